What follows belongs to an exercise in optimizing a design on an open flow for a short achievable clock period and few clock cycles; a production flow would make more cautious choices.
Only simulation tests tie the RTL to the original design; equivalence was not proved.
Runs are listed by start time; runs that overlapped did not see each other's results, and the first one shown may already differ from the original design.
The series may have gaps, and a smaller design here may also do less where the tests do not look.

==> flow/config.mk <==
export PLATFORM = sky130hd
export DESIGN_NAME = cpu
export DESIGN_NICKNAME = cpu
export VERILOG_FILES = /design/flow/design.v
export SDC_FILE = /design/flow/constraint.sdc
export NUM_CORES = 8
export LEC_CHECK = 0
export ABC_CLOCK_PERIOD_IN_PS = 10000
export CAP_MARGIN = 20
export CORE_MARGIN = 2
export CORE_UTILIZATION = 40
export SETUP_SLACK_MARGIN = 3.0
export SLEW_MARGIN = 20
==> flow/constraint.sdc <==
create_clock -name core_clock -period 14.0 [get_ports {clk}]
set_input_delay 2.8000 -clock core_clock [delete_from_list [all_inputs] [get_ports {clk}]]
set_output_delay 2.8000 -clock core_clock [all_outputs]
set_load 0.01 [all_outputs]
==> flow/design.v <==
module gnrl_dfflrs #(
    parameter DW = 32 
) (
    input lden,
    input [DW-1:0] dnxt,
    output [DW-1:0] qout,
    input clk,
    input rst_n
);
reg [DW-1: 0] qout_r;
always @(posedge clk or negedge rst_n) begin
    if (rst_n == 1'b0) begin
        qout_r <= {DW{1'b1}};
    end
    else if (lden == 1'b1) begin
        qout_r  <= dnxt;
    end
end
assign qout = qout_r;
endmodule
module gnrl_dfflr #(
    parameter DW = 32 
) (
    input lden,
    input [DW-1:0] dnxt,
    output [DW-1:0] qout,
    input clk,
    input rst_n
);
reg [DW-1: 0] qout_r;
always @(posedge clk or negedge rst_n) begin
    if (rst_n == 1'b0) begin
        qout_r <= {DW{1'b0}};
    end
    else if (lden == 1'b1) begin
        qout_r  <= dnxt;
    end
end
assign qout = qout_r;
endmodule
module gnrl_dffl #(
    parameter DW = 32 
) (
    input lden,
    input [DW-1:0] dnxt,
    output [DW-1:0] qout,
    input clk
);
reg [DW-1: 0] qout_r;
always @(posedge clk) begin
    if (lden == 1'b1) begin
        qout_r  <= dnxt;
    end
end
assign qout = qout_r;
endmodule
module gnrl_dffrs #(
    parameter DW = 32 
) (
    input [DW-1:0] dnxt,
    output [DW-1:0] qout,
    input clk,
    input rst_n
);
reg [DW-1: 0] qout_r;
always @(posedge clk or negedge rst_n) begin
    if (rst_n == 1'b0) begin
        qout_r <= {DW{1'b1}};
    end
    else begin
        qout_r  <= dnxt;
    end
end
assign qout = qout_r;
endmodule
module gnrl_dffr #(
    parameter DW = 32 
) (
    input [DW-1:0] dnxt,
    output [DW-1:0] qout,
    input clk,
    input rst_n
);
reg [DW-1: 0] qout_r;
always @(posedge clk or negedge rst_n) begin
    if (rst_n == 1'b0) begin
        qout_r <= {DW{1'b0}};
    end
    else begin
        qout_r  <= dnxt;
    end
end
assign qout = qout_r;
endmodule
module gnrl_pipe_stage #(
    parameter DP = 1,
    parameter DW = 32
)(
    input           i_vld, 
    output          i_rdy, 
    input  [DW-1:0] i_dat,
    output          o_vld, 
    input           o_rdy, 
    output [DW-1:0] o_dat,
    input           clk,
    input           rst_n
);
    wire vld_set;
    wire vld_clr;
    wire vld_ena;
    wire vld_r;
    wire vld_nxt;
    assign vld_set = i_vld & i_rdy;
    assign vld_clr = o_vld & o_rdy;
    assign vld_ena = vld_set | vld_clr;
    assign vld_nxt = vld_set | (~ vld_clr);
    gnrl_dfflr #(1) vld_dfflr(vld_ena, vld_nxt, vld_r, clk, rst_n);
    gnrl_dfflr #(DW) dat_dfflr(vld_set, i_dat, o_dat, clk, rst_n);
    assign o_vld = vld_r;
    assign i_rdy = (~vld_r) | vld_clr;
endmodule
module exu_decode (
    input[32-1: 0] i_instr,
    input[32-1:0] i_pc,
    input i_prdt_taken,
    output dec_rs1en,
    output dec_rs2en,
    output dec_rdwen,
    output [5-1:0] dec_rs1idx,
    output [5-1:0] dec_rs2idx,
    output [5-1:0] dec_rdidx,
    output [0+2 - 1+1+1+1+1+1+1+1+1+1+1+1+1+1+1+1-1:0] dec_info,
    output [32-1:0] dec_imm,
    output [32-1:0] dec_pc,
    output dec_illegal,
    output dec_bjp,
    output dec_jal,
    output dec_jalr,
    output dec_bxx,
    output [5-1:0] dec_jalr_rs1idx,
    output [32-1:0] dec_bjp_imm
);
wire opcode_1_0_00 = i_instr[1:0] == 2'b00;
wire opcode_1_0_11 = i_instr[1:0] == 2'b11;
wire opcode_4_2_000 = i_instr[4:2] == 3'b000;
wire opcode_4_2_001 = i_instr[4:2] == 3'b001;
wire opcode_4_2_011 = i_instr[4:2] == 3'b011;
wire opcode_4_2_100 = i_instr[4:2] == 3'b100;
wire opcode_4_2_101 = i_instr[4:2] == 3'b101;
wire opcode_4_2_111 = i_instr[4:2] == 3'b111;
wire opcode_6_5_00 = i_instr[6:5] == 2'b00;
wire opcode_6_5_01 = i_instr[6:5] == 2'b01;
wire opcode_6_5_11 = i_instr[6:5] == 2'b11;
wire func3_000 = i_instr[14:12] == 3'b000;
wire func3_001 = i_instr[14:12] == 3'b001;
wire func3_010 = i_instr[14:12] == 3'b010;
wire func3_011 = i_instr[14:12] == 3'b011;
wire func3_100 = i_instr[14:12] == 3'b100;
wire func3_101 = i_instr[14:12] == 3'b101;
wire func3_110 = i_instr[14:12] == 3'b110;
wire func3_111 = i_instr[14:12] == 3'b111;
wire func7_0000000 = i_instr[31:25] == 7'b000_0000;
wire func7_0000001 = i_instr[31:25] == 7'b000_0001;
wire func7_0100000 = i_instr[31:25] == 7'b010_0000;
wire func7_1111111 = i_instr[31:25] == 7'b111_1111;
wire rv32_lui = opcode_4_2_101 & opcode_6_5_01;
wire rv32_auipc = opcode_4_2_101 & opcode_6_5_00;
wire rv32_jal = opcode_4_2_011 & opcode_6_5_11;
wire rv32_jalr = opcode_4_2_001 & opcode_6_5_11;
wire rv32_branch = opcode_4_2_000 & opcode_6_5_11;
wire rv32_load = opcode_4_2_000 & opcode_6_5_00 & opcode_1_0_11;
wire rv32_store = opcode_4_2_000 & opcode_6_5_01;
wire rv32_op_imm = opcode_4_2_100 & opcode_6_5_00;
wire rv32_op = opcode_4_2_100 & opcode_6_5_01; 
wire need_rs1 = ~(rv32_lui | rv32_auipc | rv32_jal) ;
wire need_rs2 = rv32_branch | rv32_store | rv32_op;
wire need_rd = ~(rv32_branch | rv32_store);
wire[5-1:0] rs1_idx = i_instr[19:15];
wire[5-1:0] rs2_idx = i_instr[24:20];
wire[5-1:0] rd_idx = i_instr[11:7];
wire rs1_x0 = rs1_idx == {5{1'b0}};
wire rd_x0 = rd_idx == {5{1'b0}};
wire rs1_x31 = rs1_idx == {5{1'b1}};
wire rs2_x31 = rs1_idx == {5{1'b1}};
wire rd_x31 = rd_idx == {5{1'b1}};
wire rv32_beq = rv32_branch & func3_000;
wire rv32_bne = rv32_branch & func3_001;
wire rv32_blt = rv32_branch & func3_100;
wire rv32_bge = rv32_branch & func3_101;
wire rv32_bltu = rv32_branch & func3_110;
wire rv32_bgeu = rv32_branch & func3_111;
wire bjp_op = rv32_branch | rv32_jal | rv32_jalr;
wire [0+2 - 1+1+1+1+1+1+1+1+1+1+1-1:0] bjp_info_bus;
assign bjp_info_bus[0+2 - 1:0] = 2'd1;  
assign bjp_info_bus[0+2 - 1+1] = rv32_jal | rv32_jalr;
assign bjp_info_bus[0+2 - 1+1+1] = i_prdt_taken;
assign bjp_info_bus[0+2 - 1+1+1+1] = rv32_beq;
assign bjp_info_bus[0+2 - 1+1+1+1+1] = rv32_bne;
assign bjp_info_bus[0+2 - 1+1+1+1+1+1] = rv32_blt;
assign bjp_info_bus[0+2 - 1+1+1+1+1+1+1] = rv32_bge;
assign bjp_info_bus[0+2 - 1+1+1+1+1+1+1+1] = rv32_bltu;
assign bjp_info_bus[0+2 - 1+1+1+1+1+1+1+1+1] = rv32_bgeu;
assign bjp_info_bus[0+2 - 1+1+1+1+1+1+1+1+1+1] = rv32_branch;
wire rv32_addi = rv32_op_imm & func3_000;
wire rv32_slti = rv32_op_imm & func3_010;
wire rv32_sltiu = rv32_op_imm & func3_011;
wire rv32_xori = rv32_op_imm & func3_100;
wire rv32_ori = rv32_op_imm & func3_110;
wire rv32_andi = rv32_op_imm & func3_111;
wire rv32_slli = rv32_op_imm & func3_001 & func7_0000000;
wire rv32_srli = rv32_op_imm & func3_101 & func7_0000000;
wire rv32_srai = rv32_op_imm & func3_101 &func7_0100000;
wire rv32_op_imm_sxxi  = rv32_slli | rv32_srli | rv32_srai;
wire rv32_nop = rv32_addi & rs1_x0 & rd_x0 & (~(|i_instr[31:20])); 
wire rv32_add = rv32_op & func3_000 & func7_0000000;
wire rv32_sub = rv32_op & func3_000 & func7_0100000;
wire rv32_sll = rv32_op & func3_001 & func7_0000000;
wire rv32_slt = rv32_op & func3_010 & func7_0000000;
wire rv32_sltu = rv32_op & func3_011 & func7_0000000;
wire rv32_xor = rv32_op & func3_100 & func7_0000000;
wire rv32_srl = rv32_op & func3_101 & func7_0000000;
wire rv32_sra = rv32_op & func3_101 & func7_0100000;
wire rv32_or = rv32_op & func3_110 & func7_0000000;
wire rv32_and = rv32_op & func3_111 & func7_0000000;
wire rv32_mul = rv32_op & func3_000 & func7_0000001;
wire rv32_mulh = rv32_op & func3_001 & func7_0000001;
wire rv32_mulhsu = rv32_op & func3_010 & func7_0000001;
wire rv32_mulhu = rv32_op & func3_011 & func7_0000001;
wire rv32_div = rv32_op & func3_100 & func7_0000001;
wire rv32_divu = rv32_op & func3_101 & func7_0000001;
wire rv32_rem = rv32_op & func3_110 & func7_0000001;
wire rv32_remu = rv32_op & func3_111 & func7_0000001;
wire alu_op =  
                (rv32_lui
                | rv32_auipc
                | rv32_op_imm
                | (rv32_op & ~func7_0000001)  
                );
wire need_imm;
wire [0+2 - 1+1+1+1+1+1+1+1+1+1+1+1+1+1+1+1-1:0] alu_info_bus;
assign alu_info_bus[0+2 - 1:0] = 2'd0;
assign alu_info_bus[0+2 - 1+1] = rv32_add | rv32_addi | rv32_auipc;
assign alu_info_bus[0+2 - 1+1+1] = rv32_sub; 
assign alu_info_bus[0+2 - 1+1+1+1] = rv32_slt | rv32_slti;
assign alu_info_bus[0+2 - 1+1+1+1+1] = rv32_sltu | rv32_sltiu;
assign alu_info_bus[0+2 - 1+1+1+1+1+1] = rv32_xor | rv32_xori;
assign alu_info_bus[0+2 - 1+1+1+1+1+1+1] = rv32_or | rv32_ori;
assign alu_info_bus[0+2 - 1+1+1+1+1+1+1+1] = rv32_and | rv32_andi;
assign alu_info_bus[0+2 - 1+1+1+1+1+1+1+1+1] = rv32_sll | rv32_slli;
assign alu_info_bus[0+2 - 1+1+1+1+1+1+1+1+1+1] = rv32_srl | rv32_srli;
assign alu_info_bus[0+2 - 1+1+1+1+1+1+1+1+1+1+1] = rv32_sra | rv32_srai;
assign alu_info_bus[0+2 - 1+1+1+1+1+1+1+1+1+1+1+1] = rv32_lui;
assign alu_info_bus[0+2 - 1+1+1+1+1+1+1+1+1+1+1+1+1] = need_imm;
assign alu_info_bus[0+2 - 1+1+1+1+1+1+1+1+1+1+1+1+1+1] =rv32_auipc;
assign alu_info_bus[0+2 - 1+1+1+1+1+1+1+1+1+1+1+1+1+1+1] = rv32_nop;
wire muldiv_op = rv32_op & func7_0000001;
wire [0+2 - 1+1+1+1+1+1+1+1+1+1-1:0] muldiv_info_bus;
assign muldiv_info_bus[0+2 - 1:0] = 2'd2;
assign muldiv_info_bus[0+2 - 1+1] = rv32_mul;
assign muldiv_info_bus[0+2 - 1+1+1] = rv32_mulh;
assign muldiv_info_bus[0+2 - 1+1+1+1] = rv32_mulhsu;
assign muldiv_info_bus[0+2 - 1+1+1+1+1] = rv32_mulhu;
assign muldiv_info_bus[0+2 - 1+1+1+1+1+1] = rv32_div;
assign muldiv_info_bus[0+2 - 1+1+1+1+1+1+1] = rv32_divu;
assign muldiv_info_bus[0+2 - 1+1+1+1+1+1+1+1] = rv32_rem;
assign muldiv_info_bus[0+2 - 1+1+1+1+1+1+1+1+1] = rv32_remu;
wire rv32_lb = rv32_load & func3_000;
wire rv32_lh = rv32_load & func3_001;
wire rv32_lw = rv32_load & func3_010;
wire rv32_lbu = rv32_load & func3_100;
wire rv32_lhu = rv32_load & func3_101;
wire rv32_sb = rv32_store & func3_000;
wire rv32_sh = rv32_store & func3_001;
wire rv32_sw = rv32_store & func3_010;
wire ls_op = rv32_load | rv32_store;
wire [1:0] lsu_info_size = i_instr[13:12];
wire lsu_info_usign = i_instr[14];
wire [0+2 - 1+1+1+2+1+1+1-1:0] agu_info_bus;
assign agu_info_bus[0+2 - 1:0] = 2'd3;
assign agu_info_bus[0+2 - 1+1] = rv32_load;
assign agu_info_bus[0+2 - 1+1+1] = rv32_store;
assign agu_info_bus[0+2 - 1+1+1+2:0+2 - 1+1+1+1] = lsu_info_size; 
assign agu_info_bus[0+2 - 1+1+1+2+1] = lsu_info_usign;
assign agu_info_bus[0+2 - 1+1+1+2+1+1] = need_imm;
wire rv32_imm_sel_i = rv32_jalr | rv32_op_imm | rv32_load;
wire rv32_imm_sel_s = rv32_store;
wire rv32_imm_sel_b = rv32_branch;
wire rv32_imm_sel_u = rv32_lui | rv32_auipc;
wire rv32_imm_sel_j = rv32_jal;
assign need_imm = ~rv32_op;
wire[32-1:0] rv32_i_imm =  {{20{i_instr[31]}},i_instr[31:20]};
wire[32-1:0] rv32_s_imm = {{20{i_instr[31]}},i_instr[31], i_instr[30:25],i_instr[11:8], i_instr[7]};
wire[32-1:0] rv32_b_imm = {{20{i_instr[31]}},
                                                 i_instr[7], 
                                                 i_instr[30:25], 
                                                 i_instr[11:8], 
                                                 1'b0};
wire[32-1:0] rv32_u_imm ={i_instr[31:12],
                                                12'b0};
wire[32-1:0] rv32_j_imm = {{11{i_instr[31]}},
                                                i_instr[31],
                                                i_instr[19:12],
                                                i_instr[20],
                                                i_instr[30:25],
                                                i_instr[24:21],
                                                1'b0};
wire all_zeros_illegal = opcode_1_0_00 
                                    & opcode_4_2_000 
                                    & opcode_6_5_00
                                    & rd_x0
                                    & func3_000
                                    & i_instr[15] == 1'b0;
wire all_ones_illegal = opcode_1_0_11
                                    & opcode_4_2_111
                                    & opcode_6_5_11
                                    & rd_x31
                                    & func3_111
                                    & rs1_x31
                                    & rs2_x31
                                    & func7_1111111;
wire rv32_legal_ops = alu_op | muldiv_op | ls_op | bjp_op;
assign dec_rs1idx = rs1_idx;
assign dec_rs2idx = rs2_idx;
assign dec_rs1en = need_rs1;
assign dec_rs2en = need_rs2;
assign dec_rdidx = rd_idx;
assign dec_rdwen = need_rd & (~dec_illegal);
assign dec_jalr_rs1idx = rs1_idx;
assign dec_pc = i_pc;
assign dec_imm = ({32{rv32_imm_sel_i}} & rv32_i_imm)
                            | ({32{rv32_imm_sel_s}} & rv32_s_imm)
                            | ({32{rv32_imm_sel_b}} & rv32_b_imm)
                            | ({32{rv32_imm_sel_u}} & rv32_u_imm)
                            | ({32{rv32_imm_sel_j}} & rv32_j_imm);
assign dec_illegal = all_ones_illegal
                                | all_zeros_illegal
                                | ~rv32_legal_ops;
assign dec_jal = rv32_jal;
assign dec_jalr = rv32_jalr;
assign dec_bjp = bjp_op;
assign dec_bjp_imm =({32{rv32_jalr}} & rv32_i_imm)
                            | ({32{rv32_branch}} & rv32_b_imm)
                            | ({32{rv32_jal}} & rv32_j_imm);
assign dec_bxx = rv32_branch;
assign dec_info = {{0+2 - 1+1+1+1+1+1+1+1+1+1+1+1+1+1+1+1{bjp_op}}&
                            {{0+2 - 1+1+1+1+1+1+1+1+1+1+1+1+1+1+1+1-0+2 - 1+1+1+1+1+1+1+1+1+1+1{1'b0}},bjp_info_bus}}
                            | ({0+2 - 1+1+1+1+1+1+1+1+1+1+1+1+1+1+1+1{alu_op}} & 
                            {{0+2 - 1+1+1+1+1+1+1+1+1+1+1+1+1+1+1+1-0+2 - 1+1+1+1+1+1+1+1+1+1+1+1+1+1+1+1{1'b0}},
                            alu_info_bus})
                            | ({0+2 - 1+1+1+1+1+1+1+1+1+1+1+1+1+1+1+1{muldiv_op}} & 
                            {{0+2 - 1+1+1+1+1+1+1+1+1+1+1+1+1+1+1+1-0+2 - 1+1+1+1+1+1+1+1+1+1{1'b0}},
                            muldiv_info_bus})
                            |({0+2 - 1+1+1+1+1+1+1+1+1+1+1+1+1+1+1+1{ls_op}} & 
                            {{0+2 - 1+1+1+1+1+1+1+1+1+1+1+1+1+1+1+1-0+2 - 1+1+1+2+1+1+1{1'b0}},
                            agu_info_bus});
endmodule
module ifu_minidec(
  input  [32-1:0] instr,
  output dec_rs1en,
  output dec_rs2en,
  output [5-1:0] dec_rs1idx,
  output [5-1:0] dec_rs2idx,
  output dec_bjp,  
  output dec_jal,
  output dec_jalr,
  output dec_bxx,  
  output [5-1:0] dec_jalr_rs1idx,
  output [32-1:0] dec_bjp_imm 
  );
  exu_decode u_exu_decode(
  .i_instr(instr),
  .i_pc(32'b0),
  .i_prdt_taken(1'b0), 
  .dec_illegal(),
  .dec_rs1en(dec_rs1en),
  .dec_rs2en(dec_rs2en),
  .dec_rdwen(),
  .dec_rs1idx(dec_rs1idx),
  .dec_rs2idx(dec_rs2idx),
  .dec_rdidx(),
  .dec_info(),  
  .dec_imm(),
  .dec_pc(),
  .dec_bjp (dec_bjp ),
  .dec_jal (dec_jal ),
  .dec_jalr(dec_jalr),
  .dec_bxx (dec_bxx ),
  .dec_jalr_rs1idx(dec_jalr_rs1idx),
  .dec_bjp_imm    (dec_bjp_imm    )  
  );
endmodule
module ifu_bpu(
  input  [32-1:0] pc,
  input  dec_jal,  
  input  dec_jalr,
  input  dec_bxx,   
  input  [32-1:0] dec_bjp_imm,  
  input  [5-1:0] dec_jalr_rs1idx,
  input  oitf_empty,  
  input  ir_rs1en,
  input  jalr_rs1idx_match_irrdidx,
  output bpu_wait,  
  output prdt_taken,   
  output [32-1:0] prdt_pc_add_op1,  
  output [32-1:0] prdt_pc_add_op2,
  input  dec_i_valid,
  input  ir_nop_instr,
  input  [32-1:0] rf2bpu_x1,
  input  [32-1:0] rf2bpu_rs1,
  input  clk,
  input  rst_n
);
  assign prdt_taken   = (dec_jal | dec_jalr | (dec_bxx & dec_bjp_imm[32-1]));  
  wire dec_jalr_rs1x0 = (dec_jalr_rs1idx == 5'd0);     
  wire dec_jalr_rs1x1 = (dec_jalr_rs1idx == 5'd1);     
  wire dec_jalr_rs1xn = (~dec_jalr_rs1x0) & (~dec_jalr_rs1x1);    
  wire jalr_rs1x1_dep = dec_i_valid & dec_jalr & dec_jalr_rs1x1 & ((~oitf_empty) | (jalr_rs1idx_match_irrdidx));
  wire jalr_rs1xn_dep = dec_i_valid & dec_jalr & dec_jalr_rs1xn & ((~oitf_empty) | (~ir_nop_instr));
  assign bpu_wait = jalr_rs1x1_dep | jalr_rs1xn_dep;
  assign prdt_pc_add_op1 = (dec_bxx | dec_jal) ? pc[32-1:0]                        
                         : (dec_jalr & dec_jalr_rs1x0) ? 32'b0                     
                         : (dec_jalr & dec_jalr_rs1x1) ? rf2bpu_x1[32-1:0]         
                         : rf2bpu_rs1[32-1:0];                                     
  assign prdt_pc_add_op2 = dec_bjp_imm[32-1:0];  
endmodule
module ifu_ifetch(
   input  [32-1:0] pc_rtvec,               
   output ifu_req_valid, 
   input  ifu_req_ready,
   output [32-1:0] ifu_req_pc,
   input  ifu_rsp_valid, 
   output ifu_rsp_ready, 
   input  [32-1:0] ifu_rsp_instr, 
   output [32-1:0] ifu_o_ir,            
   output [32-1:0] ifu_o_pc,
   output [5-1:0] ifu_o_rs1idx,
   output [5-1:0] ifu_o_rs2idx,
   output ifu_o_prdt_taken,                      
   output ifu_o_valid,                           
   input  ifu_o_ready,
   output  pipe_flush_ack,                       
   input   pipe_flush_req,                       
   input   [32-1:0] pipe_flush_add_op1,  
   input   [32-1:0] pipe_flush_add_op2,
   input  oitf_empty,
   input  [32-1:0] rf2ifu_x1,
   input  [32-1:0] rf2ifu_rs1,
   input  dec2ifu_rs1en,
   input  dec2ifu_rden,
   input  [5-1:0] dec2ifu_rdidx,
   input  clk,
   input  rst_n
);
   wire [32-1:0] pc_r;
   wire prdt_taken;
   wire ir_nop_instr_r;
   wire minidec_bjp;
   wire minidec_jal;
   wire minidec_jalr;
   wire minidec_bxx;
   wire [32-1:0] minidec_bjp_imm;
   wire [5-1:0] minidec_jalr_rs1idx;
   wire minidec_rs1en;  
   wire minidec_rs2en;
   wire [5-1:0] minidec_rs1idx;
   wire [5-1:0] minidec_rs2idx;
   ifu_minidec u_ifu_minidec (
      .instr       (ifu_rsp_instr         ),
      .dec_rs1en   (minidec_rs1en      ),
      .dec_rs2en   (minidec_rs2en      ),
      .dec_rs1idx  (minidec_rs1idx     ),
      .dec_rs2idx  (minidec_rs2idx     ),
      .dec_bjp     (minidec_bjp        ),
      .dec_jal     (minidec_jal        ),
      .dec_jalr    (minidec_jalr       ),
      .dec_bxx     (minidec_bxx        ),
      .dec_jalr_rs1idx (minidec_jalr_rs1idx),
      .dec_bjp_imm (minidec_bjp_imm)
   );
   wire bpu_wait;
   wire [32-1:0] prdt_pc_add_op1;  
   wire [32-1:0] prdt_pc_add_op2;
   wire jalr_rs1idx_match_irrdidx = dec2ifu_rden & (minidec_jalr_rs1idx == dec2ifu_rdidx);
   ifu_bpu u_ifu_bpu(
      .pc                           (pc_r),
      .dec_jal                      (minidec_jal  ),
      .dec_jalr                     (minidec_jalr ),
      .dec_bxx                      (minidec_bxx  ),
      .dec_bjp_imm                  (minidec_bjp_imm  ),
      .dec_jalr_rs1idx              (minidec_jalr_rs1idx  ),
      .dec_i_valid                  (ifu_rsp_valid),
      .oitf_empty                   (oitf_empty),
      .ir_rs1en                     (dec2ifu_rs1en  ),
      .jalr_rs1idx_match_irrdidx    (jalr_rs1idx_match_irrdidx),
      .bpu_wait                     (bpu_wait       ),  
      .prdt_taken                   (prdt_taken     ),  
      .prdt_pc_add_op1              (prdt_pc_add_op1),  
      .prdt_pc_add_op2              (prdt_pc_add_op2),
      .ir_nop_instr                 (ir_nop_instr_r),
      .rf2bpu_x1                    (rf2ifu_x1    ),
      .rf2bpu_rs1                   (rf2ifu_rs1   ),
      .clk                          (clk  ) ,
      .rst_n                        (rst_n )                 
   );
   wire reset_flag_r;
   wire ifu_o_hsked = (ifu_o_valid & ifu_o_ready);              
   assign ifu_req_valid = ~reset_flag_r;
   wire ifu_req_hsked  = (ifu_req_valid & ifu_req_ready);
   wire ifu_rsp_hsked  = (ifu_rsp_valid & ifu_rsp_ready);
   assign pipe_flush_ack = 1'b1;                                
  gnrl_dffrs #(1) reset_flag_dffrs (1'b0, reset_flag_r, clk, rst_n);
  wire reset_req_r;
  wire reset_req_set = (~reset_req_r) & reset_flag_r;
  wire reset_req_clr = reset_req_r & ifu_req_hsked;
  wire reset_req_ena = reset_req_set | reset_req_clr;
  wire reset_req_nxt = reset_req_set | (~reset_req_clr);
  gnrl_dfflr #(1) reset_req_dfflr (reset_req_ena, reset_req_nxt, reset_req_r, clk, rst_n);
  wire ifu_reset_req = reset_req_r;
   wire pc_hold_req = (~ifu_o_hsked) | bpu_wait;                                 
   wire [32-1:0] ifu_ir_r;
   wire instr_nop_req = (bpu_wait & ifu_o_hsked) | pipe_flush_req;
   wire [32-1:0] ifu_ir_nxt = instr_nop_req ? 32'b0000000_00000_00000_000_00000_001_0011:ifu_rsp_instr; 
   wire [32-1:0] ifu_pc_nxt = pc_r;
   wire [32-1:0] ifu_pc_r;
   wire [5-1:0] ir_rs1idx_r;
   wire [5-1:0] ir_rs2idx_r;
   wire ifu_prdt_taken_r;
   wire ifu_exu_ena = ifu_o_hsked;
   gnrl_dfflr #(32) ifu_pc_dfflr (ifu_exu_ena, ifu_pc_nxt,  ifu_pc_r, clk, rst_n);
   gnrl_dfflr #(5) ifu_rs1idx_dfflr (ifu_exu_ena, minidec_rs1idx,  ir_rs1idx_r, clk, rst_n);
   gnrl_dfflr #(5) ifu_rs2idx_dfflr (ifu_exu_ena, minidec_rs2idx,  ir_rs2idx_r, clk, rst_n);
   gnrl_dfflr #(1) ifu_prdt_taken_dfflr (ifu_exu_ena, prdt_taken, ifu_prdt_taken_r, clk, rst_n);
   gnrl_dfflr #(32) ifu_ir_dfflr (ifu_exu_ena, ifu_ir_nxt, ifu_ir_r, clk, rst_n);
   assign ifu_o_ir  = ifu_ir_r;            
   assign ifu_o_pc  = ifu_pc_r;            
   wire ir_nop_instr_set = bpu_wait & ifu_o_hsked & (~pipe_flush_req);
   wire ir_nop_instr_clr = ir_nop_instr_r;
   wire ir_nop_instr_ena = ir_nop_instr_set | ir_nop_instr_clr;
   wire ir_nop_instr_nxt = ir_nop_instr_set | (~ir_nop_instr_clr);
   gnrl_dfflr #(1) ir_nop_instr_dfflr (ir_nop_instr_ena, ir_nop_instr_nxt, ir_nop_instr_r, clk, rst_n);
   assign ifu_o_rs1idx = ir_rs1idx_r;
   assign ifu_o_rs2idx = ir_rs2idx_r;
   assign ifu_o_prdt_taken = ifu_prdt_taken_r;
   assign ifu_o_valid  = ~reset_flag_r;
   wire bjp_req = minidec_bjp & prdt_taken;
   wire [32-1:0] pc_add_op1 = 
                                 reset_req_r ? pc_rtvec:
                                 pipe_flush_req  ? pipe_flush_add_op1 :
                                 pc_hold_req   ? pc_r :
                                 bjp_req ? prdt_pc_add_op1    :
                                                   pc_r;
   wire [32-1:0] pc_add_op2 =  
                                 reset_req_r ? 32'b0:
                                 pipe_flush_req  ? pipe_flush_add_op2 :
                                 pc_hold_req   ? 32'b0 :
                                 bjp_req ? prdt_pc_add_op2    :
                                  32'd4 ;
   wire [32-1:0] pc_nxt_pre = pc_add_op1 + pc_add_op2;
   wire [32-1:0] pc_nxt = {pc_nxt_pre[32-1:2],2'b00};
   gnrl_dfflr #(32) pc_dfflr (1'b1, pc_nxt, pc_r, clk, rst_n);
   assign ifu_rsp_ready = 1'b1;
   assign ifu_req_pc = pc_nxt;
   endmodule
module ifu_ifu2itcm(
  input  ifu_req_valid,  
  output ifu_req_ready,  
  input  [32-1:0] ifu_req_pc,  
  output ifu_rsp_valid,  
  input  ifu_rsp_ready,  
  output [32-1:0] ifu_rsp_instr,  
  output ifu2itcm_cmd_valid,  
  input  ifu2itcm_cmd_ready,  
  output [16-1:0]   ifu2itcm_cmd_addr,  
  input  ifu2itcm_rsp_valid,  
  output ifu2itcm_rsp_ready,  
  input  [32-1:0] ifu2itcm_rsp_rdata
);
  assign ifu2itcm_cmd_valid = ifu_req_valid;
  assign ifu_req_ready = ifu2itcm_cmd_ready;
  assign ifu2itcm_cmd_addr = ifu_req_pc[16-1:0]; 
  assign ifu_rsp_valid = ifu2itcm_rsp_valid;
  assign ifu2itcm_rsp_ready = ifu_rsp_ready;
  assign ifu_rsp_instr = ifu2itcm_rsp_rdata;
endmodule
module ifu (
   input [32-1:0] pc_rtvec,
  output [32-1:0] ifu_o_ir, 
  output [32-1:0] ifu_o_pc,    
  output [5-1:0] ifu_o_rs1idx,
  output [5-1:0] ifu_o_rs2idx,
  output ifu_o_prdt_taken,                
  output ifu_o_valid,  
  input  ifu_o_ready,
  output  pipe_flush_ack,
  input   pipe_flush_req,
  input   [32-1:0] pipe_flush_add_op1,  
  input   [32-1:0] pipe_flush_add_op2,
  output ifu2itcm_cmd_valid,  
  input  ifu2itcm_cmd_ready,  
  output [16-1:0]   ifu2itcm_cmd_addr,  
  input  ifu2itcm_rsp_valid,  
  output ifu2itcm_rsp_ready,  
  input  [32-1:0] ifu2itcm_rsp_rdata, 
  input  oitf_empty,
  input  [32-1:0] rf2ifu_x1,
  input  [32-1:0] rf2ifu_rs1,
  input  dec2ifu_rden,
  input  dec2ifu_rs1en,
  input  [5-1:0] dec2ifu_rdidx,
  input  clk,
  input  rst_n
);
  wire ifu_req_valid; 
  wire ifu_req_ready; 
  wire [32-1:0]   ifu_req_pc; 
  wire ifu_rsp_valid; 
  wire ifu_rsp_ready; 
  wire [32-1:0] ifu_rsp_instr; 
  ifu_ifetch u_ifu_ifetch(
    .pc_rtvec      (pc_rtvec),  
    .ifu_req_valid (ifu_req_valid),
    .ifu_req_ready (ifu_req_ready),
    .ifu_req_pc    (ifu_req_pc   ),
    .ifu_rsp_valid (ifu_rsp_valid),
    .ifu_rsp_ready (ifu_rsp_ready),
    .ifu_rsp_instr (ifu_rsp_instr),
    .ifu_o_ir      (ifu_o_ir     ),
    .ifu_o_pc      (ifu_o_pc     ),
    .ifu_o_rs1idx  (ifu_o_rs1idx),
    .ifu_o_rs2idx  (ifu_o_rs2idx),
    .ifu_o_prdt_taken(ifu_o_prdt_taken),
    .ifu_o_valid   (ifu_o_valid  ),
    .ifu_o_ready   (ifu_o_ready  ),
    .pipe_flush_ack (pipe_flush_ack),
    .pipe_flush_req     (pipe_flush_req),
    .pipe_flush_add_op1 (pipe_flush_add_op1),     
    .pipe_flush_add_op2 (pipe_flush_add_op2), 
    .oitf_empty    (oitf_empty   ),
    .rf2ifu_x1     (rf2ifu_x1    ),
    .rf2ifu_rs1    (rf2ifu_rs1   ),
    .dec2ifu_rden  (dec2ifu_rden ),
    .dec2ifu_rs1en (dec2ifu_rs1en),
    .dec2ifu_rdidx (dec2ifu_rdidx),
    .clk           (clk),
    .rst_n         (rst_n) 
  );
  ifu_ifu2itcm u_ifu_ifu2itcm (
    .ifu_req_valid (ifu_req_valid),
    .ifu_req_ready (ifu_req_ready),
    .ifu_req_pc    (ifu_req_pc),
    .ifu_rsp_valid (ifu_rsp_valid),
    .ifu_rsp_ready (ifu_rsp_ready),
    .ifu_rsp_instr (ifu_rsp_instr),
    .ifu2itcm_cmd_valid(ifu2itcm_cmd_valid),
    .ifu2itcm_cmd_ready(ifu2itcm_cmd_ready),
    .ifu2itcm_cmd_addr(ifu2itcm_cmd_addr),
    .ifu2itcm_rsp_valid(ifu2itcm_rsp_valid),
    .ifu2itcm_rsp_ready(ifu2itcm_rsp_ready),
    .ifu2itcm_rsp_rdata(ifu2itcm_rsp_rdata)
  );
endmodule
module exu_regfile (
    input [5-1:0] read_src1_idx,
    input [5-1:0] read_src2_idx,
    output [32-1:0] read_src1_data,
    output [32-1:0] read_src2_data,
    input [5-1:0] wbck_dest_idx,
    input [32-1:0] wbck_dest_data,
    input wbck_dest_ena,
    output [32-1:0] x1_data,
    input clk,
    input rst_n
);
wire [32-1:0] rf_r[32-1:0];
wire [32-1:0] rf_wen;
genvar i;
generate
    for(i=0; i<32; i=i+1) begin:regfile
        if(i==0) begin:x0
            assign rf_wen[i] = 1'b0;
            assign rf_r[i] = 32'b0;          
        end        
        else begin:not_x0
            assign rf_wen[i] = wbck_dest_ena & (wbck_dest_idx == i);
            gnrl_dfflr #(32) rf_dfflr(rf_wen[i], wbck_dest_data, rf_r[i], clk, rst_n);
        end
    end
endgenerate
assign read_src1_data = rf_r[read_src1_idx];
assign read_src2_data = rf_r[read_src2_idx];
assign x1_data = rf_r[1]; 
endmodule
module exu_disp (
    input oitf_empty,
    input disp_i_valid,          
    output disp_i_ready,      
    input disp_i_rs1en,
    input disp_i_rs2en,
    input disp_i_rdwen,
    input [5-1:0] disp_i_rs1idx,
    input [5-1:0] disp_i_rs2idx,
    input [5-1:0] disp_i_rdidx,
    input [32-1:0] disp_i_rs1,
    input [32-1:0] disp_i_rs2,
    input [0+2 - 1+1+1+1+1+1+1+1+1+1+1+1+1+1+1+1-1:0] disp_i_info,
    input [32-1:0] disp_i_imm,
    input [32-1:0] disp_i_pc,
    input disp_ilegl,
    output disp_o_alu_valid,
    input disp_o_alu_ready,
    input disp_o_alu_longpipe,  
    output [32-1:0] disp_o_alu_rs1,
    output [32-1:0] disp_o_alu_rs2,
    output disp_o_alu_rdwen,
    output [5-1:0] disp_o_alu_rdidx,
    output [0+2 - 1+1+1+1+1+1+1+1+1+1+1+1+1+1+1+1-1:0] disp_o_alu_info,
    output [32-1:0] disp_o_alu_imm,
    output [32-1:0] disp_o_alu_pc,
    output [1-1:0] disp_o_alu_itag,  
    output disp_o_alu_ilegl,
    input oitfrd_match_disprs1,  
    input oitfrd_match_disprs2,  
    input oitfrd_match_disprd,   
    input [1-1:0] disp_oitf_ptr, 
    output disp_oitf_ena,
    input disp_oitf_ready,
    output  disp_oitf_rs1en,
    output disp_oitf_rs2en,
    output disp_oitf_rdwen,
    output [5-1:0] disp_oitf_rs1idx,
    output [5-1:0] disp_oitf_rs2idx,
    output [5-1:0] disp_oitf_rdidx
);
wire raw_dep = oitfrd_match_disprs1 | oitfrd_match_disprs2;
wire waw_dep = oitfrd_match_disprd;
wire dep = raw_dep | waw_dep;
wire disp_condition = (~dep)
                                    & (disp_o_alu_longpipe ? disp_oitf_ready: 1'b1);
wire disp_i_valid_pos = disp_condition & disp_i_valid;
assign disp_i_ready = disp_condition & disp_o_alu_ready;
assign disp_o_alu_valid = disp_i_valid_pos;
assign disp_o_alu_rs1 = disp_i_rs1;
assign disp_o_alu_rs2 = disp_i_rs2;
assign disp_o_alu_rdwen = disp_i_rdwen;
assign disp_o_alu_rdidx = disp_i_rdidx;
assign disp_o_alu_info = disp_i_info;
assign disp_oitf_ena = disp_o_alu_valid & disp_o_alu_ready & disp_o_alu_longpipe;
assign disp_o_alu_imm = disp_i_imm;
assign disp_o_alu_pc = disp_i_pc;
assign disp_o_alu_itag = disp_oitf_ptr; 
assign disp_o_alu_ilegl = disp_ilegl;
assign disp_oitf_rs1en = disp_i_rs1en;
assign disp_oitf_rs2en = disp_i_rs2en;
assign disp_oitf_rdwen = disp_i_rdwen;
assign disp_oitf_rs1idx = disp_i_rs1idx;
assign disp_oitf_rs2idx = disp_i_rs2idx;
assign disp_oitf_rdidx = disp_i_rdidx;
endmodule
module exu_alu_dpath(
  input  alu_req_alu,
  input  alu_req_alu_add ,
  input  alu_req_alu_sub ,
  input  alu_req_alu_xor ,
  input  alu_req_alu_sll ,
  input  alu_req_alu_srl ,
  input  alu_req_alu_sra ,
  input  alu_req_alu_or  ,
  input  alu_req_alu_and ,
  input  alu_req_alu_slt ,
  input  alu_req_alu_sltu,
  input  alu_req_alu_lui ,
  input  [32-1:0] alu_req_alu_op1,
  input  [32-1:0] alu_req_alu_op2,
  output [32-1:0] alu_req_alu_res,
  input  bjp_req_alu,
  input  [32-1:0] bjp_req_alu_op1,
  input  [32-1:0] bjp_req_alu_op2,
  input  bjp_req_alu_cmp_eq ,
  input  bjp_req_alu_cmp_ne ,
  input  bjp_req_alu_cmp_lt ,
  input  bjp_req_alu_cmp_ge ,
  input  bjp_req_alu_cmp_ltu,
  input  bjp_req_alu_cmp_geu,
  input  bjp_req_alu_add,
  output bjp_req_alu_cmp_res,
  output [32-1:0] bjp_req_alu_add_res,
  input  agu_req_alu,
  input  [32-1:0] agu_req_alu_op1,
  input  [32-1:0] agu_req_alu_op2,
  input  agu_req_alu_swap,
  input  agu_req_alu_add ,
  input  agu_req_alu_and ,
  input  agu_req_alu_or  ,
  input  agu_req_alu_xor ,
  input  agu_req_alu_max ,
  input  agu_req_alu_min ,
  input  agu_req_alu_maxu,
  input  agu_req_alu_minu,
  output [32-1:0] agu_req_alu_res,
  input  agu_sbf_0_ena,
  input  [32-1:0] agu_sbf_0_nxt,
  output [32-1:0] agu_sbf_0_r,
  input  agu_sbf_1_ena,
  input  [32-1:0] agu_sbf_1_nxt,
  output [32-1:0] agu_sbf_1_r,
  input  muldiv_req_alu,
  input  [32+1-1:0] muldiv_req_alu_op1,
  input  [32+1-1:0] muldiv_req_alu_op2,
  input                         muldiv_req_alu_add,
  input                         muldiv_req_alu_sub,
  output [32+1-1:0] muldiv_req_alu_res,
  input           muldiv_sbf_0_ena,
  input  [33-1:0] muldiv_sbf_0_nxt,
  output [33-1:0] muldiv_sbf_0_r,
  input           muldiv_sbf_1_ena,
  input  [33-1:0] muldiv_sbf_1_nxt,
  output [33-1:0] muldiv_sbf_1_r,
  input  clk,
  input  rst_n
  );
  wire [32-1:0] mux_op1;
  wire [32-1:0] mux_op2;
  wire [32-1:0] misc_op1 = mux_op1[32-1:0];
  wire [32-1:0] misc_op2 = mux_op2[32-1:0];
  wire [32-1:0] shifter_op1 = alu_req_alu_op1[32-1:0];
  wire [32-1:0] shifter_op2 = alu_req_alu_op2[32-1:0];
  wire op_max;  
  wire op_min; 
  wire op_maxu;
  wire op_minu;
  wire op_add;
  wire op_sub;
  wire op_addsub = op_add | op_sub; 
  wire op_or;
  wire op_xor;
  wire op_and;
  wire op_sll;
  wire op_srl;
  wire op_sra;
  wire op_slt;
  wire op_sltu;
  wire op_mvop2;
  wire op_cmp_eq ;
  wire op_cmp_ne ;
  wire op_cmp_lt ;
  wire op_cmp_gt ;
  wire op_cmp_ltu;
  wire op_cmp_gtu;
  wire cmp_res;
  wire sbf_0_ena;
  wire [33-1:0] sbf_0_nxt;
  wire [33-1:0] sbf_0_r;
  wire sbf_1_ena;
  wire [33-1:0] sbf_1_nxt;
  wire [33-1:0] sbf_1_r;
  wire [32-1:0] shifter_in1;
  wire [4:0] shifter_in2;
  wire [32-1:0] shifter_res;
  wire op_shift = op_sra | op_sll | op_srl; 
  assign shifter_in1 = {32{op_shift}} &
           ((op_sra | op_srl) ? 
                 {
                    shifter_op1[00],shifter_op1[01],shifter_op1[02],shifter_op1[03],
                    shifter_op1[04],shifter_op1[05],shifter_op1[06],shifter_op1[07],
                    shifter_op1[08],shifter_op1[09],shifter_op1[10],shifter_op1[11],
                    shifter_op1[12],shifter_op1[13],shifter_op1[14],shifter_op1[15],
                    shifter_op1[16],shifter_op1[17],shifter_op1[18],shifter_op1[19],
                    shifter_op1[20],shifter_op1[21],shifter_op1[22],shifter_op1[23],
                    shifter_op1[24],shifter_op1[25],shifter_op1[26],shifter_op1[27],
                    shifter_op1[28],shifter_op1[29],shifter_op1[30],shifter_op1[31]
                 } : shifter_op1
           );
  assign shifter_in2 = {5{op_shift}} & shifter_op2[4:0];
  assign shifter_res = (shifter_in1 << shifter_in2);
  wire [32-1:0] sll_res = shifter_res;
  wire [32-1:0] srl_res =  
                 {
                    shifter_res[00],shifter_res[01],shifter_res[02],shifter_res[03],
                    shifter_res[04],shifter_res[05],shifter_res[06],shifter_res[07],
                    shifter_res[08],shifter_res[09],shifter_res[10],shifter_res[11],
                    shifter_res[12],shifter_res[13],shifter_res[14],shifter_res[15],
                    shifter_res[16],shifter_res[17],shifter_res[18],shifter_res[19],
                    shifter_res[20],shifter_res[21],shifter_res[22],shifter_res[23],
                    shifter_res[24],shifter_res[25],shifter_res[26],shifter_res[27],
                    shifter_res[28],shifter_res[29],shifter_res[30],shifter_res[31]
                 };
  wire [32-1:0] eff_mask = (~(32'b0)) >> shifter_in2;
  wire [32-1:0] sra_res = (srl_res & eff_mask) | ({32{shifter_op1[31]}} & (~eff_mask));
  wire op_unsigned = op_sltu | op_cmp_ltu | op_cmp_gtu | op_maxu | op_minu;
  wire [32+1-1:0] misc_adder_op1 =
      {{32+1-32{(~op_unsigned) & misc_op1[32-1]}},misc_op1};
  wire [32+1-1:0] misc_adder_op2 =
      {{32+1-32{(~op_unsigned) & misc_op2[32-1]}},misc_op2};
  wire [32+1-1:0] adder_op1 =  misc_adder_op1;
  wire [32+1-1:0] adder_op2 =  misc_adder_op2;
  wire adder_cin;
  wire [32+1-1:0] adder_in1;
  wire [32+1-1:0] adder_in2;
  wire [32+1-1:0] adder_res;
  wire adder_add;
  wire adder_sub;
  assign adder_add = op_add; 
  assign adder_sub = (
                      (op_sub) 
                    | (op_cmp_lt | op_cmp_gt  | 
                      op_cmp_ltu | op_cmp_gtu |
                      op_max     | op_maxu    |
                      op_min     | op_minu    |
                      op_slt     | op_sltu 
                    ));
  wire adder_addsub = adder_add | adder_sub; 
  assign adder_in1 = {32+1{adder_addsub}} & (adder_op1);
  assign adder_in2 = {32+1{adder_addsub}} & (adder_sub ? (~adder_op2) : adder_op2);
  assign adder_cin = adder_addsub & adder_sub;
  assign adder_res = adder_in1 + adder_in2 + adder_cin;
  wire [32-1:0] xorer_in1;
  wire [32-1:0] xorer_in2;
  wire xorer_op = op_xor | (op_cmp_eq | op_cmp_ne); 
  assign xorer_in1 = {32{xorer_op}} & misc_op1;
  assign xorer_in2 = {32{xorer_op}} & misc_op2;
  wire [32-1:0] xorer_res = xorer_in1 ^ xorer_in2;
  wire [32-1:0] orer_res  = misc_op1 | misc_op2; 
  wire [32-1:0] ander_res = misc_op1 & misc_op2; 
  wire neq  = (|xorer_res); 
  wire cmp_res_ne  = (op_cmp_ne & neq);
  wire cmp_res_eq  = op_cmp_eq  & (~neq);
  wire cmp_res_lt  = op_cmp_lt  & adder_res[32];
  wire cmp_res_ltu = op_cmp_ltu & adder_res[32];
  wire op1_gt_op2  = (~adder_res[32]);
  wire cmp_res_gt  = op_cmp_gt  & op1_gt_op2;
  wire cmp_res_gtu = op_cmp_gtu & op1_gt_op2;
  assign cmp_res = cmp_res_eq 
                 | cmp_res_ne 
                 | cmp_res_lt 
                 | cmp_res_gt  
                 | cmp_res_ltu 
                 | cmp_res_gtu; 
  wire [32-1:0] mvop2_res = misc_op2;
  wire op_slttu = (op_slt | op_sltu);
  wire slttu_cmp_lt = op_slttu & adder_res[32];
  wire [32-1:0] slttu_res = slttu_cmp_lt ? 32'b1 : 32'b0;
  wire maxmin_sel_op1 =  ((op_max | op_maxu) &   op1_gt_op2) 
                      |  ((op_min | op_minu) & (~op1_gt_op2));
  wire [32-1:0] maxmin_res  = maxmin_sel_op1 ? misc_op1 : misc_op2;  
  wire [32-1:0] alu_dpath_res = 
                                   ({32{op_or       }} & orer_res )
                                 | ({32{op_and      }} & ander_res)
                                 | ({32{op_xor      }} & xorer_res)
                                 | ({32{op_addsub   }} & adder_res[32-1:0])
                                 | ({32{op_srl      }} & srl_res)
                                 | ({32{op_sll      }} & sll_res)
                                 | ({32{op_sra      }} & sra_res)
                                 | ({32{op_mvop2    }} & mvop2_res)
                                 | ({32{op_slttu    }} & slttu_res)
                                 | ({32{op_max | op_maxu | op_min | op_minu}} & maxmin_res)
                                  ;
  gnrl_dffl #(33) sbf_0_dffl (sbf_0_ena, sbf_0_nxt, sbf_0_r, clk);
  gnrl_dffl #(33) sbf_1_dffl (sbf_1_ena, sbf_1_nxt, sbf_1_r, clk);
  localparam DPATH_MUX_WIDTH = ((32*2) + 21);
  assign  {
             mux_op1
            ,mux_op2
            ,op_max  
            ,op_min  
            ,op_maxu 
            ,op_minu 
            ,op_add
            ,op_sub
            ,op_or
            ,op_xor
            ,op_and
            ,op_sll
            ,op_srl
            ,op_sra
            ,op_slt
            ,op_sltu
            ,op_mvop2
            ,op_cmp_eq 
            ,op_cmp_ne 
            ,op_cmp_lt 
            ,op_cmp_gt 
            ,op_cmp_ltu
            ,op_cmp_gtu
            }
            = 
        ({DPATH_MUX_WIDTH{alu_req_alu}} & {
             alu_req_alu_op1
            ,alu_req_alu_op2
            ,1'b0
            ,1'b0
            ,1'b0
            ,1'b0
            ,alu_req_alu_add
            ,alu_req_alu_sub
            ,alu_req_alu_or
            ,alu_req_alu_xor
            ,alu_req_alu_and
            ,alu_req_alu_sll
            ,alu_req_alu_srl
            ,alu_req_alu_sra
            ,alu_req_alu_slt
            ,alu_req_alu_sltu
            ,alu_req_alu_lui 
            ,1'b0
            ,1'b0
            ,1'b0
            ,1'b0
            ,1'b0
            ,1'b0
        })
      | ({DPATH_MUX_WIDTH{bjp_req_alu}} & {
             bjp_req_alu_op1
            ,bjp_req_alu_op2
            ,1'b0
            ,1'b0
            ,1'b0
            ,1'b0
            ,bjp_req_alu_add
            ,1'b0
            ,1'b0
            ,1'b0
            ,1'b0
            ,1'b0
            ,1'b0
            ,1'b0
            ,1'b0
            ,1'b0
            ,1'b0
            ,bjp_req_alu_cmp_eq 
            ,bjp_req_alu_cmp_ne 
            ,bjp_req_alu_cmp_lt 
            ,bjp_req_alu_cmp_ge 
            ,bjp_req_alu_cmp_ltu
            ,bjp_req_alu_cmp_geu
        })
      | ({DPATH_MUX_WIDTH{agu_req_alu}} & {
             agu_req_alu_op1
            ,agu_req_alu_op2
            ,agu_req_alu_max  
            ,agu_req_alu_min  
            ,agu_req_alu_maxu 
            ,agu_req_alu_minu 
            ,agu_req_alu_add
            ,1'b0
            ,agu_req_alu_or
            ,agu_req_alu_xor
            ,agu_req_alu_and
            ,1'b0
            ,1'b0
            ,1'b0
            ,1'b0
            ,1'b0
            ,agu_req_alu_swap 
            ,1'b0
            ,1'b0
            ,1'b0
            ,1'b0
            ,1'b0
            ,1'b0
        })
        ;
  assign alu_req_alu_res     = alu_dpath_res[32-1:0];
  assign agu_req_alu_res     = alu_dpath_res[32-1:0];
  assign bjp_req_alu_add_res = alu_dpath_res[32-1:0];
  assign bjp_req_alu_cmp_res = cmp_res;
  assign muldiv_req_alu_res  = adder_res;
  assign sbf_0_ena = muldiv_req_alu ? muldiv_sbf_0_ena : agu_sbf_0_ena;
  assign sbf_1_ena = muldiv_req_alu ? muldiv_sbf_1_ena : agu_sbf_1_ena;
  assign sbf_0_nxt = muldiv_req_alu ? muldiv_sbf_0_nxt : {1'b0,agu_sbf_0_nxt};
  assign sbf_1_nxt = muldiv_req_alu ? muldiv_sbf_1_nxt : {1'b0,agu_sbf_1_nxt};
  assign agu_sbf_0_r = sbf_0_r[32-1:0];
  assign agu_sbf_1_r = sbf_1_r[32-1:0];
  assign muldiv_sbf_0_r = sbf_0_r;
  assign muldiv_sbf_1_r = sbf_1_r;
endmodule                                      
module exu_alu_rglr(
  input  alu_i_valid,  
  output alu_i_ready,  
  input  [32-1:0] alu_i_rs1,
  input  [32-1:0] alu_i_rs2,
  input  [32-1:0] alu_i_imm,
  input  [32-1:0] alu_i_pc,
  input  [0+2 - 1+1+1+1+1+1+1+1+1+1+1+1+1+1+1+1-1:0] alu_i_info,  
  output alu_o_valid,                          
  input  alu_o_ready,                          
  output [32-1:0] alu_o_wbck_wdat,
  output alu_req_alu_add ,
  output alu_req_alu_sub ,
  output alu_req_alu_xor ,
  output alu_req_alu_sll ,
  output alu_req_alu_srl ,
  output alu_req_alu_sra ,
  output alu_req_alu_or  ,
  output alu_req_alu_and ,
  output alu_req_alu_slt ,
  output alu_req_alu_sltu,
  output alu_req_alu_lui ,
  output [32-1:0] alu_req_alu_op1,
  output [32-1:0] alu_req_alu_op2,
  input  [32-1:0] alu_req_alu_res,
  input  clk,
  input  rst_n
  );
  wire op2imm  = alu_i_info [0+2 - 1+1+1+1+1+1+1+1+1+1+1+1+1];                   
  wire op1pc   = alu_i_info [0+2 - 1+1+1+1+1+1+1+1+1+1+1+1+1+1 ];                   
  assign alu_req_alu_op1  = op1pc  ? alu_i_pc  : alu_i_rs1;
  assign alu_req_alu_op2  = op2imm ? alu_i_imm : alu_i_rs2;  
  wire nop    = alu_i_info [0+2 - 1+1+1+1+1+1+1+1+1+1+1+1+1+1+1 ] ;                      
  assign alu_req_alu_add  = alu_i_info [0+2 - 1+1 ] & (~nop);  
  assign alu_req_alu_sub  = alu_i_info [0+2 - 1+1+1 ];           
  assign alu_req_alu_slt  = alu_i_info [0+2 - 1+1+1+1 ];           
  assign alu_req_alu_sltu = alu_i_info [0+2 - 1+1+1+1+1];           
  assign alu_req_alu_xor  = alu_i_info [0+2 - 1+1+1+1+1+1 ];           
  assign alu_req_alu_or   = alu_i_info [0+2 - 1+1+1+1+1+1+1  ];           
  assign alu_req_alu_and  = alu_i_info [0+2 - 1+1+1+1+1+1+1+1 ];           
  assign alu_req_alu_sll  = alu_i_info [0+2 - 1+1+1+1+1+1+1+1+1 ];           
  assign alu_req_alu_srl  = alu_i_info [0+2 - 1+1+1+1+1+1+1+1+1+1 ];           
  assign alu_req_alu_sra  = alu_i_info [0+2 - 1+1+1+1+1+1+1+1+1+1+1 ];           
  assign alu_req_alu_lui  = alu_i_info [0+2 - 1+1+1+1+1+1+1+1+1+1+1+1 ];           
  assign alu_o_valid = alu_i_valid;
  assign alu_i_ready = alu_o_ready;
  assign alu_o_wbck_wdat = alu_req_alu_res;
endmodule
module exu_alu_bjp(
  input  bjp_i_valid,        
  output bjp_i_ready,        
  input  [32-1:0] bjp_i_rs1,
  input  [32-1:0] bjp_i_rs2,
  input  [32-1:0] bjp_i_imm,
  input  [32-1:0] bjp_i_pc,
  input  [0+2 - 1+1+1+1+1+1+1+1+1+1+1-1:0] bjp_i_info,  
  output bjp_o_valid,        
  input  bjp_o_ready,        
  output [32-1:0] bjp_o_wbck_wdat,
  output bjp_o_wbck_err,
  output bjp_o_cmt_bjp,
  output bjp_o_cmt_prdt,     
  output bjp_o_cmt_rslv,     
  output [32-1:0] bjp_req_alu_op1,
  output [32-1:0] bjp_req_alu_op2,
  output bjp_req_alu_cmp_eq ,   
  output bjp_req_alu_cmp_ne ,  
  output bjp_req_alu_cmp_lt ,   
  output bjp_req_alu_cmp_ge ,    
  output bjp_req_alu_cmp_ltu,
  output bjp_req_alu_cmp_geu,
  output bjp_req_alu_add,
  input  bjp_req_alu_cmp_res,
  input  [32-1:0] bjp_req_alu_add_res,
  input  clk,
  input  rst_n
  );
  wire bxx   = bjp_i_info [0+2 - 1+1+1+1+1+1+1+1+1+1 ];    
  wire jump  = bjp_i_info [0+2 - 1+1 ];   
  wire wbck_link = jump;
  wire bjp_i_bprdt = bjp_i_info [0+2 - 1+1+1];
  assign bjp_req_alu_op1 = wbck_link ? bjp_i_pc : bjp_i_rs1;
  assign bjp_req_alu_op2 = wbck_link ? 32'd4 : bjp_i_rs2;
  assign bjp_o_cmt_bjp = bxx | jump;
  assign bjp_req_alu_cmp_eq  = bjp_i_info [0+2 - 1+1+1+1  ];   
  assign bjp_req_alu_cmp_ne  = bjp_i_info [0+2 - 1+1+1+1+1  ];   
  assign bjp_req_alu_cmp_lt  = bjp_i_info [0+2 - 1+1+1+1+1+1  ];   
  assign bjp_req_alu_cmp_ge  = bjp_i_info [0+2 - 1+1+1+1+1+1+1  ];   
  assign bjp_req_alu_cmp_ltu = bjp_i_info [0+2 - 1+1+1+1+1+1+1+1 ];   
  assign bjp_req_alu_cmp_geu = bjp_i_info [0+2 - 1+1+1+1+1+1+1+1+1 ];   
  assign bjp_req_alu_add  = wbck_link;
  assign bjp_o_valid     = bjp_i_valid;
  assign bjp_i_ready     = bjp_o_ready;
  assign bjp_o_cmt_prdt  = bjp_i_bprdt;
  assign bjp_o_cmt_rslv  = jump ? 1'b1 : bjp_req_alu_cmp_res;
  assign bjp_o_wbck_wdat  = bjp_req_alu_add_res;
  assign bjp_o_wbck_err   = 1'b0;
endmodule
module exu_alu_lsuagu(
  input  agu_i_valid,                                 
  output agu_i_ready,                                 
  input  [32-1:0] agu_i_rs1,
  input  [32-1:0] agu_i_rs2,
  input  [32-1:0] agu_i_imm,
  input  [0+2 - 1+1+1+2+1+1+1-1:0] agu_i_info,        
  input  [1-1:0] agu_i_itag,
  output agu_i_longpipe,
  output agu_o_valid,                                
  input  agu_o_ready,                                
  output [32-1:0] agu_o_wbck_wdat,
  output agu_cmd_usign,
  output [1:0] agu_cmd_size,
  output                  agu_cmd_valid,             
  input                   agu_cmd_ready,             
  output [16-1:0] agu_cmd_addr,              
  output                  agu_cmd_read,              
  output [32-1:0]      agu_cmd_wdata,
  output [32/8-1:0] agu_cmd_wmask,
  output [1-1:0]agu_cmd_itag,
  input                        agu_rsp_valid,        
  output                       agu_rsp_ready,        
  output [32-1:0] agu_req_alu_op1,
  output [32-1:0] agu_req_alu_op2,
  output agu_req_alu_swap,
  output agu_req_alu_add ,
  output agu_req_alu_and ,
  output agu_req_alu_or  ,
  output agu_req_alu_xor ,
  output agu_req_alu_max ,
  output agu_req_alu_min ,
  output agu_req_alu_maxu,
  output agu_req_alu_minu,
  input  [32-1:0] agu_req_alu_res,
  output agu_sbf_0_ena,
  output [32-1:0] agu_sbf_0_nxt,
  input  [32-1:0] agu_sbf_0_r,
  output agu_sbf_1_ena,
  output [32-1:0] agu_sbf_1_nxt,
  input  [32-1:0] agu_sbf_1_r,
  input  clk,
  input  rst_n
  );
  wire       sta_is_idle;                            
wire       agu_i_load    = agu_i_info [0+2 - 1+1   ];
wire       agu_i_store   = agu_i_info [0+2 - 1+1+1  ];
  wire [1:0] agu_i_size    = agu_i_info [0+2 - 1+1+1+2:0+2 - 1+1+1+1   ];
  wire       agu_i_usign   = agu_i_info [0+2 - 1+1+1+2+1  ];
  wire agu_i_size_b  = (agu_i_size == 2'b00);
  wire agu_i_size_hw = (agu_i_size == 2'b01);
  wire agu_i_size_w  = (agu_i_size == 2'b10);
  wire state_last_exit_ena;
  localparam STATE_WIDTH = 1;
  wire state_ena;
  wire [STATE_WIDTH-1:0] state_nxt;
  wire [STATE_WIDTH-1:0] state_r;
  localparam STATE_IDLE = 1'd0;
  assign sta_is_idle    = (state_r == STATE_IDLE);
  assign state_ena = 1'b0;
  assign state_nxt =({STATE_WIDTH{1'b0}});
  gnrl_dfflr #(STATE_WIDTH) state_dfflr (state_ena, state_nxt, state_r, clk, rst_n);
  wire  sta_is_last = 1'b0; 
  assign state_last_exit_ena = 1'b0;
  wire leftover_ena;
  wire [32-1:0] leftover_nxt;
  wire [32-1:0] leftover_r;
  wire leftover_err_nxt;
  wire leftover_err_r;
  wire [32-1:0] leftover_1_r;
  wire leftover_1_ena;
  wire [32-1:0] leftover_1_nxt;
  assign agu_sbf_0_ena = 1'b0;
  assign agu_sbf_0_nxt = {32{1'b0}};
  assign agu_sbf_1_ena = 1'b0;
  assign agu_sbf_1_nxt = {32{1'b0}};
  assign agu_req_alu_add  = 1'b0 | sta_is_idle;
  assign agu_req_alu_op1 =  sta_is_idle ? agu_i_rs1: 32'd0 ;
  wire [32-1:0] agu_addr_gen_op2 = agu_i_imm;
  assign agu_req_alu_op2 =  sta_is_idle   ? agu_addr_gen_op2 : 32'd0 ;
  assign agu_req_alu_swap = 1'b0;
  assign agu_req_alu_and  = 1'b0;
  assign agu_req_alu_or   = 1'b0;
  assign agu_req_alu_xor  = 1'b0;
  assign agu_req_alu_max  = 1'b0;
  assign agu_req_alu_min  = 1'b0;
  assign agu_req_alu_maxu = 1'b0;
  assign agu_req_alu_minu = 1'b0;
  assign agu_i_ready =( 1'b0) ? state_last_exit_ena : (agu_cmd_ready & agu_o_ready) ;
  assign agu_i_longpipe = agu_i_load | agu_i_store;
  assign agu_o_valid =   agu_i_valid & agu_cmd_ready;
  assign agu_o_wbck_wdat = {32{1'b0 }};
  assign agu_rsp_ready = 1'b1;
  assign agu_cmd_valid = agu_i_valid & agu_o_ready ;
  assign agu_cmd_addr = agu_req_alu_res[16-1:0];
  assign agu_cmd_read = agu_i_load;
  wire [32-1:0] algnst_wdata   = 
                                    ({32{agu_i_size_b }} & {4{agu_i_rs2[ 7:0]}})
                                  | ({32{agu_i_size_hw}} & {2{agu_i_rs2[15:0]}})
                                  | ({32{agu_i_size_w }} & {1{agu_i_rs2[31:0]}});
  assign agu_cmd_wmask =             ({32/8{agu_i_size_b }} & (4'b0001 << agu_cmd_addr[1:0]))
          | ({32/8{agu_i_size_hw}} & (4'b0011 << {agu_cmd_addr[1],1'b0}))
          | ({32/8{agu_i_size_w }} & (4'b1111));
  assign agu_cmd_wdata = algnst_wdata;
  assign agu_cmd_itag     = agu_i_itag;
  assign agu_cmd_usign    = agu_i_usign;
  assign agu_cmd_size     = agu_i_size;
endmodule       
module exu_alu(
  input  i_valid, 
  output i_ready, 
  output i_longpipe,                                 
  input  [1-1:0] i_itag,
  input  [32-1:0] i_rs1,
  input  [32-1:0] i_rs2,
  input  [32-1:0] i_imm,
  input  [0+2 - 1+1+1+1+1+1+1+1+1+1+1+1+1+1+1+1-1:0]  i_info,  
  input  [32-1:0] i_pc,
  input  i_pc_vld,
  input  [5-1:0] i_rdidx,
  input  i_rdwen,
  input  i_ilegl,
  output cmt_o_valid,                                
  input  cmt_o_ready,                                
  output cmt_o_pc_vld,  
  output [32-1:0] cmt_o_pc,  
  output [32-1:0]    cmt_o_imm,                  
  output cmt_o_bjp,
  output cmt_o_ifu_misalgn,
  output cmt_o_ifu_ilegl,
  output cmt_o_bjp_prdt,                             
  output cmt_o_bjp_rslv,                             
  output wbck_o_valid,                               
  input  wbck_o_ready,                               
  output [32-1:0] wbck_o_wdat,
  output [5-1:0] wbck_o_rdidx,
  input  mdv_nob2b,
  output                         agu_cmd_valid,      
  input                          agu_cmd_ready,     
  output [16-1:0]        agu_cmd_addr,            
  output                         agu_cmd_read,       
  output [32-1:0]             agu_cmd_wdata, 
  output [32/8-1:0] agu_cmd_wmask,
  output [1:0]                   agu_cmd_size,
  output                          agu_cmd_usign,
  output [1 -1:0]       agu_cmd_itag,
  input                          agu_rsp_valid,      
  output                         agu_rsp_ready,      
  input  [32-1:0]             agu_rsp_rdata,
  input  clk,
  input  rst_n
  );
  wire ifu_excp_op = i_ilegl;
  wire alu_op = (~ifu_excp_op) & (i_info[0+2 - 1:0] == 2'd0); 
  wire agu_op = (~ifu_excp_op) & (i_info[0+2 - 1:0] == 2'd3); 
  wire bjp_op = (~ifu_excp_op) & (i_info[0+2 - 1:0] == 2'd1); 
  wire mdv_op = (~ifu_excp_op) & (i_info[0+2 - 1:0] == 2'd2); 
  wire mdv_i_valid = i_valid & mdv_op;
  wire agu_i_valid = i_valid & agu_op;
  wire alu_i_valid = i_valid & alu_op;
  wire bjp_i_valid = i_valid & bjp_op;
  wire ifu_excp_i_valid = i_valid & ifu_excp_op;
  wire mdv_i_ready;
  wire agu_i_ready;
  wire alu_i_ready;
  wire bjp_i_ready;
  wire ifu_excp_i_ready;
  assign i_ready =   (agu_i_ready & agu_op)
                   | (mdv_i_ready & mdv_op)
                   | (alu_i_ready & alu_op)
                   | (ifu_excp_i_ready & ifu_excp_op)
                   | (bjp_i_ready & bjp_op)
                     ;
  wire agu_i_longpipe;
  assign i_longpipe = (agu_i_longpipe & agu_op)    
                   ;
  wire bjp_o_valid; 
  wire bjp_o_ready; 
  wire [32-1:0] bjp_o_wbck_wdat;
  wire bjp_o_wbck_err;
  wire bjp_o_cmt_bjp;
  wire bjp_o_cmt_prdt;
  wire bjp_o_cmt_rslv;
  wire [32-1:0] bjp_req_alu_op1;
  wire [32-1:0] bjp_req_alu_op2;
  wire bjp_req_alu_cmp_eq ;
  wire bjp_req_alu_cmp_ne ;
  wire bjp_req_alu_cmp_lt ;
  wire bjp_req_alu_cmp_ge ;
  wire bjp_req_alu_cmp_ltu;
  wire bjp_req_alu_cmp_geu;
  wire bjp_req_alu_add;
  wire bjp_req_alu_cmp_res;
  wire [32-1:0] bjp_req_alu_add_res;
  wire  [32-1:0]           bjp_i_rs1  = {32         {bjp_op}} & i_rs1;
  wire  [32-1:0]           bjp_i_rs2  = {32         {bjp_op}} & i_rs2;
  wire  [32-1:0]           bjp_i_imm  = {32         {bjp_op}} & i_imm;
  wire  [0+2 - 1+1+1+1+1+1+1+1+1+1+1+1+1+1+1+1-1:0]  bjp_i_info = {0+2 - 1+1+1+1+1+1+1+1+1+1+1+1+1+1+1+1{bjp_op}} & i_info;  
  wire  [32-1:0]        bjp_i_pc   = {32      {bjp_op}} & i_pc;  
  exu_alu_bjp u_exu_alu_bjp(
      .bjp_i_valid         (bjp_i_valid         ),
      .bjp_i_ready         (bjp_i_ready         ),
      .bjp_i_rs1           (bjp_i_rs1           ),
      .bjp_i_rs2           (bjp_i_rs2           ),
      .bjp_i_info          (bjp_i_info[0+2 - 1+1+1+1+1+1+1+1+1+1+1-1:0]),
      .bjp_i_imm           (bjp_i_imm           ),
      .bjp_i_pc            (bjp_i_pc            ),
      .bjp_o_valid         (bjp_o_valid      ),
      .bjp_o_ready         (bjp_o_ready      ),
      .bjp_o_wbck_wdat     (bjp_o_wbck_wdat  ),
      .bjp_o_wbck_err      (bjp_o_wbck_err   ),
      .bjp_o_cmt_bjp       (bjp_o_cmt_bjp    ),
      .bjp_o_cmt_prdt      (bjp_o_cmt_prdt   ),
      .bjp_o_cmt_rslv      (bjp_o_cmt_rslv   ),
      .bjp_req_alu_op1     (bjp_req_alu_op1       ),
      .bjp_req_alu_op2     (bjp_req_alu_op2       ),
      .bjp_req_alu_cmp_eq  (bjp_req_alu_cmp_eq    ),
      .bjp_req_alu_cmp_ne  (bjp_req_alu_cmp_ne    ),
      .bjp_req_alu_cmp_lt  (bjp_req_alu_cmp_lt    ),
      .bjp_req_alu_cmp_ge  (bjp_req_alu_cmp_ge    ),
      .bjp_req_alu_cmp_ltu (bjp_req_alu_cmp_ltu   ),
      .bjp_req_alu_cmp_geu (bjp_req_alu_cmp_geu   ),
      .bjp_req_alu_add     (bjp_req_alu_add       ),
      .bjp_req_alu_cmp_res (bjp_req_alu_cmp_res   ),
      .bjp_req_alu_add_res (bjp_req_alu_add_res   ),
      .clk                 (clk),
      .rst_n               (rst_n)
  );
  wire agu_o_valid; 
  wire agu_o_ready; 
  wire [32-1:0] agu_o_wbck_wdat;
  wire agu_o_wbck_err;   
  wire [32-1:0] agu_req_alu_op1;
  wire [32-1:0] agu_req_alu_op2;
  wire agu_req_alu_swap;
  wire agu_req_alu_add ;
  wire agu_req_alu_and ;
  wire agu_req_alu_or  ;
  wire agu_req_alu_xor ;
  wire agu_req_alu_max ;
  wire agu_req_alu_min ;
  wire agu_req_alu_maxu;
  wire agu_req_alu_minu;
  wire [32-1:0] agu_req_alu_res;
  wire agu_sbf_0_ena;
  wire [32-1:0] agu_sbf_0_nxt;
  wire [32-1:0] agu_sbf_0_r;
  wire agu_sbf_1_ena;
  wire [32-1:0] agu_sbf_1_nxt;
  wire [32-1:0] agu_sbf_1_r;
  wire  [32-1:0]           agu_i_rs1  = {32         {agu_op}} & i_rs1;
  wire  [32-1:0]           agu_i_rs2  = {32         {agu_op}} & i_rs2;
  wire  [32-1:0]           agu_i_imm  = {32         {agu_op}} & i_imm;
  wire  [0+2 - 1+1+1+1+1+1+1+1+1+1+1+1+1+1+1+1-1:0]  agu_i_info = {0+2 - 1+1+1+1+1+1+1+1+1+1+1+1+1+1+1+1{agu_op}} & i_info;  
  wire  [1-1:0]     agu_i_itag = {1   {agu_op}} & i_itag;  
  exu_alu_lsuagu u_exu_alu_lsuagu(
      .agu_i_valid         (agu_i_valid     ),
      .agu_i_ready         (agu_i_ready     ),
      .agu_i_rs1           (agu_i_rs1       ),
      .agu_i_rs2           (agu_i_rs2       ),
      .agu_i_imm           (agu_i_imm       ),
      .agu_i_info          (agu_i_info[0+2 - 1+1+1+2+1+1+1-1:0]),
      .agu_i_longpipe      (agu_i_longpipe  ),
      .agu_i_itag          (agu_i_itag      ),
      .agu_o_valid         (agu_o_valid         ),
      .agu_o_ready         (agu_o_ready         ),
      .agu_o_wbck_wdat     (agu_o_wbck_wdat     ),
      .agu_cmd_valid   (agu_cmd_valid   ),
      .agu_cmd_ready   (agu_cmd_ready   ),
      .agu_cmd_addr    (agu_cmd_addr    ),
      .agu_cmd_read    (agu_cmd_read    ),
      .agu_cmd_wdata   (agu_cmd_wdata   ),
      .agu_cmd_wmask (agu_cmd_wmask),
      .agu_cmd_size    (agu_cmd_size    ),
      .agu_cmd_usign   (agu_cmd_usign   ),
      .agu_cmd_itag    (agu_cmd_itag    ),
      .agu_rsp_valid   (agu_rsp_valid   ),
      .agu_rsp_ready   (agu_rsp_ready   ),
      .agu_req_alu_op1     (agu_req_alu_op1     ),
      .agu_req_alu_op2     (agu_req_alu_op2     ),
      .agu_req_alu_swap    (agu_req_alu_swap    ),
      .agu_req_alu_add     (agu_req_alu_add     ),
      .agu_req_alu_and     (agu_req_alu_and     ),
      .agu_req_alu_or      (agu_req_alu_or      ),
      .agu_req_alu_xor     (agu_req_alu_xor     ),
      .agu_req_alu_max     (agu_req_alu_max     ),
      .agu_req_alu_min     (agu_req_alu_min     ),
      .agu_req_alu_maxu    (agu_req_alu_maxu    ),
      .agu_req_alu_minu    (agu_req_alu_minu    ),
      .agu_req_alu_res     (agu_req_alu_res     ),
      .agu_sbf_0_ena       (agu_sbf_0_ena       ),
      .agu_sbf_0_nxt       (agu_sbf_0_nxt       ),
      .agu_sbf_0_r         (agu_sbf_0_r         ),
      .agu_sbf_1_ena       (agu_sbf_1_ena       ),
      .agu_sbf_1_nxt       (agu_sbf_1_nxt       ),
      .agu_sbf_1_r         (agu_sbf_1_r         ),
      .clk                 (clk),
      .rst_n               (rst_n)
  );
  wire alu_o_valid; 
  wire alu_o_ready; 
  wire [32-1:0] alu_o_wbck_wdat;
  wire alu_o_wbck_err;   
  wire alu_req_alu_add ;
  wire alu_req_alu_sub ;
  wire alu_req_alu_xor ;
  wire alu_req_alu_sll ;
  wire alu_req_alu_srl ;
  wire alu_req_alu_sra ;
  wire alu_req_alu_or  ;
  wire alu_req_alu_and ;
  wire alu_req_alu_slt ;
  wire alu_req_alu_sltu;
  wire alu_req_alu_lui ;
  wire [32-1:0] alu_req_alu_op1;
  wire [32-1:0] alu_req_alu_op2;
  wire [32-1:0] alu_req_alu_res;
  wire  [32-1:0]           alu_i_rs1  = {32         {alu_op}} & i_rs1;
  wire  [32-1:0]           alu_i_rs2  = {32         {alu_op}} & i_rs2;
  wire  [32-1:0]           alu_i_imm  = {32         {alu_op}} & i_imm;
  wire  [0+2 - 1+1+1+1+1+1+1+1+1+1+1+1+1+1+1+1-1:0]  alu_i_info = {0+2 - 1+1+1+1+1+1+1+1+1+1+1+1+1+1+1+1{alu_op}} & i_info;  
  wire  [32-1:0]        alu_i_pc   = {32      {alu_op}} & i_pc;  
  exu_alu_rglr u_exu_alu_rglr(
      .alu_i_valid         (alu_i_valid     ),
      .alu_i_ready         (alu_i_ready     ),
      .alu_i_rs1           (alu_i_rs1           ),
      .alu_i_rs2           (alu_i_rs2           ),
      .alu_i_info          (alu_i_info[0+2 - 1+1+1+1+1+1+1+1+1+1+1+1+1+1+1+1-1:0]),
      .alu_i_imm           (alu_i_imm           ),
      .alu_i_pc            (alu_i_pc            ),
      .alu_o_valid         (alu_o_valid         ),
      .alu_o_ready         (alu_o_ready         ),
      .alu_o_wbck_wdat     (alu_o_wbck_wdat     ),
      .alu_req_alu_add     (alu_req_alu_add       ),
      .alu_req_alu_sub     (alu_req_alu_sub       ),
      .alu_req_alu_xor     (alu_req_alu_xor       ),
      .alu_req_alu_sll     (alu_req_alu_sll       ),
      .alu_req_alu_srl     (alu_req_alu_srl       ),
      .alu_req_alu_sra     (alu_req_alu_sra       ),
      .alu_req_alu_or      (alu_req_alu_or        ),
      .alu_req_alu_and     (alu_req_alu_and       ),
      .alu_req_alu_slt     (alu_req_alu_slt       ),
      .alu_req_alu_sltu    (alu_req_alu_sltu      ),
      .alu_req_alu_lui     (alu_req_alu_lui       ),
      .alu_req_alu_op1     (alu_req_alu_op1       ),
      .alu_req_alu_op2     (alu_req_alu_op2       ),
      .alu_req_alu_res     (alu_req_alu_res       ),
      .clk                 (clk           ),
      .rst_n               (rst_n         ) 
  );
  wire [32-1:0]           mdv_i_rs1  = {32         {mdv_op}} & i_rs1;
  wire [32-1:0]           mdv_i_rs2  = {32         {mdv_op}} & i_rs2;
  wire [32-1:0]           mdv_i_imm  = {32         {mdv_op}} & i_imm;
  wire [0+2 - 1+1+1+1+1+1+1+1+1+1+1+1+1+1+1+1-1:0]  mdv_i_info = {0+2 - 1+1+1+1+1+1+1+1+1+1+1+1+1+1+1+1{mdv_op}} & i_info;  
  wire  [1-1:0]    mdv_i_itag = {1   {mdv_op}} & i_itag;  
  wire mdv_o_valid; 
  wire mdv_o_ready;
  wire [32-1:0] mdv_o_wbck_wdat;
  wire mdv_o_wbck_err;
  wire [32+1-1:0] muldiv_req_alu_op1;
  wire [32+1-1:0] muldiv_req_alu_op2;
  wire                             muldiv_req_alu_add ;
  wire                             muldiv_req_alu_sub ;
  wire [32+1-1:0] muldiv_req_alu_res;
  wire          muldiv_sbf_0_ena;
  wire [33-1:0] muldiv_sbf_0_nxt;
  wire [33-1:0] muldiv_sbf_0_r;
  wire          muldiv_sbf_1_ena;
  wire [33-1:0] muldiv_sbf_1_nxt;
  wire [33-1:0] muldiv_sbf_1_r;
  assign mdv_i_ready        = mdv_o_ready;
  assign mdv_o_valid        = mdv_i_valid;
  assign mdv_o_wbck_wdat    = 32'b0;
  assign mdv_o_wbck_err     = 1'b0;
  assign muldiv_req_alu_op1 = {32+1{1'b0}};
  assign muldiv_req_alu_op2 = {32+1{1'b0}};
  assign muldiv_req_alu_add = 1'b0;
  assign muldiv_req_alu_sub = 1'b0;
  assign muldiv_sbf_0_ena   = 1'b0;
  assign muldiv_sbf_0_nxt   = 33'b0;
  assign muldiv_sbf_1_ena   = 1'b0;
  assign muldiv_sbf_1_nxt   = 33'b0;
  wire alu_req_alu = alu_op & i_rdwen; 
  wire muldiv_req_alu = mdv_op; 
  wire bjp_req_alu = bjp_op; 
  wire agu_req_alu = agu_op; 
  exu_alu_dpath u_exu_alu_dpath(
      .alu_req_alu         (alu_req_alu           ),    
      .alu_req_alu_add     (alu_req_alu_add       ),
      .alu_req_alu_sub     (alu_req_alu_sub       ),
      .alu_req_alu_xor     (alu_req_alu_xor       ),
      .alu_req_alu_sll     (alu_req_alu_sll       ),
      .alu_req_alu_srl     (alu_req_alu_srl       ),
      .alu_req_alu_sra     (alu_req_alu_sra       ),
      .alu_req_alu_or      (alu_req_alu_or        ),
      .alu_req_alu_and     (alu_req_alu_and       ),
      .alu_req_alu_slt     (alu_req_alu_slt       ),
      .alu_req_alu_sltu    (alu_req_alu_sltu      ),
      .alu_req_alu_lui     (alu_req_alu_lui       ),
      .alu_req_alu_op1     (alu_req_alu_op1       ),
      .alu_req_alu_op2     (alu_req_alu_op2       ),
      .alu_req_alu_res     (alu_req_alu_res       ),
      .bjp_req_alu         (bjp_req_alu           ),
      .bjp_req_alu_op1     (bjp_req_alu_op1       ),
      .bjp_req_alu_op2     (bjp_req_alu_op2       ),
      .bjp_req_alu_cmp_eq  (bjp_req_alu_cmp_eq    ),
      .bjp_req_alu_cmp_ne  (bjp_req_alu_cmp_ne    ),
      .bjp_req_alu_cmp_lt  (bjp_req_alu_cmp_lt    ),
      .bjp_req_alu_cmp_ge  (bjp_req_alu_cmp_ge    ),
      .bjp_req_alu_cmp_ltu (bjp_req_alu_cmp_ltu   ),
      .bjp_req_alu_cmp_geu (bjp_req_alu_cmp_geu   ),
      .bjp_req_alu_add     (bjp_req_alu_add       ),
      .bjp_req_alu_cmp_res (bjp_req_alu_cmp_res   ),
      .bjp_req_alu_add_res (bjp_req_alu_add_res   ),
      .agu_req_alu         (agu_req_alu           ),
      .agu_req_alu_op1     (agu_req_alu_op1       ),
      .agu_req_alu_op2     (agu_req_alu_op2       ),
      .agu_req_alu_swap    (agu_req_alu_swap      ),
      .agu_req_alu_add     (agu_req_alu_add       ),
      .agu_req_alu_and     (agu_req_alu_and       ),
      .agu_req_alu_or      (agu_req_alu_or        ),
      .agu_req_alu_xor     (agu_req_alu_xor       ),
      .agu_req_alu_max     (agu_req_alu_max       ),
      .agu_req_alu_min     (agu_req_alu_min       ),
      .agu_req_alu_maxu    (agu_req_alu_maxu      ),
      .agu_req_alu_minu    (agu_req_alu_minu      ),
      .agu_req_alu_res     (agu_req_alu_res       ),
      .agu_sbf_0_ena       (agu_sbf_0_ena         ),
      .agu_sbf_0_nxt       (agu_sbf_0_nxt         ),
      .agu_sbf_0_r         (agu_sbf_0_r           ),
      .agu_sbf_1_ena       (agu_sbf_1_ena         ),
      .agu_sbf_1_nxt       (agu_sbf_1_nxt         ),
      .agu_sbf_1_r         (agu_sbf_1_r           ),      
      .muldiv_req_alu      (muldiv_req_alu    ),
      .muldiv_req_alu_op1  (muldiv_req_alu_op1),
      .muldiv_req_alu_op2  (muldiv_req_alu_op2),
      .muldiv_req_alu_add  (muldiv_req_alu_add),
      .muldiv_req_alu_sub  (muldiv_req_alu_sub),
      .muldiv_req_alu_res  (muldiv_req_alu_res),
      .muldiv_sbf_0_ena    (muldiv_sbf_0_ena  ),
      .muldiv_sbf_0_nxt    (muldiv_sbf_0_nxt  ),
      .muldiv_sbf_0_r      (muldiv_sbf_0_r    ),
      .muldiv_sbf_1_ena    (muldiv_sbf_1_ena  ),
      .muldiv_sbf_1_nxt    (muldiv_sbf_1_nxt  ),
      .muldiv_sbf_1_r      (muldiv_sbf_1_r    ),
      .clk                 (clk           ),
      .rst_n               (rst_n         ) 
    );
  wire ifu_excp_o_valid;
  wire ifu_excp_o_ready;
  wire [32-1:0] ifu_excp_o_wbck_wdat;
  wire ifu_excp_o_wbck_err;
  assign ifu_excp_i_ready = ifu_excp_o_ready;
  assign ifu_excp_o_valid = ifu_excp_i_valid;
  assign ifu_excp_o_wbck_wdat = 32'b0;
  assign ifu_excp_o_wbck_err  = 1'b1; 
  wire o_valid;
  wire o_ready;
  wire o_sel_ifu_excp = ifu_excp_op;
  wire o_sel_alu = alu_op;
  wire o_sel_bjp = bjp_op;
  wire o_sel_agu = agu_op;
  wire o_sel_mdv = mdv_op;
  assign o_valid =     (o_sel_alu      & alu_o_valid     )
                     | (o_sel_bjp      & bjp_o_valid     )
                     | (o_sel_agu      & agu_o_valid     )
                     | (o_sel_ifu_excp & ifu_excp_o_valid)
                     | (o_sel_mdv      & mdv_o_valid     )
                     ;
  assign ifu_excp_o_ready = o_sel_ifu_excp & o_ready;
  assign alu_o_ready      = o_sel_alu & o_ready;
  assign agu_o_ready      = o_sel_agu & o_ready;
  assign mdv_o_ready      = o_sel_mdv & o_ready;
  assign bjp_o_ready      = o_sel_bjp & o_ready;
  assign wbck_o_wdat = 
                    ({32{o_sel_alu}} & alu_o_wbck_wdat)
                  | ({32{o_sel_bjp}} & bjp_o_wbck_wdat)
                  | ({32{o_sel_agu}} & agu_o_wbck_wdat)
                  | ({32{o_sel_mdv}} & mdv_o_wbck_wdat)
                  | ({32{o_sel_ifu_excp}} & ifu_excp_o_wbck_wdat)
                  ;
  assign wbck_o_rdidx = i_rdidx; 
  wire wbck_o_rdwen = i_rdwen;                  
  wire o_need_wbck = wbck_o_rdwen & (~i_longpipe);
  wire o_need_cmt  = 1'b1;
  assign o_ready = 
           (o_need_cmt  ? cmt_o_ready  : 1'b1)  
         & (o_need_wbck ? wbck_o_ready : 1'b1); 
  assign wbck_o_valid = o_need_wbck & o_valid & (o_need_cmt  ? cmt_o_ready  : 1'b1);
  assign cmt_o_valid  = o_need_cmt  & o_valid & (o_need_wbck ? wbck_o_ready : 1'b1);
  assign cmt_o_pc   = i_pc;  
  assign cmt_o_imm  = i_imm;
  assign cmt_o_pc_vld      = i_pc_vld;
  assign cmt_o_bjp         = o_sel_bjp & bjp_o_cmt_bjp;
  assign cmt_o_bjp_prdt    = o_sel_bjp & bjp_o_cmt_prdt;
  assign cmt_o_bjp_rslv    = o_sel_bjp & bjp_o_cmt_rslv;
  assign cmt_o_ifu_ilegl   = i_ilegl;
  assign cmt_o_ifu_misalgn = 1'b0;
endmodule                                      
module exu_branchslv (
    input cmt_i_valid,
    output cmt_i_ready,
    input cmt_i_bjp,
    input cmt_i_bjp_prdt,  
    input cmt_i_bjp_rslv, 
    input [32-1:0] cmt_i_pc,
    input [32-1:0] cmt_i_imm,
    input brchmis_flush_ack, 
    output brchmis_flush_req,
    output [32-1:0] brchmis_flush_add_op1,
    output [32-1:0] brchmis_flush_add_op2
);
wire brchmis_need_flush = cmt_i_bjp
                                            & (cmt_i_bjp_prdt ^ cmt_i_bjp_rslv);  
assign brchmis_flush_req = cmt_i_valid & brchmis_need_flush;
assign cmt_i_ready = (~cmt_i_bjp) | 
                                   (brchmis_need_flush? brchmis_flush_ack:1'b1);
assign brchmis_flush_add_op1    = cmt_i_pc;
assign brchmis_flush_add_op2 = cmt_i_bjp_prdt? 32'd4:cmt_i_imm[32-1:0];
endmodule 
module exu_commit (
    output nonflush_cmt_ena,
    input alu_cmt_i_valid,
    output alu_cmt_i_ready,
    input [32-1:0] alu_cmt_i_imm,
    input alu_cmt_i_bjp,
    input alu_cmt_i_bjp_prdt, 
    input alu_cmt_i_bjp_rslv, 
    input [32-1:0] alu_cmt_i_pc,
    input alu_cmt_i_ilegl,
    output flush_pulse,
    input pipe_flush_ack,
    output pipe_flush_req,
    output [32-1:0] pipe_flush_add_op1,
    output [32-1:0] pipe_flush_add_op2
);
    wire alu_brchmis_flush_ack = pipe_flush_ack;
    wire [32-1:0] alu_brchmis_add_op1;
    wire [32-1:0] alu_brchmis_add_op2;
    assign pipe_flush_add_op1 = alu_brchmis_add_op1;
    assign pipe_flush_add_op2 = alu_brchmis_add_op2;
    exu_branchslv u_exu_branchslv (
        .cmt_i_valid(alu_cmt_i_valid),
        .cmt_i_ready(alu_cmt_i_ready),
        .cmt_i_bjp(alu_cmt_i_bjp),
        .cmt_i_bjp_prdt(alu_cmt_i_bjp_prdt),
        .cmt_i_bjp_rslv(alu_cmt_i_bjp_rslv),
        .cmt_i_pc(alu_cmt_i_pc),
        .cmt_i_imm(alu_cmt_i_imm),
        .brchmis_flush_ack(alu_brchmis_flush_ack),
        .brchmis_flush_req(pipe_flush_req),
        .brchmis_flush_add_op1(alu_brchmis_add_op1),
        .brchmis_flush_add_op2(alu_brchmis_add_op2)
    );
    assign flush_pulse = pipe_flush_ack & pipe_flush_req;  
    wire cmt_ena = alu_cmt_i_valid & alu_cmt_i_ready;
    assign nonflush_cmt_ena = (~pipe_flush_req) & cmt_ena;
endmodule
module exu_oitf (
    output disp_ready,
    input disp_ena,  
    input ret_ena,       
    output [1-1:0] dis_ptr,
    output [1-1:0] ret_ptr,
    output [5-1:0] ret_rdidx,
    output ret_rdwen,
    input disp_i_rs1en,
    input disp_i_rs2en,
    input disp_i_rdwen,
    input [5-1:0] disp_i_rs1idx,
    input [5-1:0] disp_i_rs2idx,
    input [5-1:0] disp_i_rdidx,
    output oitfrd_match_disprs1,
    output oitfrd_match_disprs2,
    output oitfrd_match_disprd,
    output oitf_empty,
    input clk,
    input rst_n
);
    wire [1-1:0] vld_set;
    wire [1-1:0] vld_clr;
    wire [1-1:0] vld_ena;
    wire [1-1:0] vld_nxt;
    wire [1-1:0] vld_r;
    wire [1-1:0] rdwen_r;
    wire [5-1:0] rdidx_r[1-1:0];
    wire alc_ptr_ena = disp_ena;
    wire ret_ptr_ena = ret_ena;
    wire oitf_full;  
    wire [1-1:0] alc_ptr_r;
    wire [1-1:0] ret_ptr_r;
    generate
        if(1 > 1) begin: depth_gt1
            wire alc_ptr_flg_r;
            wire alc_ptr_flg_nxt = ~alc_ptr_flg_r;
            wire alc_ptr_flg_ena = (alc_ptr_r == ($unsigned(1-1))) & alc_ptr_ena;
            wire [1-1:0] alc_ptr_nxt = alc_ptr_flg_ena ? 1'b0: (alc_ptr_r + 1'b1);
            wire ret_ptr_flg_r;
            wire ret_ptr_flg_nxt = ~ret_ptr_flg_r;
            wire ret_ptr_flg_ena = (ret_ptr_r == ($unsigned(1-1))) & ret_ptr_ena;
            wire [1-1:0] ret_ptr_nxt = ret_ptr_flg_ena? 1'b0:(ret_ptr_r + 1'b1);
            gnrl_dfflr #(1) alc_ptr_flg_dfflr(alc_ptr_flg_ena, alc_ptr_flg_nxt, alc_ptr_flg_r, clk, rst_n);
            gnrl_dfflr #(1) alc_ptr_dfflr(alc_ptr_ena, alc_ptr_nxt, alc_ptr_r, clk, rst_n);
            gnrl_dfflr #(1) ret_ptr_flg_dfflr(ret_ptr_flg_ena, ret_ptr_flg_nxt, ret_ptr_flg_r, clk, rst_n);
            gnrl_dfflr #(1) ret_ptr_dfflr(ret_ptr_ena, ret_ptr_nxt, ret_ptr_r, clk, rst_n);
            assign oitf_empty = (alc_ptr_r == ret_ptr_r) & (ret_ptr_flg_r == alc_ptr_flg_r);
            assign oitf_full = (alc_ptr_r == ret_ptr_r) & (~(ret_ptr_flg_r == alc_ptr_flg_r));
        end
        else begin: depth_eq1
            assign alc_ptr_r = 1'b0;
            assign ret_ptr_r = 1'b0;
            assign oitf_empty = ~vld_r[0];
            assign oitf_full = vld_r[0];
        end
    endgenerate
    assign dis_ptr = alc_ptr_r;
    assign ret_ptr = ret_ptr_r;
    assign disp_ready = ~oitf_full;
    wire [1-1:0] rd_match_rs1idx;
    wire [1-1:0] rd_match_rs2idx;
    wire [1-1:0] rd_match_rdidx;
    genvar i;
    generate
        for(i=0; i<1;i=i+1) begin:oitf_entries
            assign vld_set[i] = alc_ptr_ena & (alc_ptr_r == i);
            assign vld_clr[i] = ret_ptr_ena & (ret_ptr_r == i);
            assign vld_ena[i] = vld_set[i] | vld_clr[i];
            assign vld_nxt[i] = vld_set[i] | (~vld_clr[i]);
            gnrl_dfflr #(1) vld_dfflr(vld_ena[i], vld_nxt[i], vld_r[i], clk, rst_n);
            gnrl_dfflr #(5) rdidx_dffl(vld_set[i], disp_i_rdidx, rdidx_r[i],clk, rst_n);
            gnrl_dfflr #(1) rdwen_dffl(vld_set[i], disp_i_rdwen, rdwen_r[i], clk, rst_n);
            assign rd_match_rs1idx[i] = vld_r[i] & rdwen_r[i] & disp_i_rs1en & (rdidx_r[i] == disp_i_rs1idx);
            assign rd_match_rs2idx[i] = vld_r[i] & rdwen_r[i] & disp_i_rs2en & (rdidx_r[i] == disp_i_rs2idx);
            assign rd_match_rdidx[i] = vld_r[i] & rdwen_r[i] & disp_i_rdwen & (rdidx_r[i] == disp_i_rdidx);
        end
    endgenerate
    assign oitfrd_match_disprs1 = |rd_match_rs1idx;
    assign oitfrd_match_disprs2 = |rd_match_rs2idx;
    assign oitfrd_match_disprd = |rd_match_rdidx;
    assign ret_rdidx = rdidx_r[ret_ptr];
    assign ret_rdwen = rdwen_r[ret_ptr];
endmodule
module exu_longpwbck (
    input lsu_wbck_i_valid,
    output lsu_wbck_i_ready,
    input [32-1:0] lsu_wbck_i_data,
    input [1-1:0] lsu_wbck_i_itag,
    output longp_wbck_o_valid,
    input longp_wbck_o_ready,
    output [32-1:0] longp_wbck_o_data,
    output [5-1:0] longp_wbck_o_rdidx,
    input oitf_empty,
    input [1-1:0] oitf_ret_ptr,
    input oitf_ret_rdwen,
    output oitf_ret_ena,
    input [5-1:0] oitf_ret_rdidx
);
wire wbck_ready4lsu = (lsu_wbck_i_itag == oitf_ret_ptr) & (~oitf_empty);
wire need_wbck = oitf_ret_rdwen;
wire wbck_i_ready = need_wbck? longp_wbck_o_ready:1'b1;
assign lsu_wbck_i_ready = wbck_ready4lsu & wbck_i_ready;
wire wbck_i_valid = lsu_wbck_i_valid;
assign longp_wbck_o_valid = need_wbck & wbck_i_valid;
assign longp_wbck_o_data = lsu_wbck_i_data;
assign longp_wbck_o_rdidx = oitf_ret_rdidx;
assign oitf_ret_ena = wbck_i_valid & wbck_i_ready;
endmodule
module exu_wbck (
    input alu_wbck_i_valid, 
    output alu_wbck_i_ready,
    input [32-1:0] alu_wbck_i_data,
    input [5-1:0] alu_wbck_i_rdidx,
    input longp_wbck_i_valid,
    output longp_wbck_i_ready,
    input [32-1:0] longp_wbck_i_data,
    input [5-1:0] longp_wbck_i_rdidx,
    output rf_wbck_o_ena,
    output [32-1:0] rf_wbck_o_data,
    output [5-1:0] rf_wbck_o_rdidx
);
    wire wbck_ready4alu = (~longp_wbck_i_valid);
    wire wbck_sel_alu = alu_wbck_i_valid & wbck_ready4alu; 
    wire wbck_ready4longp = 1'b1;
    wire wbck_sel_longp = longp_wbck_i_valid & wbck_ready4longp;
    wire wbck_i_ready;
    wire wbck_i_valid;
    wire [32-1:0] wbck_i_data;
    wire [5-1:0] wbck_i_rdidx;
    assign alu_wbck_i_ready = wbck_i_ready & wbck_ready4alu;
    assign longp_wbck_i_ready = wbck_i_ready & wbck_ready4longp;
    assign wbck_i_valid = wbck_sel_alu? alu_wbck_i_valid : longp_wbck_i_valid;
    assign wbck_i_data = wbck_sel_alu? alu_wbck_i_data : longp_wbck_i_data;
    assign wbck_i_rdidx = wbck_sel_alu? alu_wbck_i_rdidx : longp_wbck_i_rdidx;
    wire rf_wbck_o_ready;
    assign rf_wbck_o_ready = 1'b1;  
    assign wbck_i_ready = rf_wbck_o_ready;
    wire rf_wbck_o_valid = wbck_i_valid;
    assign rf_wbck_o_ena = rf_wbck_o_valid & rf_wbck_o_ready;
    assign rf_wbck_o_rdidx = wbck_i_rdidx;
    assign rf_wbck_o_data = wbck_i_data;
endmodule
module exu (
    input i_valid,
    output i_ready,
    input [32-1:0] i_ir,
    input [32-1:0] i_pc,
    input i_prdt_taken, 
    input [5-1:0] i_rs1idx,  
    input [5-1:0] i_rs2idx,  
    input pipe_flush_ack,
    output pipe_flush_req,
    output [32-1:0] pipe_flush_add_op1,
    output [32-1:0] pipe_flush_add_op2,
    input lsu_wbck_i_valid,
    output lsu_wbck_i_ready,
    input [32-1:0] lsu_wbck_i_data,
    input [1-1:0] lsu_wbck_i_itag,
    output oitf_empty,
    output [32-1:0] rf2ifu_x1,
    output [32-1:0] rf2ifu_rs1,
    output dec2ifu_rden,
    output dec2ifu_rs1en,
    output [5-1:0] dec2ifu_rdidx,
    output agu_cmd_valid,
    input agu_cmd_ready,
    output [16-1:0] agu_cmd_addr,
    output agu_cmd_read,
    output [1-1:0] agu_cmd_itag,
    output [1:0] agu_cmd_size,
    output agu_cmd_usign,
    output [32-1:0] agu_cmd_wdata,
    output [32/8-1:0] agu_cmd_wmask,
    input agu_rsp_valid,
    output agu_rsp_ready,
    input [32-1:0] agu_rsp_rdata,
    input clk,
    input rst_n
);
wire [32-1:0] rf_read_src1_data;
wire [32-1:0] rf_read_src2_data;
wire [5-1:0] rf_wbck_o_rdidx;
wire rf_wbck_o_ena;
wire [32-1:0] rf_wbck_o_data;
wire [32-1:0] rf_x1_data;
assign rf2ifu_rs1 = rf_read_src1_data;
exu_regfile u_exu_regfile (
    .read_src1_idx(i_rs1idx),  
    .read_src2_idx(i_rs2idx),  
    .read_src1_data(rf_read_src1_data), 
    .read_src2_data(rf_read_src2_data), 
    .wbck_dest_idx(rf_wbck_o_rdidx), 
    .wbck_dest_data(rf_wbck_o_data), 
    .wbck_dest_ena(rf_wbck_o_ena), 
    .x1_data(rf2ifu_x1),
    .clk(clk),
    .rst_n(rst_n)
);  
wire [0+2 - 1+1+1+1+1+1+1+1+1+1+1+1+1+1+1+1-1:0] dec_info;
wire [32-1:0] dec_imm;
wire dec_rdwen;
wire [32-1:0] dec_pc;
wire dec_illegal;
wire [5-1:0] dec_rs1idx;
wire [5-1:0] dec_rs2idx;
wire [5-1:0] dec_rdidx;
wire dec_rs1en;
wire dec_rs2en;
assign dec2ifu_rden = dec_rdwen;
assign dec2ifu_rs1en = dec_rs1en;
assign dec2ifu_rdidx = dec_rdidx;
exu_decode u_exu_decode (
    .i_instr(i_ir), 
    .i_pc(i_pc), 
    .i_prdt_taken(i_prdt_taken), 
    .dec_rs1en(dec_rs1en), 
    .dec_rs2en(dec_rs2en), 
    .dec_rdwen(dec_rdwen), 
    .dec_rs1idx(),
    .dec_rs2idx(),
    .dec_rdidx(dec_rdidx), 
    .dec_info(dec_info), 
    .dec_imm(dec_imm), 
    .dec_pc(dec_pc), 
    .dec_illegal(dec_illegal), 
    .dec_bjp(),
    .dec_jal(),
    .dec_jalr(),
    .dec_bxx(),
    .dec_jalr_rs1idx(),
    .dec_bjp_imm()
);
wire disp_oitf_ena;
wire disp_oitf_rs1en;
wire disp_oitf_rs2en;
wire disp_oitf_rdwen;
wire [5-1:0] disp_oitf_rs1idx;
wire [5-1:0] disp_oitf_rs2idx;
wire [5-1:0] disp_oitf_rdidx;
wire disp_o_alu_valid;
wire [32-1:0] disp_o_alu_rs1;
wire [32-1:0] disp_o_alu_rs2;
wire disp_o_alu_rdwen;
wire [5-1:0] disp_o_alu_rdidx;
wire [0+2 - 1+1+1+1+1+1+1+1+1+1+1+1+1+1+1+1-1:0] disp_o_alu_info;
wire [32-1:0] disp_o_alu_imm;
wire [32-1:0] disp_o_alu_pc;
wire [1-1:0] disp_o_alu_itag;
wire disp_o_alu_ilegl;
wire oitfrd_match_disprs1;
wire oitfrd_match_disprs2;
wire oitfrd_match_disprd;
wire disp_oitf_ready;
wire [1-1:0] disp_oitf_ptr;
wire disp_o_alu_ready;
wire disp_o_alu_longpipe;
exu_disp u_exu_disp (
    .oitf_empty(oitf_empty), 
    .disp_i_valid(i_valid), 
    .disp_i_ready(i_ready), 
    .disp_i_rs1idx(i_rs1idx), 
    .disp_i_rs2idx(i_rs2idx), 
    .disp_i_rs1en(dec_rs1en), 
    .disp_i_rs2en(dec_rs2en), 
    .disp_i_rdwen(dec_rdwen), 
    .disp_i_rdidx(dec_rdidx),  
    .disp_i_rs1(rf_read_src1_data), 
    .disp_i_rs2(rf_read_src2_data), 
    .disp_i_info(dec_info), 
    .disp_i_imm(dec_imm), 
    .disp_i_pc(dec_pc), 
    .disp_ilegl(dec_illegal), 
    .disp_o_alu_valid(disp_o_alu_valid), 
    .disp_o_alu_ready(disp_o_alu_ready), 
    .disp_o_alu_longpipe(disp_o_alu_longpipe), 
    .disp_o_alu_rs1(disp_o_alu_rs1), 
    .disp_o_alu_rs2(disp_o_alu_rs2), 
    .disp_o_alu_rdwen(disp_o_alu_rdwen), 
    .disp_o_alu_rdidx(disp_o_alu_rdidx), 
    .disp_o_alu_info(disp_o_alu_info), 
    .disp_o_alu_imm(disp_o_alu_imm), 
    .disp_o_alu_pc(disp_o_alu_pc), 
    .disp_o_alu_itag(disp_o_alu_itag), 
    .disp_o_alu_ilegl(disp_o_alu_ilegl), 
    .oitfrd_match_disprs1(oitfrd_match_disprs1), 
    .oitfrd_match_disprs2(oitfrd_match_disprs2), 
    .oitfrd_match_disprd(oitfrd_match_disprd), 
    .disp_oitf_ptr(disp_oitf_ptr), 
    .disp_oitf_ena(disp_oitf_ena), 
    .disp_oitf_ready(disp_oitf_ready), 
    .disp_oitf_rs1en(disp_oitf_rs1en), 
    .disp_oitf_rs2en(disp_oitf_rs2en), 
    .disp_oitf_rdwen(disp_oitf_rdwen), 
    .disp_oitf_rs1idx(disp_oitf_rs1idx), 
    .disp_oitf_rs2idx(disp_oitf_rs2idx), 
    .disp_oitf_rdidx(disp_oitf_rdidx) 
);
wire alu_cmt_i_valid;
wire [32-1:0] alu_cmt_i_imm;
wire alu_cmt_i_bjp;
wire alu_cmt_i_ilegl;
wire alu_cmt_i_bjp_prdt;
wire alu_cmt_i_bjp_rslv;
wire alu_wbck_i_valid;
wire [32-1:0] alu_wbck_i_data;
wire [5-1:0] alu_wbck_i_rdidx;
wire alu_cmt_i_ready;
wire alu_wbck_i_ready;
wire [32-1:0] alu_cmt_i_pc;
exu_alu u_exu_alu (
    .i_valid(disp_o_alu_valid), 
    .i_ready(disp_o_alu_ready), 
    .i_longpipe(disp_o_alu_longpipe), 
    .i_itag(disp_o_alu_itag), 
    .i_rs1(disp_o_alu_rs1), 
    .i_rs2(disp_o_alu_rs2), 
    .i_imm(disp_o_alu_imm), 
    .i_info(disp_o_alu_info), 
    .i_pc(disp_o_alu_pc), 
    .i_pc_vld(), 
    .i_rdidx(disp_o_alu_rdidx), 
    .i_rdwen(disp_o_alu_rdwen), 
    .i_ilegl(disp_o_alu_ilegl), 
    .cmt_o_valid(alu_cmt_i_valid), 
    .cmt_o_ready(alu_cmt_i_ready), 
    .cmt_o_pc(alu_cmt_i_pc), 
    .cmt_o_imm(alu_cmt_i_imm), 
    .cmt_o_bjp(alu_cmt_i_bjp), 
    .cmt_o_ifu_ilegl(alu_cmt_i_ilegl), 
    .cmt_o_bjp_prdt(alu_cmt_i_bjp_prdt), 
    .cmt_o_bjp_rslv(alu_cmt_i_bjp_rslv), 
    .wbck_o_valid(alu_wbck_i_valid), 
    .wbck_o_ready(alu_wbck_i_ready), 
    .wbck_o_wdat(alu_wbck_i_data), 
    .wbck_o_rdidx(alu_wbck_i_rdidx), 
    .mdv_nob2b(),
    .agu_cmd_valid(agu_cmd_valid), 
    .agu_cmd_ready(agu_cmd_ready), 
    .agu_cmd_addr(agu_cmd_addr), 
    .agu_cmd_read(agu_cmd_read), 
    .agu_cmd_wdata(agu_cmd_wdata), 
    .agu_cmd_wmask(agu_cmd_wmask), 
    .agu_cmd_size(agu_cmd_size),
    .agu_cmd_usign(agu_cmd_usign),
    .agu_cmd_itag(agu_cmd_itag), 
    .agu_rsp_valid(agu_rsp_valid), 
    .agu_rsp_ready(agu_rsp_ready), 
    .agu_rsp_rdata(agu_rsp_rdata), 
    .clk(clk),
    .rst_n(rst_n)
);
exu_commit u_exu_commit (
    .nonflush_cmt_ena(),
    .alu_cmt_i_valid(alu_cmt_i_valid), 
    .alu_cmt_i_ready(alu_cmt_i_ready), 
    .alu_cmt_i_imm(alu_cmt_i_imm), 
    .alu_cmt_i_bjp(alu_cmt_i_bjp), 
    .alu_cmt_i_bjp_prdt(alu_cmt_i_bjp_prdt), 
    .alu_cmt_i_bjp_rslv(alu_cmt_i_bjp_rslv), 
    .alu_cmt_i_pc(alu_cmt_i_pc), 
    .alu_cmt_i_ilegl(alu_cmt_i_ilegl), 
    .pipe_flush_ack(pipe_flush_ack), 
    .pipe_flush_req(pipe_flush_req), 
    .pipe_flush_add_op1(pipe_flush_add_op1), 
    .pipe_flush_add_op2(pipe_flush_add_op2) 
);
wire [1-1:0] oitf_ret_ptr;
wire oitf_ret_ena;
wire [5-1:0] oitf_ret_rdidx;
wire oitf_ret_rdwen;
exu_oitf u_exu_oitf (
    .disp_ready(disp_oitf_ready), 
    .disp_ena(disp_oitf_ena), 
    .dis_ptr(disp_oitf_ptr), 
    .ret_ena(oitf_ret_ena), 
    .ret_ptr(oitf_ret_ptr), 
    .ret_rdidx(oitf_ret_rdidx), 
    .ret_rdwen(oitf_ret_rdwen), 
    .disp_i_rs1en(disp_oitf_rs1en), 
    .disp_i_rs2en(disp_oitf_rs2en), 
    .disp_i_rdwen(disp_oitf_rdwen), 
    .disp_i_rs1idx(disp_oitf_rs1idx), 
    .disp_i_rs2idx(disp_oitf_rs2idx), 
    .disp_i_rdidx(disp_oitf_rdidx), 
    .oitfrd_match_disprs1(oitfrd_match_disprs1), 
    .oitfrd_match_disprs2(oitfrd_match_disprs2), 
    .oitfrd_match_disprd(oitfrd_match_disprd), 
    .oitf_empty(oitf_empty),  
    .clk(clk),
    .rst_n(rst_n)
);
wire longp_wbck_o_valid;
wire [32-1:0] longp_wbck_o_data;
wire [5-1:0] longp_wbck_o_rdidx;
wire longp_wbck_o_ready;
exu_longpwbck u_exu_longpwbck (
    .lsu_wbck_i_valid(lsu_wbck_i_valid), 
    .lsu_wbck_i_ready(lsu_wbck_i_ready), 
    .lsu_wbck_i_data(lsu_wbck_i_data), 
    .lsu_wbck_i_itag(lsu_wbck_i_itag), 
    .longp_wbck_o_valid(longp_wbck_o_valid), 
    .longp_wbck_o_ready(longp_wbck_o_ready), 
    .longp_wbck_o_data(longp_wbck_o_data), 
    .longp_wbck_o_rdidx(longp_wbck_o_rdidx), 
    .oitf_empty(oitf_empty), 
    .oitf_ret_ptr(oitf_ret_ptr), 
    .oitf_ret_rdwen(oitf_ret_rdwen), 
    .oitf_ret_ena(oitf_ret_ena), 
    .oitf_ret_rdidx(oitf_ret_rdidx) 
);
exu_wbck u_exu_wbck (
    .alu_wbck_i_valid(alu_wbck_i_valid), 
    .alu_wbck_i_ready(alu_wbck_i_ready), 
    .alu_wbck_i_data(alu_wbck_i_data), 
    .alu_wbck_i_rdidx(alu_wbck_i_rdidx), 
    .longp_wbck_i_valid(longp_wbck_o_valid), 
    .longp_wbck_i_ready(longp_wbck_o_ready), 
    .longp_wbck_i_data(longp_wbck_o_data), 
    .longp_wbck_i_rdidx(longp_wbck_o_rdidx), 
    .rf_wbck_o_ena(rf_wbck_o_ena), 
    .rf_wbck_o_data(rf_wbck_o_data), 
    .rf_wbck_o_rdidx(rf_wbck_o_rdidx) 
);
endmodule
module lsu_ctrl (
    output lsu_o_valid,
    input lsu_o_ready,
    output [32-1:0] lsu_o_wbck_data,
    output [1-1:0] lsu_o_wbck_itag,
    input agu_cmd_valid,
    output agu_cmd_ready,
    input agu_cmd_read,
    input [16-1:0] agu_cmd_addr,
    input [32-1:0] agu_cmd_wdata,
    input [32/8-1:0] agu_cmd_wmask,
    input [1-1:0] agu_cmd_itag,
    input agu_cmd_usign,       
    input [1:0] agu_cmd_size,  
    output agu_rsp_valid,
    input agu_rsp_ready,
    output dtcm_cmd_valid,
    input dtcm_cmd_ready,
    output dtcm_cmd_read,
    output [16-1:0] dtcm_cmd_addr,
    output [32-1:0] dtcm_cmd_wdata,
    output [32/8-1:0] dtcm_cmd_wmask,
    input dtcm_rsp_valid,
    output dtcm_rsp_ready,
    input [32-1:0] dtcm_rsp_rdata,
    input clk,
    input rst_n
);
   wire wbck_hsked = dtcm_rsp_ready & dtcm_rsp_valid;
    assign lsu_o_valid = wbck_hsked;
    wire fifo_i_ready;
    assign agu_cmd_ready = fifo_i_ready;  
    assign agu_rsp_valid = wbck_hsked;
    assign dtcm_cmd_valid = agu_cmd_valid;
    assign dtcm_cmd_read = agu_cmd_read;
    assign dtcm_cmd_addr = agu_cmd_addr;
    assign dtcm_cmd_wdata = agu_cmd_wdata;
    assign dtcm_cmd_wmask = agu_cmd_wmask;
    assign dtcm_rsp_ready = 1'b1;  
    wire [1:0] agu_cmd_addr_align_shift = agu_cmd_addr[1:0];
    wire [1+6-1:0] agu_cmd_fifo_data = 
                                                {agu_cmd_itag, 
                                                agu_cmd_read, 
                                                agu_cmd_usign, 
                                                agu_cmd_size,
                                                agu_cmd_addr_align_shift};
    wire fifo_i_valid = agu_cmd_valid;
    wire fifo_o_valid;
    wire fifo_o_ready = 1'b1;
    wire [1+6-1:0] agu_cmd_fifo_data_o;
    assign lsu_o_wbck_itag= {1{wbck_hsked}} & agu_cmd_fifo_data_o;
    wire [1-1:0] agu_cmd_itag_o;
    wire agu_cmd_read_o;
    wire [1:0] agu_cmd_size_o;
    wire agu_cmd_usign_o;
    wire [1:0] agu_cmd_cmd_align_shift_o;
    assign {agu_cmd_itag_o,
            agu_cmd_read_o,
            agu_cmd_usign_o,
            agu_cmd_size_o,
            agu_cmd_cmd_align_shift_o} = agu_cmd_fifo_data_o;
    wire [2-1:0]     pre_agu_rsp_size;
    wire rsp_lb   = (agu_cmd_size_o == 2'b00) & (agu_cmd_usign_o  == 1'b0);
    wire rsp_lh   = (agu_cmd_size_o == 2'b01) & (agu_cmd_usign_o  == 1'b0);
    wire rsp_lw   = (agu_cmd_size_o == 2'b10);
    wire rsp_lbu  = (agu_cmd_size_o == 2'b00) & (agu_cmd_usign_o  == 1'b1);
    wire rsp_lhu  = (agu_cmd_size_o == 2'b01) & (agu_cmd_usign_o  == 1'b1);
    wire [16-1:0]   pre_agu_rsp_addr;
    assign   pre_agu_rsp_addr = dtcm_cmd_addr;
    wire [32-1:0] pre_agu_rsp_rdata;
    assign pre_agu_rsp_rdata = dtcm_rsp_rdata;
    wire [32-1:0] rdata_algn= 
      (pre_agu_rsp_rdata >> {agu_cmd_cmd_align_shift_o,3'b0});
    assign lsu_o_wbck_data   =  {(({32{rsp_lb }} & {{24{rdata_algn[7]}}, rdata_algn[ 7:0]})
                                | ({32{rsp_lh }} & {{16{rdata_algn[15]}}, rdata_algn[15:0]}) 
                                | ({32{rsp_lw }} & rdata_algn[31:0])) 
                                |({32{rsp_lbu }} & {{24'b0}, rdata_algn[ 7:0]})
                                | ({32{rsp_lhu }} & {{16'b0}, rdata_algn[15:0]})};
    gnrl_pipe_stage #(
        .DW(1+6),
        .DP(1)
    ) u_lsu_pipe_stage (
        .i_vld(fifo_i_valid),
        .i_rdy(fifo_i_ready),
        .i_dat(agu_cmd_fifo_data),
        .o_vld(fifo_o_valid),  
        .o_rdy(fifo_o_ready),
        .o_dat(agu_cmd_fifo_data_o),
        .clk(clk),
        .rst_n(rst_n)
    );
endmodule
module lsu (
    output lsu_o_valid,
    input lsu_o_ready,
    output [32-1:0] lsu_o_wbck_data,
    output [1-1:0] lsu_o_wbck_itag,
    input agu_cmd_valid,
    output agu_cmd_ready,
    input agu_cmd_read,
    input [16-1:0] agu_cmd_addr,
    input [32-1:0] agu_cmd_wdata,
    input [32/8-1:0] agu_cmd_wmask,
    input [1-1:0] agu_cmd_itag,
    input agu_cmd_usign,
    input [1:0] agu_cmd_size,
    output agu_rsp_valid,
    input agu_rsp_ready,
    output dtcm_cmd_valid,
    input dtcm_cmd_ready,
    output dtcm_cmd_read,
    output [16-1:0] dtcm_cmd_addr,
    output [32-1:0] dtcm_cmd_wdata,
    output [32/8-1:0] dtcm_cmd_wmask,
    input dtcm_rsp_valid,
    output dtcm_rsp_ready,
    input [32-1:0] dtcm_rsp_rdata,
    input clk,
    input rst_n
);
lsu_ctrl u_lsu_ctrl (
    .lsu_o_valid(lsu_o_valid),
    .lsu_o_ready(lsu_o_ready),
    .lsu_o_wbck_data(lsu_o_wbck_data),
    .lsu_o_wbck_itag(lsu_o_wbck_itag),
    .agu_cmd_valid(agu_cmd_valid),
    .agu_cmd_ready(agu_cmd_ready),
    .agu_cmd_read(agu_cmd_read),
    .agu_cmd_addr(agu_cmd_addr),
    .agu_cmd_wdata(agu_cmd_wdata),
    .agu_cmd_wmask(agu_cmd_wmask),
    .agu_cmd_itag(agu_cmd_itag),
     .agu_cmd_usign(agu_cmd_usign),
    .agu_cmd_size(agu_cmd_size),
    .agu_rsp_valid(agu_rsp_valid),
    .agu_rsp_ready(agu_rsp_ready),
    .dtcm_cmd_valid(dtcm_cmd_valid),
    .dtcm_cmd_ready(dtcm_cmd_ready),
    .dtcm_cmd_read(dtcm_cmd_read),
    .dtcm_cmd_addr(dtcm_cmd_addr),
    .dtcm_cmd_wdata(dtcm_cmd_wdata),
    .dtcm_cmd_wmask(dtcm_cmd_wmask),
    .dtcm_rsp_valid(dtcm_rsp_valid),
    .dtcm_rsp_ready(dtcm_rsp_ready),
    .dtcm_rsp_rdata(dtcm_rsp_rdata),
    .clk(clk),
    .rst_n(rst_n)
);
endmodule
module core (
    input [32-1:0] pc_rtvec,     
    output ifu2itcm_cmd_valid,    
    input ifu2itcm_cmd_ready,
    output [16-1:0] ifu2itcm_cmd_addr,
    input ifu2itcm_rsp_valid,
    output ifu2itcm_rsp_ready,
    input [32-1:0] ifu2itcm_rsp_rdata,
    output lsu2dtcm_cmd_valid,
    input lsu2dtcm_cmd_ready,
    output lsu2dtcm_cmd_read,
    output [16-1:0] lsu2dtcm_cmd_addr,
    output [32-1:0] lsu2dtcm_cmd_wdata,
    output [32/8-1:0] lsu2dtcm_cmd_wmask,
    input lsu2dtcm_rsp_valid,
    output lsu2dtcm_rsp_ready,
    input [32-1:0] lsu2dtcm_rsp_rdata,
    input clk,
    input rst_n
);
wire ifu_exu_valid;
wire [32-1:0] ifu_o_ir;
wire [32-1:0] ifu_o_pc;
wire [5-1:0]ifu_o_rs1idx;
wire [5-1:0]ifu_o_rs2idx;
wire ifu_o_prdt_taken;
wire ifu_exu_ready;
wire oitf_empty;
wire pipe_flush_ack;
wire pipe_flush_req;
wire [32-1:0] pipe_flush_add_op1;
wire [32-1:0] pipe_flush_add_op2;
wire [32-1:0] rf2ifu_x1;
wire [32-1:0] rf2ifu_rs1;
wire dec2ifu_rden;
wire dec2ifu_rs1en;
wire [5-1:0] dec2ifu_rdidx;
ifu u_ifu (
    .pc_rtvec(pc_rtvec),                         
    .ifu_o_ir(ifu_o_ir),                         
    .ifu_o_pc(ifu_o_pc),                         
    .ifu_o_rs1idx(ifu_o_rs1idx),                 
    .ifu_o_rs2idx(ifu_o_rs2idx),                 
    .ifu_o_prdt_taken(ifu_o_prdt_taken),         
    .ifu_o_valid(ifu_exu_valid),                 
    .ifu_o_ready(ifu_exu_ready),                 
    .pipe_flush_ack(pipe_flush_ack),             
    .pipe_flush_req(pipe_flush_req),             
    .pipe_flush_add_op1(pipe_flush_add_op1),     
    .pipe_flush_add_op2(pipe_flush_add_op2),     
    .ifu2itcm_cmd_valid(ifu2itcm_cmd_valid),     
    .ifu2itcm_cmd_ready(ifu2itcm_cmd_ready),     
    .ifu2itcm_cmd_addr(ifu2itcm_cmd_addr),       
    .ifu2itcm_rsp_valid(ifu2itcm_rsp_valid),     
    .ifu2itcm_rsp_ready(ifu2itcm_rsp_ready),     
    .ifu2itcm_rsp_rdata(ifu2itcm_rsp_rdata),     
    .oitf_empty(oitf_empty),                     
    .rf2ifu_x1(rf2ifu_x1),                       
    .rf2ifu_rs1(rf2ifu_rs1),                     
    .dec2ifu_rden(dec2ifu_rden),                 
    .dec2ifu_rs1en(dec2ifu_rs1en),               
    .dec2ifu_rdidx(dec2ifu_rdidx),               
    .clk(clk),
    .rst_n(rst_n)
);
wire agu_cmd_ready;
wire agu_cmd_usign;
wire agu_cmd_valid;
wire agu_cmd_read;
wire agu_rsp_valid;
wire agu_rsp_ready;
wire [1:0] agu_cmd_size;
wire [16-1:0] agu_cmd_addr;
wire [1-1:0] agu_cmd_itag;
wire [32-1:0] agu_cmd_wdata;
wire [32/8-1:0] agu_cmd_wmask;
wire lsu_o_valid;
wire lsu_o_ready;
wire [32-1:0] lsu_o_wbck_data;
wire [1-1:0] lsu_o_wbck_itag;
exu u_exu (
    .i_valid(ifu_exu_valid),                     
    .i_ready(ifu_exu_ready),                     
    .i_ir(ifu_o_ir),                             
    .i_pc(ifu_o_pc),                             
    .i_prdt_taken(ifu_o_prdt_taken),             
    .i_rs1idx(ifu_o_rs1idx),                     
    .i_rs2idx(ifu_o_rs2idx),                     
    .pipe_flush_ack(pipe_flush_ack),             
    .pipe_flush_req(pipe_flush_req),             
    .pipe_flush_add_op1(pipe_flush_add_op1),     
    .pipe_flush_add_op2(pipe_flush_add_op2),     
    .lsu_wbck_i_valid(lsu_o_valid),              
    .lsu_wbck_i_ready(lsu_o_ready),              
    .lsu_wbck_i_data(lsu_o_wbck_data),           
    .lsu_wbck_i_itag(lsu_o_wbck_itag),           
    .oitf_empty(oitf_empty),                     
    .rf2ifu_x1(rf2ifu_x1),                       
    .rf2ifu_rs1(rf2ifu_rs1),                     
    .dec2ifu_rden(dec2ifu_rden),                 
    .dec2ifu_rs1en(dec2ifu_rs1en),               
    .dec2ifu_rdidx(dec2ifu_rdidx),               
    .agu_cmd_valid(agu_cmd_valid),               
    .agu_cmd_ready(agu_cmd_ready),               
    .agu_cmd_addr(agu_cmd_addr),                 
    .agu_cmd_read(agu_cmd_read),                 
    .agu_cmd_itag(agu_cmd_itag),                 
     .agu_cmd_usign(agu_cmd_usign),              
    .agu_cmd_size(agu_cmd_size),                 
    .agu_cmd_wdata(agu_cmd_wdata),               
    .agu_cmd_wmask(agu_cmd_wmask),               
    .agu_rsp_valid(agu_rsp_valid),               
    .agu_rsp_ready(agu_rsp_ready),               
    .clk(clk),
    .rst_n(rst_n)
);
lsu u_lsu (
    .lsu_o_valid(lsu_o_valid),                   
    .lsu_o_ready(lsu_o_ready),                   
    .lsu_o_wbck_data(lsu_o_wbck_data),           
    .lsu_o_wbck_itag(lsu_o_wbck_itag),           
    .agu_cmd_valid(agu_cmd_valid),               
    .agu_cmd_ready(agu_cmd_ready),               
    .agu_cmd_read(agu_cmd_read),                 
    .agu_cmd_addr(agu_cmd_addr),                 
    .agu_cmd_wdata(agu_cmd_wdata),               
    .agu_cmd_wmask(agu_cmd_wmask),               
    .agu_cmd_itag(agu_cmd_itag),                 
    .agu_cmd_usign(agu_cmd_usign),               
    .agu_cmd_size(agu_cmd_size),                 
    .agu_rsp_valid(agu_rsp_valid),               
    .agu_rsp_ready(agu_rsp_ready),               
    .dtcm_cmd_valid(lsu2dtcm_cmd_valid),         
    .dtcm_cmd_ready(lsu2dtcm_cmd_ready),         
    .dtcm_cmd_read(lsu2dtcm_cmd_read),           
    .dtcm_cmd_addr(lsu2dtcm_cmd_addr),           
    .dtcm_cmd_wdata(lsu2dtcm_cmd_wdata),         
    .dtcm_cmd_wmask(lsu2dtcm_cmd_wmask),         
    .dtcm_rsp_valid(lsu2dtcm_rsp_valid),         
    .dtcm_rsp_ready(lsu2dtcm_rsp_ready),         
    .dtcm_rsp_rdata(lsu2dtcm_rsp_rdata),         
    .clk(clk),
    .rst_n(rst_n)
);
endmodule
module itcm_ctrl (
    input ifu2itcm_cmd_valid,
    output ifu2itcm_cmd_ready,
    input [16-1:0] ifu2itcm_cmd_addr,
    output ifu2itcm_rsp_valid,
    input ifu2itcm_rsp_ready,
    output [32-1:0] ifu2itcm_rsp_rdata,
    output [16-2-1:0] itcm_ram_addr,
    input [32-1:0] itcm_ram_dout,
    input clk,
    input rst_n
);
    assign ifu2itcm_cmd_ready = 1; 
    wire ifu2itcm_rsp_hdskd = ifu2itcm_rsp_valid & ifu2itcm_rsp_ready;
    assign ifu2itcm_rsp_rdata = {32{ifu2itcm_rsp_hdskd}} & itcm_ram_dout;
    assign itcm_ram_addr = ifu2itcm_cmd_addr[16-1:2];
    wire ifu2itcm_rsp_valid_set = ifu2itcm_cmd_valid;
    wire ifu2itcm_rsp_valid_clr = ifu2itcm_rsp_valid;
    wire ifu2itcm_rsp_valid_nxt = ifu2itcm_rsp_valid_set | (~ifu2itcm_rsp_valid_clr);
    wire ifu2itcm_rsp_valid_ena = ifu2itcm_rsp_valid_set | ifu2itcm_rsp_valid_clr;
    gnrl_dfflr #(1) ifu2itcm_rsp_valid_dfflr(ifu2itcm_rsp_valid_ena, ifu2itcm_rsp_valid_nxt, ifu2itcm_rsp_valid, clk, rst_n);
endmodule
module dtcm_ctrl (
    input lsu2dtcm_cmd_valid,
    output lsu2dtcm_cmd_ready,
    input lsu2dtcm_cmd_read,
    input [16-1:0] lsu2dtcm_cmd_addr,
    input [4-1:0] lsu2dtcm_cmd_wmask,
    input [32-1:0] lsu2dtcm_cmd_wdata,
    output lsu2dtcm_rsp_valid,
    input lsu2dtcm_rsp_ready,
    output [32-1:0] lsu2dtcm_rsp_rdata,
    output dtcm_ram_we,
    output [16-2-1:0] dtcm_ram_addr,
    output [4-1:0] dtcm_ram_wem,
    output [32-1:0] dtcm_ram_din,
    input [32-1:0] dtcm_ram_dout,
    input clk,
    input rst_n
);
    wire lsu2dtcm_rsp_valid_r;
    assign lsu2dtcm_cmd_ready = 1; 
    assign lsu2dtcm_rsp_valid = lsu2dtcm_rsp_valid_r;
    assign lsu2dtcm_rsp_rdata = dtcm_ram_dout;
    assign dtcm_ram_we = ~lsu2dtcm_cmd_read & lsu2dtcm_cmd_valid;
    assign dtcm_ram_addr = lsu2dtcm_cmd_addr[16-1:2];
    assign dtcm_ram_wem = lsu2dtcm_cmd_wmask;
    assign dtcm_ram_din = lsu2dtcm_cmd_wdata;
    wire lsu2dtcm_rsp_valid_set = lsu2dtcm_cmd_valid;
    wire lsu2dtcm_rsp_valid_clr = lsu2dtcm_rsp_valid_r;
    wire lsu2dtcm_rsp_valid_nxt = lsu2dtcm_rsp_valid_set | (~lsu2dtcm_rsp_valid_clr);
    wire lsu2dtcm_rsp_valid_ena = lsu2dtcm_rsp_valid_set | lsu2dtcm_rsp_valid_clr;
    gnrl_dfflr #(1) lsu2dtcm_rsp_valid_dfflr(lsu2dtcm_rsp_valid_ena, lsu2dtcm_rsp_valid_nxt, lsu2dtcm_rsp_valid_r, clk, rst_n);
endmodule
module cpu (
    input [32-1:0] pc_rtvec,
    output [16-2-1:0] itcm_ram_addr,
    input [32-1:0] itcm_ram_dout,
    output dtcm_ram_we,
    output [16-2-1:0] dtcm_ram_addr,
    output [32-1:0] dtcm_ram_din,
    output [4-1:0] dtcm_ram_wem,
    input [32-1:0] dtcm_ram_dout,
    input clk, 
    input rst_n 
);
wire ifu2itcm_cmd_valid;
wire ifu2itcm_cmd_ready;
wire [16-1:0] ifu2itcm_cmd_addr;
wire ifu2itcm_rsp_valid;
wire ifu2itcm_rsp_ready;
wire [32-1:0] ifu2itcm_rsp_rdata;
wire lsu2dtcm_cmd_valid;
wire lsu2dtcm_cmd_ready;
wire lsu2dtcm_cmd_read;
wire [16-1:0] lsu2dtcm_cmd_addr;
wire [32-1:0] lsu2dtcm_cmd_wdata;
wire [4-1:0] lsu2dtcm_cmd_wmask;
wire lsu2dtcm_rsp_valid;
wire lsu2dtcm_rsp_ready;
wire [32-1:0] lsu2dtcm_rsp_rdata;
core u_core (
    .pc_rtvec(pc_rtvec),
    .ifu2itcm_cmd_valid(ifu2itcm_cmd_valid),
    .ifu2itcm_cmd_ready(ifu2itcm_cmd_ready),
    .ifu2itcm_cmd_addr(ifu2itcm_cmd_addr),
    .ifu2itcm_rsp_valid(ifu2itcm_rsp_valid),
    .ifu2itcm_rsp_ready(ifu2itcm_rsp_ready),
    .ifu2itcm_rsp_rdata(ifu2itcm_rsp_rdata),
    .lsu2dtcm_cmd_valid(lsu2dtcm_cmd_valid),
    .lsu2dtcm_cmd_ready(lsu2dtcm_cmd_ready),
    .lsu2dtcm_cmd_read(lsu2dtcm_cmd_read),
    .lsu2dtcm_cmd_addr(lsu2dtcm_cmd_addr),
    .lsu2dtcm_cmd_wdata(lsu2dtcm_cmd_wdata),
    .lsu2dtcm_cmd_wmask(lsu2dtcm_cmd_wmask),
    .lsu2dtcm_rsp_valid(lsu2dtcm_rsp_valid),
    .lsu2dtcm_rsp_ready(lsu2dtcm_rsp_ready),
    .lsu2dtcm_rsp_rdata(lsu2dtcm_rsp_rdata),
    .clk(clk),
    .rst_n(rst_n)
);
itcm_ctrl u_itcm_ctrl (
    .ifu2itcm_cmd_valid(ifu2itcm_cmd_valid),
    .ifu2itcm_cmd_ready(ifu2itcm_cmd_ready),
    .ifu2itcm_cmd_addr(ifu2itcm_cmd_addr),
    .ifu2itcm_rsp_valid(ifu2itcm_rsp_valid),
    .ifu2itcm_rsp_ready(ifu2itcm_rsp_ready),
    .ifu2itcm_rsp_rdata(ifu2itcm_rsp_rdata),
    .itcm_ram_addr(itcm_ram_addr),
    .itcm_ram_dout(itcm_ram_dout),
    .clk(clk),
    .rst_n(rst_n)
);
dtcm_ctrl u_dtcm_ctrl (
    .lsu2dtcm_cmd_valid(lsu2dtcm_cmd_valid),
    .lsu2dtcm_cmd_ready(lsu2dtcm_cmd_ready),
    .lsu2dtcm_cmd_read(lsu2dtcm_cmd_read),
    .lsu2dtcm_cmd_addr(lsu2dtcm_cmd_addr),
    .lsu2dtcm_cmd_wmask(lsu2dtcm_cmd_wmask),
    .lsu2dtcm_cmd_wdata(lsu2dtcm_cmd_wdata),
    .lsu2dtcm_rsp_valid(lsu2dtcm_rsp_valid),
    .lsu2dtcm_rsp_ready(lsu2dtcm_rsp_ready),
    .lsu2dtcm_rsp_rdata(lsu2dtcm_rsp_rdata),
    .dtcm_ram_we(dtcm_ram_we),
    .dtcm_ram_addr(dtcm_ram_addr),
    .dtcm_ram_wem(dtcm_ram_wem),
    .dtcm_ram_din(dtcm_ram_din),
    .dtcm_ram_dout(dtcm_ram_dout),
    .clk(clk),
    .rst_n(rst_n)
);
endmodule
==> flow/run.sh <==
#!/bin/bash
# synth_recipe.tcl (not shown) runs the flow's synth.tcl, then flattens the netlist and writes it again
# the make line also repeats each setting of config.mk as NAME=value (left out here)
make -C /OpenROAD-flow-scripts/flow DESIGN_CONFIG=/design/flow/config.mk WORK_HOME=/design/flow/orfs CLKGATE_MAP_FILE= SYNTH_SCRIPT=/design/flow/synth_recipe.tcl finish
==> key figures, run 1 <==
Detailed routing
  – Top Metal Used: met5
  – Via density per instance: 7.16
  – Met3 Routed Length: 65.7 mm
  – Routed wire length on met2: 172 mm
  – Final ANT Viol Nets: 0
  – Vias: 78400
  – Number of DRC markers in iteration 0: 14800
  – Total length of routed wires: 438 mm
  – Length of the first detailed-routing pass in iterations: 14
  – Post-Route M1 WL: around 150 mm
  – DRC viols: 0
  – WL/cell: 40.0 microns

Synth
  – Sequential cell area fraction in the yosys report: 41.3%
  – Flip-flop cell with the highest count after synthesis: dfrtp_1
  – Yosys reg bits: 1112
  – Number of flops mapped to enable cells by yosys: 0
  – Post-synth design cell area: 67400 sq um
  – Synthesis Warnings: 8
  – Mapped Avg Cell Area: 8.38 sq um
  – Count of mapped cells out of synthesis: 8036
  – Number of distinct library cell variants in the gate-level netlist after synthesis: 116
  – Post-synthesis async set-or-reset flop share: 100%

STA
  – Fin Clk Skew: 61.0 ps
  – Maximum operating frequency: 0.0776 GHz
  – Number of hold violations in the final report: 0
  – PnR worst setup slack: 1110 ps
  – Minimum clock period after layout: around 13000 ps
  – Normalized max-slew margin: between 10% and 20%
  – Number of max-slew violations in the final report: 0
  – Number of setup violations in the final report: 0
  – Post-Route Setup TNS: 0 ps
  – Slew at the pin with the worst max-slew slack: 1330 ps
  – Share of the clock period used by the worst path: 92.0%
  – Unrepaired setup endpoints after global routing: yes

Global routing
  – Antenna violations before repair: 55
  – Total overflow reported by the global router: 0
  – Pin count of the biggest net entering global routing: 162
  – Global routing usage summed across all routing layers: about half
  – Wire length of the first global-routing pass: just under 600 mm
  – Via count of the first global-routing pass: 71500

Placed design
  – Placed cell count: 10300
  – Final weighted congestion in routability-driven placement: 1.07
  – Detailed-placement wirelength estimate: 290 mm
  – Dpl ws: 532 ps
  – IO Port Bufs: 161

Layout
  – Post-route non-filler standard cell count: 10900
  – Share of layout cells above drive strength 1: 21.2%
  – Fin util: about 51%
  – Most common cell after layout, fill and taps aside: nand2_1
  – Area added between synthesis and finish: 27.2%
  – Fillers: around 16000
  – Final nets: 8745
  – Leading cell types in the layout, fill and taps excluded: nand2_1 (1371), o21ai_0 (1133), dfrtp_1 (1098)

Clocking
  – Clock input transition at the sequential cells of the worst setup and hold paths: about 60 ps
  – Worst-skew pair later-pin latency: 860 ps
  – Root Driver: clkbuf_16
  – Number of buffers on the longest clock path: 3
  – Number of buffers inserted during clock tree synthesis: 130
  – Clock sink count: 1112
  – Depth of the CTS H-tree: 4
  – Hold-fix buffer count after cts: 0
  – Clock tree from TritonCTS: yes

Floorplan
  – Die width: ~410 microns
  – Std-Cell Rows: 150
  – Floorplan die area: between 150000 and 200000 sq um
  – Vertical die dimension: a little over 400 microns
  – Core box area: 167000 sq um
  – # IOs: 163
  – Initial Util: 40.3%

Setup path
  – Most used cell, CP: buf_4
  – Slowest cell delay on critical path: 760 ps
  – Critical path launch point type: flip-flop
  – Critical Path Sink Type: output port
  – Critical path class: reg2out
  – Critical path's slowest cell: nor4_4
  – Critical path arrival: 10090 ps
  – Worst-path maximum fanout: 19
  – Req. time, crit path: 11200 ps

Job
  – Max-cap viol count: 0

Run status
  – Outcome: no timing/DRC/antenna violations

Hold path
  – Hold Crit Class: reg2reg
[routing by layer]
layer  GRT usage, %  vias up
met5           6.36        -
met4           42.6       44
met3           25.2     2715
met2           67.5     7425
met1           55.8    37400
li1               -    30700
[worst max-delay path, delay by kind of cell, from the launching register on]
kind	cells	cell delay, ps
fa+ha+maj	2	610
simple gates	14	3220
flops	1	510
compound gates	15	2850
buf+inv	11	1650
xor+xnor	2	340
[per-stage QoR]
stage / area (sq um) / hold WS, ps
after floorplan: 67500 / 421
after global placement: 74500 / 460
after detailed placement: 74600 / 464
after CTS: 83800 / 478
after global routing: 85600 / 489
final: 85700 / 484
[state kept, by name (all words and copies together), names as in the netlist, 5 cells and up]
signal and cells:
u_core.u_ifu.u_ifu_ifetch.ifu_rs2idx_dfflr.qout_r 5, u_core.u_exu.u_exu_oitf.oitf_entries.rdidx_dffl.qout_r 5, u_core.u_lsu.u_lsu_ctrl.u_lsu_pipe_stage.dat_dfflr.qout_r 5, u_core.u_ifu.u_ifu_ifetch.pc_dfflr.qout_r 30, u_core.u_exu.u_exu_regfile.regfile.not_x0.rf_dfflr.qout_r 992, u_core.u_ifu.u_ifu_ifetch.ifu_rs1idx_dfflr.qout_r 5
u_core.u_ifu.u_ifu_ifetch.ifu_ir_dfflr.qout_r 32, u_core.u_ifu.u_ifu_ifetch.ifu_pc_dfflr.qout_r 30
[synth_stat cells, types with 22 or more instances]
| library cell | instances | area [sq um] |
|---|---|---|
| o21ai_1 | 89 | 445 |
| a211oi_1 | 28 | 210 |
| nand3_1 | 154 | 771 |
| o22ai_1 | 52 | 325 |
| and3_1 | 659 | 4120 |
| nor3_1 | 51 | 255 |
| inv_1 | 45 | 169 |
| mux2_2 | 83 | 935 |
| nand2_1 | 1411 | 5300 |
| nand3b_1 | 38 | 285 |
| clkbuf_2 | 22 | 110 |
| dfrtp_1 | 1111 | 27800 |
| a21o_1 | 45 | 338 |
| a21oi_1 | 276 | 1380 |
| a221oi_1 | 119 | 1040 |
| o21ai_0 | 1147 | 5740 |
| xnor2_1 | 58 | 508 |
| nor4_1 | 43 | 269 |
| and2_1 | 53 | 332 |
| a31oi_1 | 22 | 138 |
| buf_4 | 48 | 360 |
| nand4_1 | 126 | 788 |
| clkbuf_1 | 583 | 2190 |
| a32o_1 | 30 | 300 |
| ha_1 | 62 | 776 |
| nand2b_1 | 26 | 163 |
| a22o_1 | 51 | 447 |
| a2111oi_0 | 212 | 1860 |
| buf_2 | 101 | 505 |
| xor2_1 | 46 | 403 |
| mux2i_1 | 116 | 1160 |
| a22oi_1 | 399 | 3000 |
| nor2_1 | 289 | 1080 |
[final cells by class]
| cell class | instances | area [sq um] | area share, % |
|---|---|---|---|
| Tap cell | 2204 | 2760 | 3.22 |
| Inverter | 49 | 188 | 0.219 |
| Antenna cell | 58 | 145 | 0.169 |
| Sequential cell | 1112 | 27900 | 32.5 |
| Clock inverter | 44 | 672 | 0.784 |
| Multi-Input combinational cell | 6106 | 39000 | 45.5 |
| Clock buffer | 188 | 3810 | 4.45 |
| Timing Repair Buffer | 1184 | 11200 | 13.1 |
[worst paths after layout]
check,startpoint,to,slack [ps],cells past startpoint
worst max-delay path,flip-flop,itcm_ram_addr[12],1110,44
worst min-delay path,u_core.u_ifu.u_ifu_ifetch.reset_flag_dffrs.qout_r,u_itcm_ctrl.ifu2itcm_rsp_valid_dfflr.qout_r,480,1
worst max register to register,flip-flop,u_core.u_ifu.u_ifu_ifetch.pc_dfflr.qout_r[30],3320,50
worst min register to register,u_core.u_ifu.u_ifu_ifetch.reset_flag_dffrs.qout_r,u_itcm_ctrl.ifu2itcm_rsp_valid_dfflr.qout_r,480,1
max in group asynchronous,rst_n,asynchronous set/reset pin,8860,4
min in group asynchronous,rst_n,asynchronous set/reset pin,1980,1
[kinds of logic (layout without fill, tap and decap cells)]
kind of cell / Yosys count / in the layout / synth area share, %
and+or+nand+nor: 3042 / 3052 / 22.2
other: 1 / 59 / 0.00557
adders and majority gates: 64 / 64 / 1.21
DFF: 1112 / 1112 / 41.3
AOI/OAI and AO/OA: 2683 / 2683 / 25.5
muxes: 201 / 201 / 3.18
buffers and inverters: 828 / 1465 / 5.25
xor gates and xnor gates: 105 / 105 / 1.38
[repair_timing]
action / in CTS / in global routing
cloned: 14 / 1
pin swaps: 164 / 101
endpoints found under the setup margin: 35 / 30
resized for setup: 478 / 188
setup buffers: 308 / 73
Testbench counts, summed over its fixed seeds: cycles 723,629.
Power of run 1 is not shown: the default activity estimate is doubtful for this run.
==> run 2: changes to the inputs <==
==> flow/design.v (replaced) <==
module cpu (
    input  [31:0] pc_rtvec,
    output [13:0] itcm_ram_addr,
    input  [31:0] itcm_ram_dout,
    output        dtcm_ram_we,
    output [13:0] dtcm_ram_addr,
    output [31:0] dtcm_ram_din,
    output [3:0]  dtcm_ram_wem,
    input  [31:0] dtcm_ram_dout,
    input         clk,
    input         rst_n
);
reg         boot;                
reg  [31:0] fpc;                 
reg         fv;                  
reg         f2v;
reg  [31:0] f2pc;
reg         f2pt;                
reg  [31:2] f2tgt;               
reg         q0v, q1v, q2v;
reg  [31:0] q0i, q1i, q2i;
reg  [31:0] q0pc, q1pc, q2pc;
reg         q0pt, q1pt, q2pt;
reg  [31:2] q0tgt, q1tgt, q2tgt;
reg         e_v;
reg  [4:0]  e_rd;
reg         e_wen;
reg         e_ld, e_st, e_br, e_jal, e_jalr, e_pre_sel, e_imm_sel;
reg         e_sub, e_sra;
reg  [2:0]  e_f3;
reg  [31:0] e_a, e_b, e_imm, e_pre;
reg         e_am, e_aw, e_bm, e_bw;      
reg  [31:0] e_tgt, e_link;
reg         e_pt;
reg  [31:2] e_ptgt;
reg  [15:0] e_addr;
reg         e_we;
reg  [3:0]  e_wem;
reg  [31:0] e_pc;
reg         m_wen;
reg  [4:0]  m_rd;
reg  [31:0] m_res;
reg         m_ld;
reg  [1:0]  m_off;
reg  [2:0]  m_f3;
reg         w_wen;
reg  [4:0]  w_rd;
reg  [31:0] w_val;
reg  [31:0] rf [1:31];
reg         bt_v   [0:15];
reg  [31:6] bt_tag [0:15];
reg  [31:2] bt_tgt [0:15];
reg  [1:0]  bt_ctr [0:15];
reg         bt_jmp [0:15];
reg         u_v;
reg  [31:2] u_pc;
reg  [31:2] u_tgt;
reg         u_tk;
reg         u_jmp;
wire [3:0]  fidx  = fpc[5:2];
wire        bhit  = bt_v[fidx] && (bt_tag[fidx] == fpc[31:6]);
wire        btk   = bhit && (bt_jmp[fidx] || bt_ctr[fidx][1]);
wire [31:2] fseq  = fpc[31:2] + 30'd1;
wire [31:2] fpred = btk ? bt_tgt[fidx] : fseq;
assign itcm_ram_addr = fpc[15:2];
wire [31:0] ir  = q0i;
wire [4:0]  opc = ir[6:2];
wire [4:0]  rd  = ir[11:7];
wire [2:0]  f3  = ir[14:12];
wire [4:0]  rs1 = ir[19:15];
wire [4:0]  rs2 = ir[24:20];
wire d_lui   = (opc == 5'b01101);
wire d_auipc = (opc == 5'b00101);
wire d_jal   = (opc == 5'b11011);
wire d_jalr  = (opc == 5'b11001);
wire d_br    = (opc == 5'b11000);
wire d_ld    = (opc == 5'b00000);
wire d_st    = (opc == 5'b01000);
wire d_opi   = (opc == 5'b00100);
wire d_op    = (opc == 5'b01100);
wire [31:0] imm_i = {{20{ir[31]}}, ir[31:20]};
wire [31:0] imm_s = {{20{ir[31]}}, ir[31:25], ir[11:7]};
wire [31:0] imm_b = {{19{ir[31]}}, ir[31], ir[7], ir[30:25], ir[11:8], 1'b0};
wire [31:0] imm_u = {ir[31:12], 12'b0};
wire [31:0] imm_j = {{11{ir[31]}}, ir[31], ir[19:12], ir[20], ir[30:21], 1'b0};
wire d_use1 = d_jalr | d_br | d_ld | d_st | d_opi | d_op;
wire d_use2 = d_br | d_st | d_op;
wire d_wen  = (d_lui | d_auipc | d_jal | d_jalr | d_ld | d_opi | d_op) & (rd != 5'd0);
wire [31:0] rf1 = (rs1 == 5'd0) ? 32'd0 : rf[rs1];
wire [31:0] rf2 = (rs2 == 5'd0) ? 32'd0 : rf[rs2];
wire m_hit1 = m_wen & (m_rd == rs1);
wire m_hit2 = m_wen & (m_rd == rs2);
wire w_hit1 = w_wen & (w_rd == rs1);
wire w_hit2 = w_wen & (w_rd == rs2);
wire e_hit1 = e_v & e_wen & (e_rd == rs1);
wire e_hit2 = e_v & e_wen & (e_rd == rs2);
wire [31:0] d_a = m_hit1 ? m_res : w_hit1 ? w_val : rf1;
wire [31:0] d_b = m_hit2 ? m_res : w_hit2 ? w_val : rf2;
wire lu_stall  = e_v & e_ld & ((d_use1 & e_hit1) | (d_use2 & e_hit2));
wire agu_stall = (d_ld | d_st) & (e_hit1 | (m_hit1 & m_ld));
wire d_stall   = lu_stall | agu_stall;
wire [31:0] d_off  = d_jal ? imm_j : d_br ? imm_b : imm_u;
wire [31:0] d_tgt  = q0pc + d_off;
wire [31:0] d_link = q0pc + 32'd4;
wire tgt_ok   = (q0tgt == d_tgt[31:2]);
wire d_fix_j  = d_jal & ~(q0pt & tgt_ok);
wire d_fix_b  = d_br & q0pt & ~tgt_ok;
wire d_fix_n  = q0pt & ~(d_jal | d_br | d_jalr);
wire d_fix    = d_fix_j | d_fix_b | d_fix_n;
wire [31:0] d_fix_pc = d_fix_n ? d_link : d_tgt;
wire d_pt     = d_fix_n ? 1'b0 : (d_fix_j | d_fix_b) ? 1'b1 : q0pt;
wire [15:0] d_addr = d_a[15:0] + (d_st ? imm_s[15:0] : imm_i[15:0]);
reg  [3:0]  d_wem;
always @(*) begin
    case (f3[1:0])
        2'b00:   d_wem = 4'b0001 << d_addr[1:0];
        2'b01:   d_wem = d_addr[1] ? 4'b1100 : 4'b0011;
        default: d_wem = 4'b1111;
    endcase
end
wire [31:0] x_a  = e_am ? m_res : e_aw ? w_val : e_a;
wire [31:0] x_b  = e_bm ? m_res : e_bw ? w_val : e_b;
wire [31:0] x_o2 = e_imm_sel ? e_imm : x_b;
wire [31:0] x_sum = x_a + (e_sub ? ~x_o2 : x_o2) + {31'd0, e_sub};
wire        x_eq  = (x_a == x_o2);
wire        x_ltu = (x_a < x_o2);
wire        x_lt  = (x_a[31] ^ x_o2[31]) ? x_a[31] : x_ltu;
wire [4:0]  x_sh  = x_o2[4:0];
wire [31:0] x_sll = x_a << x_sh;
wire [31:0] x_srl = x_a >> x_sh;
wire [31:0] x_sra = x_srl | ~({32{x_a[31]}} >> x_sh) & {32{x_a[31]}};
reg  [31:0] x_alu;
always @(*) begin
    case (e_f3)
        3'b000: x_alu = x_sum;
        3'b001: x_alu = x_sll;
        3'b010: x_alu = {31'd0, x_lt};
        3'b011: x_alu = {31'd0, x_ltu};
        3'b100: x_alu = x_a ^ x_o2;
        3'b101: x_alu = e_sra ? x_sra : x_srl;
        3'b110: x_alu = x_a | x_o2;
        default: x_alu = x_a & x_o2;
    endcase
end
wire [31:0] x_res = e_pre_sel ? e_pre : x_alu;
reg x_tk;
always @(*) begin
    case (e_f3)
        3'b000: x_tk = x_eq;
        3'b001: x_tk = ~x_eq;
        3'b100: x_tk = x_lt;
        3'b101: x_tk = ~x_lt;
        3'b110: x_tk = x_ltu;
        default: x_tk = ~x_ltu;
    endcase
end
wire x_br_mis = e_br & (x_tk ^ e_pt);
wire x_jr_mis = e_jalr & ~(e_pt & (e_ptgt == x_sum[31:2]));
wire x_flush  = e_v & (x_br_mis | x_jr_mis);
wire [31:0] x_fix_pc = e_jalr ? x_sum : x_tk ? e_tgt : e_link;
wire [31:0] x_sd = (e_f3[1:0] == 2'b00) ? {4{x_b[7:0]}} :
                   (e_f3[1:0] == 2'b01) ? {2{x_b[15:0]}} : x_b;
assign dtcm_ram_we   = e_we;
assign dtcm_ram_addr = e_addr[15:2];
assign dtcm_ram_wem  = e_wem;
assign dtcm_ram_din  = x_sd;
wire [31:0] ld_w  = dtcm_ram_dout;
wire [15:0] ld_h  = m_off[1] ? ld_w[31:16] : ld_w[15:0];
wire [7:0]  ld_b  = m_off[0] ? ld_h[15:8] : ld_h[7:0];
reg  [31:0] ld_val;
always @(*) begin
    case (m_f3)
        3'b000:  ld_val = {{24{ld_b[7]}}, ld_b};
        3'b001:  ld_val = {{16{ld_h[15]}}, ld_h};
        3'b100:  ld_val = {24'd0, ld_b};
        3'b101:  ld_val = {16'd0, ld_h};
        default: ld_val = ld_w;
    endcase
end
wire d_go    = q0v & ~d_stall & ~x_flush;    
wire d_redir = d_go & d_fix;
wire redir   = x_flush | d_redir;
wire [31:0] redir_pc = x_flush ? x_fix_pc : d_fix_pc;
wire consume = d_go;
wire [1:0] occ_now = {1'b0, q0v} + {1'b0, q1v} + {1'b0, q2v};
wire [2:0] occ_nxt = {1'b0, occ_now} - {2'b0, consume} + {2'b0, f2v};
wire fetch_ok = (occ_nxt + {2'b0, fv}) <= 3'd2;
always @(posedge clk or negedge rst_n) begin
    if (!rst_n) begin
        boot <= 1'b1;
        fv   <= 1'b0;
        f2v  <= 1'b0;
        q0v  <= 1'b0;
        q1v  <= 1'b0;
        q2v  <= 1'b0;
    end else begin
        boot <= 1'b0;
        if (boot) begin
            fv  <= 1'b1;
            f2v <= 1'b0;
        end else if (redir) begin
            fv  <= 1'b1;
            f2v <= 1'b0;
        end else begin
            fv  <= fetch_ok;
            f2v <= fv;
        end
        if (redir | boot) begin
            q0v <= 1'b0;
            q1v <= 1'b0;
            q2v <= 1'b0;
        end else if (consume) begin
            q0v <= q1v | f2v;
            q1v <= q2v | (q1v & f2v);
            q2v <= q2v & f2v;
        end else begin
            q0v <= q0v | f2v;
            q1v <= q1v | (q0v & f2v);
            q2v <= q2v | (q1v & f2v);
        end
    end
end
always @(posedge clk) begin
    if (boot)
        fpc <= pc_rtvec;
    else if (redir)
        fpc <= redir_pc;
    else if (fv)
        fpc <= {fpred, 2'b00};
    f2pc  <= fpc;
    f2pt  <= btk;
    f2tgt <= bt_tgt[fidx];
    if (consume) begin
        if (q1v) begin q0i <= q1i; q0pc <= q1pc; q0pt <= q1pt; q0tgt <= q1tgt; end
        else     begin q0i <= itcm_ram_dout; q0pc <= f2pc; q0pt <= f2pt; q0tgt <= f2tgt; end
        if (q2v) begin q1i <= q2i; q1pc <= q2pc; q1pt <= q2pt; q1tgt <= q2tgt; end
        else     begin q1i <= itcm_ram_dout; q1pc <= f2pc; q1pt <= f2pt; q1tgt <= f2tgt; end
        q2i <= itcm_ram_dout; q2pc <= f2pc; q2pt <= f2pt; q2tgt <= f2tgt;
    end else begin
        if (!q0v) begin q0i <= itcm_ram_dout; q0pc <= f2pc; q0pt <= f2pt; q0tgt <= f2tgt; end
        if (!q1v) begin q1i <= itcm_ram_dout; q1pc <= f2pc; q1pt <= f2pt; q1tgt <= f2tgt; end
        if (!q2v) begin q2i <= itcm_ram_dout; q2pc <= f2pc; q2pt <= f2pt; q2tgt <= f2tgt; end
    end
end
always @(posedge clk or negedge rst_n) begin
    if (!rst_n) begin
        e_v  <= 1'b0;
        e_we <= 1'b0;
    end else begin
        e_v  <= d_go;
        e_we <= d_go & d_st;
    end
end
always @(posedge clk) begin
    if (d_go) begin
        e_rd      <= rd;
        e_wen     <= d_wen;
        e_ld      <= d_ld;
        e_st      <= d_st;
        e_br      <= d_br;
        e_jal     <= d_jal;
        e_jalr    <= d_jalr;
        e_pre_sel <= d_lui | d_auipc | d_jal | d_jalr;
        e_imm_sel <= ~(d_op | d_br);
        e_sub     <= d_op & ir[30] & (f3 == 3'b000);
        e_sra     <= ir[30];
        e_f3      <= f3;
        e_a       <= d_a;
        e_b       <= d_b;
        e_imm     <= imm_i;
        e_pre     <= d_lui ? imm_u : d_auipc ? d_tgt : d_link;
        e_am      <= e_hit1;
        e_aw      <= m_hit1;
        e_bm      <= e_hit2;
        e_bw      <= m_hit2;
        e_tgt     <= d_tgt;
        e_link    <= d_link;
        e_pt      <= d_pt;
        e_ptgt    <= q0tgt;
        e_addr    <= d_addr;
        e_wem     <= d_wem;
        e_pc      <= q0pc;
    end
end
always @(posedge clk or negedge rst_n) begin
    if (!rst_n) begin
        m_wen <= 1'b0;
        w_wen <= 1'b0;
        u_v   <= 1'b0;
    end else begin
        m_wen <= e_v & e_wen;
        w_wen <= m_wen;
        u_v   <= e_v & (e_br | e_jal | e_jalr);
    end
end
always @(posedge clk) begin
    m_rd  <= e_rd;
    m_res <= x_res;
    m_ld  <= e_ld;
    m_off <= e_addr[1:0];
    m_f3  <= e_f3;
    w_rd  <= m_rd;
    w_val <= m_ld ? ld_val : m_res;
    if (w_wen) rf[w_rd] <= w_val;
    u_pc  <= e_pc[31:2];
    u_tgt <= e_jalr ? x_sum[31:2] : e_tgt[31:2];
    u_tk  <= e_jal | e_jalr | x_tk;
    u_jmp <= e_jal | e_jalr;
end
wire [3:0] uidx = u_pc[5:2];
wire       uhit = bt_v[uidx] && (bt_tag[uidx] == u_pc[31:6]);
integer k;
always @(posedge clk or negedge rst_n) begin
    if (!rst_n) begin
        for (k = 0; k < 16; k = k + 1) bt_v[k] <= 1'b0;
    end else if (u_v & (u_tk | uhit)) begin
        bt_v[uidx] <= 1'b1;
    end
end
always @(posedge clk) begin
    if (u_v) begin
        if (u_jmp) begin
            bt_tag[uidx] <= u_pc[31:6];
            bt_tgt[uidx] <= u_tgt;
            bt_jmp[uidx] <= 1'b1;
            bt_ctr[uidx] <= 2'b11;
        end else if (uhit) begin
            if (u_tk) begin
                bt_tgt[uidx] <= u_tgt;
                if (bt_ctr[uidx] != 2'b11) bt_ctr[uidx] <= bt_ctr[uidx] + 2'd1;
            end else begin
                if (bt_ctr[uidx] != 2'b00) bt_ctr[uidx] <= bt_ctr[uidx] - 2'd1;
            end
            bt_jmp[uidx] <= 1'b0;
        end else if (u_tk) begin
            bt_tag[uidx] <= u_pc[31:6];
            bt_tgt[uidx] <= u_tgt;
            bt_jmp[uidx] <= 1'b0;
            bt_ctr[uidx] <= 2'b10;
        end
    end
end
endmodule
--- a/flow/config.mk
+++ b/flow/config.mk
@@ -7,3 +7,3 @@
 export LEC_CHECK = 0
-export ABC_CLOCK_PERIOD_IN_PS = 10000
+export ABC_CLOCK_PERIOD_IN_PS = 4000
 export CAP_MARGIN = 20
@@ -11,3 +11,3 @@
 export CORE_UTILIZATION = 40
-export SETUP_SLACK_MARGIN = 3.0
+export SETUP_SLACK_MARGIN = 5.0
 export SLEW_MARGIN = 20
==> run 2 against run 1 <==
Clock-buffer cell count grew 210. Hold slack worse by 150 ps. Critical endpoint is now q1tgt[3]. Via count grew 8.8%. Largest cell class is now sequential cells.
==> key figures, run 2 <==
Setup path
  – Worst R2R Path Depth: 22
  – Critical path class: reg2reg
  – Critical path arrival: 9490 ps
  – Critical path launch point type: flip-flop
  – Req. time, crit path: 14740 ps
  – Worst-path maximum fanout: 57
  – Slack of the worst reg-to-reg path: 5250 ps
  – R2r endpoint: q1tgt[3]
  – Critical Path Sink Type: flip-flop
  – Beginning of the worst register-to-register path: e_bw

Detailed routing
  – DRC viols: 0
  – Final ANT Viol Nets: 0
  – Via density per instance: 6.20
  – Vias: roughly 85000
  – Length of the first detailed-routing pass in iterations: 8
  – Total length of routed wires: ~440 mm
  – Number of DRC markers in iteration 0: 11500
  – WL/cell: 32.2 microns

Global routing
  – Pin count of the biggest net entering global routing: ~170
  – Total overflow reported by the global router: 0
  – Global routing usage summed across all routing layers: 25.6%
  – Via count of the first global-routing pass: 83300
  – Wire length of the first global-routing pass: 623 mm
  – Antenna violations before repair: 29

STA
  – Maximum operating frequency: between 0.1 and 0.15 GHz
  – Normalized max-slew margin: 16.8%
  – Unrepaired setup endpoints after global routing: no
  – PnR worst setup slack: 5250 ps
  – Slew at the pin with the worst max-slew slack: 1250 ps
  – Post-Route Setup TNS: 0 ps
  – Minimum clock period after layout: just under 9000 ps
  – Number of hold violations in the final report: 0
  – Share of the clock period used by the worst path: 62.5%
  – Number of setup violations in the final report: 0
  – Fin Clk Skew: 98.2 ps
  – Number of max-slew violations in the final report: 0
  – Worst-case hold slack: 332 ps

Synth
  – Commonest cells post-synth: edfxtp_1 (2333), mux4_2 (921), nand2_1 (653), nor2_1 (507), a21oi_1 (480)
  – Yosys reg bits: 2765
  – Cell types with the largest area share after synthesis: edfxtp_1 (53%), mux4_2 (16%), dfxtp_1 (6.1%)
  – Flip-flop cell with the highest count after synthesis: edfxtp_1
  – Synthesis Warnings: 2
  – Cell with the most instances after synthesis: edfxtp_1
  – Number of distinct library cell variants in the gate-level netlist after synthesis: between 100 and 150
  – Number of flops mapped to enable cells by yosys: 2333
  – Mapped Avg Cell Area: about 15 sq um
  – Most area-hungry cell type in the Yosys netlist: edfxtp_1
  – Post-synth design cell area: roughly 130000 sq um
  – Sequential cell area fraction in the yosys report: between 50% and 60%
  – Post-synthesis async set-or-reset flop share: 0.976%
  – Synth top area share: between 50% and 60%
  – Count of mapped cells out of synthesis: 9098

Layout
  – Leading cell types in the layout, fill and taps excluded: edfxtp_1 (2333), mux4_2 (921), nand2_1 (651)
  – Largest registers in the final layout: rf: 992 flops, bt_tgt: 480 flops, bt_tag: 416 flops
  – Final nets: 9400
  – Share of layout cells above drive strength 1: 21.0%
  – Register area: 78900 sq um
  – Most common cell after layout, fill and taps aside: edfxtp_1
  – Fin util: ~45%
  – Fillers: 28700
  – Area added between synthesis and finish: 12.7%
  – Area occupied by multi-input gates: 50500 sq um
  – Register with the most flip-flops: rf
  – Number of flip-flops under the largest register name: slightly below 1000

Hold path
  – Hold path cells: 0
  – End of the worst hold path: u_pc[3]
  – Hold Crit Class: reg2reg
  – Source of the worst hold timing path: e_pc[3]

Floorplan
  – # IOs: 163
  – Die width: 580 microns
  – Core box area: 330000 sq um
  – Floorplan die area: about 340000 sq um
  – Std-Cell Rows: 211
  – Initial Util: roughly 40%
  – Vertical die dimension: 580 microns

Run status
  – Outcome: no timing/DRC/antenna violations

Clocking
  – Depth of the CTS H-tree: 5
  – Root Driver: clkbuf_16
  – Hold-fix buffer count after cts: 0
  – Clock input transition at the sequential cells of the worst setup and hold paths: 60 ps
  – Number of buffers on the longest clock path: 4
  – Clock tree from TritonCTS: yes
  – Clock sink count: 2765
  – Number of buffers inserted during clock tree synthesis: between 300 and 400
  – Worst-skew pair later-pin latency: 950 ps

Placed design
  – Detailed-placement wirelength estimate: 287 mm
  – Final weighted congestion in routability-driven placement: between 0.9 and 1
  – IO Port Bufs: 160
  – Dpl ws: 4090 ps

Job
  – Max-cap viol count: 0
run 2: cell count changes in the layout (fill, tap and decap cells not counted), sizes merged, moves of 379 or more:
cell,previous run,this run
mux4,2,921
dfxtp,0,405
edfxtp,0,2333
buf,1032,230
nand2,1414,653
dfrtp,1111,26
a22oi,402,23
and3,662,35
o21ai,1238,510
run 2: layout make-up:
| class | instances | share of cell area [%] |
|---|---|---|
| Tap cell | 4366 | 3.66 |
| Inverter | 299 | 0.755 |
| Timing Repair Buffer | 389 | 2.35 |
| Clock buffer | 398 | 5.50 |
| Multi-Input combinational cell | 5359 | 33.8 |
| Antenna cell | 11 | 0.0184 |
| Timing Repair inverter | 1 | 0.00335 |
| Clock inverter | 151 | 1.05 |
| Sequential cell | 2765 | 52.8 |
run 2: metrics by stage:
| stage | cells | cell area [sq um] |
|---|---|---|
| detailed placement | 13200 | 139000 |
| global route | 13700 | 149000 |
| CTS | 13700 | 149000 |
| floorplan | 9098 | 133000 |
| finish | 13700 | 149000 |
| global placement | 13200 | 139000 |
run 2: repair_timing:
| action | in CTS | in global routing |
|---|---|---|
| resized for setup | 9 | 15 |
| gates cloned | 1 | 1 |
| setup endpoints to repair | 226 | 176 |
| buffers inserted | 2 | 0 |
| pin swaps | 0 | 1 |
run 2: logic make-up (layout without fill, tap and decap cells):
group / Yosys count / in the layout / share of synthesized area, %
xor gates and xnor gates: 304 / 304 / 2.12
muxes: 1394 / 1394 / 19.3
AOI/OAI and AO/OA: 1864 / 1864 / 8.90
other: 1 / 12 / 0.00283
buffers and inverters: 975 / 1238 / 3.01
DFF: 2765 / 2765 / 59.5
adders and majority gates: 186 / 186 / 1.79
and+or+nand+nor: 1609 / 1610 / 5.37
run 2: critical path: stages, from the launching register on:
cell,delay [ps]
edfxtp_1,340
buf_6,410
mux2_2,400
mux2i_2,410
o21a_2,200
buf_6,360
xnor2_1,210
fa_2,470
xnor2_2,470
xor2_1,210
o2111ai_1,140
nor4_1,370
o2111ai_1,290
a2111oi_2,400
nand4_1,150
or4_4,570
nor4_4,310
nor2_4,80
o21ai_4,130
buf_4,550
and2_4,930
buf_4,760
a21oi_1,150
run 2: routing by layer:
layer | global-route usage, % | part of all wire (%)
met1 | 36.9 | 42
met2 | 38.5 | 44
met3 | 4.99 | 9.8
met4 | 9.53 | 4.1
met5 | 0 | 0
run 2: worst max-delay path by stage:
stage	startpoint	endpoint	slack [ps]	depth (start not counted)
2_1_floorplan	e_bw	fv	3370	33
3_3_place_gp	e_bw	e_pc[22]	4250	23
3_5_place_dp	e_bw	e_pc[31]	4090	23
4_1_cts	e_bw	q1tgt[6]	5020	22
5_1_grt	e_bw	q1tgt[10]	5010	22
6_report	e_bw	q1tgt[3]	5250	22
Testbench counts for the RTL of run 2, summed over its fixed seeds: cycles 732,752.
Power of run 2 is not shown: the default activity estimate is doubtful for this run.
==> run 3: changes to the inputs <==
==> flow/design.v (replaced) <==
module cpu (
    input  [31:0] pc_rtvec,
    output [13:0] itcm_ram_addr,
    input  [31:0] itcm_ram_dout,
    output        dtcm_ram_we,
    output [13:0] dtcm_ram_addr,
    output [31:0] dtcm_ram_din,
    output [3:0]  dtcm_ram_wem,
    input  [31:0] dtcm_ram_dout,
    input         clk,
    input         rst_n
);
function [31:0] add32;
    input [31:0] x, y;
    input        ci;
    reg   [31:0] g, p, t;
    integer i, d;
    begin
        g = x & y;
        p = x ^ y;
        t = p;
        g[0] = g[0] | (p[0] & ci);
        for (d = 1; d < 32; d = d * 2) begin
            for (i = 31; i >= d; i = i - 1) begin
                g[i] = g[i] | (t[i] & g[i-d]);
                t[i] = t[i] & t[i-d];
            end
        end
        add32 = p ^ {g[30:0], ci};
    end
endfunction
function [15:0] add16;
    input [15:0] x, y;
    reg   [15:0] g, p, t;
    integer i, d;
    begin
        g = x & y;
        p = x ^ y;
        t = p;
        for (d = 1; d < 16; d = d * 2) begin
            for (i = 15; i >= d; i = i - 1) begin
                g[i] = g[i] | (t[i] & g[i-d]);
                t[i] = t[i] & t[i-d];
            end
        end
        add16 = p ^ {g[14:0], 1'b0};
    end
endfunction
function [29:0] inc30;
    input [29:0] x;
    reg   [29:0] t;
    integer i, d;
    begin
        t = x;
        for (d = 1; d < 30; d = d * 2) begin
            for (i = 29; i >= d; i = i - 1) begin
                t[i] = t[i] & t[i-d];
            end
        end
        inc30 = x ^ {t[28:0], 1'b1};
    end
endfunction
function [2:0] cmp32;
    input [31:0] x, y;
    reg   [30:0] l, e;
    reg          lu, ls, e31;
    integer i, d;
    begin
        l = ~x[30:0] & y[30:0];
        e = ~(x[30:0] ^ y[30:0]);
        for (d = 1; d < 31; d = d * 2) begin
            for (i = 30; i >= d; i = i - 1) begin
                l[i] = l[i] | (e[i] & l[i-d]);
                e[i] = e[i] & e[i-d];
            end
        end
        e31 = ~(x[31] ^ y[31]);
        lu  = (~x[31] & y[31]) | (e31 & l[30]);
        ls  = (x[31] & ~y[31]) | (e31 & l[30]);
        cmp32 = {e31 & e[30], lu, ls};
    end
endfunction
reg         boot;                
reg  [31:0] fpc;                 
reg         fv;                  
reg  [13:0] fa;                  
reg         f2v;
reg  [31:0] f2pc;
reg         f2pt;                
reg  [31:2] f2tgt;               
reg         q0v, q1v, q2v;
reg  [31:0] q0i, q1i, q2i;
reg  [31:0] q0pc, q1pc, q2pc;
reg         q0pt, q1pt, q2pt;
reg  [31:2] q0tgt, q1tgt, q2tgt;
reg  [31:1] q0s1, q0s2;          
reg         r_fix;
reg  [31:0] r_fixpc;
reg         e_v;
reg  [4:0]  e_rd;
reg         e_wen;
reg         e_ld, e_st, e_br, e_jal, e_jalr, e_pre_sel, e_imm_sel;
reg         e_sub, e_sra;
reg  [2:0]  e_f3;
reg  [31:0] e_a, e_b, e_imm, e_pre;
reg         e_am, e_bm;          
reg  [31:0] e_tgt, e_link;
reg         e_pt;
reg  [31:2] e_ptgt;
reg  [15:0] e_addr;
reg  [3:0]  e_wem;
reg  [31:2] e_pc;
reg  [5:0]  e_s;                 
reg  [6:0]  e_f;                 
reg  [31:0] e_fixpc;
reg         dc_we;
reg  [13:0] dc_addr;
reg  [3:0]  dc_wem;
reg  [31:0] dc_din;
reg         m_wen;
reg  [4:0]  m_rd;
reg  [31:0] m_res;
reg         m_ld;
reg  [1:0]  m_off;
reg  [2:0]  m_f3;
reg         m_jv;                
reg         m_pt;
reg  [31:2] m_ptgt;
reg         m_bv;                
reg  [31:2] m_bpc;
reg  [31:2] m_btgt;
reg         m_btk;
reg         m_bjmp;
reg         w_wen;
reg  [4:0]  w_rd;
reg  [31:0] w_val;
reg  [31:0] rf [1:31];
reg         bt_v   [0:15];
reg  [31:6] bt_tag [0:15];
reg  [31:2] bt_tgt [0:15];
reg  [1:0]  bt_ctr [0:15];
reg         bt_jmp [0:15];
wire [3:0]  fidx  = fpc[5:2];
wire        bhit  = bt_v[fidx] && (bt_tag[fidx] == fpc[31:6]);
wire        btk   = bhit && (bt_jmp[fidx] || bt_ctr[fidx][1]);
wire [31:2] fseq  = inc30(fpc[31:2]);
wire [31:2] fpred = btk ? bt_tgt[fidx] : fseq;
assign itcm_ram_addr = fa;
wire [31:0] ld_w  = dtcm_ram_dout;
wire [15:0] ld_h  = m_off[1] ? ld_w[31:16] : ld_w[15:0];
wire [7:0]  ld_b  = m_off[0] ? ld_h[15:8] : ld_h[7:0];
reg  [31:0] ld_val;
always @(*) begin
    case (m_f3)
        3'b000:  ld_val = {{24{ld_b[7]}}, ld_b};
        3'b001:  ld_val = {{16{ld_h[15]}}, ld_h};
        3'b100:  ld_val = {24'd0, ld_b};
        3'b101:  ld_val = {16'd0, ld_h};
        default: ld_val = ld_w;
    endcase
end
wire [31:0] m_val = m_ld ? ld_val : m_res;
wire m_jflush = m_jv & ~(m_pt & (m_ptgt == m_btgt));
wire [31:0] ir  = q0i;
wire [4:0]  opc = ir[6:2];
wire [4:0]  rd  = ir[11:7];
wire [2:0]  f3  = ir[14:12];
wire [4:0]  rs1 = ir[19:15];
wire [4:0]  rs2 = ir[24:20];
wire d_lui   = (opc == 5'b01101);
wire d_auipc = (opc == 5'b00101);
wire d_jal   = (opc == 5'b11011);
wire d_jalr  = (opc == 5'b11001);
wire d_br    = (opc == 5'b11000);
wire d_ld    = (opc == 5'b00000);
wire d_st    = (opc == 5'b01000);
wire d_opi   = (opc == 5'b00100);
wire d_op    = (opc == 5'b01100);
wire [31:0] imm_i = {{20{ir[31]}}, ir[31:20]};
wire [31:0] imm_s = {{20{ir[31]}}, ir[31:25], ir[11:7]};
wire [31:0] imm_b = {{19{ir[31]}}, ir[31], ir[7], ir[30:25], ir[11:8], 1'b0};
wire [31:0] imm_u = {ir[31:12], 12'b0};
wire [31:0] imm_j = {{11{ir[31]}}, ir[31], ir[19:12], ir[20], ir[30:21], 1'b0};
wire d_use1 = d_jalr | d_br | d_ld | d_st | d_opi | d_op;
wire d_use2 = d_br | d_st | d_op;
wire d_wen  = (d_lui | d_auipc | d_jal | d_jalr | d_ld | d_opi | d_op) & (rd != 5'd0);
reg  [31:0] rf1, rf2;
integer r;
always @(*) begin
    rf1 = 32'd0;
    rf2 = 32'd0;
    for (r = 1; r < 32; r = r + 1) begin
        rf1 = rf1 | ({32{q0s1[r]}} & rf[r]);
        rf2 = rf2 | ({32{q0s2[r]}} & rf[r]);
    end
end
wire e_hit1 = e_v & e_wen & (e_rd == rs1);
wire e_hit2 = e_v & e_wen & (e_rd == rs2);
wire m_hit1 = m_wen & (m_rd == rs1);
wire m_hit2 = m_wen & (m_rd == rs2);
wire w_hit1 = w_wen & (w_rd == rs1);
wire w_hit2 = w_wen & (w_rd == rs2);
wire [31:0] d_rw1 = w_hit1 ? w_val : rf1;
wire [31:0] d_rw2 = w_hit2 ? w_val : rf2;
wire [31:0] d_a   = m_hit1 ? m_val : d_rw1;            
wire [31:0] d_b   = m_hit2 ? m_val : d_rw2;
wire [15:0] d_ab  = m_hit1 ? m_res[15:0] : d_rw1[15:0];  
wire lu_stall  = e_v & e_ld & ((d_use1 & e_hit1) | (d_use2 & e_hit2));
wire agu_stall = (d_ld | d_st) & (e_hit1 | (m_hit1 & m_ld));
wire ls_stall  = d_ld & e_v & e_st;          
wire jr_stall  = e_v & e_jalr;               
wire d_stall   = lu_stall | agu_stall | ls_stall | jr_stall;
wire [31:0] d_off  = d_jal ? imm_j : d_br ? imm_b : imm_u;
wire [31:0] d_tgt  = add32(q0pc, d_off, 1'b0);
wire [31:0] d_link = {inc30(q0pc[31:2]), q0pc[1:0]};
wire        d_fixj = d_jal & ~q0pt;          
wire [5:0]  d_bsel = {6{d_br}} & {f3 == 3'b111, f3 == 3'b110, f3 == 3'b101,
                                  f3 == 3'b100, f3 == 3'b001, f3 == 3'b000};
wire [15:0] d_addr = add16(d_ab, d_st ? imm_s[15:0] : imm_i[15:0]);
reg  [3:0]  d_wem;
always @(*) begin
    case (f3[1:0])
        2'b00:   d_wem = 4'b0001 << d_addr[1:0];
        2'b01:   d_wem = d_addr[1] ? 4'b1100 : 4'b0011;
        default: d_wem = 4'b1111;
    endcase
end
wire [31:0] x_a  = e_am ? m_res : e_a;
wire [31:0] x_b  = e_bm ? m_res : e_b;
wire [31:0] x_o2 = e_imm_sel ? e_imm : x_b;
wire [31:0] x_sum = add32(x_a, e_sub ? ~x_o2 : x_o2, e_sub);
wire [2:0]  x_c   = cmp32(x_a, x_o2);       
wire        x_ltu = x_c[1];
wire        x_lt  = x_c[0];
wire [2:0]  x_bc  = cmp32(x_a, x_b);        
wire        b_eq  = x_bc[2];
wire        b_ltu = x_bc[1];
wire        b_lt  = x_bc[0];
wire [4:0]  x_sh  = x_o2[4:0];
wire [31:0] x_sll = x_a << x_sh;
wire [31:0] x_srl = x_a >> x_sh;
wire [31:0] x_sra = x_srl | ~({32{x_a[31]}} >> x_sh) & {32{x_a[31]}};
reg  [31:0] x_alu;
always @(*) begin
    case (e_f3)
        3'b000: x_alu = x_sum;
        3'b001: x_alu = x_sll;
        3'b010: x_alu = {31'd0, x_lt};
        3'b011: x_alu = {31'd0, x_ltu};
        3'b100: x_alu = x_a ^ x_o2;
        3'b101: x_alu = e_sra ? x_sra : x_srl;
        3'b110: x_alu = x_a | x_o2;
        default: x_alu = x_a & x_o2;
    endcase
end
wire [31:0] x_res = e_pre_sel ? e_pre : x_alu;
wire x_tk = (e_s[0] & b_eq) | (e_s[1] & ~b_eq) | (e_s[2] & b_lt) |
            (e_s[3] & ~b_lt) | (e_s[4] & b_ltu) | (e_s[5] & ~b_ltu);
wire x_flush = (e_f[0] & b_eq) | (e_f[1] & ~b_eq) | (e_f[2] & b_lt) |
               (e_f[3] & ~b_lt) | (e_f[4] & b_ltu) | (e_f[5] & ~b_ltu) | e_f[6];
wire [31:0] x_sd = (e_f3[1:0] == 2'b00) ? {4{x_b[7:0]}} :
                   (e_f3[1:0] == 2'b01) ? {2{x_b[15:0]}} : x_b;
assign dtcm_ram_we   = dc_we;
assign dtcm_ram_addr = dc_addr;
assign dtcm_ram_wem  = dc_wem;
assign dtcm_ram_din  = dc_din;
wire flush   = x_flush | m_jflush | r_fix;       
wire d_go    = q0v & ~d_stall & ~flush;          
wire consume = q0v & ~d_stall;                   
wire d_ld_en = ~d_stall;                         
wire [1:0] occ_now = {1'b0, q0v} + {1'b0, q1v} + {1'b0, q2v};
wire [2:0] occ_in  = {1'b0, occ_now} + {2'b0, f2v} + {2'b0, fv};
wire ok0 = (occ_in <= 3'd2);
wire ok1 = (occ_in <= 3'd3);
wire fv_nxt = boot | flush | (consume ? ok1 : ok0);
wire [31:0] q_in_i  = (d_ld_en & q1v) ? q1i : itcm_ram_dout;
reg  [31:1] s1_nxt, s2_nxt;
always @(*) begin
    for (r = 1; r < 32; r = r + 1) begin
        s1_nxt[r] = (q_in_i[19:15] == r);
        s2_nxt[r] = (q_in_i[24:20] == r);
    end
end
always @(posedge clk or negedge rst_n) begin
    if (!rst_n) begin
        boot  <= 1'b1;
        fv    <= 1'b0;
        f2v   <= 1'b0;
        q0v   <= 1'b0;
        q1v   <= 1'b0;
        q2v   <= 1'b0;
        r_fix <= 1'b0;
    end else begin
        boot  <= 1'b0;
        r_fix <= d_go & d_fixj;
        if (boot | flush) begin
            fv  <= 1'b1;
            f2v <= 1'b0;
            q0v <= 1'b0;
            q1v <= 1'b0;
            q2v <= 1'b0;
        end else begin
            fv  <= fv_nxt;
            f2v <= fv;
            if (consume) begin
                q0v <= q1v | f2v;
                q1v <= q2v | (q1v & f2v);
                q2v <= q2v & f2v;
            end else begin
                q0v <= q0v | f2v;
                q1v <= q1v | (q0v & f2v);
                q2v <= q2v | (q1v & f2v);
            end
        end
    end
end
reg [31:0] fpc_upd;
always @(*) begin
    if (x_flush)
        fpc_upd = e_fixpc;
    else if (m_jflush)
        fpc_upd = {m_btgt, 2'b00};
    else if (boot)
        fpc_upd = pc_rtvec;
    else if (r_fix)
        fpc_upd = r_fixpc;
    else
        fpc_upd = {fpred, 2'b00};
end
wire fpc_en = x_flush | m_jflush | boot | r_fix | fv;
always @(posedge clk) begin
    if (fpc_en) fpc <= fpc_upd;
    fa  <= (fpc_en | ~fv_nxt) ? fpc_upd[15:2] : fpc[15:2];
    r_fixpc <= d_tgt;
    f2pc  <= fpc;
    f2pt  <= btk;
    f2tgt <= bt_tgt[fidx];
    if (d_ld_en) begin
        if (q1v) begin q0i <= q1i; q0pc <= q1pc; q0pt <= q1pt; q0tgt <= q1tgt; end
        else     begin q0i <= itcm_ram_dout; q0pc <= f2pc; q0pt <= f2pt; q0tgt <= f2tgt; end
        q0s1 <= s1_nxt;
        q0s2 <= s2_nxt;
        if (q2v) begin q1i <= q2i; q1pc <= q2pc; q1pt <= q2pt; q1tgt <= q2tgt; end
        else     begin q1i <= itcm_ram_dout; q1pc <= f2pc; q1pt <= f2pt; q1tgt <= f2tgt; end
        q2i <= itcm_ram_dout; q2pc <= f2pc; q2pt <= f2pt; q2tgt <= f2tgt;
    end else begin
        if (!q0v) begin
            q0i <= itcm_ram_dout; q0pc <= f2pc; q0pt <= f2pt; q0tgt <= f2tgt;
            q0s1 <= s1_nxt;
            q0s2 <= s2_nxt;
        end
        if (!q1v) begin q1i <= itcm_ram_dout; q1pc <= f2pc; q1pt <= f2pt; q1tgt <= f2tgt; end
        if (!q2v) begin q2i <= itcm_ram_dout; q2pc <= f2pc; q2pt <= f2pt; q2tgt <= f2tgt; end
    end
end
always @(posedge clk or negedge rst_n) begin
    if (!rst_n) begin
        e_v   <= 1'b0;
        dc_we <= 1'b0;
    end else begin
        e_v   <= d_go;
        dc_we <= e_v & e_st;
    end
end
always @(posedge clk) begin
    begin
        e_rd      <= rd;
        e_wen     <= d_wen;
        e_ld      <= d_ld;
        e_st      <= d_st;
        e_br      <= d_br;
        e_jal     <= d_jal;
        e_jalr    <= d_jalr;
        e_fixpc   <= q0pt ? d_link : d_tgt;
        e_pre_sel <= d_lui | d_auipc | d_jal | d_jalr;
        e_imm_sel <= ~(d_op | d_br);
        e_sub     <= d_op & ir[30] & (f3 == 3'b000);
        e_sra     <= ir[30];
        e_f3      <= f3;
        e_a       <= d_a;
        e_b       <= d_b;
        e_imm     <= imm_i;
        e_pre     <= d_lui ? imm_u : d_auipc ? d_tgt : d_link;
        e_am      <= e_hit1;
        e_bm      <= e_hit2;
        e_tgt     <= d_tgt;
        e_link    <= d_link;
        e_pt      <= q0pt | d_fixj;
        e_ptgt    <= d_fixj ? d_tgt[31:2] : q0tgt;
        e_addr    <= d_addr;
        e_wem     <= d_wem;
        e_pc      <= q0pc[31:2];
    end
    e_s <= d_bsel;
    e_f <= {d_go & q0pt & ~(d_jal | d_br | d_jalr),
            {6{d_go}} & (q0pt ? {d_bsel[4], d_bsel[5], d_bsel[2], d_bsel[3], d_bsel[0], d_bsel[1]} : d_bsel)};
    if (e_v & e_st)
        dc_addr <= e_addr[15:2];
    else
        dc_addr <= d_addr[15:2];
    dc_wem <= e_wem;
    dc_din <= x_sd;
end
always @(posedge clk or negedge rst_n) begin
    if (!rst_n) begin
        m_wen <= 1'b0;
        w_wen <= 1'b0;
        m_jv  <= 1'b0;
        m_bv  <= 1'b0;
    end else begin
        m_wen <= e_v & e_wen;
        w_wen <= m_wen;
        m_jv  <= e_v & e_jalr;
        m_bv  <= e_v & (e_br | e_jal | e_jalr);
    end
end
always @(posedge clk) begin
    m_rd   <= e_rd;
    m_res  <= x_res;
    m_ld   <= e_ld;
    m_off  <= e_addr[1:0];
    m_f3   <= e_f3;
    m_pt   <= e_pt;
    m_ptgt <= e_ptgt;
    m_bpc  <= e_pc;
    m_btgt <= e_jalr ? x_sum[31:2] : e_tgt[31:2];
    m_btk  <= e_jal | e_jalr | x_tk;
    m_bjmp <= e_jal | e_jalr;
    w_rd   <= m_rd;
    w_val  <= m_val;
    if (w_wen) rf[w_rd] <= w_val;
end
wire [3:0] uidx = m_bpc[5:2];
wire       uhit = bt_v[uidx] && (bt_tag[uidx] == m_bpc[31:6]);
wire [1:0] uctr = bt_ctr[uidx];
reg        u_v, u_wtgt, u_jmp;
reg  [3:0] u_idx;
reg  [31:6] u_tag;
reg  [31:2] u_tgt;
reg  [1:0] u_ctr;
always @(posedge clk or negedge rst_n) begin
    if (!rst_n)
        u_v <= 1'b0;
    else
        u_v <= m_bv & (m_btk | uhit);
end
always @(posedge clk) begin
    u_idx  <= uidx;
    u_tag  <= m_bpc[31:6];
    u_tgt  <= m_btgt;
    u_jmp  <= m_bjmp;
    u_wtgt <= m_btk;
    if (m_bjmp)
        u_ctr <= 2'b11;
    else if (!uhit)
        u_ctr <= 2'b10;
    else if (m_btk)
        u_ctr <= (uctr == 2'b11) ? 2'b11 : uctr + 2'd1;
    else
        u_ctr <= (uctr == 2'b00) ? 2'b00 : uctr - 2'd1;
end
integer k;
always @(posedge clk or negedge rst_n) begin
    if (!rst_n) begin
        for (k = 0; k < 16; k = k + 1) bt_v[k] <= 1'b0;
    end else if (u_v) begin
        bt_v[u_idx] <= 1'b1;
    end
end
always @(posedge clk) begin
    if (u_v) begin
        bt_ctr[u_idx] <= u_ctr;
        bt_jmp[u_idx] <= u_jmp;
        if (u_wtgt) begin
            bt_tag[u_idx] <= u_tag;
            bt_tgt[u_idx] <= u_tgt;
        end
    end
end
endmodule
==> flow/flow/run.sh (new file) <==
#!/bin/bash
set -euo pipefail
bash standard.sh SETUP_SLACK_MARGIN=9.5 finish > standard_flow.log 2>&1
==> flow/standard.sh (new file) <==
#!/bin/bash
# synth_recipe.tcl (not shown) runs the flow's synth.tcl, then flattens the netlist and writes it again
# the make line also repeats each setting of config.mk as NAME=value (left out here)
make -C /OpenROAD-flow-scripts/flow DESIGN_CONFIG=/design/flow/config.mk WORK_HOME=/design/flow/orfs CLKGATE_MAP_FILE= SYNTH_SCRIPT=/design/flow/synth_recipe.tcl "${@:-finish}"
removed: flow/run.sh
==> run 3 against run 2 <==
Still clean. Final cell count increased by 2.6%. Worst setup slack better by 4100 ps. Final area rose by 0.69%. Register-to-register slack gained 4100 ps. Sequential cell count increased by 226. First-iteration DRC count increased by 48%. Sequential share of layout area is 1.3 points higher. Critical path depth fell by 6. Fmax is 89% higher. Synthesized area shrank 3.1%. Non-clock buffer count grew 214. Wire length grew 15%.
==> key figures, run 3 <==
Layout
  – Register with the most flip-flops: rf
  – Fin area: approximately 150000 sq um
  – Share of layout cells above drive strength 1: 20.6%
  – Fillers: 27500
  – Area added between synthesis and finish: 17.1%
  – Final nets: around 10000
  – Leading cell types in the layout, fill and taps excluded: edfxtp_1 (2123), dfxtp_1 (786), nor2_1 (484)
  – Number of flip-flops under the largest register name: 992
  – Most common cell after layout, fill and taps aside: edfxtp_1
  – Largest registers in the final layout: rf: 992 flops, bt_tgt: 480 flops, bt_tag: 416 flops

STA
  – Normalized max-slew margin: 12.3%
  – Slew at the pin with the worst max-slew slack: 1310 ps
  – Unrepaired setup endpoints after global routing: yes
  – Maximum operating frequency: approximately 0.22 GHz
  – Number of max-slew violations in the final report: 0
  – Fin Clk Skew: 101 ps
  – Number of setup violations in the final report: 0
  – Number of hold violations in the final report: 0
  – Minimum clock period after layout: 4640 ps
  – Post-Route Setup TNS: 0 ps
  – Share of the clock period used by the worst path: approximately a third

Detailed routing
  – Length of the first detailed-routing pass in iterations: 12
  – Via density per instance: 6.60
  – Number of DRC markers in iteration 0: 17100
  – Vias: 93000
  – WL/cell: 36.0 microns
  – Total length of routed wires: 507 mm
  – Final ANT Viol Nets: 0
  – DRC viols: 0

Setup path
  – Critical path class: reg2reg
  – Critical path arrival: 5430 ps
  – Slowest cell delay on critical path: 630 ps
  – Worst-path maximum fanout: 7
  – Critical Path Sink Type: flip-flop
  – Critical path's slowest cell: or4_4
  – List of cells traversed by the critical path: buf_12 -> buf_12 -> mux2_4 -> ha_4 -> and4_1 -> and3_4 -> nand4_1 -> or4_4 -> a211oi_2 -> o31a_1 -> mux2_4 -> nand3_4 -> buf_12 -> mux2_2 -> o31a_1 -> mux2_4
  – Critical path launch point type: flip-flop
  – Req. time, crit path: 14790 ps
  – Worst path bufs/invs: 3
  – Largest delay share family, worst path: simple AND/OR/NAND/NOR gates

Synth
  – Post-synthesis async set-or-reset flop share: 1.00%
  – Most area-hungry cell type in the Yosys netlist: edfxtp_1
  – Synth top area share: just under 50%
  – Flip-flop cell with the highest count after synthesis: edfxtp_1
  – Number of flops mapped to enable cells by yosys: 2123
  – Sequential cell area fraction in the yosys report: 63.3%
  – Cell with the most instances after synthesis: edfxtp_1
  – Number of distinct library cell variants in the gate-level netlist after synthesis: 90
  – Synthesis Warnings: 2
  – Mapped Avg Cell Area: roughly 14 sq um
  – Yosys reg bits: 2991
  – Commonest cells post-synth: edfxtp_1 (2123), dfxtp_1 (838), nor2_1 (522), clkbuf_1 (447), nand2_1 (416)
  – Cell types with the largest area share after synthesis: edfxtp_1 (50%), dfxtp_1 (13%), mux4_2 (6.7%)
  – Count of mapped cells out of synthesis: 9172
  – Post-synth design cell area: 128000 sq um

Global routing
  – Total overflow reported by the global router: 0
  – Pin count of the biggest net entering global routing: 84
  – Wire length of the first global-routing pass: 690 mm
  – Global routing usage summed across all routing layers: 29.9%
  – Via count of the first global-routing pass: 88700
  – Antenna violations before repair: 51

Placed design
  – Area of placed instances: approximately 140000 sq um
  – IO Port Bufs: 160
  – Final weighted congestion in routability-driven placement: 0.985
  – Detailed-placement wirelength estimate: 295 mm

Floorplan
  – Initial Util: 40.1%
  – Die width: 571 microns
  – Std-Cell Rows: 208
  – Floorplan die area: 326000 sq um
  – # IOs: ~160
  – Core box area: 320000 sq um
  – Vertical die dimension: between 500 and 600 microns

Clocking
  – Clock input transition at the sequential cells of the worst setup and hold paths: 60 ps
  – Worst-skew pair later-pin latency: 960 ps
  – Number of buffers on the longest clock path: 4
  – Number of buffers inserted during clock tree synthesis: ~320
  – Root Driver: clkbuf_16
  – Clock tree from TritonCTS: yes
  – Depth of the CTS H-tree: 5
  – Clock sink count: 2991

Run status
  – Outcome: no timing/DRC/antenna violations

Job
  – Max-cap viol count: 0

Hold path
  – Hold Crit Class: reg2reg
## run 3: through the flow
stage	instances	util (%)	hold WS (ps)	worst slack, ps
final	14100	46.9	320	9360
after global routing	14100	46.9	329	9350
after CTS	13900	46.3	313	9320
after detailed placement	13300	42.3	312	8000
after global placement	13300	42.3	310	7960
after floorplan	9172	-	310	9020
## run 3: worst reg2reg max path, stage by stage, from the launching register on
cell	delay (ps)
dfxtp_4	420
buf_12	170
buf_12	130
mux2_4	320
ha_4	260
and4_1	180
and3_4	210
nand4_1	250
or4_4	630
a211oi_2	160
o31a_1	290
mux2_4	380
nand3_4	120
buf_12	160
mux2_2	340
o31a_1	210
mux2_4	310
## run 3: worst paths after layout
path	startpoint	end	slack, ps	cells after the start
max reg2reg	e_bm	fa[13]	9360	16
max in group asynchronous	rst_n	bt_v[12]	11580	2
min	e_ptgt[6]	m_ptgt[6]	320	0
max	e_bm	fa[13]	9360	16
min in group asynchronous	rst_n	m_jv	1850	1
min reg2reg	e_ptgt[6]	m_ptgt[6]	320	0
## run 3: layer usage
layer	global-route usage, %	up-vias	wire length (microns)
met5	0.132	-	175
met4	17.4	16	35800
met3	8.99	1787	70400
met2	43.6	7604	214000
met1	39.6	46600	187000
li1	-	37000	-
## run 3: logic make-up after synthesis
group	Yosys count	synth area share [%]
AO/OA/AOI/OAI	2235	12.5
other	1	0.00292
buffers and inverters	815	2.49
AND/OR/NAND/NOR	1655	6.03
flip-flops	2991	63.3
adder cells (fa/ha/maj)	220	2.17
multiplexers	978	11.7
XOR/XNOR	277	1.89
## run 3: final cells by class
class                   count  area (sq um)  share of cell area [%]
repair buffers            603          6160                    4.10
flip-flops and latches   2991         81400                    54.1
multi-input cells        5369         46200                    30.7
clock buffers             424          8860                    5.89
well taps                4305          5390                    3.58
clock inverters           155          1450                   0.963
diodes                     29          72.6                  0.0483
inverters                 216           845                   0.562
## run 3: repair_timing
item                                   4_1_cts  5_1_grt
resized for setup                          422      200
pin swaps                                   48       67
setup buffers                               81      106
setup endpoints to repair                  665      237
gates cloned                                11       12
endpoints found under the hold margin        0        0
hold buffers                                 0        0
Testbench counts for the RTL of run 3, summed over its fixed seeds: cycles 737,113.
Power of run 3 is not shown: the default activity estimate is doubtful for this run.
==> run 4: changes to the inputs <==
--- a/flow/design.v
+++ b/flow/design.v
@@ -12,72 +12,2 @@
 );
-function [31:0] add32;
-    input [31:0] x, y;
-    input        ci;
-    reg   [31:0] g, p, t;
-    integer i, d;
-    begin
-        g = x & y;
-        p = x ^ y;
-        t = p;
-        g[0] = g[0] | (p[0] & ci);
-        for (d = 1; d < 32; d = d * 2) begin
-            for (i = 31; i >= d; i = i - 1) begin
-                g[i] = g[i] | (t[i] & g[i-d]);
-                t[i] = t[i] & t[i-d];
-            end
-        end
-        add32 = p ^ {g[30:0], ci};
-    end
-endfunction
-function [15:0] add16;
-    input [15:0] x, y;
-    reg   [15:0] g, p, t;
-    integer i, d;
-    begin
-        g = x & y;
-        p = x ^ y;
-        t = p;
-        for (d = 1; d < 16; d = d * 2) begin
-            for (i = 15; i >= d; i = i - 1) begin
-                g[i] = g[i] | (t[i] & g[i-d]);
-                t[i] = t[i] & t[i-d];
-            end
-        end
-        add16 = p ^ {g[14:0], 1'b0};
-    end
-endfunction
-function [29:0] inc30;
-    input [29:0] x;
-    reg   [29:0] t;
-    integer i, d;
-    begin
-        t = x;
-        for (d = 1; d < 30; d = d * 2) begin
-            for (i = 29; i >= d; i = i - 1) begin
-                t[i] = t[i] & t[i-d];
-            end
-        end
-        inc30 = x ^ {t[28:0], 1'b1};
-    end
-endfunction
-function [2:0] cmp32;
-    input [31:0] x, y;
-    reg   [30:0] l, e;
-    reg          lu, ls, e31;
-    integer i, d;
-    begin
-        l = ~x[30:0] & y[30:0];
-        e = ~(x[30:0] ^ y[30:0]);
-        for (d = 1; d < 31; d = d * 2) begin
-            for (i = 30; i >= d; i = i - 1) begin
-                l[i] = l[i] | (e[i] & l[i-d]);
-                e[i] = e[i] & e[i-d];
-            end
-        end
-        e31 = ~(x[31] ^ y[31]);
-        lu  = (~x[31] & y[31]) | (e31 & l[30]);
-        ls  = (x[31] & ~y[31]) | (e31 & l[30]);
-        cmp32 = {e31 & e[30], lu, ls};
-    end
-endfunction
 reg         boot;                
@@ -103,2 +33,3 @@
 reg         e_sub, e_sra;
+reg         e_add;               
 reg  [2:0]  e_f3;
@@ -114,2 +45,5 @@
 reg  [6:0]  e_f;                 
+reg         e_sfb;               
+reg         e_kill;              
+reg         k_pend;              
 reg  [31:0] e_fixpc;
@@ -131,2 +65,4 @@
 reg  [31:2] m_btgt;
+reg  [31:2] m_jtgt;
+reg         m_isjr;
 reg         m_btk;
@@ -145,3 +81,4 @@
 wire        btk   = bhit && (bt_jmp[fidx] || bt_ctr[fidx][1]);
-wire [31:2] fseq  = inc30(fpc[31:2]);
+wire [31:2] fseq;
+ks_inc30 u_fseq (.a(fpc[31:2]), .s(fseq));
 wire [31:2] fpred = btk ? bt_tgt[fidx] : fseq;
@@ -162,3 +99,3 @@
 wire [31:0] m_val = m_ld ? ld_val : m_res;
-wire m_jflush = m_jv & ~(m_pt & (m_ptgt == m_btgt));
+wire m_jflush = m_jv & ~(m_pt & (m_ptgt == m_jtgt));
 wire [31:0] ir  = q0i;
@@ -196,4 +133,5 @@
 end
-wire e_hit1 = e_v & e_wen & (e_rd == rs1);
-wire e_hit2 = e_v & e_wen & (e_rd == rs2);
+wire e_live = e_v & ~e_kill;
+wire e_hit1 = e_live & e_wen & (e_rd == rs1);
+wire e_hit2 = e_live & e_wen & (e_rd == rs2);
 wire m_hit1 = m_wen & (m_rd == rs1);
@@ -208,3 +146,3 @@
 wire lu_stall  = e_v & e_ld & ((d_use1 & e_hit1) | (d_use2 & e_hit2));
-wire agu_stall = (d_ld | d_st) & (e_hit1 | (m_hit1 & m_ld));
+wire agu_stall = (d_ld | d_st) & ((e_hit1 & ~e_add) | (m_hit1 & m_ld));
 wire ls_stall  = d_ld & e_v & e_st;          
@@ -213,8 +151,25 @@
 wire [31:0] d_off  = d_jal ? imm_j : d_br ? imm_b : imm_u;
-wire [31:0] d_tgt  = add32(q0pc, d_off, 1'b0);
-wire [31:0] d_link = {inc30(q0pc[31:2]), q0pc[1:0]};
+wire [31:0] d_tgt;
+ks_add32 u_dtgt (.a(q0pc), .b(d_off), .ci(1'b0), .s(d_tgt));
+wire [31:2] d_link_h;
+ks_inc30 u_dlink (.a(q0pc[31:2]), .s(d_link_h));
+wire [31:0] d_link = {d_link_h, q0pc[1:0]};
 wire        d_fixj = d_jal & ~q0pt;          
+wire        d_sfb  = d_br & ~q0pt & (ir[31:25] == 7'd0) & (ir[11:7] == 5'b01000);
 wire [5:0]  d_bsel = {6{d_br}} & {f3 == 3'b111, f3 == 3'b110, f3 == 3'b101,
                                   f3 == 3'b100, f3 == 3'b001, f3 == 3'b000};
-wire [15:0] d_addr = add16(d_ab, d_st ? imm_s[15:0] : imm_i[15:0]);
+wire [31:0] x_a  = e_am ? m_res : e_a;
+wire [31:0] x_b  = e_bm ? m_res : e_b;
+wire [31:0] x_o2 = e_imm_sel ? e_imm : x_b;
+wire [15:0] d_imm   = d_st ? imm_s[15:0] : imm_i[15:0];
+wire [15:0] d_addr0;
+ks_add16 u_dadd0 (.a(d_ab), .b(d_imm), .s(d_addr0));
+wire [15:0] f_a     = x_a[15:0];
+wire [15:0] f_b     = x_o2[15:0];
+wire [15:0] f_s     = f_a ^ f_b ^ d_imm;
+wire [15:0] f_c     = (f_a & f_b) | (f_a & d_imm) | (f_b & d_imm);
+wire [15:0] d_addr1;
+ks_add16 u_dadd1 (.a(f_s), .b({f_c[14:0], 1'b0}), .s(d_addr1));
+wire        d_fuse  = e_hit1 & e_add;
+wire [15:0] d_addr  = d_fuse ? d_addr1 : d_addr0;
 reg  [3:0]  d_wem;
@@ -227,10 +182,10 @@
 end
-wire [31:0] x_a  = e_am ? m_res : e_a;
-wire [31:0] x_b  = e_bm ? m_res : e_b;
-wire [31:0] x_o2 = e_imm_sel ? e_imm : x_b;
-wire [31:0] x_sum = add32(x_a, e_sub ? ~x_o2 : x_o2, e_sub);
-wire [2:0]  x_c   = cmp32(x_a, x_o2);       
+wire [31:0] x_sum;
+ks_add32 u_xsum (.a(x_a), .b(e_sub ? ~x_o2 : x_o2), .ci(e_sub), .s(x_sum));
+wire [2:0]  x_c;                          
+cmp32m u_xc (.a(x_a), .b(x_o2), .c(x_c));
 wire        x_ltu = x_c[1];
 wire        x_lt  = x_c[0];
-wire [2:0]  x_bc  = cmp32(x_a, x_b);        
+wire [2:0]  x_bc;                         
+cmp32m u_xbc (.a(x_a), .b(x_b), .c(x_bc));
 wire        b_eq  = x_bc[2];
@@ -294,3 +249,3 @@
         boot  <= 1'b0;
-        r_fix <= d_go & d_fixj;
+        r_fix <= d_go & d_fixj & ~kill_now;
         if (boot | flush) begin
@@ -318,6 +273,4 @@
 always @(*) begin
-    if (x_flush)
-        fpc_upd = e_fixpc;
-    else if (m_jflush)
-        fpc_upd = {m_btgt, 2'b00};
+    if (m_jflush)
+        fpc_upd = {m_jtgt, 2'b00};
     else if (boot)
@@ -329,6 +282,13 @@
 end
-wire fpc_en = x_flush | m_jflush | boot | r_fix | fv;
+wire fpc_en  = m_jflush | boot | r_fix | fv;
+wire fv_nxt0 = boot | m_jflush | r_fix | (consume ? ok1 : ok0);
 always @(posedge clk) begin
-    if (fpc_en) fpc <= fpc_upd;
-    fa  <= (fpc_en | ~fv_nxt) ? fpc_upd[15:2] : fpc[15:2];
+    if (x_flush)
+        fpc <= e_fixpc;
+    else if (fpc_en)
+        fpc <= fpc_upd;
+    if (x_flush)
+        fa <= e_fixpc[15:2];
+    else
+        fa <= (fpc_en | ~fv_nxt0) ? fpc_upd[15:2] : fpc[15:2];
     r_fixpc <= d_tgt;
@@ -355,9 +315,14 @@
 end
+wire kill_now = k_pend | (e_v & e_sfb & x_tk);
 always @(posedge clk or negedge rst_n) begin
     if (!rst_n) begin
-        e_v   <= 1'b0;
-        dc_we <= 1'b0;
+        e_v    <= 1'b0;
+        e_kill <= 1'b0;
+        e_sfb  <= 1'b0;
+        k_pend <= 1'b0;
     end else begin
+        e_kill <= d_go & kill_now;
+        e_sfb  <= d_go & d_sfb & ~kill_now;
+        k_pend <= kill_now & ~d_go & ~flush;
         e_v   <= d_go;
-        dc_we <= e_v & e_st;
     end
@@ -377,2 +342,3 @@
         e_sub     <= d_op & ir[30] & (f3 == 3'b000);
+        e_add     <= ((d_op & ~ir[30]) | d_opi) & (f3 == 3'b000);
         e_sra     <= ir[30];
@@ -394,4 +360,5 @@
     e_s <= d_bsel;
-    e_f <= {d_go & q0pt & ~(d_jal | d_br | d_jalr),
-            {6{d_go}} & (q0pt ? {d_bsel[4], d_bsel[5], d_bsel[2], d_bsel[3], d_bsel[0], d_bsel[1]} : d_bsel)};
+    e_f <= {d_go & q0pt & (kill_now | ~(d_jal | d_br | d_jalr)),
+            {6{d_go & ~kill_now & ~d_sfb}} &
+            (q0pt ? {d_bsel[4], d_bsel[5], d_bsel[2], d_bsel[3], d_bsel[0], d_bsel[1]} : d_bsel)};
     if (e_v & e_st)
@@ -401,2 +368,3 @@
     dc_wem <= e_wem;
+    dc_we  <= e_live & e_st;     
     dc_din <= x_sd;
@@ -410,6 +378,6 @@
     end else begin
-        m_wen <= e_v & e_wen;
+        m_wen <= e_live & e_wen;
         w_wen <= m_wen;
-        m_jv  <= e_v & e_jalr;
-        m_bv  <= e_v & (e_br | e_jal | e_jalr);
+        m_jv  <= e_live & e_jalr;
+        m_bv  <= e_live & (e_br | e_jal | e_jalr);
     end
@@ -425,3 +393,5 @@
     m_bpc  <= e_pc;
-    m_btgt <= e_jalr ? x_sum[31:2] : e_tgt[31:2];
+    m_btgt <= e_tgt[31:2];
+    m_jtgt <= x_sum[31:2];
+    m_isjr <= e_jalr;
     m_btk  <= e_jal | e_jalr | x_tk;
@@ -449,3 +419,3 @@
     u_tag  <= m_bpc[31:6];
-    u_tgt  <= m_btgt;
+    u_tgt  <= m_isjr ? m_jtgt : m_btgt;
     u_jmp  <= m_bjmp;
@@ -480 +450,293 @@
 endmodule
+module ks_add32 (input [31:0] a, input [31:0] b, input ci, output [31:0] s);
+function [31:0] add32;
+    input [31:0] x, y;
+    input        ci;
+    reg   [31:0] g, p, t;
+    integer i, d;
+    begin
+        g = x & y;
+        p = x ^ y;
+        t = p;
+        g[0] = g[0] | (p[0] & ci);
+        for (d = 1; d < 32; d = d * 2) begin
+            for (i = 31; i >= d; i = i - 1) begin
+                g[i] = g[i] | (t[i] & g[i-d]);
+                t[i] = t[i] & t[i-d];
+            end
+        end
+        add32 = p ^ {g[30:0], ci};
+    end
+endfunction
+function [15:0] add16;
+    input [15:0] x, y;
+    reg   [15:0] g, p, t;
+    integer i, d;
+    begin
+        g = x & y;
+        p = x ^ y;
+        t = p;
+        for (d = 1; d < 16; d = d * 2) begin
+            for (i = 15; i >= d; i = i - 1) begin
+                g[i] = g[i] | (t[i] & g[i-d]);
+                t[i] = t[i] & t[i-d];
+            end
+        end
+        add16 = p ^ {g[14:0], 1'b0};
+    end
+endfunction
+function [29:0] inc30;
+    input [29:0] x;
+    reg   [29:0] t;
+    integer i, d;
+    begin
+        t = x;
+        for (d = 1; d < 30; d = d * 2) begin
+            for (i = 29; i >= d; i = i - 1) begin
+                t[i] = t[i] & t[i-d];
+            end
+        end
+        inc30 = x ^ {t[28:0], 1'b1};
+    end
+endfunction
+function [2:0] cmp32;
+    input [31:0] x, y;
+    reg   [30:0] l, e;
+    reg          lu, ls, e31;
+    integer i, d;
+    begin
+        l = ~x[30:0] & y[30:0];
+        e = ~(x[30:0] ^ y[30:0]);
+        for (d = 1; d < 31; d = d * 2) begin
+            for (i = 30; i >= d; i = i - 1) begin
+                l[i] = l[i] | (e[i] & l[i-d]);
+                e[i] = e[i] & e[i-d];
+            end
+        end
+        e31 = ~(x[31] ^ y[31]);
+        lu  = (~x[31] & y[31]) | (e31 & l[30]);
+        ls  = (x[31] & ~y[31]) | (e31 & l[30]);
+        cmp32 = {e31 & e[30], lu, ls};
+    end
+endfunction
+assign s = add32(a, b, ci);
+endmodule
+module ks_add16 (input [15:0] a, input [15:0] b, output [15:0] s);
+function [31:0] add32;
+    input [31:0] x, y;
+    input        ci;
+    reg   [31:0] g, p, t;
+    integer i, d;
+    begin
+        g = x & y;
+        p = x ^ y;
+        t = p;
+        g[0] = g[0] | (p[0] & ci);
+        for (d = 1; d < 32; d = d * 2) begin
+            for (i = 31; i >= d; i = i - 1) begin
+                g[i] = g[i] | (t[i] & g[i-d]);
+                t[i] = t[i] & t[i-d];
+            end
+        end
+        add32 = p ^ {g[30:0], ci};
+    end
+endfunction
+function [15:0] add16;
+    input [15:0] x, y;
+    reg   [15:0] g, p, t;
+    integer i, d;
+    begin
+        g = x & y;
+        p = x ^ y;
+        t = p;
+        for (d = 1; d < 16; d = d * 2) begin
+            for (i = 15; i >= d; i = i - 1) begin
+                g[i] = g[i] | (t[i] & g[i-d]);
+                t[i] = t[i] & t[i-d];
+            end
+        end
+        add16 = p ^ {g[14:0], 1'b0};
+    end
+endfunction
+function [29:0] inc30;
+    input [29:0] x;
+    reg   [29:0] t;
+    integer i, d;
+    begin
+        t = x;
+        for (d = 1; d < 30; d = d * 2) begin
+            for (i = 29; i >= d; i = i - 1) begin
+                t[i] = t[i] & t[i-d];
+            end
+        end
+        inc30 = x ^ {t[28:0], 1'b1};
+    end
+endfunction
+function [2:0] cmp32;
+    input [31:0] x, y;
+    reg   [30:0] l, e;
+    reg          lu, ls, e31;
+    integer i, d;
+    begin
+        l = ~x[30:0] & y[30:0];
+        e = ~(x[30:0] ^ y[30:0]);
+        for (d = 1; d < 31; d = d * 2) begin
+            for (i = 30; i >= d; i = i - 1) begin
+                l[i] = l[i] | (e[i] & l[i-d]);
+                e[i] = e[i] & e[i-d];
+            end
+        end
+        e31 = ~(x[31] ^ y[31]);
+        lu  = (~x[31] & y[31]) | (e31 & l[30]);
+        ls  = (x[31] & ~y[31]) | (e31 & l[30]);
+        cmp32 = {e31 & e[30], lu, ls};
+    end
+endfunction
+assign s = add16(a, b);
+endmodule
+module ks_inc30 (input [29:0] a, output [29:0] s);
+function [31:0] add32;
+    input [31:0] x, y;
+    input        ci;
+    reg   [31:0] g, p, t;
+    integer i, d;
+    begin
+        g = x & y;
+        p = x ^ y;
+        t = p;
+        g[0] = g[0] | (p[0] & ci);
+        for (d = 1; d < 32; d = d * 2) begin
+            for (i = 31; i >= d; i = i - 1) begin
+                g[i] = g[i] | (t[i] & g[i-d]);
+                t[i] = t[i] & t[i-d];
+            end
+        end
+        add32 = p ^ {g[30:0], ci};
+    end
+endfunction
+function [15:0] add16;
+    input [15:0] x, y;
+    reg   [15:0] g, p, t;
+    integer i, d;
+    begin
+        g = x & y;
+        p = x ^ y;
+        t = p;
+        for (d = 1; d < 16; d = d * 2) begin
+            for (i = 15; i >= d; i = i - 1) begin
+                g[i] = g[i] | (t[i] & g[i-d]);
+                t[i] = t[i] & t[i-d];
+            end
+        end
+        add16 = p ^ {g[14:0], 1'b0};
+    end
+endfunction
+function [29:0] inc30;
+    input [29:0] x;
+    reg   [29:0] t;
+    integer i, d;
+    begin
+        t = x;
+        for (d = 1; d < 30; d = d * 2) begin
+            for (i = 29; i >= d; i = i - 1) begin
+                t[i] = t[i] & t[i-d];
+            end
+        end
+        inc30 = x ^ {t[28:0], 1'b1};
+    end
+endfunction
+function [2:0] cmp32;
+    input [31:0] x, y;
+    reg   [30:0] l, e;
+    reg          lu, ls, e31;
+    integer i, d;
+    begin
+        l = ~x[30:0] & y[30:0];
+        e = ~(x[30:0] ^ y[30:0]);
+        for (d = 1; d < 31; d = d * 2) begin
+            for (i = 30; i >= d; i = i - 1) begin
+                l[i] = l[i] | (e[i] & l[i-d]);
+                e[i] = e[i] & e[i-d];
+            end
+        end
+        e31 = ~(x[31] ^ y[31]);
+        lu  = (~x[31] & y[31]) | (e31 & l[30]);
+        ls  = (x[31] & ~y[31]) | (e31 & l[30]);
+        cmp32 = {e31 & e[30], lu, ls};
+    end
+endfunction
+assign s = inc30(a);
+endmodule
+module cmp32m (input [31:0] a, input [31:0] b, output [2:0] c);
+function [31:0] add32;
+    input [31:0] x, y;
+    input        ci;
+    reg   [31:0] g, p, t;
+    integer i, d;
+    begin
+        g = x & y;
+        p = x ^ y;
+        t = p;
+        g[0] = g[0] | (p[0] & ci);
+        for (d = 1; d < 32; d = d * 2) begin
+            for (i = 31; i >= d; i = i - 1) begin
+                g[i] = g[i] | (t[i] & g[i-d]);
+                t[i] = t[i] & t[i-d];
+            end
+        end
+        add32 = p ^ {g[30:0], ci};
+    end
+endfunction
+function [15:0] add16;
+    input [15:0] x, y;
+    reg   [15:0] g, p, t;
+    integer i, d;
+    begin
+        g = x & y;
+        p = x ^ y;
+        t = p;
+        for (d = 1; d < 16; d = d * 2) begin
+            for (i = 15; i >= d; i = i - 1) begin
+                g[i] = g[i] | (t[i] & g[i-d]);
+                t[i] = t[i] & t[i-d];
+            end
+        end
+        add16 = p ^ {g[14:0], 1'b0};
+    end
+endfunction
+function [29:0] inc30;
+    input [29:0] x;
+    reg   [29:0] t;
+    integer i, d;
+    begin
+        t = x;
+        for (d = 1; d < 30; d = d * 2) begin
+            for (i = 29; i >= d; i = i - 1) begin
+                t[i] = t[i] & t[i-d];
+            end
+        end
+        inc30 = x ^ {t[28:0], 1'b1};
+    end
+endfunction
+function [2:0] cmp32;
+    input [31:0] x, y;
+    reg   [30:0] l, e;
+    reg          lu, ls, e31;
+    integer i, d;
+    begin
+        l = ~x[30:0] & y[30:0];
+        e = ~(x[30:0] ^ y[30:0]);
+        for (d = 1; d < 31; d = d * 2) begin
+            for (i = 30; i >= d; i = i - 1) begin
+                l[i] = l[i] | (e[i] & l[i-d]);
+                e[i] = e[i] & e[i-d];
+            end
+        end
+        e31 = ~(x[31] ^ y[31]);
+        lu  = (~x[31] & y[31]) | (e31 & l[30]);
+        ls  = (x[31] & ~y[31]) | (e31 & l[30]);
+        cmp32 = {e31 & e[30], lu, ls};
+    end
+endfunction
+assign c = cmp32(a, b);
+endmodule
==> flow/flow/run.sh (replaced) <==
#!/bin/bash
set -euo pipefail
bash standard.sh SETUP_SLACK_MARGIN=10.5 finish > standard_flow.log 2>&1
--- a/flow/config.mk
+++ b/flow/config.mk
@@ -13 +13,2 @@
 export SLEW_MARGIN = 20
+export SYNTH_HIERARCHICAL = 1
==> run 4 against run 3 <==
Still clean on timing, DRC and antenna. Wire length increased by 11%. Core utilization increased by 3.1 points. Via count up 8.2%. Final area grew 9.9%. Global-route usage up 2.4 points. Synthesized area increased by 3.1%. Final cell count is 6.1% higher. First-iteration DRC count up 9.9%. Register-to-register slack improved by 320 ps. Sequential share of layout area decreased by 4.4 points. Synthesized cell count is 3.8% higher. Critical path depth is 2 higher.
==> key figures, run 4 <==
Run status
  – Outcome: no timing/DRC/antenna violations

Layout
  – Final nets: 10600
  – Leading cell types in the layout, fill and taps excluded: edfxtp_1 (2123), dfxtp_1 (789), buf_4 (542)
  – Area added between synthesis and finish: 24.7%
  – Largest registers in the final layout: rf: 992 flops, bt_tgt: 480 flops, bt_tag: 416 flops
  – Most common cell after layout, fill and taps aside: edfxtp_1
  – Register with the most flip-flops: rf
  – Number of flip-flops under the largest register name: 992
  – Share of layout cells above drive strength 1: 31.1%

Detailed routing
  – WL/cell: between 30 and 40 microns
  – Total length of routed wires: 562 mm
  – Final ANT Viol Nets: 0
  – Length of the first detailed-routing pass in iterations: 13
  – Number of DRC markers in iteration 0: 18800
  – Vias: 101000
  – Via density per instance: 6.73
  – DRC viols: 0

Clocking
  – Worst-skew pair later-pin latency: around 960 ps
  – Clock tree from TritonCTS: yes
  – Number of buffers on the longest clock path: 4
  – Number of buffers inserted during clock tree synthesis: 321
  – Clock sink count: 3027
  – Root Driver: clkbuf_16
  – Clock input transition at the sequential cells of the worst setup and hold paths: around 70 ps
  – Depth of the CTS H-tree: 5
  – Hold-fix buffer count after cts: 0

STA
  – Post-Route Setup TNS: 0 ps
  – Number of hold violations in the final report: 0
  – Minimum clock period after layout: 4320 ps
  – Number of max-slew violations in the final report: 0
  – Share of the clock period used by the worst path: 30.9%
  – Unrepaired setup endpoints after global routing: yes
  – Normalized max-slew margin: 13.3%
  – Maximum operating frequency: 0.231 GHz
  – Number of setup violations in the final report: 0
  – Fin Clk Skew: 81.6 ps
  – Slew at the pin with the worst max-slew slack: 1290 ps

Floorplan
  – Die width: 580 microns
  – Initial Util: 40.1%
  – Floorplan die area: 336000 sq um
  – Vertical die dimension: 580 microns
  – Std-Cell Rows: 211
  – Core box area: 330000 sq um
  – # IOs: 163

Setup path
  – Critical path launch point type: flip-flop
  – Worst-path maximum fanout: 8
  – Critical path arrival: 5110 ps
  – Most used cell, CP: buf_12
  – Critical Path Sink Type: flip-flop
  – Req. time, crit path: 14780 ps
  – Worst path bufs/invs: 6
  – List of cells traversed by the critical path: buf_16 -> mux2i_4 -> clkinvlp_4 -> inv_2 -> ha_4 -> and2_4 -> a221o_1 -> a221oi_2 -> a21o_1 -> nand3b_1 -> buf_6 -> mux2i_2 -> and4b_2 -> buf_12 -> buf_12 -> o21ai_2 -> o21bai_4 -> o211ai_1
  – Critical path's slowest cell: dfxtp_4
  – Largest delay share family, worst path: compound AO/OA/AOI/OAI gates
  – Slowest cell delay on critical path: approximately 450 ps
  – Critical path class: reg2reg

Synth
  – Mapped Avg Cell Area: roughly 14 sq um
  – Count of mapped cells out of synthesis: 9519
  – Post-synth design cell area: 132000 sq um
  – Synthesis Warnings: 12

Global routing
  – Wire length of the first global-routing pass: 761 mm
  – Global routing usage summed across all routing layers: between 30% and 40%
  – Antenna violations before repair: 44
  – Via count of the first global-routing pass: between 90000 and 100k
  – Pin count of the biggest net entering global routing: 150
  – Total overflow reported by the global router: 0

Placed design
  – Detailed-placement wirelength estimate: 311 mm
  – Final weighted congestion in routability-driven placement: 0.979
  – IO Port Bufs: between 150 and 200

Hold path
  – Hold Crit Class: reg2reg

Job
  – Max-cap viol count: 0
[run 4: what timing repair did]
action                     4_1_cts  5_1_grt
setup buffers                  445      141
pin swaps                      337      245
gates cloned                    61        7
setup endpoints to repair      966      693
gates resized for setup       1623      390
[run 4: stage by stage]
stage,worst slack [ps],instances,area [sq um],hold slack (ps),util [%]
finish,9680,15000,165000,281,50.1
global route,9640,14900,165000,303,50.1
CTS,9700,14800,162000,301,49.1
detailed placement,7980,13700,140000,312,42.5
global placement,8120,13700,140000,311,42.5
floorplan,9690,9522,134000,310,-
[run 4: final cells by class]
cell class	instances	area [sq um]
Tap cell	4366	5460
Inverter	245	1040
Sequential cell	3027	82200
Multi-Input combinational cell	5663	54200
Clock inverter	143	1390
Timing Repair Buffer	1031	11500
Fill cell	27500	165000
Clock buffer	450	9300
Antenna cell	26	65.1
[run 4: final timing paths]
kind | from | to | slack, ps | cells after the start
max | e_am | fa[5] | 9680 | 18
min | e_pc[17] | m_bpc[17] | 280 | 0
max reg2reg | e_am | fa[5] | 9680 | 18
min reg2reg | e_pc[17] | m_bpc[17] | 280 | 0
max in group asynchronous | rst_n | m_bv | 11490 | 2
min in group asynchronous | rst_n | fv | 1980 | 2
[run 4: layer usage]
layer / routed length, microns / global-route usage [%]
met1: 204000 / 42.1
met2: 236000 / 46.8
met3: 80300 / 11.0
met4: 41300 / 19.0
met5: 92 / 0
Testbench counts for the RTL of run 4, summed over its fixed seeds: cycles 716,221.
Power of run 4 is not shown: the default activity estimate is doubtful for this run.
==> run 5: changes to the inputs <==
--- a/flow/design.v
+++ b/flow/design.v
@@ -16,2 +16,4 @@
 reg  [13:0] fa;                  
+reg         xf_q;
+reg  [31:0] xf_pc;
 reg         f2v;
@@ -80,3 +82,3 @@
 wire        bhit  = bt_v[fidx] && (bt_tag[fidx] == fpc[31:6]);
-wire        btk   = bhit && (bt_jmp[fidx] || bt_ctr[fidx][1]);
+wire        btk   = bhit && (bt_jmp[fidx] || bt_ctr[fidx][1]) && !xf_q;
 wire [31:2] fseq;
@@ -84,2 +86,4 @@
 wire [31:2] fpred = btk ? bt_tgt[fidx] : fseq;
+wire [31:2] xf_seq;
+ks_inc30 u_xfseq (.a(xf_pc[31:2]), .s(xf_seq));
 assign itcm_ram_addr = fa;
@@ -273,3 +277,5 @@
 always @(*) begin
-    if (m_jflush)
+    if (xf_q)
+        fpc_upd = {xf_seq, 2'b00};
+    else if (m_jflush)
         fpc_upd = {m_jtgt, 2'b00};
@@ -282,8 +288,8 @@
 end
-wire fpc_en  = m_jflush | boot | r_fix | fv;
+wire fpc_en  = xf_q | m_jflush | boot | r_fix | fv;
 wire fv_nxt0 = boot | m_jflush | r_fix | (consume ? ok1 : ok0);
 always @(posedge clk) begin
-    if (x_flush)
-        fpc <= e_fixpc;
-    else if (fpc_en)
+    xf_q  <= x_flush;
+    xf_pc <= e_fixpc;
+    if (fpc_en)
         fpc <= fpc_upd;
@@ -294,3 +300,3 @@
     r_fixpc <= d_tgt;
-    f2pc  <= fpc;
+    f2pc  <= xf_q ? xf_pc : fpc;
     f2pt  <= btk;
==> flow/flow/run.sh (replaced) <==
#!/bin/bash
set -euo pipefail
bash standard.sh SETUP_SLACK_MARGIN=11.5 finish > standard_flow.log 2>&1
==> run 5 against run 4 <==
Sequential share of layout area fell by 3.5 points. Die area rose by 1.2%. Final area rose by 8.6%. Highest routed layer unchanged. Clock skew rose by 4.0 ps. First-iteration DRC count rose by 15%. Register-to-register slack barely moved. Core utilization rose by 3.7 points. Still clean on timing, DRC and antenna.
==> key figures, run 5 <==
Job
  – Max-cap viol count: 0

Layout
  – Number of flip-flops under the largest register name: 992
  – Most common cell after layout, fill and taps aside: edfxtp_1
  – Final nets: 11500
  – Leading cell types in the layout, fill and taps excluded: edfxtp_1 (2123), dfxtp_1 (781), buf_4 (652)
  – Share of layout cells above drive strength 1: 37.0%
  – Largest registers in the final layout: rf: 992 flops, bt_tgt: 480 flops, bt_tag: 416 flops
  – Fin util: 53.8%
  – Area added between synthesis and finish: 33.7%
  – Register with the most flip-flops: rf

Global routing
  – Global routing usage summed across all routing layers: around a third
  – Pin count of the biggest net entering global routing: 80
  – Antenna violations before repair: 52
  – Total overflow reported by the global router: 0
  – Wire length of the first global-routing pass: slightly above 800 mm
  – Via count of the first global-routing pass: 102000

Detailed routing
  – Total length of routed wires: 623 mm
  – Final ANT Viol Nets: 0
  – Number of DRC markers in iteration 0: 21600
  – DRC viols: 0
  – WL/cell: just under 40 microns
  – Vias: 109000
  – Length of the first detailed-routing pass in iterations: 14
  – Via density per instance: between 6 and 7

Clocking
  – Clock tree from TritonCTS: yes
  – Number of buffers on the longest clock path: 4
  – Clock input transition at the sequential cells of the worst setup and hold paths: 60 ps
  – Worst-skew pair later-pin latency: 990 ps
  – Hold-fix buffer count after cts: 0
  – Clock sink count: 3060
  – Depth of the CTS H-tree: 5
  – Root Driver: clkbuf_16
  – Number of buffers inserted during clock tree synthesis: 329

Setup path
  – Critical path arrival: around 1500 ps
  – Largest delay share family, worst path: flip-flops
  – List of cells traversed by the critical path: buf_6
  – Worst R2R Path Depth: 17
  – Worst path bufs/invs: 1
  – Critical path's slowest cell: dfxtp_4
  – Critical Path Sink Type: output port
  – Slowest cell delay on critical path: approximately 420 ps
  – Worst-path maximum fanout: 1
  – Req. time, crit path: roughly 11000 ps
  – Critical path launch point type: flip-flop
  – Depth of the critical timing path with buffers and inverters included: 1
  – Slack of the worst reg-to-reg path: 9680 ps
  – Critical path class: reg2out
  – Beginning of the worst register-to-register path: e_bm
  – Startpoint of the most critical setup path: fa[8]

STA
  – Fin Clk Skew: about 86 ps
  – Slew at the pin with the worst max-slew slack: between 1000 and 1500 ps
  – PnR worst setup slack: roughly 9700 ps
  – Post-Route Setup TNS: 0 ps
  – Maximum operating frequency: 0.231 GHz
  – Normalized max-slew margin: a little under an eighth
  – Minimum clock period after layout: 4330 ps
  – Number of max-slew violations in the final report: 0
  – Number of setup violations in the final report: 0
  – Share of the clock period used by the worst path: 30.9%
  – Number of hold violations in the final report: 0
  – Unrepaired setup endpoints after global routing: yes

Run status
  – Outcome: no timing/DRC/antenna violations

Floorplan
  – Die width: 583 microns
  – Floorplan die area: 340000 sq um
  – Core box area: 334000 sq um
  – Vertical die dimension: 583 microns
  – Std-Cell Rows: 212
  – # IOs: 163
  – Initial Util: 40.2%

Synth
  – Mapped Avg Cell Area: ~14 sq um
  – Count of mapped cells out of synthesis: a little under 10000
  – Synthesis Warnings: 12
  – Post-synth design cell area: roughly 130000 sq um

Placed design
  – Dpl ws: 8000 ps
  – Detailed-placement wirelength estimate: 336 mm
  – IO Port Bufs: 160
  – Final weighted congestion in routability-driven placement: 0.980

Hold path
  – Hold path cells: 0
  – Hold Crit Class: reg2reg
  – Source of the worst hold timing path: e_ptgt[12]
## run 5: final cells by class
cell class	count	area, sq um
flip-flops and latches	3060	82900
clock inverters	171	1870
repair inverters	3	32.5
multi-input cells	5966	59100
diodes	32	80.1
repair buffers	1509	19500
clock buffers	436	9140
well taps	4387	5490
fillers	26400	154000
inverters	285	1270
## run 5: worst register-to-register path, cell delays in order (launching register included)
cell and delay [ps]:
dfxtp_4 370, buf_12 140, mux2_4 360, mux2i_4 220
buf_12 150, xnor2_4 60, fa_2 400, fa_2 410
a211oi_4 250, o21a_1 220, o22ai_4 100, o21ba_4 230
a211oi_4 250, xnor2_2 150, a222oi_1 340, o21ai_1 140
a21oi_2 250, o31ai_2 120
## run 5: layer usage
layer	GRT usage, %	share of wire [%]
met4	19.9	7.7
met1	45.4	36
met3	14.2	16
met5	0.326	0.10
met2	48.9	41
## run 5: path summary, 6_finish.rpt
check                                   end
setup / recovery           itcm_ram_addr[8]
hold / removal                   m_ptgt[12]
setup reg to reg                  m_res[30]
hold reg to reg                  m_ptgt[12]
max in group asynchronous             w_wen
min in group asynchronous               u_v
## run 5: through the flow
stage	hold slack, ps	area (sq um)	std cells
2_1_floorplan	310	137000	9870
3_3_place_gp	311	143000	14100
3_5_place_dp	312	143000	14100
4_1_cts	319	174000	15600
5_1_grt	315	179000	15800
6_report	321	179000	15800
## run 5: repair_timing
item | 4_1_cts | 5_1_grt
hold endpoints to repair | 0 | 0
gates cloned | 191 | 16
endpoints found under the setup margin | 2347 | 1608
buffers inserted | 719 | 230
gates resized for setup | 2399 | 602
pin swaps | 474 | 361
Testbench counts for the RTL of run 5, summed over its fixed seeds: cycles 716,398.
Power of run 5 is not shown: the default activity estimate is doubtful for this run.
==> run 6: changes to the inputs <==
--- a/flow/design.v
+++ b/flow/design.v
@@ -48,2 +48,7 @@
 reg         e_sfb;               
+reg         e_lbv, e_lb1, e_lb2;   
+reg  [5:0]  e_lbf;
+reg         m_lbv, m_lb1, m_lb2;
+reg  [5:0]  m_lbf, m_lbs;
+reg  [31:0] m_la, m_lb, m_lfix;
 reg         e_kill;              
@@ -149,3 +154,4 @@
 wire [15:0] d_ab  = m_hit1 ? m_res[15:0] : d_rw1[15:0];  
-wire lu_stall  = e_v & e_ld & ((d_use1 & e_hit1) | (d_use2 & e_hit2));
+wire d_lbr     = d_br & e_ld & (e_hit1 | e_hit2);
+wire lu_stall  = e_v & e_ld & ((d_use1 & e_hit1) | (d_use2 & e_hit2)) & ~d_br;
 wire agu_stall = (d_ld | d_st) & ((e_hit1 & ~e_add) | (m_hit1 & m_ld));
@@ -161,3 +167,3 @@
 wire        d_fixj = d_jal & ~q0pt;          
-wire        d_sfb  = d_br & ~q0pt & (ir[31:25] == 7'd0) & (ir[11:7] == 5'b01000);
+wire        d_sfb  = d_br & ~q0pt & (ir[31:25] == 7'd0) & (ir[11:7] == 5'b01000) & ~d_lbr;
 wire [5:0]  d_bsel = {6{d_br}} & {f3 == 3'b111, f3 == 3'b110, f3 == 3'b101,
@@ -192,7 +198,2 @@
 wire        x_lt  = x_c[0];
-wire [2:0]  x_bc;                         
-cmp32m u_xbc (.a(x_a), .b(x_b), .c(x_bc));
-wire        b_eq  = x_bc[2];
-wire        b_ltu = x_bc[1];
-wire        b_lt  = x_bc[0];
 wire [4:0]  x_sh  = x_o2[4:0];
@@ -215,6 +216,7 @@
 wire [31:0] x_res = e_pre_sel ? e_pre : x_alu;
-wire x_tk = (e_s[0] & b_eq) | (e_s[1] & ~b_eq) | (e_s[2] & b_lt) |
-            (e_s[3] & ~b_lt) | (e_s[4] & b_ltu) | (e_s[5] & ~b_ltu);
-wire x_flush = (e_f[0] & b_eq) | (e_f[1] & ~b_eq) | (e_f[2] & b_lt) |
-               (e_f[3] & ~b_lt) | (e_f[4] & b_ltu) | (e_f[5] & ~b_ltu) | e_f[6];
+wire x_tk, x_flush, x_flush_f, x_tk_f;
+brunit u_br_ctl (.ea(e_a), .eb(e_b), .mres(m_res), .am(e_am), .bm(e_bm),
+                 .s(e_s), .f(e_f), .tk(x_tk), .fl(x_flush));
+brunit u_br_fa  (.ea(e_a), .eb(e_b), .mres(m_res), .am(e_am), .bm(e_bm),
+                 .s(e_s), .f(e_f), .tk(x_tk_f), .fl(x_flush_f));
 wire [31:0] x_sd = (e_f3[1:0] == 2'b00) ? {4{x_b[7:0]}} :
@@ -225,3 +227,9 @@
 assign dtcm_ram_din  = dc_din;
-wire flush   = x_flush | m_jflush | r_fix;       
+wire m_ltk, m_lflush, m_ltk_f, m_lflush_f;
+lbunit u_lb_ctl (.w(w_val), .a(m_la), .b(m_lb), .s1(m_lb1), .s2(m_lb2), .v(m_lbv),
+                 .s(m_lbs), .f(m_lbf), .tk(m_ltk), .fl(m_lflush));
+lbunit u_lb_fa  (.w(w_val), .a(m_la), .b(m_lb), .s1(m_lb1), .s2(m_lb2), .v(m_lbv),
+                 .s(m_lbs), .f(m_lbf), .tk(m_ltk_f), .fl(m_lflush_f));
+wire e_eff = e_live & ~m_lflush;     
+wire flush   = x_flush | m_lflush | m_jflush | r_fix;    
 wire d_go    = q0v & ~d_stall & ~flush;          
@@ -291,7 +299,9 @@
 always @(posedge clk) begin
-    xf_q  <= x_flush;
-    xf_pc <= e_fixpc;
+    xf_q  <= x_flush_f | m_lflush_f;
+    xf_pc <= m_lflush_f ? m_lfix : e_fixpc;
     if (fpc_en)
         fpc <= fpc_upd;
-    if (x_flush)
+    if (m_lflush_f)
+        fa <= m_lfix[15:2];
+    else if (x_flush_f)
         fa <= e_fixpc[15:2];
@@ -366,4 +376,8 @@
     e_s <= d_bsel;
+    e_lbv <= d_go & ~kill_now & d_lbr;
+    e_lb1 <= e_hit1;
+    e_lb2 <= e_hit2;
+    e_lbf <= q0pt ? {d_bsel[4], d_bsel[5], d_bsel[2], d_bsel[3], d_bsel[0], d_bsel[1]} : d_bsel;
     e_f <= {d_go & q0pt & (kill_now | ~(d_jal | d_br | d_jalr)),
-            {6{d_go & ~kill_now & ~d_sfb}} &
+            {6{d_go & ~kill_now & ~d_sfb & ~d_lbr}} &
             (q0pt ? {d_bsel[4], d_bsel[5], d_bsel[2], d_bsel[3], d_bsel[0], d_bsel[1]} : d_bsel)};
@@ -374,3 +388,3 @@
     dc_wem <= e_wem;
-    dc_we  <= e_live & e_st;     
+    dc_we  <= e_eff & e_st;     
     dc_din <= x_sd;
@@ -383,7 +397,9 @@
         m_bv  <= 1'b0;
+        m_lbv <= 1'b0;
     end else begin
-        m_wen <= e_live & e_wen;
+        m_wen <= e_eff & e_wen;
         w_wen <= m_wen;
-        m_jv  <= e_live & e_jalr;
-        m_bv  <= e_live & (e_br | e_jal | e_jalr);
+        m_jv  <= e_eff & e_jalr;
+        m_bv  <= e_eff & (e_br | e_jal | e_jalr);
+        m_lbv <= e_eff & e_lbv;
     end
@@ -403,2 +419,9 @@
     m_btk  <= e_jal | e_jalr | x_tk;
+    m_la   <= x_a;
+    m_lb   <= x_b;
+    m_lb1  <= e_lb1;
+    m_lb2  <= e_lb2;
+    m_lbf  <= e_lbf;
+    m_lbs  <= e_s;
+    m_lfix <= e_fixpc;
     m_bjmp <= e_jal | e_jalr;
@@ -408,2 +431,3 @@
 end
+wire       m_btkx = m_lbv ? m_ltk : m_btk;
 wire [3:0] uidx = m_bpc[5:2];
@@ -420,3 +444,3 @@
     else
-        u_v <= m_bv & (m_btk | uhit);
+        u_v <= m_bv & (m_btkx | uhit);
 end
@@ -427,3 +451,3 @@
     u_jmp  <= m_bjmp;
-    u_wtgt <= m_btk;
+    u_wtgt <= m_btkx;
     if (m_bjmp)
@@ -432,3 +456,3 @@
         u_ctr <= 2'b10;
-    else if (m_btk)
+    else if (m_btkx)
         u_ctr <= (uctr == 2'b11) ? 2'b11 : uctr + 2'd1;
@@ -748 +772,21 @@
 endmodule
+module brunit (input [31:0] ea, input [31:0] eb, input [31:0] mres, input am, input bm,
+               input [5:0] s, input [6:0] f, output tk, output fl);
+wire [31:0] a = am ? mres : ea;
+wire [31:0] b = bm ? mres : eb;
+wire [2:0]  c;
+cmp32m u_c (.a(a), .b(b), .c(c));
+wire eq = c[2], ltu = c[1], lt = c[0];
+assign tk = (s[0] & eq) | (s[1] & ~eq) | (s[2] & lt) | (s[3] & ~lt) | (s[4] & ltu) | (s[5] & ~ltu);
+assign fl = (f[0] & eq) | (f[1] & ~eq) | (f[2] & lt) | (f[3] & ~lt) | (f[4] & ltu) | (f[5] & ~ltu) | f[6];
+endmodule
+module lbunit (input [31:0] w, input [31:0] a, input [31:0] b, input s1, input s2, input v,
+               input [5:0] s, input [5:0] f, output tk, output fl);
+wire [31:0] x = s1 ? w : a;
+wire [31:0] y = s2 ? w : b;
+wire [2:0]  c;
+cmp32m u_c (.a(x), .b(y), .c(c));
+wire eq = c[2], ltu = c[1], lt = c[0];
+assign tk = (s[0] & eq) | (s[1] & ~eq) | (s[2] & lt) | (s[3] & ~lt) | (s[4] & ltu) | (s[5] & ~ltu);
+assign fl = v & ((f[0] & eq) | (f[1] & ~eq) | (f[2] & lt) | (f[3] & ~lt) | (f[4] & ltu) | (f[5] & ~ltu));
+endmodule
==> run 6 against run 5 <==
Core utilization is 0.90 points lower. Synthesized cell count rose by 5.9%. Synthesized area increased by 6.8%. Sequential cell count increased by 110. Still clean. Hold slack lost 71 ps. Final cell count is 5.8% higher. Fmax is 6.9% lower. Register-to-register slack lost 330 ps. Worst setup slack lost 320 ps.
==> key figures, run 6 <==
Run status
  – Outcome: no timing/DRC/antenna violations

Setup path
  – Critical Path Sink Type: flip-flop
  – Worst R2R Path Depth: 17
  – Worst path bufs/invs: 2
  – Critical path class: reg2reg
  – Beginning of the worst register-to-register path: e_lb2
  – Critical path arrival: 5380 ps
  – Critical path's slowest cell: a2111o_1
  – R2r endpoint: m_res[26]
  – Slowest cell delay on critical path: between 400 and 500 ps
  – Req. time, crit path: 14730 ps
  – Critical path launch point type: flip-flop
  – Slack of the worst reg-to-reg path: ~9400 ps
  – Largest delay share family, worst path: compound AO/OA/AOI/OAI gates
  – List of cells traversed by the critical path: mux2_4 -> o21ai_4 -> buf_12 -> xnor2_4 -> fa_2 -> fa_2 -> a211o_1 -> a2111o_1 -> a31oi_4 -> o21ai_4 -> buf_6 -> a211oi_4 -> o21ai_2 -> xnor2_2 -> a222oi_1 -> o2bb2ai_1 -> o21ai_1
  – Worst-path maximum fanout: 5

Floorplan
  – Floorplan die area: between 300000 and 400000 sq um
  – Core box area: around 360000 sq um
  – # IOs: about 160
  – Initial Util: between 40% and 50%
  – Vertical die dimension: ~600 microns
  – Std-Cell Rows: 219
  – Die width: 602 microns

Hold path
  – Hold Crit Class: reg2reg
  – Source of the worst hold timing path: e_ptgt[20]
  – End of the worst hold path: m_ptgt[20]
  – Hold path cells: 0

STA
  – Number of setup violations in the final report: 0
  – Post-Route Setup TNS: 0 ps
  – Slew at the pin with the worst max-slew slack: 1350 ps
  – PnR worst setup slack: between 9000 and 10000 ps
  – Number of hold violations in the final report: 0
  – Normalized max-slew margin: about a tenth
  – Unrepaired setup endpoints after global routing: yes
  – Minimum clock period after layout: 4650 ps
  – Number of max-slew violations in the final report: 0
  – Maximum operating frequency: roughly 0.22 GHz
  – Share of the clock period used by the worst path: between 30% and 40%
  – Fin Clk Skew: 112 ps

Layout
  – Leading cell types in the layout, fill and taps excluded: edfxtp_1 (2123), dfxtp_1 (872), buf_4 (630)
  – Largest registers in the final layout: rf: 992 flops, bt_tgt: 480 flops, bt_tag: 416 flops
  – Number of flip-flops under the largest register name: 992
  – Most common cell after layout, fill and taps aside: edfxtp_1
  – Fin util: 52.9%
  – Area added between synthesis and finish: 31.4%
  – Final nets: around 12000
  – Share of layout cells above drive strength 1: about 38%
  – Post-route non-filler standard cell count: approximately 17000
  – Register with the most flip-flops: rf

Clocking
  – Depth of the CTS H-tree: 5
  – Root Driver: clkbuf_16
  – Clock input transition at the sequential cells of the worst setup and hold paths: 70 ps
  – Number of buffers on the longest clock path: 4
  – Worst-skew pair later-pin latency: 1000 ps
  – Clock sink count: roughly 3200
  – Number of buffers inserted during clock tree synthesis: between 300 and 400
  – Clock tree from TritonCTS: yes

Detailed routing
  – DRC viols: 0
  – Final ANT Viol Nets: 0
  – Length of the first detailed-routing pass in iterations: 12
  – Via density per instance: 6.64
  – Number of DRC markers in iteration 0: 20000
  – WL/cell: 38.3 microns
  – Total length of routed wires: 643 mm
  – Vias: 111000

Global routing
  – Wire length of the first global-routing pass: 864 mm
  – Via count of the first global-routing pass: 107000
  – Antenna violations before repair: 60
  – Total overflow reported by the global router: 0
  – Pin count of the biggest net entering global routing: 75
  – Global routing usage summed across all routing layers: 34.0%

Placed design
  – IO Port Bufs: 160
  – Placed cell count: 15000
  – Final weighted congestion in routability-driven placement: between 0.9 and 1
  – Detailed-placement wirelength estimate: 359 mm
  – Dpl ws: approximately 7200 ps

Synth
  – Synthesis Warnings: 12
  – Mapped Avg Cell Area: 13.7 sq um
  – Count of mapped cells out of synthesis: 10400
  – Post-synth design cell area: 143000 sq um

Job
  – Max-cap viol count: 0
-- run 6: metrics by stage --
step	cell area, sq um	hold WS, ps
3_3_place_gp	153000	311
2_1_floorplan	147000	310
6_report	188000	249
5_1_grt	188000	285
3_5_place_dp	153000	312
4_1_cts	183000	273
-- run 6: how the worst max path moves through the flow --
| stage | from | cells after the start | endpoint | slack (ps) |
|---|---|---|---|---|
| after floorplan | e_lb2 | 19 | m_res[30] | 9590 |
| after global placement | e_lb1 | 15 | fa[3] | 7280 |
| after detailed placement | e_lb1 | 15 | fa[2] | 7240 |
| after CTS | e_lb2 | 17 | m_res[30] | 9410 |
| after global routing | e_lb2 | 17 | m_res[30] | 9310 |
| final | e_lb2 | 17 | m_res[26] | 9350 |
-- run 6: area by class of cell --
cell class | count | area [sq um]
Antenna cell | 41 | 103
Clock buffer | 459 | 9600
Clock inverter | 162 | 1910
Fill cell | 28700 | 168000
Inverter | 371 | 1530
Multi-Input combinational cell | 6284 | 64400
Sequential cell | 3170 | 85200
Tap cell | 4751 | 5940
Timing Repair Buffer | 1525 | 19500
Timing Repair inverter | 3 | 26.3
-- run 6: metal layers --
| layer | global-route usage (%) | part of all wire [%] | vias up |
|---|---|---|---|
| li1 | - | - | 43700 |
| met1 | 43.1 | 36 | 55900 |
| met2 | 50.6 | 43 | 9303 |
| met3 | 10.1 | 13 | 2445 |
| met4 | 21.9 | 8.4 | 30 |
| met5 | 0.449 | 0.065 | - |
-- run 6: what timing repair did --
| action | in CTS | in global routing |
|---|---|---|
| gates cloned | 152 | 17 |
| hold buffers | 0 | 0 |
| pin swaps | 544 | 333 |
| resized for setup | 2386 | 571 |
| endpoints found under the setup margin | 2443 | 1763 |
| buffers inserted | 779 | 197 |
Testbench counts for the RTL of run 6, summed over its fixed seeds: cycles 706,679.
Power of run 6 is not shown: the default activity estimate is doubtful for this run.
==> run 7: changes to the inputs <==
--- a/flow/design.v
+++ b/flow/design.v
@@ -38,2 +38,5 @@
 reg  [31:0] e_a, e_b, e_imm, e_pre;
+reg  [31:0] e_o2, e_o2s;             
+reg         e_o2m;                   
+reg         e_sadd;                  
 reg         e_am, e_bm;          
@@ -48,7 +51,2 @@
 reg         e_sfb;               
-reg         e_lbv, e_lb1, e_lb2;   
-reg  [5:0]  e_lbf;
-reg         m_lbv, m_lb1, m_lb2;
-reg  [5:0]  m_lbf, m_lbs;
-reg  [31:0] m_la, m_lb, m_lfix;
 reg         e_kill;              
@@ -154,4 +152,3 @@
 wire [15:0] d_ab  = m_hit1 ? m_res[15:0] : d_rw1[15:0];  
-wire d_lbr     = d_br & e_ld & (e_hit1 | e_hit2);
-wire lu_stall  = e_v & e_ld & ((d_use1 & e_hit1) | (d_use2 & e_hit2)) & ~d_br;
+wire lu_stall  = e_v & e_ld & ((d_use1 & e_hit1) | (d_use2 & e_hit2));
 wire agu_stall = (d_ld | d_st) & ((e_hit1 & ~e_add) | (m_hit1 & m_ld));
@@ -167,3 +164,3 @@
 wire        d_fixj = d_jal & ~q0pt;          
-wire        d_sfb  = d_br & ~q0pt & (ir[31:25] == 7'd0) & (ir[11:7] == 5'b01000) & ~d_lbr;
+wire        d_sfb  = d_br & ~q0pt & (ir[31:25] == 7'd0) & (ir[11:7] == 5'b01000);
 wire [5:0]  d_bsel = {6{d_br}} & {f3 == 3'b111, f3 == 3'b110, f3 == 3'b101,
@@ -172,3 +169,4 @@
 wire [31:0] x_b  = e_bm ? m_res : e_b;
-wire [31:0] x_o2 = e_imm_sel ? e_imm : x_b;
+wire [31:0] x_o2  = e_o2m ? m_res : e_o2;
+wire [31:0] x_o2s = e_o2m ? (m_res ^ {32{e_sub}}) : e_o2s;
 wire [15:0] d_imm   = d_st ? imm_s[15:0] : imm_i[15:0];
@@ -193,3 +191,3 @@
 wire [31:0] x_sum;
-ks_add32 u_xsum (.a(x_a), .b(e_sub ? ~x_o2 : x_o2), .ci(e_sub), .s(x_sum));
+ks_add32 u_xsum (.a(x_a), .b(x_o2s), .ci(e_sub), .s(x_sum));
 wire [2:0]  x_c;                          
@@ -205,3 +203,3 @@
     case (e_f3)
-        3'b000: x_alu = x_sum;
+        3'b000: x_alu = x_sum;    
         3'b001: x_alu = x_sll;
@@ -215,3 +213,5 @@
 end
-wire [31:0] x_res = e_pre_sel ? e_pre : x_alu;
+wire [31:0] x_oth = e_pre_sel ? e_pre : x_alu;
+wire [31:0] x_res;
+alusum u_xres (.a(x_a), .b(x_o2s), .ci(e_sub), .sadd(e_sadd), .oth(x_oth), .y(x_res));
 wire x_tk, x_flush, x_flush_f, x_tk_f;
@@ -227,9 +227,3 @@
 assign dtcm_ram_din  = dc_din;
-wire m_ltk, m_lflush, m_ltk_f, m_lflush_f;
-lbunit u_lb_ctl (.w(w_val), .a(m_la), .b(m_lb), .s1(m_lb1), .s2(m_lb2), .v(m_lbv),
-                 .s(m_lbs), .f(m_lbf), .tk(m_ltk), .fl(m_lflush));
-lbunit u_lb_fa  (.w(w_val), .a(m_la), .b(m_lb), .s1(m_lb1), .s2(m_lb2), .v(m_lbv),
-                 .s(m_lbs), .f(m_lbf), .tk(m_ltk_f), .fl(m_lflush_f));
-wire e_eff = e_live & ~m_lflush;     
-wire flush   = x_flush | m_lflush | m_jflush | r_fix;    
+wire flush   = x_flush | m_jflush | r_fix;       
 wire d_go    = q0v & ~d_stall & ~flush;          
@@ -299,9 +293,7 @@
 always @(posedge clk) begin
-    xf_q  <= x_flush_f | m_lflush_f;
-    xf_pc <= m_lflush_f ? m_lfix : e_fixpc;
+    xf_q  <= x_flush_f;
+    xf_pc <= e_fixpc;
     if (fpc_en)
         fpc <= fpc_upd;
-    if (m_lflush_f)
-        fa <= m_lfix[15:2];
-    else if (x_flush_f)
+    if (x_flush_f)
         fa <= e_fixpc[15:2];
@@ -331,3 +323,3 @@
 end
-wire kill_now = k_pend | (e_v & e_sfb & x_tk);
+wire kill_now = k_pend | (e_v & e_sfb & x_tk_f);
 always @(posedge clk or negedge rst_n) begin
@@ -364,2 +356,6 @@
         e_imm     <= imm_i;
+        e_o2      <= ~(d_op | d_br) ? imm_i : d_b;
+        e_o2s     <= ~(d_op | d_br) ? imm_i : ((d_op & ir[30] & (f3 == 3'b000)) ? ~d_b : d_b);
+        e_o2m     <= e_hit2 & (d_op | d_br);
+        e_sadd    <= ~(d_lui | d_auipc | d_jal | d_jalr) & (f3 == 3'b000);
         e_pre     <= d_lui ? imm_u : d_auipc ? d_tgt : d_link;
@@ -376,8 +372,4 @@
     e_s <= d_bsel;
-    e_lbv <= d_go & ~kill_now & d_lbr;
-    e_lb1 <= e_hit1;
-    e_lb2 <= e_hit2;
-    e_lbf <= q0pt ? {d_bsel[4], d_bsel[5], d_bsel[2], d_bsel[3], d_bsel[0], d_bsel[1]} : d_bsel;
     e_f <= {d_go & q0pt & (kill_now | ~(d_jal | d_br | d_jalr)),
-            {6{d_go & ~kill_now & ~d_sfb & ~d_lbr}} &
+            {6{d_go & ~kill_now & ~d_sfb}} &
             (q0pt ? {d_bsel[4], d_bsel[5], d_bsel[2], d_bsel[3], d_bsel[0], d_bsel[1]} : d_bsel)};
@@ -388,3 +380,3 @@
     dc_wem <= e_wem;
-    dc_we  <= e_eff & e_st;     
+    dc_we  <= e_live & e_st;     
     dc_din <= x_sd;
@@ -397,9 +389,7 @@
         m_bv  <= 1'b0;
-        m_lbv <= 1'b0;
     end else begin
-        m_wen <= e_eff & e_wen;
+        m_wen <= e_live & e_wen;
         w_wen <= m_wen;
-        m_jv  <= e_eff & e_jalr;
-        m_bv  <= e_eff & (e_br | e_jal | e_jalr);
-        m_lbv <= e_eff & e_lbv;
+        m_jv  <= e_live & e_jalr;
+        m_bv  <= e_live & (e_br | e_jal | e_jalr);
     end
@@ -419,9 +409,2 @@
     m_btk  <= e_jal | e_jalr | x_tk;
-    m_la   <= x_a;
-    m_lb   <= x_b;
-    m_lb1  <= e_lb1;
-    m_lb2  <= e_lb2;
-    m_lbf  <= e_lbf;
-    m_lbs  <= e_s;
-    m_lfix <= e_fixpc;
     m_bjmp <= e_jal | e_jalr;
@@ -431,3 +414,2 @@
 end
-wire       m_btkx = m_lbv ? m_ltk : m_btk;
 wire [3:0] uidx = m_bpc[5:2];
@@ -444,3 +426,3 @@
     else
-        u_v <= m_bv & (m_btkx | uhit);
+        u_v <= m_bv & (m_btk | uhit);
 end
@@ -451,3 +433,3 @@
     u_jmp  <= m_bjmp;
-    u_wtgt <= m_btkx;
+    u_wtgt <= m_btk;
     if (m_bjmp)
@@ -456,3 +438,3 @@
         u_ctr <= 2'b10;
-    else if (m_btkx)
+    else if (m_btk)
         u_ctr <= (uctr == 2'b11) ? 2'b11 : uctr + 2'd1;
@@ -782,11 +764,7 @@
 endmodule
-module lbunit (input [31:0] w, input [31:0] a, input [31:0] b, input s1, input s2, input v,
-               input [5:0] s, input [5:0] f, output tk, output fl);
-wire [31:0] x = s1 ? w : a;
-wire [31:0] y = s2 ? w : b;
-wire [2:0]  c;
-cmp32m u_c (.a(x), .b(y), .c(c));
-wire eq = c[2], ltu = c[1], lt = c[0];
-assign tk = (s[0] & eq) | (s[1] & ~eq) | (s[2] & lt) | (s[3] & ~lt) | (s[4] & ltu) | (s[5] & ~ltu);
-assign fl = v & ((f[0] & eq) | (f[1] & ~eq) | (f[2] & lt) | (f[3] & ~lt) | (f[4] & ltu) | (f[5] & ~ltu));
+module alusum (input [31:0] a, input [31:0] b, input ci, input sadd, input [31:0] oth,
+               output [31:0] y);
+wire [31:0] sum;
+ks_add32 u_a (.a(a), .b(b), .ci(ci), .s(sum));
+assign y = sadd ? sum : oth;
 endmodule
==> run 7 against run 6 <==
Still clean on timing, DRC and antenna. Via count fell by 0.50%. Fmax is 7.6% higher. Sequential cell count decreased by 56. Non-clock buffer count up 33. First-iteration DRC count fell by 1.5%. Register-to-register slack better by 370 ps. Clock skew down 38 ps. Synthesized area down 1.3%. Worst setup slack improved by 330 ps. Global-route usage shrank 0.28 points. Clock-buffer cell count shrank 13. Critical path type is now reg2out. Critical endpoint is now itcm_ram_addr[13]. Largest cell class unchanged.
==> key figures, run 7 <==
Setup path
  – Critical Path Sink Type: output port
  – Critical path arrival: 1520 ps
  – Critical path's slowest cell: dfxtp_4
  – Startpoint of the most critical setup path: fa[13]
  – Critical path launch point type: flip-flop
  – List of cells traversed by the critical path: buf_6
  – Req. time, crit path: 11200 ps
  – Slowest cell delay on critical path: around 430 ps
  – Worst-path maximum fanout: 1
  – Largest delay share family, worst path: flip-flops
  – Critical path class: reg2out
  – Beginning of the worst register-to-register path: e_am
  – Worst path bufs/invs: 1

Hold path
  – Hold Crit Class: reg2reg
  – Source of the worst hold timing path: e_ptgt[13]

Synth
  – Mapped Avg Cell Area: 13.5 sq um
  – Post-synth design cell area: 141000 sq um
  – Synthesis Warnings: 12
  – Count of mapped cells out of synthesis: between 10000 and 15000

STA
  – Share of the clock period used by the worst path: 30.8%
  – Slew at the pin with the worst max-slew slack: 1340 ps
  – Number of max-slew violations in the final report: 0
  – Maximum operating frequency: 0.232 GHz
  – Minimum clock period after layout: around 4300 ps
  – Number of hold violations in the final report: 0
  – Post-Route Setup TNS: 0 ps
  – Unrepaired setup endpoints after global routing: yes
  – PnR worst setup slack: 9680 ps
  – Number of setup violations in the final report: 0
  – Fin Clk Skew: 74.8 ps
  – Normalized max-slew margin: 10.2%

Floorplan
  – Std-Cell Rows: 218
  – Die width: between 500 and 600 microns
  – Initial Util: 40.1%
  – Core box area: 352000 sq um
  – # IOs: 163
  – Vertical die dimension: 599 microns
  – Floorplan die area: 358000 sq um

Detailed routing
  – Post-Route M1 WL: 222 mm
  – WL/cell: approximately 38 microns
  – Final ANT Viol Nets: 0
  – DRC viols: 0
  – Vias: 111000
  – Met3 Routed Length: 78.6 mm
  – Number of DRC markers in iteration 0: between 15000 and 20000
  – Routed wire length on met2: 273 mm
  – Length of the first detailed-routing pass in iterations: 13
  – Top Metal Used: met5
  – Total length of routed wires: approximately 630 mm
  – Via density per instance: ~6.6

Placed design
  – Placed cell count: about 15000
  – Detailed-placement wirelength estimate: 346 mm
  – Dpl ws: 7450 ps
  – Final weighted congestion in routability-driven placement: 0.953
  – IO Port Bufs: 160

Clocking
  – Hold-fix buffer count after cts: 0
  – Depth of the CTS H-tree: 5
  – Clock sink count: 3114
  – Clock input transition at the sequential cells of the worst setup and hold paths: 70 ps
  – Number of buffers inserted during clock tree synthesis: ~330
  – Clock tree from TritonCTS: yes
  – Root Driver: clkbuf_16
  – Number of buffers on the longest clock path: 4
  – Worst-skew pair later-pin latency: 970 ps

Run status
  – Outcome: no timing/DRC/antenna violations

Layout
  – Register with the most flip-flops: rf
  – Number of flip-flops under the largest register name: 992
  – Post-route non-filler standard cell count: 16800
  – Leading cell types in the layout, fill and taps excluded: edfxtp_1 (2123), dfxtp_1 (815), buf_4 (617)
  – Final nets: 12200
  – Fin util: 53.3%
  – Fillers: 27900
  – Area added between synthesis and finish: 32.7%
  – Most common cell after layout, fill and taps aside: edfxtp_1
  – Share of layout cells above drive strength 1: 37.6%
  – Largest registers in the final layout: rf: 992 flops, bt_tgt: 480 flops, bt_tag: 416 flops
  – Area occupied by multi-input gates: between 60000 and 70000 sq um
  – Register area: roughly 84000 sq um

Job
  – Max-cap viol count: 0

Global routing
  – Wire length of the first global-routing pass: 848 mm
  – Via count of the first global-routing pass: 106000
  – Total overflow reported by the global router: 0
  – Global routing usage summed across all routing layers: 33.7%
  – Antenna violations before repair: 53
  – Pin count of the biggest net entering global routing: 67
-- run 7: timing repair --
item / 4_1_cts / 5_1_grt
gates cloned: 161 / 21
setup buffers: 764 / 247
pin swaps: 507 / 430
setup endpoints to repair: 2438 / 1614
gates resized for setup: 2388 / 706
-- run 7: metrics by stage --
step | hold slack, ps | area [sq um]
floorplan | 310 | 144000
global placement | 310 | 150000
detailed placement | 312 | 151000
CTS | 295 | 182000
global route | 295 | 188000
finish | 276 | 188000
-- run 7: routing by layer --
layer	global-route usage [%]	vias up
li1	-	43900
met1	41.3	55200
met2	50.9	8899
met3	9.94	2795
met4	23.9	16
met5	0	-
-- run 7: final timing paths --
kind	end	cells after the start	slack [ps]
worst max-delay path	itcm_ram_addr[13]	1	9680
worst min-delay path	m_ptgt[13]	0	280
worst max register to register	e_f[5]	23	9720
worst min register to register	m_ptgt[13]	0	280
max in group asynchronous	w_wen	1	11660
min in group asynchronous	bt_v[3]	1	1830
-- run 7: cell type report --
| class | count | share of cell area, % |
|---|---|---|
| flip-flops and latches | 3114 | 44.8 |
| multi-input cells | 6467 | 34.5 |
| repair buffers | 1558 | 10.9 |
| clock buffers | 446 | 4.99 |
| well taps | 4730 | 3.16 |
| clock inverters | 154 | 0.956 |
| inverters | 319 | 0.698 |
| diodes | 20 | 0.0267 |
Testbench counts for the RTL of run 7, summed over its fixed seeds: cycles 716,398.
Power of run 7 is not shown: the default activity estimate is doubtful for this run.

port drivers added, routing unchanged:
How much do the figures lean on ideal ports? The routed layouts below were timed once more, with nothing changed but the port constraints.
Step 1 sets driving cells, clkbuf_16 on the clock port and buf_2 on the other inputs (assumed; they add their load-dependent delay and slew).
Step 2 moves the port delays by t, midway between the first and last clock arrival at a register: inputs arrive t later, outputs are due t later. That takes back most of the time a late clock gives input paths.
a / b / c = ideal / step 1 / step 2; a / b = the first two.
| run | t (ns) | setup slack, ns | latest minus earliest clock arrival (ns) | worst data-port slew with drivers (ns) |
|---|---|---|---|---|
| run 1 | 0.915 | 1.115 / 1.026 / 1.698 | 0.061 / 0.061 | 0.07 |
| run 2 | 1.006 | 5.251 / 5.251 / 5.251 | 0.099 / 0.099 | 0.17 |
| run 3 | 1.011 | 9.360 / 9.360 / 8.644 | 0.106 / 0.106 | 0.18 |
| run 4 | 1.037 | 9.676 / 9.567 / 9.177 | 0.082 / 0.082 | 0.20 |
| run 5 | 1.063 | 9.674 / 9.553 / 9.032 | 0.088 / 0.088 | 0.25 |
| run 6 | 1.042 | 9.355 / 9.355 / 9.240 | 0.131 / 0.131 | 0.22 |
| run 7 | 1.043 | 9.682 / 9.576 / 8.812 | 0.078 / 0.078 | 0.33 |
After both steps setup and hold are still met in every run listed. The setup slack of run 7, which loses most, moves by -0.106 ns with the drivers and by -0.870 ns with both steps.
